Context: an optimization exercise on an open-source flow, tuned for a short achievable clock period and few clock cycles. The choices shown serve that exercise and are no tape-out recipe.
The RTL was checked by simulation tests, not by an equivalence proof against the original design.
The runs stand in the order in which they began. Some may have run side by side, so a run need not build on the results above it, and the first need not be the original design.
The series may have gaps, and a smaller design here may also do less where the tests do not look.
Power figures rest on the tool's default switching activity, not on a simulated workload.

### flow/run.sh
#!/bin/bash
# synth_recipe.tcl (not shown) runs the flow's synth.tcl, then flattens the netlist and writes it again
# the make line also repeats each setting of config.mk as NAME=value (left out here)
make -C /OpenROAD-flow-scripts/flow DESIGN_CONFIG=/design/flow/config.mk WORK_HOME=/design/flow/orfs CLKGATE_MAP_FILE= SYNTH_SCRIPT=/design/flow/synth_recipe.tcl finish
### flow/config.mk
export PLATFORM = sky130hd
export DESIGN_NAME = mips
export DESIGN_NICKNAME = mips
export VERILOG_FILES = /design/flow/design.v
export SDC_FILE = /design/flow/constraint.sdc
export NUM_CORES = 4
export LEC_CHECK = 0
export CAP_MARGIN = 20
export CORE_MARGIN = 2
export CORE_UTILIZATION = 40
export PLACE_DENSITY = 0.6
export SLEW_MARGIN = 20
### flow/constraint.sdc
create_clock -name core_clock -period 15.0 [get_ports {clk}]
set_input_delay 3.0000 -clock core_clock [delete_from_list [all_inputs] [get_ports {clk}]]
set_output_delay 3.0000 -clock core_clock [all_outputs]
set_load 0.01 [all_outputs]
### flow/design.v
module regfile(
		input [4:0] wr_num, input [31:0] wr_data, input wr_en,
		input [4:0] rd0_num, output [31:0] rd0_data,
		input [4:0] rd1_num, output [31:0] rd1_data,
		input clk, reset);
	parameter [31:0] sp_init = 0;
	parameter [31:0] ra_init = 0;
    wire [32*32-1:0] data;
    assign data[31:0] = 32'h00000000;
    genvar i;
    generate
        for (i = 1; i < 32; i = i + 1) begin : g_reg
            reg [31:0] q;
            if (i == 29 || i == 31) begin : g_rst
                always @(posedge clk or posedge reset)
                if(reset)
                    q <= (i == 29) ? sp_init : ra_init;
                else if(wr_en && wr_num == i)
                    q <= wr_data;
            end
            else begin : g_norst
                always @(posedge clk)
                if(wr_en && wr_num == i)
                    q <= wr_data;
            end
            assign data[i*32 +: 32] = q;
        end
    endgenerate
   	assign rd0_data = data[rd0_num*32 +: 32];
   	assign rd1_data = data[rd1_num*32 +: 32];
endmodule
module mul_s1(input [31:0] a, input [31:0] b, output [159:0] rows);
    wire [31:0] p0 = b[0] ? (a << 0) : 32'd0;
    wire [31:0] p1 = b[1] ? (a << 1) : 32'd0;
    wire [31:0] p2 = b[2] ? (a << 2) : 32'd0;
    wire [31:0] p3 = b[3] ? (a << 3) : 32'd0;
    wire [31:0] p4 = b[4] ? (a << 4) : 32'd0;
    wire [31:0] p5 = b[5] ? (a << 5) : 32'd0;
    wire [31:0] p6 = b[6] ? (a << 6) : 32'd0;
    wire [31:0] p7 = b[7] ? (a << 7) : 32'd0;
    wire [31:0] p8 = b[8] ? (a << 8) : 32'd0;
    wire [31:0] p9 = b[9] ? (a << 9) : 32'd0;
    wire [31:0] p10 = b[10] ? (a << 10) : 32'd0;
    wire [31:0] p11 = b[11] ? (a << 11) : 32'd0;
    wire [31:0] p12 = b[12] ? (a << 12) : 32'd0;
    wire [31:0] p13 = b[13] ? (a << 13) : 32'd0;
    wire [31:0] p14 = b[14] ? (a << 14) : 32'd0;
    wire [31:0] p15 = b[15] ? (a << 15) : 32'd0;
    wire [31:0] p16 = b[16] ? (a << 16) : 32'd0;
    wire [31:0] p17 = b[17] ? (a << 17) : 32'd0;
    wire [31:0] p18 = b[18] ? (a << 18) : 32'd0;
    wire [31:0] p19 = b[19] ? (a << 19) : 32'd0;
    wire [31:0] p20 = b[20] ? (a << 20) : 32'd0;
    wire [31:0] p21 = b[21] ? (a << 21) : 32'd0;
    wire [31:0] p22 = b[22] ? (a << 22) : 32'd0;
    wire [31:0] p23 = b[23] ? (a << 23) : 32'd0;
    wire [31:0] p24 = b[24] ? (a << 24) : 32'd0;
    wire [31:0] p25 = b[25] ? (a << 25) : 32'd0;
    wire [31:0] p26 = b[26] ? (a << 26) : 32'd0;
    wire [31:0] p27 = b[27] ? (a << 27) : 32'd0;
    wire [31:0] p28 = b[28] ? (a << 28) : 32'd0;
    wire [31:0] p29 = b[29] ? (a << 29) : 32'd0;
    wire [31:0] p30 = b[30] ? (a << 30) : 32'd0;
    wire [31:0] p31 = b[31] ? (a << 31) : 32'd0;
    wire [31:0] s0_0 = p0 ^ p1 ^ p2;
    wire [31:0] s0_1 = ((p0 & p1) | (p0 & p2) | (p1 & p2)) << 1;
    wire [31:0] s0_2 = p3 ^ p4 ^ p5;
    wire [31:0] s0_3 = ((p3 & p4) | (p3 & p5) | (p4 & p5)) << 1;
    wire [31:0] s0_4 = p6 ^ p7 ^ p8;
    wire [31:0] s0_5 = ((p6 & p7) | (p6 & p8) | (p7 & p8)) << 1;
    wire [31:0] s0_6 = p9 ^ p10 ^ p11;
    wire [31:0] s0_7 = ((p9 & p10) | (p9 & p11) | (p10 & p11)) << 1;
    wire [31:0] s0_8 = p12 ^ p13 ^ p14;
    wire [31:0] s0_9 = ((p12 & p13) | (p12 & p14) | (p13 & p14)) << 1;
    wire [31:0] s0_10 = p15 ^ p16 ^ p17;
    wire [31:0] s0_11 = ((p15 & p16) | (p15 & p17) | (p16 & p17)) << 1;
    wire [31:0] s0_12 = p18 ^ p19 ^ p20;
    wire [31:0] s0_13 = ((p18 & p19) | (p18 & p20) | (p19 & p20)) << 1;
    wire [31:0] s0_14 = p21 ^ p22 ^ p23;
    wire [31:0] s0_15 = ((p21 & p22) | (p21 & p23) | (p22 & p23)) << 1;
    wire [31:0] s0_16 = p24 ^ p25 ^ p26;
    wire [31:0] s0_17 = ((p24 & p25) | (p24 & p26) | (p25 & p26)) << 1;
    wire [31:0] s0_18 = p27 ^ p28 ^ p29;
    wire [31:0] s0_19 = ((p27 & p28) | (p27 & p29) | (p28 & p29)) << 1;
    wire [31:0] s1_0 = s0_0 ^ s0_1 ^ s0_2;
    wire [31:0] s1_1 = ((s0_0 & s0_1) | (s0_0 & s0_2) | (s0_1 & s0_2)) << 1;
    wire [31:0] s1_2 = s0_3 ^ s0_4 ^ s0_5;
    wire [31:0] s1_3 = ((s0_3 & s0_4) | (s0_3 & s0_5) | (s0_4 & s0_5)) << 1;
    wire [31:0] s1_4 = s0_6 ^ s0_7 ^ s0_8;
    wire [31:0] s1_5 = ((s0_6 & s0_7) | (s0_6 & s0_8) | (s0_7 & s0_8)) << 1;
    wire [31:0] s1_6 = s0_9 ^ s0_10 ^ s0_11;
    wire [31:0] s1_7 = ((s0_9 & s0_10) | (s0_9 & s0_11) | (s0_10 & s0_11)) << 1;
    wire [31:0] s1_8 = s0_12 ^ s0_13 ^ s0_14;
    wire [31:0] s1_9 = ((s0_12 & s0_13) | (s0_12 & s0_14) | (s0_13 & s0_14)) << 1;
    wire [31:0] s1_10 = s0_15 ^ s0_16 ^ s0_17;
    wire [31:0] s1_11 = ((s0_15 & s0_16) | (s0_15 & s0_17) | (s0_16 & s0_17)) << 1;
    wire [31:0] s1_12 = s0_18 ^ s0_19 ^ p30;
    wire [31:0] s1_13 = ((s0_18 & s0_19) | (s0_18 & p30) | (s0_19 & p30)) << 1;
    wire [31:0] s2_0 = s1_0 ^ s1_1 ^ s1_2;
    wire [31:0] s2_1 = ((s1_0 & s1_1) | (s1_0 & s1_2) | (s1_1 & s1_2)) << 1;
    wire [31:0] s2_2 = s1_3 ^ s1_4 ^ s1_5;
    wire [31:0] s2_3 = ((s1_3 & s1_4) | (s1_3 & s1_5) | (s1_4 & s1_5)) << 1;
    wire [31:0] s2_4 = s1_6 ^ s1_7 ^ s1_8;
    wire [31:0] s2_5 = ((s1_6 & s1_7) | (s1_6 & s1_8) | (s1_7 & s1_8)) << 1;
    wire [31:0] s2_6 = s1_9 ^ s1_10 ^ s1_11;
    wire [31:0] s2_7 = ((s1_9 & s1_10) | (s1_9 & s1_11) | (s1_10 & s1_11)) << 1;
    wire [31:0] s2_8 = s1_12 ^ s1_13 ^ p31;
    wire [31:0] s2_9 = ((s1_12 & s1_13) | (s1_12 & p31) | (s1_13 & p31)) << 1;
    wire [31:0] s3_0 = s2_0 ^ s2_1 ^ s2_2;
    wire [31:0] s3_1 = ((s2_0 & s2_1) | (s2_0 & s2_2) | (s2_1 & s2_2)) << 1;
    wire [31:0] s3_2 = s2_3 ^ s2_4 ^ s2_5;
    wire [31:0] s3_3 = ((s2_3 & s2_4) | (s2_3 & s2_5) | (s2_4 & s2_5)) << 1;
    wire [31:0] s3_4 = s2_6 ^ s2_7 ^ s2_8;
    wire [31:0] s3_5 = ((s2_6 & s2_7) | (s2_6 & s2_8) | (s2_7 & s2_8)) << 1;
    wire [31:0] s4_0 = s3_0 ^ s3_1 ^ s3_2;
    wire [31:0] s4_1 = ((s3_0 & s3_1) | (s3_0 & s3_2) | (s3_1 & s3_2)) << 1;
    wire [31:0] s4_2 = s3_3 ^ s3_4 ^ s3_5;
    wire [31:0] s4_3 = ((s3_3 & s3_4) | (s3_3 & s3_5) | (s3_4 & s3_5)) << 1;
    assign rows = {s2_9, s4_3, s4_2, s4_1, s4_0};
endmodule
module mul_s2(input [159:0] rows, output [31:0] y);
    wire [31:0] r0 = rows[31:0];
    wire [31:0] r1 = rows[63:32];
    wire [31:0] r2 = rows[95:64];
    wire [31:0] r3 = rows[127:96];
    wire [31:0] r4 = rows[159:128];
    wire [31:0] t0_0 = r0 ^ r1 ^ r2;
    wire [31:0] t0_1 = ((r0 & r1) | (r0 & r2) | (r1 & r2)) << 1;
    wire [31:0] t1_0 = t0_0 ^ t0_1 ^ r3;
    wire [31:0] t1_1 = ((t0_0 & t0_1) | (t0_0 & r3) | (t0_1 & r3)) << 1;
    wire [31:0] t2_0 = t1_0 ^ t1_1 ^ r4;
    wire [31:0] t2_1 = ((t1_0 & t1_1) | (t1_0 & r4) | (t1_1 & r4)) << 1;
    assign y = t2_0 + t2_1;
endmodule
module mips(
	input clk, reset,
    output [31:0] instr_addr,
    input [31:0] instr_in,
    output [31:0] data_addr,
    input [31:0] data_in,
    output logic [31:0] data_out,
    output logic [1:0] data_access_size,
    output data_rd_wr);
	parameter [31:0] pc_init = 0;
	parameter [31:0] sp_init = 0;
	parameter [31:0] ra_init = 0;
	localparam BI = 4;                
	localparam BN = 1 << BI;
	localparam BT = 8;                
	logic [31:0] pc;
	assign instr_addr = pc;
	logic [31:0] pc_plus4;
	assign pc_plus4 = pc + 32'd4;
	logic [BN-1:0] btb_v;
	logic [BT-1:0] btb_tag [0:BN-1];
	logic [31:0] btb_tgt [0:BN-1];
	wire [BI-1:0] f_idx = pc[BI+1:2];
	wire f_hit = btb_v[f_idx] && (btb_tag[f_idx] == pc[BT+BI+1:BI+2]);
	wire [31:0] f_pred = f_hit ? btb_tgt[f_idx] : pc_plus4;
	logic i_v;
	logic [31:0] i_pc, i_pc4;
	logic d_v;
	logic [31:0] ir, d_pc, d_pc4, d_pnpc;
	logic [31:0] ras;
	wire [5:0] op = ir[31:26];
	wire [5:0] fn = ir[5:0];
	wire [4:0] rs = ir[25:21];
	wire [4:0] rt = ir[20:16];
	wire [4:0] rd = ir[15:11];
	wire [15:0] imm = ir[15:0];
	wire is_r    = (op == 6'h00);
	wire is_sll  = is_r && (fn == 6'h00);
	wire is_addu = is_r && (fn == 6'h21);
	wire is_subu = is_r && (fn == 6'h23);
	wire is_jr   = is_r && (fn == 6'h08);
	wire is_mul  = (op == 6'h1c) && (fn == 6'h02);
	wire is_addiu = (op == 6'h09);
	wire is_lui  = (op == 6'h0f);
	wire is_slti = (op == 6'h0a);
	wire is_lw   = (op == 6'h23);
	wire is_lbu  = (op == 6'h24);
	wire is_sw   = (op == 6'h2b);
	wire is_sb   = (op == 6'h28);
	wire is_j    = (op == 6'h02);
	wire is_jal  = (op == 6'h03);
	wire is_beq  = (op == 6'h04);
	wire is_bne  = (op == 6'h05);
	wire is_br   = is_beq || is_bne;
	wire is_ld   = is_lw || is_lbu;
	wire is_st   = is_sw || is_sb;
	wire [4:0] d_dst = (is_sll || is_addu || is_subu || is_mul) ? rd :
	                   (is_addiu || is_lui || is_slti || is_ld) ? rt :
	                   is_jal ? 5'd31 : 5'd0;
	wire d_wen = (d_dst != 5'd0);
	wire use_rs = is_addu || is_subu || is_mul || is_addiu || is_slti || is_ld || is_st || is_br || is_jr;
	wire use_rt = is_sll || is_addu || is_subu || is_mul || is_st || is_br;
	logic e_v;
	logic [31:0] e_a, e_b, e_imm, e_k, e_pc4, e_btgt, e_dnpc, e_pc;
	logic [4:0] e_sh, e_dst;
	logic e_faM, e_faW, e_fbM, e_fbW;
	logic e_sel_add, e_sel_sub, e_sel_shl, e_sel_slt, e_sel_k;
	logic e_use_imm, e_wen, e_ld, e_lbu, e_st, e_sb, e_mul, e_br, e_bne, e_jr, e_ptk;
	logic m_v;
	logic [31:0] m_res, m_addr, m_dout;
	logic [1:0] m_size;
	logic m_st;
	logic [4:0] m_dst;
	logic m_wen, m_ld, m_lbu, m_mul;
	logic [159:0] m_rows;
	assign data_addr = m_addr;
	assign data_out = m_dout;
	assign data_access_size = m_size;
	assign data_rd_wr = ~m_st;
	logic w_v;
	logic [31:0] w_res;
	logic [4:0] w_dst;
	logic w_wen, w_ld, w_lbu;
	wire [31:0] w_val = w_ld ? (w_lbu ? {24'b0, data_in[7:0]} : data_in) : w_res;
	wire w_we = w_v && w_wen;
	wire [31:0] rf_rs, rf_rt;
	regfile #(.sp_init(sp_init), .ra_init(ra_init)) regs(
		.wr_num(w_dst), .wr_data(w_val), .wr_en(w_we),
		.rd0_num(rs), .rd0_data(rf_rs),
		.rd1_num(rt), .rd1_data(rf_rt),
		.clk(clk), .reset(reset));
	wire [31:0] rs_val = (w_we && w_dst == rs) ? w_val : rf_rs;
	wire [31:0] rt_val = (w_we && w_dst == rt) ? w_val : rf_rt;
	wire e_wr = e_v && e_wen;
	wire m_wr = m_v && m_wen;
	wire rs_e = e_wr && (e_dst == rs);
	wire rt_e = e_wr && (e_dst == rt);
	wire rs_m = m_wr && (m_dst == rs);
	wire rt_m = m_wr && (m_dst == rt);
	wire haz_rs = use_rs && ((rs_e && (e_ld || e_mul)) || (!rs_e && rs_m && m_ld));
	wire haz_rt = use_rt && ((rt_e && (e_ld || e_mul)) || (!rt_e && rt_m && m_ld));
	wire stall = d_v && (haz_rs || haz_rt);
	wire [31:0] d_sext = {{16{imm[15]}}, imm};
	wire [31:0] d_btgt = d_pc4 + {d_sext[29:0], 2'b00};
	wire [31:0] d_jtgt = {d_pc4[31:28], ir[25:0], 2'b00};
	wire eq_pc4 = (d_pnpc == d_pc4);
	wire eq_bt = (d_pnpc == d_btgt);
	wire eq_jt = (d_pnpc == d_jtgt);
	wire eq_ras = (d_pnpc == ras);
	wire d_ptk = is_br && (imm[15] || !eq_pc4);      
	wire jr_ras = is_jr && (rs == 5'd31);
	wire d_mis = (is_j || is_jal) ? !eq_jt :
	             is_br ? (d_ptk ? !eq_bt : !eq_pc4) :
	             jr_ras ? !eq_ras :
	             is_jr ? 1'b0 : !eq_pc4;
	wire [31:0] d_npc = (is_j || is_jal) ? d_jtgt :
	                    is_br ? (d_ptk ? d_btgt : d_pc4) :
	                    jr_ras ? ras :
	                    is_jr ? d_pnpc : d_pc4;
	wire [31:0] a = e_faM ? m_res : e_faW ? w_res : e_a;
	wire [31:0] b = e_fbM ? m_res : e_fbW ? w_res : e_b;
	wire [31:0] add = a + (e_use_imm ? e_imm : b);
	wire [31:0] sub = a - b;
	wire [31:0] shl = b << e_sh;
	wire slt = (a < e_imm);
	wire [31:0] res = e_sel_add ? add : e_sel_sub ? sub : e_sel_shl ? shl :
	                  e_sel_slt ? {31'b0, slt} : e_k;
	wire taken = (a == b) ^ e_bne;
	wire redir_e = e_v && ((e_br && (taken != e_ptk)) || (e_jr && (a != e_dnpc)));
	wire [31:0] e_npc = e_jr ? a : (taken ? e_btgt : e_pc4);
	wire [159:0] mul_rows;
	mul_s1 mul1(.a(a), .b(b), .rows(mul_rows));
	wire [31:0] mul_y;
	mul_s2 mul2(.rows(m_rows), .y(mul_y));
	wire redir_d = d_v && !stall && d_mis;
	wire rewind = stall && i_v;
	always @(posedge clk or posedge reset) begin
		if (reset) begin
			pc <= pc_init;
			i_v <= 1'b0;
			d_v <= 1'b0;
			e_v <= 1'b0;
			m_v <= 1'b0;
			w_v <= 1'b0;
			m_st <= 1'b0;
			btb_v <= '0;
			ras <= ra_init;
		end else begin
			if (redir_e) pc <= e_npc;
			else if (rewind) pc <= i_pc;
			else if (redir_d) pc <= d_npc;
			else pc <= f_pred;
			i_v <= !(redir_e || rewind || redir_d);
			d_v <= redir_e ? 1'b0 : stall ? 1'b1 : (i_v && !redir_d);
			e_v <= d_v && !stall && !redir_e;
			m_v <= e_v;
			w_v <= m_v;
			m_st <= e_v && e_st;
			if (e_v && e_br) begin
				if (taken) btb_v[e_pc[BI+1:2]] <= 1'b1;
				else if (btb_tag[e_pc[BI+1:2]] == e_pc[BT+BI+1:BI+2]) btb_v[e_pc[BI+1:2]] <= 1'b0;
			end
			if (d_v && is_jal && !redir_e) ras <= d_pc4 + 32'd4;
		end
	end
	always @(posedge clk) begin
		if (e_v && e_br && taken) begin
			btb_tag[e_pc[BI+1:2]] <= e_pc[BT+BI+1:BI+2];
			btb_tgt[e_pc[BI+1:2]] <= e_btgt;
		end
		i_pc <= pc;
		i_pc4 <= pc_plus4;
		if (!stall) begin
			ir <= instr_in;
			d_pc <= i_pc;
			d_pc4 <= i_pc4;
			d_pnpc <= pc;
		end
		e_a <= rs_val;
		e_b <= rt_val;
		e_imm <= d_sext;
		e_k <= is_lui ? {imm, 16'b0} : (d_pc4 + 32'd4);
		e_pc <= d_pc;
		e_pc4 <= d_pc4;
		e_btgt <= d_btgt;
		e_dnpc <= d_npc;
		e_sh <= ir[10:6];
		e_dst <= d_dst;
		e_wen <= d_wen;
		e_faM <= rs_e;
		e_faW <= !rs_e && rs_m;
		e_fbM <= rt_e;
		e_fbW <= !rt_e && rt_m;
		e_sel_add <= is_addu || is_addiu || is_ld || is_st;
		e_sel_sub <= is_subu;
		e_sel_shl <= is_sll;
		e_sel_slt <= is_slti;
		e_sel_k <= is_lui || is_jal;
		e_use_imm <= !(is_addu || is_subu);
		e_ld <= is_ld;
		e_lbu <= is_lbu;
		e_st <= is_st;
		e_sb <= is_sb;
		e_mul <= is_mul;
		e_br <= is_br;
		e_bne <= is_bne;
		e_jr <= is_jr;
		e_ptk <= d_ptk;
		m_res <= res;
		m_addr <= add;
		m_dout <= b;
		m_size <= (e_lbu || e_sb) ? 2'd0 : 2'd1;
		m_dst <= e_dst;
		m_wen <= e_wen;
		m_ld <= e_ld;
		m_lbu <= e_lbu;
		m_mul <= e_mul;
		m_rows <= mul_rows;
		w_res <= m_mul ? mul_y : m_res;
		w_dst <= m_dst;
		w_wen <= m_wen;
		w_ld <= m_ld;
		w_lbu <= m_lbu;
	end
endmodule
==> flow_metrics.tcl, run 1 <==
set metrics [dict create \
    outcome "no timing/DRC/antenna violations" \
    yosys_warnings 2 \
    drive_gt1_share_pct 18.8 \
    synth_area_um2 122000 \
    port_buffers 163 \
    synthFlopType "edfxtp_1" \
    min_period_ns 7.37 \
    cp_data_arrival_time_ns 8.05 \
    dieArea_um2 309000 \
    multiInputGateArea_um2 53300 \
    ys_seq_area_share_pct 53.2 \
    hpwl_um 286000 \
    avgSynthCellArea_um2 14.1 \
    setup_viol 0 \
    synth_fa_ha_area_share_pct 9.54 \
    antenna_found_initial 41 \
    use_met3_pct 5.04 \
    slew_headroom_pct 18.0 \
    syn_inst 8644 \
    numClockSinks 2362 \
    start_kind "flop" \
    synth_top_family_by_area "multiplexers" \
    drtIter0Drc 10106 \
    drc_errors 0 \
    final_antenna_net_count 0 \
    p_sw_share_pct 40.4 \
    cts_resized 0 \
    start_util_pct 40.2 \
    drt_pre_antenna_iters 6 \
    met2_usage_pct 42.1 \
    insertion_delay_ns 0.92 \
    seq_area_um2 64800 \
    grt_usage_pct 27.1 \
    synthArstFlopShare_pct 6.35 \
    ir_worst_vdd_uv 369 \
    synth_cell_types 96 \
    use_met1_pct 36.8 \
    cts_made_buffers 267 \
    hold_viol 0 \
    htree_levels 5 \
    clk_pin_slew_ns 0.06 \
    power_switching_w 0.0114 \
    vias 78321 \
    postCtsSetupBuffers 0 \
    synth-xor-area-share_pct 3.10 \
    final_cell_mix "edfxtp_1 (1,676), mux4_2 (836), nor2_1 (743), dfxtp_1 (529), inv_1 (487)" \
    p_clk_share_pct 23.6 \
    rsz0062_at_grt "no" \
    ioPinCount 165 \
    die_h_um 556 \
    grt_most_used_layer "met2" \
    core_area_um2 303000 \
    wl_per_cell_um 32.8 \
    clockBufferDepth 4 \
    tns_ns 0 \
    utilization_pct 45.3 \
    synthSimpleGateAreaFrac_pct 6.21 \
    area_growth_syn_to_layout_pct 12.8 \
    synth-compound-area-share_pct 5.92 \
    critPathMaxFanout 48 \
    endpoint_kind "flop" \
    max_freq_ghz 0.136 \
    n_fill_cell 26466 \
    dieWidth_um 556 \
    synth_mux_area_share_pct 18.5 \
    internal-power_w 0.0168 \
    cts-root-buf "clkbuf_16" \
    p_leak_nw 49.5 \
    first_global_vias 78349 \
    required_ns 15.67 \
    grt_pass1_wl_um 595000 \
    row_count 202 \
    power_frac_comb_pct 42.7 \
    wirelength_um 424000 \
    globalRouteOverflowTotal 0 \
    nNetsFinal 9457 \
    cts_hold_buffers 0 \
    p_seq_share_pct 33.7 \
    hp-class "reg2reg" \
    synth_seq_cells 2362 \
    gp_congestion 0.986 \
    syn_nets 9388 \
    layout_commonest_cell "edfxtp_1" \
    synth_edf_count 1676 \
    tightest_slew_ns 1.22 \
    grt_start_max_net_pins 138 \
    p_per_area_nw_per_um2 205 \
    viasPerCell 6.06 \
    worstSetupPathType "reg2reg" \
    tritoncts "done" \
    cap_violations 0 \
    slew_viol_final 0 \
    period_share_pct 49.2 \
    fin_skew_ns 0.0913 \
]
layer usage:
metal	share of wire, %	vias up
met3	8.9	890
met4	5.4	18
met2	46	4209
met5	0.027	-
li1	-	32267
met1	40	40937
registers in the layout (all words and copies together) (netlist names), 30 cells and up, named ones only:
register,count
w_res,32
e_btgt,30
ras,32
i_pc4,32
m_dout,32
btb_tag,128
e_pc4,30
m_res,32
e_a,32
regs.g.q,992
btb_tgt,512
e_dnpc,32
m_addr,32
pc,32
ir,32
i_pc,30
e_b,32
e_k,32
m_rows,86
d_pc4,30
d_pnpc,32
final cells by class:
cell class	instances	area share, %
clock inverters	125	1.04
repair buffers	380	2.46
well taps	3978	3.63
multi-input cells	5200	38.8
diodes	20	0.0365
inverters	502	1.38
clock buffers	352	5.41
flip-flops and latches	2362	47.2
synthesized netlist by cell type (all sizes together) (30+ instances only):
cell type  number  share of area [%]
nor3           56               0.23
dfxtp         536                8.8
xor2          125               0.90
nor2b          51               0.26
and3           30               0.15
ha            261                2.7
nand2b         80               0.41
nand3          59               0.24
dfrtp         150                3.1
fa            417                6.9
xnor2         287                2.1
o21ai         285                1.2
nor2          790                2.4
a21oi         483                2.0
o21a           60               0.37
nand4          70               0.36
mux4          836                 15
nand2         464                1.4
clkbuf        400                1.2
mux2i         266                2.2
mux2           97               0.90
buf           180               0.67
inv           491                1.5
a211oi         37               0.24
edfxtp       1676                 41
o211ai         69               0.43
a21o           56               0.35
power by group through the flow:
stage	registers (W)	clock network [W]	logic, W
floorplan	0.00891	0	0.00714
global placement	0.00959	0	0.0119
detailed placement	0.00962	0	0.0120
CTS	0.00949	0.00674	0.0121
global route	0.00958	0.00697	0.0132
finish	0.00951	0.00665	0.0120
worst max-delay path, cell delays in order (launching register included):
cell and delay [ns]:
dfxtp_2 0.59, buf_4 0.49, mux2i_1 0.25, o21a_1 0.13, buf_4 0.32, clkinv_1 0.70
ha_1 0.67, nand4_1 0.12, nor4_1 0.24, and3_1 0.35, xnor2_2 0.14, buf_4 0.60
xnor2_1 0.19, a22oi_1 0.12, nor2b_4 0.67, buf_4 0.46, or2_2 0.73, o221ai_1 0.22
per-stage QoR:
stage / hold WS, ns / power, W / worst slack (ns) / area, µm² / std cells
final: 0.329 / 0.0282 / 7.63 / 137000 / 12919
after global routing: 0.345 / 0.0297 / 7.49 / 137000 / 12905
after CTS: 0.329 / 0.0283 / 7.79 / 137000 / 12899
after detailed placement: 0.325 / 0.0216 / 7.87 / 128000 / 12422
after global placement: 0.322 / 0.0215 / 7.99 / 128000 / 12421
after floorplan: 0.310 / 0.0161 / 7.96 / 122000 / 8644
logic make-up after synthesis:
group | after synthesis
adders and majority gates | 678
other | 1
buffers and inverters | 1082
and+or+nand+nor | 1714
AOI/OAI and AO/OA | 1189
muxes | 1199
DFF | 2362
xor gates and xnor gates | 419
path summary, 6_finish.rpt:
kind,startpoint,to,slack (ns),cells past startpoint
max,e_faW,pc[8],7.63,17
min reg2reg,d_pc[3],e_pc[3],0.33,0
max reg2reg,e_faW,pc[8],7.63,17
max in group asynchronous,reset,regs.g_reg[31].q[10],10.94,3
min in group asynchronous,reset,async pin,2.72,2
min,d_pc[3],e_pc[3],0.33,0
Testbench counts, summed over its fixed seeds: cycles 181,283.
==> inputs of run 2 (changes only) <==
==> flow/flow/run.sh (new file) <==
#!/bin/bash
set -euo pipefail
bash standard.sh SETUP_SLACK_MARGIN=10.5 finish > standard_flow.log 2>&1
==> flow/standard.sh (new file) <==
#!/bin/bash
# synth_recipe.tcl (not shown) runs the flow's synth.tcl, then flattens the netlist and writes it again
# the make line also repeats each setting of config.mk as NAME=value (left out here)
make -C /OpenROAD-flow-scripts/flow DESIGN_CONFIG=/design/flow/config.mk WORK_HOME=/design/flow/orfs CLKGATE_MAP_FILE= SYNTH_SCRIPT=/design/flow/synth_recipe.tcl "${@:-finish}"
removed: flow/run.sh
==> run 2 against run 1 <==
  * Final area grew 5.7%
  * Worst setup slack gained 2.7 ns
  * Count of clock-buffer cells in the layout grew 4
  * Sequential share of layout area shrank 2.5 points
  * Clock skew shrank 0.044 ns
  * Non-clock buffer count grew 429
  * Still clean
  * Maximum frequency grew 58%
  * Hold slack lost 0.0048 ns
  * Largest power group unchanged
  * Sequential cell count is the same
  * Core utilization grew 2.6 points
  * Synthesized area is the same
==> flow_metrics.tcl, run 2 <==
set metrics [dict create \
    synth.largest_area_cell "edfxtp_1" \
    fin_skew_ns 0.0476 \
    numClockSinks 2362 \
    gp_congestion 0.983 \
    drt_pre_antenna_iters 7 \
    dieWidth_um 556 \
    worstSetupPathType "reg2reg" \
    nNetsFinal 9887 \
    tritoncts "done" \
    ir_worst_vdd_uv 555 \
    cts-root-buf "clkbuf_16" \
    min_period_ns 4.68 \
    start_util_pct 40.2 \
    slew_headroom_pct 15.1 \
    setup_viol 0 \
    layout_commonest_cell "edfxtp_1" \
    synth_most_common_cell "edfxtp_1" \
    ys_seq_area_share_pct 53.2 \
    wl_per_cell_um 34.0 \
    row_count 202 \
    viasPerCell 6.14 \
    rsz0062_at_grt "yes" \
    hold_viol 0 \
    htree_levels 5 \
    wirelength_um 454000 \
    syn_nets 9388 \
    grt_pass1_wl_um 621000 \
    dieArea_um2 309000 \
    syn_inst 8644 \
    cap_violations 0 \
    synthFlopType "edfxtp_1" \
    rrSetupSlack_ns 10.32 \
    endpoint_kind "flop" \
    port_buffers 163 \
    globalRouteOverflowTotal 0 \
    regMostFlops "regs.g.q" \
    hpwl_um 290000 \
    final_cell_mix "edfxtp_1 (1,676), mux4_2 (836), nor2_1 (730), dfxtp_1 (507), a21oi_1 (445)" \
    period_share_pct 31.2 \
    outcome "no timing/DRC/antenna violations" \
    final_antenna_net_count 0 \
    synth.top_cells.by_count "edfxtp_1 (1,676), mux4_2 (836), nor2_1 (790)" \
    cp_slowest_stage_delay_ns 0.52 \
    cts_hold_buffers 0 \
    die_h_um 556 \
    r2r_cells 18 \
    synth_edf_count 1676 \
    n_fill_cell 25873 \
    antenna_found_initial 42 \
    crit_top_cell "ha_4" \
    synth_area_um2 122000 \
    grt_usage_pct 28.5 \
    insertion_delay_ns 0.90 \
    seq_area_um2 64900 \
    largest_register_ffs 992 \
    path_cells "ha_4 -> ha_4 -> ha_4 -> ha_4 -> fa_2 -> a21o_1 -> a21oi_2 -> o21bai_2 -> a2111o_1 -> a31oi_4 -> o21ai_2 -> o211ai_1 -> o21ai_2 -> or4_4 -> a31oi_4 -> xnor2_2 -> buf_6 -> mux2_4" \
    synth_cell_types 96 \
    start_kind "flop" \
    grt_start_max_net_pins 127 \
    vias 81983 \
    ioPinCount 165 \
    synthArstFlopShare_pct 6.35 \
    drc_errors 0 \
    required_ns 15.78 \
    cp_data_arrival_time_ns 5.46 \
    critPathMaxFanout 3 \
    slew_viol_final 0 \
    cts_made_buffers 264 \
    synth_area_leaders "edfxtp_1 (41%), mux4_2 (15%), dfxtp_1 (8.8%)" \
    hp-class "reg2reg" \
    hold_ws_ns 0.324 \
    synth_seq_cells 2362 \
    multiInputGateArea_um2 55200 \
    drive_gt1_share_pct 27.4 \
    p_per_area_nw_per_um2 204 \
    drtIter0Drc 10909 \
    hold-path-cell-count 0 \
    max_freq_ghz 0.214 \
    p_leak_nw 52.6 \
    clk_pin_slew_ns 0.06 \
    slowest_stage "or4_4" \
    tns_ns 0 \
    core_area_um2 303000 \
    first_global_vias 80739 \
    clockBufferDepth 4 \
    area_growth_syn_to_layout_pct 19.2 \
    yosys_warnings 2 \
    yosysTopAreaCellShare_pct 41.3 \
    avgSynthCellArea_um2 14.1 \
    tightest_slew_ns 1.26 \
]
run 2: changes by cell type in the layout (fill, tap and decap cells not counted), sizes merged, moves of 22 or more:
cell	delta
buf	+443
clkbuf	+29
clkdlybuf4s15	+22
clkdlybuf4s50	-98
clkinvlp	+34
dlygate4sd2	+25
run 2: logic make-up after synthesis:
family	synth area share [%]
mux	18.5
compound gates	5.92
other cells	0.00308
flops	53.2
simple gates	6.21
xor+xnor	3.10
buf+inv	3.45
fa+ha+maj	9.54
run 2: power by group:
| part | switching (W) | internal, W |
|---|---|---|
| Combinational | 0.00829 | 0.00534 |
| Clock | 0.00276 | 0.00380 |
| Sequential | 0.00102 | 0.00839 |
run 2: final timing paths:
kind | endpoint | startpoint
hold reg to reg | w_lbu | m_lbu
setup reg to reg | w_res[31] | m_rows[41]
setup / recovery | w_res[31] | m_rows[41]
max in group asynchronous | regs.g_reg[29].q[5] | reset
hold / removal | w_lbu | m_lbu
min in group asynchronous | async pin | reset
run 2: repair_timing:
action | CTS | global route
pin swaps | 89 | 206
setup endpoints to repair | 1046 | 868
resized for setup | 832 | 372
buffers inserted | 226 | 125
gates cloned | 31 | 31
run 2: metrics by stage:
stage | instance area, µm² | instances | total power, W | setup WS [ns] | util (%)
2_1_floorplan | 122000 | 8644 | 0.0161 | 10.11 | -
4_1_cts | 142000 | 13177 | 0.0290 | 10.31 | 46.9
3_5_place_dp | 129000 | 12442 | 0.0217 | 8.44 | 42.5
3_3_place_gp | 129000 | 12439 | 0.0215 | 8.49 | 42.5
5_1_grt | 145000 | 13336 | 0.0309 | 10.18 | 47.9
6_report | 145000 | 13347 | 0.0296 | 10.32 | 47.9
run 2: final cells by class:
type                       count  share of cell area (%)
antenna                       14                  0.0241
tap                         3978                    3.43
clock buffer                 356                    4.96
multi-input combinational   5201                    38.0
inverter                     502                    1.40
clock inverter               122                   0.998
sequential                  2362                    44.7
timing repair inverter         3                  0.0155
timing repair buffer         809                    6.39
run 2: routing by layer:
layer  up-vias  share of wire, %  track usage [%]
li1      33164                 -                -
met1     42712                38             37.9
met2      4971                45             43.9
met3      1114               9.8             5.66
met4        22               6.8             15.6
met5         -             0.034                0
run 2: worst max-delay path: cells and delay by family, from the launching register on:
kind                     cells  cell delay [ns]
adder cells (fa/ha/maj)      5             1.23
AO/OA/AOI/OAI                9             1.95
multiplexers                 1             0.26
buffers and inverters        1             0.17
flip-flops                   1             0.32
AND/OR/NAND/NOR              1             0.52
XOR/XNOR                     1             0.13
==> inputs of run 3 (changes only) <==
--- a/flow/design.v
+++ b/flow/design.v
@@ -145,22 +145,21 @@
 	parameter [31:0] sp_init = 0;
 	parameter [31:0] ra_init = 0;
-	localparam BI = 4;                
+	localparam BI = 3;                
 	localparam BN = 1 << BI;
-	localparam BT = 8;                
+	localparam BT = 6;                
+	localparam BW = 14;               
 	logic [31:0] pc;
 	assign instr_addr = pc;
-	logic [31:0] pc_plus4;
-	assign pc_plus4 = pc + 32'd4;
+	wire [31:0] pc_plus4 = pc + 32'd4;
 	logic [BN-1:0] btb_v;
 	logic [BT-1:0] btb_tag [0:BN-1];
-	logic [31:0] btb_tgt [0:BN-1];
+	logic [BW-1:0] btb_tgt [0:BN-1];
 	wire [BI-1:0] f_idx = pc[BI+1:2];
 	wire f_hit = btb_v[f_idx] && (btb_tag[f_idx] == pc[BT+BI+1:BI+2]);
-	wire [31:0] f_pred = f_hit ? btb_tgt[f_idx] : pc_plus4;
-	logic i_v;
-	logic [31:0] i_pc, i_pc4;
-	logic d_v;
-	logic [31:0] ir, d_pc, d_pc4, d_pnpc;
+	wire [31:0] f_pred = f_hit ? {pc[31:BW+2], btb_tgt[f_idx], pc[1:0]} : pc_plus4;
+	logic id_v, id_ptk, hold_v;
+	logic [31:0] id_pc, id_pc4, hold_ir;
 	logic [31:0] ras;
+	wire [31:0] ir = hold_v ? hold_ir : instr_in;
 	wire [5:0] op = ir[31:26];
 	wire [5:0] fn = ir[5:0];
@@ -187,18 +186,19 @@
 	wire is_bne  = (op == 6'h05);
 	wire is_br   = is_beq || is_bne;
+	wire is_jmp  = is_j || is_jal;
 	wire is_ld   = is_lw || is_lbu;
 	wire is_st   = is_sw || is_sb;
-	wire [4:0] d_dst = (is_sll || is_addu || is_subu || is_mul) ? rd :
-	                   (is_addiu || is_lui || is_slti || is_ld) ? rt :
-	                   is_jal ? 5'd31 : 5'd0;
-	wire d_wen = (d_dst != 5'd0);
+	wire [4:0] id_dst = (is_sll || is_addu || is_subu || is_mul) ? rd :
+	                    (is_addiu || is_lui || is_slti || is_ld) ? rt :
+	                    is_jal ? 5'd31 : 5'd0;
+	wire id_wen = (id_dst != 5'd0);
 	wire use_rs = is_addu || is_subu || is_mul || is_addiu || is_slti || is_ld || is_st || is_br || is_jr;
 	wire use_rt = is_sll || is_addu || is_subu || is_mul || is_st || is_br;
 	logic e_v;
-	logic [31:0] e_a, e_b, e_imm, e_k, e_pc4, e_btgt, e_dnpc, e_pc;
+	logic [31:0] e_a, e_b, e_imm, e_k, e_pc, e_pc4, e_jt, e_pnpc;
 	logic [4:0] e_sh, e_dst;
-	logic e_faM, e_faW, e_fbM, e_fbW;
-	logic e_sel_add, e_sel_sub, e_sel_shl, e_sel_slt, e_sel_k;
-	logic e_use_imm, e_wen, e_ld, e_lbu, e_st, e_sb, e_mul, e_br, e_bne, e_jr, e_ptk;
+	logic e_faM, e_faW, e_fbM, e_fbW, e_addop;
+	logic e_sel_add, e_sel_sub, e_sel_shl, e_sel_slt;
+	logic e_use_imm, e_wen, e_ld, e_lbu, e_st, e_sb, e_mul, e_br, e_bne, e_jmp, e_jr;
 	logic m_v;
 	logic [31:0] m_res, m_addr, m_dout;
@@ -234,22 +234,12 @@
 	wire haz_rs = use_rs && ((rs_e && (e_ld || e_mul)) || (!rs_e && rs_m && m_ld));
 	wire haz_rt = use_rt && ((rt_e && (e_ld || e_mul)) || (!rt_e && rt_m && m_ld));
-	wire stall = d_v && (haz_rs || haz_rt);
-	wire [31:0] d_sext = {{16{imm[15]}}, imm};
-	wire [31:0] d_btgt = d_pc4 + {d_sext[29:0], 2'b00};
-	wire [31:0] d_jtgt = {d_pc4[31:28], ir[25:0], 2'b00};
-	wire eq_pc4 = (d_pnpc == d_pc4);
-	wire eq_bt = (d_pnpc == d_btgt);
-	wire eq_jt = (d_pnpc == d_jtgt);
-	wire eq_ras = (d_pnpc == ras);
-	wire d_ptk = is_br && (imm[15] || !eq_pc4);      
+	wire stall = id_v && (haz_rs || haz_rt);
+	wire [31:0] id_sext = {{16{imm[15]}}, imm};
+	wire [31:0] id_jtgt = {id_pc4[31:28], ir[25:0], 2'b00};
 	wire jr_ras = is_jr && (rs == 5'd31);
-	wire d_mis = (is_j || is_jal) ? !eq_jt :
-	             is_br ? (d_ptk ? !eq_bt : !eq_pc4) :
-	             jr_ras ? !eq_ras :
-	             is_jr ? 1'b0 : !eq_pc4;
-	wire [31:0] d_npc = (is_j || is_jal) ? d_jtgt :
-	                    is_br ? (d_ptk ? d_btgt : d_pc4) :
-	                    jr_ras ? ras :
-	                    is_jr ? d_pnpc : d_pc4;
+	wire jr_e = is_jr && rs_e && e_addop;
+	wire br_nt = is_br && (rt == 5'd0) && rs_e && e_addop && (e_addz == is_bne);
+	wire redir_id = id_v && !stall && (id_ptk ? br_nt : (is_jmp || jr_e || jr_ras));
+	wire [31:0] id_tgt = id_ptk ? id_pc4 : jr_e ? add_nl : jr_ras ? ras : id_jtgt;
 	wire [31:0] a = e_faM ? m_res : e_faW ? w_res : e_a;
 	wire [31:0] b = e_fbM ? m_res : e_fbW ? w_res : e_b;
@@ -260,18 +250,23 @@
 	wire [31:0] res = e_sel_add ? add : e_sel_sub ? sub : e_sel_shl ? shl :
 	                  e_sel_slt ? {31'b0, slt} : e_k;
-	wire taken = (a == b) ^ e_bne;
-	wire redir_e = e_v && ((e_br && (taken != e_ptk)) || (e_jr && (a != e_dnpc)));
-	wire [31:0] e_npc = e_jr ? a : (taken ? e_btgt : e_pc4);
+	wire [31:0] nb = e_use_imm ? e_imm : b;
+	wire [31:0] add_nl = a + nb;
+	wire e_addz = ((a ^ nb) == {a[30:0] | nb[30:0], 1'b0});
+	wire [31:0] e_tgt = e_br ? (e_pc4 + {e_imm[29:0], 2'b00}) : e_jt;
+	wire taken = e_jmp || (e_br && ((a == b) ^ e_bne));
+	wire eq_tgt = (e_pnpc == e_tgt);
+	wire eq_pc4 = (e_pnpc == e_pc4);
+	wire redir_e = e_v && (e_jr ? (a != e_pnpc) : taken ? !eq_tgt : !eq_pc4);
+	wire [31:0] e_npc = e_jr ? a : (taken ? e_tgt : e_pc4);
 	wire [159:0] mul_rows;
 	mul_s1 mul1(.a(a), .b(b), .rows(mul_rows));
 	wire [31:0] mul_y;
 	mul_s2 mul2(.rows(m_rows), .y(mul_y));
-	wire redir_d = d_v && !stall && d_mis;
-	wire rewind = stall && i_v;
+	wire [BI-1:0] e_idx = e_pc[BI+1:2];
 	always @(posedge clk or posedge reset) begin
 		if (reset) begin
 			pc <= pc_init;
-			i_v <= 1'b0;
-			d_v <= 1'b0;
+			id_v <= 1'b0;
+			hold_v <= 1'b0;
 			e_v <= 1'b0;
 			m_v <= 1'b0;
@@ -282,53 +277,52 @@
 		end else begin
 			if (redir_e) pc <= e_npc;
-			else if (rewind) pc <= i_pc;
-			else if (redir_d) pc <= d_npc;
+			else if (stall) pc <= pc;
+			else if (redir_id) pc <= id_tgt;
 			else pc <= f_pred;
-			i_v <= !(redir_e || rewind || redir_d);
-			d_v <= redir_e ? 1'b0 : stall ? 1'b1 : (i_v && !redir_d);
-			e_v <= d_v && !stall && !redir_e;
+			id_v <= redir_e ? 1'b0 : stall ? 1'b1 : !redir_id;
+			hold_v <= stall && !redir_e;
+			e_v <= id_v && !stall && !redir_e;
 			m_v <= e_v;
 			w_v <= m_v;
 			m_st <= e_v && e_st;
-			if (e_v && e_br) begin
-				if (taken) btb_v[e_pc[BI+1:2]] <= 1'b1;
-				else if (btb_tag[e_pc[BI+1:2]] == e_pc[BT+BI+1:BI+2]) btb_v[e_pc[BI+1:2]] <= 1'b0;
+			if (e_v && (e_br || e_jmp)) begin
+				if (taken) btb_v[e_idx] <= 1'b1;
+				else if (btb_tag[e_idx] == e_pc[BT+BI+1:BI+2]) btb_v[e_idx] <= 1'b0;
 			end
-			if (d_v && is_jal && !redir_e) ras <= d_pc4 + 32'd4;
+			if (id_v && is_jal) ras <= id_pc4 + 32'd4;
 		end
 	end
 	always @(posedge clk) begin
-		if (e_v && e_br && taken) begin
-			btb_tag[e_pc[BI+1:2]] <= e_pc[BT+BI+1:BI+2];
-			btb_tgt[e_pc[BI+1:2]] <= e_btgt;
+		if (e_v && (e_br || e_jmp) && taken) begin
+			btb_tag[e_idx] <= e_pc[BT+BI+1:BI+2];
+			btb_tgt[e_idx] <= e_tgt[BW+1:2];
 		end
-		i_pc <= pc;
-		i_pc4 <= pc_plus4;
-		if (!stall) begin
-			ir <= instr_in;
-			d_pc <= i_pc;
-			d_pc4 <= i_pc4;
-			d_pnpc <= pc;
+		if (stall)
+			hold_ir <= ir;
+		else begin
+			id_pc <= pc;
+			id_pc4 <= pc_plus4;
+			id_ptk <= f_hit;
 		end
 		e_a <= rs_val;
 		e_b <= rt_val;
-		e_imm <= d_sext;
-		e_k <= is_lui ? {imm, 16'b0} : (d_pc4 + 32'd4);
-		e_pc <= d_pc;
-		e_pc4 <= d_pc4;
-		e_btgt <= d_btgt;
-		e_dnpc <= d_npc;
+		e_imm <= id_sext;
+		e_k <= is_lui ? {imm, 16'b0} : (id_pc4 + 32'd4);
+		e_pc <= id_pc;
+		e_pc4 <= id_pc4;
+		e_jt <= id_jtgt;
+		e_pnpc <= redir_id ? id_tgt : pc;
 		e_sh <= ir[10:6];
-		e_dst <= d_dst;
-		e_wen <= d_wen;
+		e_dst <= id_dst;
+		e_wen <= id_wen;
 		e_faM <= rs_e;
 		e_faW <= !rs_e && rs_m;
 		e_fbM <= rt_e;
 		e_fbW <= !rt_e && rt_m;
+		e_addop <= is_addu || is_addiu;
 		e_sel_add <= is_addu || is_addiu || is_ld || is_st;
 		e_sel_sub <= is_subu;
 		e_sel_shl <= is_sll;
 		e_sel_slt <= is_slti;
-		e_sel_k <= is_lui || is_jal;
 		e_use_imm <= !(is_addu || is_subu);
 		e_ld <= is_ld;
@@ -339,6 +333,6 @@
 		e_br <= is_br;
 		e_bne <= is_bne;
+		e_jmp <= is_jmp;
 		e_jr <= is_jr;
-		e_ptk <= d_ptk;
 		m_res <= res;
 		m_addr <= add;
==> run 3 against run 2 <==
  * Still clean
  * Final area down 12%
  * Total power down 27%
  * Cell count down 3.6%
  * Worst setup slack worse by 0.46 ns
  * Combinational power down 25%
  * Core utilization up 3.1 points
  * Clock power down 26%
  * Global-route usage up 5.6 points
  * Count of clock-buffer cells in the layout down 102
  * First-iteration DRC count up 19%
  * Die area down 17%
  * Maximum frequency down 9.0%
  * Critical endpoint is now e_fbW
==> flow_metrics.tcl, run 3 <==
set metrics [dict create \
    outcome "no timing/DRC/antenna violations" \
    final_cell_area_um2 128000 \
    finalWorstSetupSlack_ns 9.86 \
    slowest_stage "nand4_1" \
    drc_errors 0 \
    endpoint_kind "flop" \
    yosysTopAreaCellShare_pct 34.5 \
    multiInputGateArea_um2 53700 \
    drtIter0Drc 12928 \
    met2_usage_pct 51.2 \
    dieArea_um2 257000 \
    drive_gt1_share_pct 29.1 \
    hpwl_um 256000 \
    synth_area_leaders "edfxtp_1 (34%), mux4_2 (11%), dfxtp_1 (8.9%)" \
    use_met1_pct 40.9 \
    p_per_area_nw_per_um2 169 \
    post-place-ws_ns 6.92 \
    clockBufferDepth 3 \
    crit_path_end "e_fbW" \
    htree_levels 4 \
    grt_start_max_net_pins 134 \
    synth_area_um2 101000 \
    syn_nets 9381 \
    synth_mux_area_share_pct 14.4 \
    numClockSinks 1756 \
    slew_headroom_pct 7.64 \
    final_cell_mix "edfxtp_1 (1,162), nand2_1 (869), nor2_1 (801), mux4_2 (514), buf_4 (497)" \
    globalRouteOverflowTotal 0 \
    crit_top_cell "buf_4" \
    layout_commonest_cell "edfxtp_1" \
    gp_congestion 1.01 \
    regMostFlops "regs.g.q" \
    max_freq_ghz 0.195 \
    synth.largest_area_cell "edfxtp_1" \
    cp_slowest_stage_delay_ns 0.29 \
    p_seq_share_pct 30.5 \
    start_util_pct 40.2 \
    synth_cell_types 105 \
    hold_viol 0 \
    period_share_pct 34.3 \
    first_global_vias 80089 \
    power_switching_w 0.00898 \
    cts-root-buf "clkbuf_16" \
    synth-xor-area-share_pct 3.43 \
    rsz0062_at_grt "yes" \
    synth_top_family_by_area "multiplexers" \
    hp-class "reg2reg" \
    instances_no_fill 12863 \
    insertion_delay_ns 0.90 \
    p_sw_share_pct 41.5 \
    tns_ns 0 \
    required_ns 15.78 \
    core_area_um2 252000 \
    cap_violations 0 \
    viasPerCell 6.40 \
    path_cells "buf_8 -> mux2i_4 -> buf_12 -> buf_16 -> xnor2_2 -> nor4_2 -> nand4_1 -> buf_4 -> buf_4 -> buf_4 -> buf_4 -> buf_4 -> buf_4 -> buf_4 -> buf_4 -> buf_4 -> buf_4 -> buf_4 -> buf_4 -> buf_6 -> nand3_2 -> nor2_1" \
    placed_cells 11767 \
    placed_area_um2 108000 \
    p_clk_share_pct 22.4 \
    internal-power_w 0.0127 \
    rrSetupSlack_ns 10.02 \
    tightest_slew_ns 1.37 \
    vias 82356 \
    port_buffers 163 \
    final_antenna_net_count 0 \
    cts_made_buffers 183 \
    synthFlopType "edfxtp_1" \
    synth.top_cells.by_count "edfxtp_1 (1,162), nand2_1 (916), nor2_1 (904)" \
    nNetsFinal 10114 \
    dieWidth_um 507 \
    die_h_um 507 \
    setup_viol 0 \
    ys_seq_area_share_pct 46.9 \
    slew_viol_final 0 \
    synth-compound-area-share_pct 9.10 \
    tritoncts "done" \
    largest_register_ffs 992 \
    synth_fa_ha_area_share_pct 11.8 \
    antenna_found_initial 44 \
    rr_endpoint "pc[17]" \
    p_leak_nw 48.3 \
    r2r_cells 20 \
    startpoint "instr_in[16]" \
    n_fill_cell 21213 \
    synthArstFlopShare_pct 8.09 \
    yosys_warnings 2 \
    seq_area_um2 47600 \
    grt_usage_pct 34.1 \
    grt_most_used_layer "met2" \
    cp_data_arrival_time_ns 5.91 \
    power_frac_comb_pct 47.1 \
    worstSetupPathType "in2reg" \
    use_met3_pct 10.5 \
    drt_pre_antenna_iters 6 \
    fin_skew_ns 0.0377 \
    start_kind "input port" \
    min_period_ns 5.14 \
    clk_pin_slew_ns 0.07 \
    wirelength_um 456000 \
    synth_seq_cells 1756 \
    synth_edf_count 1162 \
    row_count 184 \
    syn_inst 8608 \
    grt_pass1_wl_um 617000 \
    avgSynthCellArea_um2 11.8 \
    reg2reg_from "e_faW" \
    area_growth_syn_to_layout_pct 26.8 \
    synthSimpleGateAreaFrac_pct 9.86 \
    wl_per_cell_um 35.4 \
    ir_worst_vdd_uv 374 \
    critPathMaxFanout 2 \
    synth_most_common_cell "edfxtp_1" \
    ioPinCount 165 \
]
[run 3: worst min-delay path by stage]
stage                         start       end  slack, ns  depth (start not counted)
after floorplan               m_lbu     w_lbu       0.31                          0
after global placement        m_lbu     w_lbu       0.32                          0
after detailed placement      m_lbu     w_lbu       0.32                          0
after CTS                 id_pc[10]  e_pc[10]       0.34                          0
after global routing       id_pc[2]   e_pc[2]       0.35                          0
final                      id_pc[5]   e_pc[5]       0.34                          0
[run 3: metrics by stage]
step	total power (W)	util (%)	hold slack, ns
2_1_floorplan	0.0114	-	0.310
3_5_place_dp	0.0149	42.7	0.319
4_1_cts	0.0208	49.4	0.341
3_3_place_gp	0.0148	42.7	0.317
6_report	0.0216	51.0	0.340
5_1_grt	0.0224	51.0	0.347
[run 3: logic make-up after synthesis]
group / after synthesis
xor+xnor: 393
other cells: 1
mux: 804
compound gates: 1431
buf+inv: 1164
fa+ha+maj: 707
flops: 1756
simple gates: 2352
[run 3: routing by layer]
layer / vias up / share of wire, %
li1: 32523 / -
met1: 41239 / 34
met2: 6716 / 43
met3: 1828 / 13
met4: 50 / 9.7
met5: - / 0.071
[run 3: critical path: cells and delay by family]
| family | cells | cell delay [ns] |
|---|---|---|
| and+or+nand+nor | 4 | 0.63 |
| muxes | 1 | 0.18 |
| buffers and inverters | 16 | 2.05 |
| xor gates and xnor gates | 1 | 0.06 |
[run 3: power by group through the flow]
| stage | clock network [W] | logic, W | registers, W |
|---|---|---|---|
| 5_1_grt | 0.00505 | 0.0107 | 0.00662 |
| 4_1_cts | 0.00486 | 0.00936 | 0.00656 |
| 2_1_floorplan | 0 | 0.00504 | 0.00637 |
| 3_5_place_dp | 0 | 0.00821 | 0.00669 |
| 3_3_place_gp | 0 | 0.00812 | 0.00668 |
| 6_report | 0.00485 | 0.0102 | 0.00660 |
[run 3: repair_timing]
action                                  in CTS  in global routing
buffers inserted                           463                152
gates resized for setup                   1370                526
endpoints found under the setup margin     693                569
cloned                                      92                 28
pin swaps                                  237                333
hold buffers                                 0                  0
[run 3: layout make-up]
class / count / share of cell area [%]
clock inverter: 92 / 0.916
inverter: 581 / 1.99
timing repair buffer: 1101 / 10.8
timing repair inverter: 19 / 0.163
multi-input combinational: 5699 / 41.8
tap: 3348 / 3.26
clock buffer: 254 / 4.02
sequential: 1756 / 37.1
antenna: 13 / 0.0253
Testbench counts for the RTL of run 3, summed over its fixed seeds: cycles 169,266.
==> inputs of run 4 (changes only) <==
--- a/flow/design.v
+++ b/flow/design.v
@@ -158,8 +158,17 @@
 	wire f_hit = btb_v[f_idx] && (btb_tag[f_idx] == pc[BT+BI+1:BI+2]);
 	wire [31:0] f_pred = f_hit ? {pc[31:BW+2], btb_tgt[f_idx], pc[1:0]} : pc_plus4;
-	logic id_v, id_ptk, hold_v;
-	logic [31:0] id_pc, id_pc4, hold_ir;
+	logic iv, iw_ptk;                           
+	logic [31:0] iw_pc, iw_pc4, iw_pnpc;
+	logic hold_v, hold_ptk, skid_v, skid_ptk;
+	logic [31:0] hold_ir, hold_pc, hold_pc4, hold_pnpc;
+	logic [31:0] skid_ir, skid_pc, skid_pc4, skid_pnpc;
 	logic [31:0] ras;
-	wire [31:0] ir = hold_v ? hold_ir : instr_in;
+	wire [31:0] ir = hold_v ? hold_ir : skid_v ? skid_ir : instr_in;
+	wire [31:0] id_pc = hold_v ? hold_pc : skid_v ? skid_pc : iw_pc;
+	wire [31:0] id_pc4 = hold_v ? hold_pc4 : skid_v ? skid_pc4 : iw_pc4;
+	wire [31:0] id_pnpc = hold_v ? hold_pnpc : skid_v ? skid_pnpc : iw_pnpc;
+	wire id_ptk = hold_v ? hold_ptk : skid_v ? skid_ptk : iw_ptk;
+	wire id_v = hold_v || skid_v || iv;
+	wire pc_stay = hold_v && (skid_v || iv);
 	wire [5:0] op = ir[31:26];
 	wire [5:0] fn = ir[5:0];
@@ -197,4 +206,7 @@
 	logic e_v;
 	logic [31:0] e_a, e_b, e_imm, e_k, e_pc, e_pc4, e_jt, e_pnpc;
+	logic [15:0] e_tlo;
+	logic [13:0] e_hip1, e_him1;
+	logic e_tc;
 	logic [4:0] e_sh, e_dst;
 	logic e_faM, e_faW, e_fbM, e_fbW, e_addop;
@@ -240,5 +252,5 @@
 	wire jr_e = is_jr && rs_e && e_addop;
 	wire br_nt = is_br && (rt == 5'd0) && rs_e && e_addop && (e_addz == is_bne);
-	wire redir_id = id_v && !stall && (id_ptk ? br_nt : (is_jmp || jr_e || jr_ras));
+	wire redir_id = id_v && (id_ptk ? br_nt : (is_jmp || jr_e || jr_ras));
 	wire [31:0] id_tgt = id_ptk ? id_pc4 : jr_e ? add_nl : jr_ras ? ras : id_jtgt;
 	wire [31:0] a = e_faM ? m_res : e_faW ? w_res : e_a;
@@ -253,5 +265,6 @@
 	wire [31:0] add_nl = a + nb;
 	wire e_addz = ((a ^ nb) == {a[30:0] | nb[30:0], 1'b0});
-	wire [31:0] e_tgt = e_br ? (e_pc4 + {e_imm[29:0], 2'b00}) : e_jt;
+	wire [13:0] e_thi = (e_imm[15] ^ e_tc) ? (e_tc ? e_hip1 : e_him1) : e_pc4[31:18];
+	wire [31:0] e_tgt = e_br ? {e_thi, e_tlo, e_pc4[1:0]} : e_jt;
 	wire taken = e_jmp || (e_br && ((a == b) ^ e_bne));
 	wire eq_tgt = (e_pnpc == e_tgt);
@@ -267,6 +280,7 @@
 		if (reset) begin
 			pc <= pc_init;
-			id_v <= 1'b0;
+			iv <= 1'b0;
 			hold_v <= 1'b0;
+			skid_v <= 1'b0;
 			e_v <= 1'b0;
 			m_v <= 1'b0;
@@ -277,9 +291,10 @@
 		end else begin
 			if (redir_e) pc <= e_npc;
-			else if (stall) pc <= pc;
 			else if (redir_id) pc <= id_tgt;
+			else if (pc_stay) pc <= pc;
 			else pc <= f_pred;
-			id_v <= redir_e ? 1'b0 : stall ? 1'b1 : !redir_id;
+			iv <= !(redir_e || redir_id);
 			hold_v <= stall && !redir_e;
+			skid_v <= !(redir_e || redir_id) && hold_v && (skid_v || iv);
 			e_v <= id_v && !stall && !redir_e;
 			m_v <= e_v;
@@ -298,10 +313,21 @@
 			btb_tgt[e_idx] <= e_tgt[BW+1:2];
 		end
-		if (stall)
+		iw_pc <= pc;
+		iw_pc4 <= pc_plus4;
+		iw_ptk <= f_hit;
+		iw_pnpc <= f_pred;
+		if (stall) begin
 			hold_ir <= ir;
-		else begin
-			id_pc <= pc;
-			id_pc4 <= pc_plus4;
-			id_ptk <= f_hit;
+			hold_pc <= id_pc;
+			hold_pc4 <= id_pc4;
+			hold_ptk <= id_ptk || redir_id;
+			hold_pnpc <= redir_id ? id_tgt : id_pnpc;
+		end
+		if (hold_v && !skid_v) begin
+			skid_ir <= instr_in;
+			skid_pc <= iw_pc;
+			skid_pc4 <= iw_pc4;
+			skid_ptk <= iw_ptk;
+			skid_pnpc <= iw_pnpc;
 		end
 		e_a <= rs_val;
@@ -312,5 +338,8 @@
 		e_pc4 <= id_pc4;
 		e_jt <= id_jtgt;
-		e_pnpc <= redir_id ? id_tgt : pc;
+		{e_tc, e_tlo} <= {1'b0, id_pc4[17:2]} + {1'b0, imm};
+		e_hip1 <= id_pc4[31:18] + 14'd1;
+		e_him1 <= id_pc4[31:18] - 14'd1;
+		e_pnpc <= redir_id ? id_tgt : id_pnpc;
 		e_sh <= ir[10:6];
 		e_dst <= id_dst;
==> run 4 against run 3 <==
  * Total power rose by 6.9%
  * Synthesized area is 8.5% higher
  * Register-to-register slack lost 0.02 ns
  * Critical endpoint is now hold_pc4[22]
==> flow_metrics.tcl, run 4 <==
set metrics [dict create \
    outcome "no timing/DRC/antenna violations" \
    grt_usage_pct 34.5 \
    synth_most_common_cell "edfxtp_1" \
    globalRouteOverflowTotal 0 \
    final_antenna_net_count 0 \
    antenna_found_initial 39 \
    grt_start_max_net_pins 71 \
    synthFlopType "edfxtp_1" \
    fin_skew_ns 0.0944 \
    slew_headroom_pct 11.2 \
    power_frac_comb_pct 44.3 \
    ir_worst_vdd_uv 277 \
    required_ns 15.62 \
    synth_cell_types 103 \
    path_cells "buf_6 -> mux2_4 -> a211o_1 -> a22oi_2 -> nand2_2 -> nor4b_4 -> nor4_2 -> a22o_1 -> a21oi_2 -> nor2_4 -> buf_6 -> buf_6 -> buf_12 -> buf_16" \
    p_seq_share_pct 32.3 \
    p_leak_nw 53.2 \
    final_cell_mix "edfxtp_1 (1,298), nand2_1 (1,084), nor2_1 (668), dfxtp_1 (554), inv_1 (545)" \
    start_util_pct 40.2 \
    instances_no_fill 13928 \
    gp_congestion 1.01 \
    port_buffers 163 \
    synth_edf_count 1298 \
    area_growth_syn_to_layout_pct 28.7 \
    p_clk_share_pct 23.4 \
    slowest_stage "nor4b_4" \
    row_count 192 \
    p_sw_share_pct 39.9 \
    syn_inst 9236 \
    hold_viol 0 \
    ioPinCount 165 \
    cts_hold_buffers 0 \
    drc_errors 0 \
    synth_fa_ha_area_share_pct 10.8 \
    synth_seq_cells 2009 \
    regMostFlops "regs.g.q" \
    use_met1_pct 40.6 \
    synth.largest_area_cell "edfxtp_1" \
    worstSetupPathType "in2reg" \
    synth_top_family_by_area "multiplexers" \
    synth_area_leaders "edfxtp_1 (35%), mux4_2 (11%), dfxtp_1 (10%)" \
    start_kind "input port" \
    clk_pin_slew_ns 0.07 \
    insertion_delay_ns 0.93 \
    wl_per_cell_um 35.9 \
    hpwl_um 277000 \
    cp_slowest_stage_delay_ns 0.44 \
    drtIter0Drc 13455 \
    met2_usage_pct 52.4 \
    cts_made_buffers 215 \
    cap_violations 0 \
    critPathBufInv 5 \
    tns_ns 0 \
    layout_commonest_cell "edfxtp_1" \
    drive_gt1_share_pct 29.5 \
    largest_register_ffs 992 \
    yosysTopAreaCellShare_pct 35.5 \
    placed_area_um2 117000 \
    grt_pass1_wl_um 678000 \
    synth_area_um2 110000 \
    synth.top_cells.by_count "edfxtp_1 (1,298), nand2_1 (1,156), nor2_1 (743)" \
    syn_nets 9999 \
    final_cell_area_um2 141000 \
    synthArstFlopShare_pct 7.12 \
    dieWidth_um 528 \
    rsz0062_at_grt "yes" \
    nNetsFinal 10894 \
    synth-compound-area-share_pct 8.59 \
    first_global_vias 86849 \
    use_met3_pct 9.84 \
    cp_top_family "compound AO/OA/AOI/OAI gates" \
    crit_top_cell "buf_6" \
    placed_cells 12647 \
    yosys_warnings 2 \
    p_per_area_nw_per_um2 164 \
    tightest_slew_ns 1.32 \
    numClockSinks 2009 \
    max_freq_ghz 0.200 \
    avgSynthCellArea_um2 11.9 \
    ys_seq_area_share_pct 49.1 \
    endpoint_kind "flop" \
    slew_viol_final 0 \
    period_share_pct 33.4 \
    synth-xor-area-share_pct 3.24 \
    cp_data_arrival_time_ns 5.62 \
    cts-root-buf "clkbuf_16" \
    grt_most_used_layer "met2" \
    power_switching_w 0.00923 \
    tritoncts "done" \
    htree_levels 4 \
    hp-class "reg2reg" \
    n_fill_cell 22629 \
    wirelength_um 500000 \
    synthSimpleGateAreaFrac_pct 9.75 \
    setup_viol 0 \
    viasPerCell 6.40 \
    die_h_um 528 \
    synth_mux_area_share_pct 14.1 \
    core_area_um2 273000 \
    internal-power_w 0.0139 \
    drt_pre_antenna_iters 12 \
    critPathMaxFanout 5 \
    min_period_ns 5.01 \
    dieArea_um2 279000 \
    vias 89088 \
    clockBufferDepth 4 \
]
[run 4: per-layer routing]
metal / wire length, µm / share of wire (%) / vias to the layer above
li1: - / - / 35037
met1: 165000 / 33 / 44286
met2: 217000 / 43 / 7373
met3: 63600 / 13 / 2360
met4: 54400 / 11 / 32
met5: 218 / 0.044 / -
[run 4: cells by family (layout without fill, tap and decap cells)]
family | count (synthesis) | in the layout
and+or+nand+nor | 2524 | 2528
DFF | 2009 | 2009
AOI/OAI and AO/OA | 1483 | 1485
buffers and inverters | 1237 | 2304
muxes | 880 | 880
adders and majority gates | 697 | 697
xor gates and xnor gates | 405 | 405
other | 1 | 31
[run 4: area by class of cell]
type / instances / area [µm²] / area share, %
timing repair inverter: 29 / 538 / 0.380
inverter: 645 / 2780 / 1.96
tap: 3589 / 4490 / 3.18
clock inverter: 107 / 1050 / 0.743
sequential: 2009 / 54000 / 38.2
antenna: 30 / 75.1 / 0.0531
multi-input combinational: 5996 / 56200 / 39.7
timing repair buffer: 1235 / 16300 / 11.5
clock buffer: 288 / 5990 / 4.24
[run 4: per-stage QoR]
step / utilization, % / total power [W] / worst slack, ns / hold slack, ns
5_1_grt: 51.7 / 0.0240 / 9.92 / 0.363
3_3_place_gp: 42.7 / 0.0159 / 6.88 / 0.343
2_1_floorplan: - / 0.0125 / 8.54 / 0.310
6_report: 51.7 / 0.0231 / 9.99 / 0.367
4_1_cts: 50.1 / 0.0224 / 10.10 / 0.360
3_5_place_dp: 42.7 / 0.0160 / 6.89 / 0.340
[run 4: worst paths after layout]
path / from / to / slack [ns] / cells after the start
max in group asynchronous: reset / regs.g_reg[29].q[1] / 10.67 / 4
min in group asynchronous: reset / ras[15] / 2.96 / 2
setup reg to reg: e_fbW / m_rows[20] / 10.00 / 19
setup / recovery: instr_in[23] / hold_pc4[22] / 9.99 / 14
hold / removal: m_wen / w_wen / 0.37 / 0
hold reg to reg: m_wen / w_wen / 0.37 / 0
[run 4: repair_timing]
action | CTS | global route
gates cloned | 144 | 29
buffers inserted | 515 | 168
gates resized for setup | 1596 | 572
pin swaps | 267 | 299
setup endpoints to repair | 787 | 555
[run 4: power groups by stage]
| stage | sequential, W | clock [W] | combinational [W] |
|---|---|---|---|
| 2_1_floorplan | 0.00730 | 0 | 0.00517 |
| 5_1_grt | 0.00751 | 0.00563 | 0.0109 |
| 4_1_cts | 0.00745 | 0.00542 | 0.00953 |
| 3_5_place_dp | 0.00757 | 0 | 0.00843 |
| 6_report | 0.00748 | 0.00541 | 0.0103 |
| 3_3_place_gp | 0.00756 | 0 | 0.00837 |
Testbench counts for the RTL of run 4, summed over its fixed seeds: cycles 169,266.
==> inputs of run 5 (changes only) <==
==> flow/design.v (replaced) <==
module regfile(
		input [4:0] wr_num, input [31:0] wr_data, input wr_en,
		input [4:0] rd0_num, output [31:0] rd0_data,
		input [4:0] rd1_num, output [31:0] rd1_data,
		input clk, reset);
	parameter [31:0] sp_init = 0;
	parameter [31:0] ra_init = 0;
    wire [32*32-1:0] data;
    assign data[31:0] = 32'h00000000;
    genvar i;
    generate
        for (i = 1; i < 32; i = i + 1) begin : g_reg
            reg [31:0] q;
            if (i == 29 || i == 31) begin : g_rst
                always @(posedge clk or posedge reset)
                if(reset)
                    q <= (i == 29) ? sp_init : ra_init;
                else if(wr_en && wr_num == i)
                    q <= wr_data;
            end
            else begin : g_norst
                always @(posedge clk)
                if(wr_en && wr_num == i)
                    q <= wr_data;
            end
            assign data[i*32 +: 32] = q;
        end
    endgenerate
   	assign rd0_data = data[rd0_num*32 +: 32];
   	assign rd1_data = data[rd1_num*32 +: 32];
endmodule
module mul_s1(input [31:0] a, input [31:0] b, output [191:0] rows);
    wire [32:0] bx = {b, 1'b0};
    wire [31:0] a2 = a << 1;
    wire [15:0] neg, one, two;
    genvar j;
    generate for (j = 0; j < 16; j = j + 1) begin : g_booth
        assign neg[j] = bx[2*j+2];
        assign one[j] = bx[2*j+1] ^ bx[2*j];
        assign two[j] = (bx[2*j+2] & ~bx[2*j+1] & ~bx[2*j]) | (~bx[2*j+2] & bx[2*j+1] & bx[2*j]);
    end endgenerate
    wire [31:0] x0 = ({32{one[0]}} & a) | ({32{two[0]}} & a2);
    wire [31:0] p0 = (x0 ^ {32{neg[0]}}) << 0;
    wire [31:0] x1 = ({32{one[1]}} & a) | ({32{two[1]}} & a2);
    wire [31:0] p1 = (x1 ^ {32{neg[1]}}) << 2;
    wire [31:0] x2 = ({32{one[2]}} & a) | ({32{two[2]}} & a2);
    wire [31:0] p2 = (x2 ^ {32{neg[2]}}) << 4;
    wire [31:0] x3 = ({32{one[3]}} & a) | ({32{two[3]}} & a2);
    wire [31:0] p3 = (x3 ^ {32{neg[3]}}) << 6;
    wire [31:0] x4 = ({32{one[4]}} & a) | ({32{two[4]}} & a2);
    wire [31:0] p4 = (x4 ^ {32{neg[4]}}) << 8;
    wire [31:0] x5 = ({32{one[5]}} & a) | ({32{two[5]}} & a2);
    wire [31:0] p5 = (x5 ^ {32{neg[5]}}) << 10;
    wire [31:0] x6 = ({32{one[6]}} & a) | ({32{two[6]}} & a2);
    wire [31:0] p6 = (x6 ^ {32{neg[6]}}) << 12;
    wire [31:0] x7 = ({32{one[7]}} & a) | ({32{two[7]}} & a2);
    wire [31:0] p7 = (x7 ^ {32{neg[7]}}) << 14;
    wire [31:0] x8 = ({32{one[8]}} & a) | ({32{two[8]}} & a2);
    wire [31:0] p8 = (x8 ^ {32{neg[8]}}) << 16;
    wire [31:0] x9 = ({32{one[9]}} & a) | ({32{two[9]}} & a2);
    wire [31:0] p9 = (x9 ^ {32{neg[9]}}) << 18;
    wire [31:0] x10 = ({32{one[10]}} & a) | ({32{two[10]}} & a2);
    wire [31:0] p10 = (x10 ^ {32{neg[10]}}) << 20;
    wire [31:0] x11 = ({32{one[11]}} & a) | ({32{two[11]}} & a2);
    wire [31:0] p11 = (x11 ^ {32{neg[11]}}) << 22;
    wire [31:0] x12 = ({32{one[12]}} & a) | ({32{two[12]}} & a2);
    wire [31:0] p12 = (x12 ^ {32{neg[12]}}) << 24;
    wire [31:0] x13 = ({32{one[13]}} & a) | ({32{two[13]}} & a2);
    wire [31:0] p13 = (x13 ^ {32{neg[13]}}) << 26;
    wire [31:0] x14 = ({32{one[14]}} & a) | ({32{two[14]}} & a2);
    wire [31:0] p14 = (x14 ^ {32{neg[14]}}) << 28;
    wire [31:0] x15 = ({32{one[15]}} & a) | ({32{two[15]}} & a2);
    wire [31:0] p15 = (x15 ^ {32{neg[15]}}) << 30;
    wire [31:0] pc = {1'b0, neg[15], 1'b0, neg[14], 1'b0, neg[13], 1'b0, neg[12], 1'b0, neg[11], 1'b0, neg[10], 1'b0, neg[9], 1'b0, neg[8], 1'b0, neg[7], 1'b0, neg[6], 1'b0, neg[5], 1'b0, neg[4], 1'b0, neg[3], 1'b0, neg[2], 1'b0, neg[1], 1'b0, neg[0]};
    wire [31:0] s0_0 = p0 ^ p1 ^ p2;
    wire [31:0] s0_1 = ((p0 & p1) | (p0 & p2) | (p1 & p2)) << 1;
    wire [31:0] s0_2 = p3 ^ p4 ^ p5;
    wire [31:0] s0_3 = ((p3 & p4) | (p3 & p5) | (p4 & p5)) << 1;
    wire [31:0] s0_4 = p6 ^ p7 ^ p8;
    wire [31:0] s0_5 = ((p6 & p7) | (p6 & p8) | (p7 & p8)) << 1;
    wire [31:0] s0_6 = p9 ^ p10 ^ p11;
    wire [31:0] s0_7 = ((p9 & p10) | (p9 & p11) | (p10 & p11)) << 1;
    wire [31:0] s0_8 = p12 ^ p13 ^ p14;
    wire [31:0] s0_9 = ((p12 & p13) | (p12 & p14) | (p13 & p14)) << 1;
    wire [31:0] s1_0 = s0_0 ^ s0_1 ^ s0_2;
    wire [31:0] s1_1 = ((s0_0 & s0_1) | (s0_0 & s0_2) | (s0_1 & s0_2)) << 1;
    wire [31:0] s1_2 = s0_3 ^ s0_4 ^ s0_5;
    wire [31:0] s1_3 = ((s0_3 & s0_4) | (s0_3 & s0_5) | (s0_4 & s0_5)) << 1;
    wire [31:0] s1_4 = s0_6 ^ s0_7 ^ s0_8;
    wire [31:0] s1_5 = ((s0_6 & s0_7) | (s0_6 & s0_8) | (s0_7 & s0_8)) << 1;
    wire [31:0] s1_6 = s0_9 ^ p15 ^ pc;
    wire [31:0] s1_7 = ((s0_9 & p15) | (s0_9 & pc) | (p15 & pc)) << 1;
    wire [31:0] s2_0 = s1_0 ^ s1_1 ^ s1_2;
    wire [31:0] s2_1 = ((s1_0 & s1_1) | (s1_0 & s1_2) | (s1_1 & s1_2)) << 1;
    wire [31:0] s2_2 = s1_3 ^ s1_4 ^ s1_5;
    wire [31:0] s2_3 = ((s1_3 & s1_4) | (s1_3 & s1_5) | (s1_4 & s1_5)) << 1;
    assign rows = {s1_7, s1_6, s2_3, s2_2, s2_1, s2_0};
endmodule
module mul_s2(input [191:0] rows, output [31:0] y);
    wire [31:0] r0 = rows[31:0];
    wire [31:0] r1 = rows[63:32];
    wire [31:0] r2 = rows[95:64];
    wire [31:0] r3 = rows[127:96];
    wire [31:0] r4 = rows[159:128];
    wire [31:0] r5 = rows[191:160];
    wire [31:0] t0_0 = r0 ^ r1 ^ r2;
    wire [31:0] t0_1 = ((r0 & r1) | (r0 & r2) | (r1 & r2)) << 1;
    wire [31:0] t0_2 = r3 ^ r4 ^ r5;
    wire [31:0] t0_3 = ((r3 & r4) | (r3 & r5) | (r4 & r5)) << 1;
    wire [31:0] t1_0 = t0_0 ^ t0_1 ^ t0_2;
    wire [31:0] t1_1 = ((t0_0 & t0_1) | (t0_0 & t0_2) | (t0_1 & t0_2)) << 1;
    wire [31:0] t2_0 = t1_0 ^ t1_1 ^ t0_3;
    wire [31:0] t2_1 = ((t1_0 & t1_1) | (t1_0 & t0_3) | (t1_1 & t0_3)) << 1;
    assign y = t2_0 + t2_1;
endmodule
module mips(
	input clk, reset,
    output [31:0] instr_addr,
    input [31:0] instr_in,
    output [31:0] data_addr,
    input [31:0] data_in,
    output logic [31:0] data_out,
    output logic [1:0] data_access_size,
    output data_rd_wr);
	parameter [31:0] pc_init = 0;
	parameter [31:0] sp_init = 0;
	parameter [31:0] ra_init = 0;
	localparam BI = 3;                
	localparam BN = 1 << BI;
	localparam BT = 6;                
	localparam BW = 14;               
	logic [31:0] pc, pc_out, pc_next;
	assign instr_addr = pc_out;
	wire [31:0] pc_plus4 = pc + 32'd4;
	logic [BN-1:0] btb_v;
	logic [BT-1:0] btb_tag [0:BN-1];
	logic [BW-1:0] btb_tgt [0:BN-1];
	wire [BI-1:0] f_idx = pc[BI+1:2];
	wire f_hit = btb_v[f_idx] && (btb_tag[f_idx] == pc[BT+BI+1:BI+2]);
	wire [31:0] f_pred = f_hit ? {pc[31:BW+2], btb_tgt[f_idx], pc[1:0]} : pc_plus4;
	logic iv, iw_ptk;                           
	logic [31:0] iw_pc, iw_pc4, iw_pnpc;
	logic hold_v, hold_ptk, skid_v, skid_ptk;
	logic [31:0] hold_ir, hold_pc, hold_pc4, hold_pnpc;
	logic [31:0] skid_ir, skid_pc, skid_pc4, skid_pnpc;
	logic [31:0] ras;
	wire use_in = !(hold_v || skid_v);
	wire [31:0] q_ir = hold_v ? hold_ir : skid_ir;
	wire [31:0] ir = use_in ? instr_in : q_ir;
	wire [31:0] id_pc = hold_v ? hold_pc : skid_v ? skid_pc : iw_pc;
	wire [31:0] id_pc4 = hold_v ? hold_pc4 : skid_v ? skid_pc4 : iw_pc4;
	wire [31:0] id_pnpc = hold_v ? hold_pnpc : skid_v ? skid_pnpc : iw_pnpc;
	wire id_ptk = hold_v ? hold_ptk : skid_v ? skid_ptk : iw_ptk;
	wire id_v = hold_v || skid_v || iv;
	wire pc_stay = hold_v && (skid_v || iv);
	wire [5:0] op = ir[31:26];
	wire [5:0] fn = ir[5:0];
	wire [4:0] rs = ir[25:21];
	wire [4:0] rt = ir[20:16];
	wire [4:0] rd = ir[15:11];
	wire [15:0] imm = ir[15:0];
	wire is_r    = (op == 6'h00);
	wire is_sll  = is_r && (fn == 6'h00);
	wire is_addu = is_r && (fn == 6'h21);
	wire is_subu = is_r && (fn == 6'h23);
	wire is_jr   = is_r && (fn == 6'h08);
	wire is_mul  = (op == 6'h1c) && (fn == 6'h02);
	wire is_addiu = (op == 6'h09);
	wire is_lui  = (op == 6'h0f);
	wire is_slti = (op == 6'h0a);
	wire is_lw   = (op == 6'h23);
	wire is_lbu  = (op == 6'h24);
	wire is_sw   = (op == 6'h2b);
	wire is_sb   = (op == 6'h28);
	wire is_j    = (op == 6'h02);
	wire is_jal  = (op == 6'h03);
	wire is_beq  = (op == 6'h04);
	wire is_bne  = (op == 6'h05);
	wire is_br   = is_beq || is_bne;
	wire is_jmp  = is_j || is_jal;
	wire is_ld   = is_lw || is_lbu;
	wire is_st   = is_sw || is_sb;
	wire [4:0] id_dst = (is_sll || is_addu || is_subu || is_mul) ? rd :
	                    (is_addiu || is_lui || is_slti || is_ld) ? rt :
	                    is_jal ? 5'd31 : 5'd0;
	wire id_wen = (id_dst != 5'd0);
	wire use_rs = is_addu || is_subu || is_mul || is_addiu || is_slti || is_ld || is_st || is_br || is_jr;
	wire use_rt = is_sll || is_addu || is_subu || is_mul || is_st || is_br;
	logic e_v;
	logic [31:0] e_a, e_b, e_imm, e_k, e_pc, e_pc4, e_jt, e_pnpc;
	logic [31:0] e_tokv;
	wire e_tok = &e_tokv;
	logic [4:0] e_sh, e_dst;
	logic e_faM, e_faW, e_faX, e_fbM, e_fbW, e_fbX;
	logic e_sel_add, e_sel_sub, e_sel_shl, e_sel_slt;
	logic e_use_imm, e_wen, e_ld, e_lbu, e_st, e_sb, e_mul, e_br, e_bne, e_jmp, e_jr;
	logic m_v;
	logic [31:0] m_res, m_addr, m_dout;
	logic [1:0] m_size;
	logic m_rd;
	logic [4:0] m_dst;
	logic m_wen, m_ld, m_lbu, m_mul;
	logic [191:0] m_rows;
	assign data_addr = m_addr;
	assign data_out = m_dout;
	assign data_access_size = m_size;
	assign data_rd_wr = m_rd;
	logic w_v;
	logic [31:0] w_res;
	logic [4:0] w_dst;
	logic w_wen, w_ld, w_lbu;
	wire [31:0] w_val = w_ld ? (w_lbu ? {24'b0, data_in[7:0]} : data_in) : w_res;
	wire w_we = w_v && w_wen;
	wire [31:0] rf_rs, rf_rt;
	regfile #(.sp_init(sp_init), .ra_init(ra_init)) regs(
		.wr_num(w_dst), .wr_data(w_val), .wr_en(w_we),
		.rd0_num(rs), .rd0_data(rf_rs),
		.rd1_num(rt), .rd1_data(rf_rt),
		.clk(clk), .reset(reset));
	logic [31:0] x_val;
	wire e_wr = e_v && e_wen;
	wire m_wr = m_v && m_wen;
	wire rs_e = e_wr && (e_dst == rs);
	wire rt_e = e_wr && (e_dst == rt);
	wire rs_m = m_wr && (m_dst == rs);
	wire rt_m = m_wr && (m_dst == rt);
	wire haz_rs = use_rs && ((rs_e && (e_ld || e_mul)) || (!rs_e && rs_m && m_ld));
	wire haz_rt = use_rt && ((rt_e && (e_ld || e_mul)) || (!rt_e && rt_m && m_ld));
	wire stall = id_v && (haz_rs || haz_rt);
	wire [31:0] id_sext = {{16{imm[15]}}, imm};
	wire [31:0] id_jtgt = {id_pc4[31:28], ir[25:0], 2'b00};
	wire [31:0] ta = id_pc4;
	wire [31:0] tb = {id_sext[29:0], 2'b00};
	wire [31:0] tk = id_pnpc;
	wire [31:0] tneed = ta ^ tb ^ tk;
	wire [31:0] tgen = {(ta[30:0] & tb[30:0]) | ((ta[30:0] | tb[30:0]) & ~tk[30:0]), 1'b0};
	wire [31:0] tgt_okv = ~(tneed ^ tgen);
	wire jr_ras = is_jr && (rs == 5'd31);
	wire br_back = is_br && (imm[15:6] == 10'h3ff);
	wire [6:0] bb_lo = {1'b0, id_pc4[7:2]} + {1'b0, imm[5:0]};
	wire [31:0] id_bbtgt = {id_pc4[31:8], bb_lo[5:0], id_pc4[1:0]};
	wire redir_id = id_v && !id_ptk && (is_jmp || jr_ras || br_back);
	wire [31:0] id_tgt = jr_ras ? ras : is_br ? id_bbtgt : id_jtgt;
	wire [31:0] a = e_faM ? m_res : e_faW ? w_res : e_faX ? x_val : e_a;
	wire [31:0] b = e_fbM ? m_res : e_fbW ? w_res : e_fbX ? x_val : e_b;
	wire [31:0] add = a + (e_use_imm ? e_imm : b);
	wire [31:0] sub = a - b;
	wire [31:0] shl = b << e_sh;
	wire slt = (a < e_imm);
	wire [31:0] res = e_sel_add ? add : e_sel_sub ? sub : e_sel_shl ? shl :
	                  e_sel_slt ? {31'b0, slt} : e_k;
	wire [31:0] e_tgt = e_br ? (e_pc4 + {e_imm[29:0], 2'b00}) : e_jt;
	wire taken = e_jmp || (e_br && ((a == b) ^ e_bne));
	wire eq_pc4 = (e_pnpc == e_pc4);
	wire redir_e = e_v && (e_jr ? (a != e_pnpc) : taken ? !e_tok : !eq_pc4);
	wire [31:0] e_npc = e_jr ? a : (taken ? e_tgt : e_pc4);
	wire [191:0] mul_rows;
	mul_s1 mul1(.a(a), .b(b), .rows(mul_rows));
	wire [31:0] mul_y;
	mul_s2 mul2(.rows(m_rows), .y(mul_y));
	wire [BI-1:0] e_idx = e_pc[BI+1:2];
	always @(*) begin
		if (redir_id && !redir_e) pc_next = id_tgt;
		else if (redir_e) pc_next = e_npc;
		else if (pc_stay) pc_next = pc;
		else pc_next = f_pred;
	end
	always @(posedge clk or posedge reset) begin
		if (reset) begin
			pc <= pc_init;
			iv <= 1'b0;
			hold_v <= 1'b0;
			skid_v <= 1'b0;
			e_v <= 1'b0;
			m_v <= 1'b0;
			w_v <= 1'b0;
			btb_v <= '0;
			ras <= ra_init;
		end else begin
			pc <= pc_next;
			iv <= !(redir_e || redir_id);
			hold_v <= stall && !redir_e;
			skid_v <= !(redir_e || redir_id) && hold_v && (skid_v || iv);
			e_v <= id_v && !stall && !redir_e;
			m_v <= e_v;
			w_v <= m_v;
			if (e_v && (e_br || e_jmp)) begin
				if (taken) btb_v[e_idx] <= 1'b1;
				else if (btb_tag[e_idx] == e_pc[BT+BI+1:BI+2]) btb_v[e_idx] <= 1'b0;
			end
			if (id_v && is_jal) ras <= id_pc4 + 32'd4;
		end
	end
	always @(posedge clk) begin
		if (e_v && (e_br || e_jmp) && taken) begin
			btb_tag[e_idx] <= e_pc[BT+BI+1:BI+2];
			btb_tgt[e_idx] <= e_tgt[BW+1:2];
		end
		pc_out <= reset ? pc_init : pc_next;
		m_rd <= !(e_v && e_st);
		iw_pc <= pc;
		iw_pc4 <= pc_plus4;
		iw_ptk <= f_hit;
		iw_pnpc <= f_pred;
		hold_ir <= ir;
		hold_pc <= id_pc;
		hold_pc4 <= id_pc4;
		hold_ptk <= id_ptk || redir_id;
		hold_pnpc <= redir_id ? id_tgt : id_pnpc;
		if (hold_v && !skid_v) begin
			skid_ir <= instr_in;
			skid_pc <= iw_pc;
			skid_pc4 <= iw_pc4;
			skid_ptk <= iw_ptk;
			skid_pnpc <= iw_pnpc;
		end
		e_a <= rf_rs;
		e_b <= rf_rt;
		x_val <= w_val;
		e_imm <= id_sext;
		e_k <= is_lui ? {imm, 16'b0} : (id_pc4 + 32'd4);
		e_pc <= id_pc;
		e_pc4 <= id_pc4;
		e_jt <= id_jtgt;
		e_tokv <= redir_id ? {32{!is_br || bb_lo[6]}} : is_br ? tgt_okv : ~(id_pnpc ^ id_jtgt);
		e_pnpc <= redir_id ? id_tgt : id_pnpc;
		e_sh <= ir[10:6];
		e_dst <= id_dst;
		e_wen <= id_wen;
		e_faM <= rs_e;
		e_faW <= !rs_e && rs_m;
		e_fbM <= rt_e;
		e_fbW <= !rt_e && rt_m;
		e_faX <= !rs_e && !rs_m && w_we && (w_dst == rs);
		e_fbX <= !rt_e && !rt_m && w_we && (w_dst == rt);
		e_sel_add <= is_addu || is_addiu || is_ld || is_st;
		e_sel_sub <= is_subu;
		e_sel_shl <= is_sll;
		e_sel_slt <= is_slti;
		e_use_imm <= !(is_addu || is_subu);
		e_ld <= is_ld;
		e_lbu <= is_lbu;
		e_st <= is_st;
		e_sb <= is_sb;
		e_mul <= is_mul;
		e_br <= is_br;
		e_bne <= is_bne;
		e_jmp <= is_jmp;
		e_jr <= is_jr;
		m_res <= res;
		m_addr <= add;
		m_dout <= b;
		m_size <= (e_lbu || e_sb) ? 2'd0 : 2'd1;
		m_dst <= e_dst;
		m_wen <= e_wen;
		m_ld <= e_ld;
		m_lbu <= e_lbu;
		m_mul <= e_mul;
		m_rows <= mul_rows;
		w_res <= m_mul ? mul_y : m_res;
		w_dst <= m_dst;
		w_wen <= m_wen;
		w_ld <= m_ld;
		w_lbu <= m_lbu;
	end
endmodule
==> flow/flow/run.sh (replaced) <==
#!/bin/bash
set -euo pipefail
bash standard.sh SETUP_SLACK_MARGIN=10.5 "BUFFER_PORTS_ARGS=-buffer_cell sky130_fd_sc_hd__buf_8" finish > standard_flow.log 2>&1
==> run 5 against run 4 <==
  * Maximum frequency up 5.4%
  * Hold slack worse by 0.037 ns
  * Total power up 13%
  * Count of clock-buffer cells in the layout up 13
  * Clock power up 2%
  * Final area down 3.7%
==> flow_metrics.tcl, run 5 <==
set metrics [dict create \
    dieWidth_um 527 \
    max_freq_ghz 0.211 \
    synth_area_um2 109000 \
    viasPerCell 6.53 \
    synth.top_cells.by_count "edfxtp_1 (1,201), nand2_1 (1,079), a21oi_1 (945)" \
    min_period_ns 4.75 \
    cp_data_arrival_time_ns 5.57 \
    tns_ns 0 \
    p_per_area_nw_per_um2 192 \
    outcome "no timing/DRC/antenna violations" \
    clk_pin_slew_ns 0.07 \
    power_frac_comb_pct 49.9 \
    vias 92266 \
    core_area_um2 271000 \
    htree_levels 4 \
    power_switching_w 0.0115 \
    synth.largest_area_cell "edfxtp_1" \
    hpwl_um 300000 \
    drtIter0Drc 14872 \
    utilization_pct 50.2 \
    synth_cell_types 99 \
    drt_pre_antenna_iters 9 \
    required_ns 15.82 \
    gp_congestion 1.01 \
    globalRouteOverflowTotal 0 \
    yosysTopAreaCellShare_pct 33.0 \
    ioPinCount 165 \
    p_seq_share_pct 29.1 \
    synthFlopType "edfxtp_1" \
    grt_pass1_wl_um 685000 \
    critPathMaxFanout 7 \
    cts_hold_buffers 0 \
    wl_per_cell_um 35.6 \
    antenna_found_initial 33 \
    final_cell_mix "edfxtp_1 (1,201), nand2_1 (1,046), a21oi_1 (863), dfxtp_1 (593), nor2_1 (586)" \
    hp-class "reg2reg" \
    cts-root-buf "clkbuf_16" \
    fin_skew_ns 0.0708 \
    clockBufferDepth 4 \
    finalWorstSetupSlack_ns 10.25 \
    finalPower_w 0.0262 \
    n_fill_cell 23580 \
    rsz0062_at_grt "yes" \
    hold_viol 0 \
    post-place-ws_ns 7.56 \
    row_count 191 \
    internal-power_w 0.0147 \
    synth_most_common_cell "edfxtp_1" \
    cap_violations 0 \
    final_antenna_net_count 0 \
    drive_gt1_share_pct 25.7 \
    setup_viol 0 \
    synth_area_leaders "edfxtp_1 (33%), dfxtp_1 (12%), mux4_2 (11%)" \
    period_share_pct 31.7 \
    cts_made_buffers 219 \
    tritoncts "done" \
    endpoint_kind "flop" \
    insertion_delay_ns 0.92 \
    tightest_slew_ns 1.43 \
    wirelength_um 504000 \
    largest_register_ffs 992 \
    worstSetupPathType "reg2reg" \
    nNetsFinal 10913 \
    syn_inst 9897 \
    p_leak_nw 50.5 \
    area_growth_syn_to_layout_pct 24.6 \
    ys_seq_area_share_pct 47.9 \
    p_clk_share_pct 21.0 \
    drc_errors 0 \
    die_h_um 527 \
    grt_start_max_net_pins 77 \
    layout_commonest_cell "edfxtp_1" \
    slew_headroom_pct 3.81 \
    port_buffers 163 \
    start_util_pct 40.3 \
    syn_nets 10437 \
    synth_edf_count 1201 \
    slew_viol_final 0 \
    yosys_warnings 2 \
    regMostFlops "regs.g.q" \
    dieArea_um2 277000 \
    p_sw_share_pct 43.8 \
    avgSynthCellArea_um2 11.0 \
    synthArstFlopShare_pct 7.18 \
    reg2reg_from "e_fbX" \
    startpoint "e_fbX" \
    start_kind "flop" \
    first_global_vias 87878 \
    synth_seq_cells 1978 \
    hp-start "m_lbu" \
    grt_usage_pct 34.7 \
    numClockSinks 1978 \
    ir_worst_vdd_uv 487 \
]
## run 5: changes by cell type after synthesis, sizes merged, moves of 97 or more
cell and delta:
clkbuf +130, fa -185, edfxtp -97, a21oi +439, inv -122, o221ai +131, o21ai +274
## run 5: cells by family (layout without fill, tap and decap cells)
logic type | count (synthesis) | in the layout | synth area share [%]
XOR/XNOR | 454 | 454 | 3.64
flip-flops | 1978 | 1978 | 47.9
multiplexers | 869 | 869 | 13.9
AO/OA/AOI/OAI | 2360 | 2370 | 13.1
AND/OR/NAND/NOR | 2487 | 2506 | 9.82
other | 1 | 9 | 0.00343
buffers and inverters | 1274 | 1905 | 4.62
adder cells (fa/ha/maj) | 474 | 474 | 7.02
## run 5: path summary, 6_finish.rpt
path / to / slack [ns] / cells after the start
min in group asynchronous: async pin / 2.25 / 2
max: m_rows[31] / 10.25 / 24
min: w_lbu / 0.33 / 0
min reg2reg: w_lbu / 0.33 / 0
max reg2reg: m_rows[31] / 10.25 / 24
max in group asynchronous: regs.g_reg[29].q[1] / 10.78 / 4
## run 5: metal layers
layer	vias up	track usage [%]	part of all wire [%]
li1	37300	-	-
met1	45865	44.3	36
met2	7121	50.4	42
met3	1950	9.93	13
met4	30	24.6	9.0
met5	-	0.0519	0.039
## run 5: power by group through the flow
stage               registers [W]  clock network (W)  logic [W]
floorplan                 0.00723                  0    0.00624
global placement          0.00766                  0     0.0106
detailed placement        0.00767                  0     0.0107
CTS                       0.00759            0.00554     0.0118
global route              0.00765            0.00575     0.0135
finish                    0.00763            0.00551     0.0131
## run 5: repair_timing
action | in CTS | in global routing
pin swaps | 160 | 143
gates cloned | 103 | 25
buffers inserted | 312 | 164
resized for setup | 918 | 367
endpoints found under the setup margin | 617 | 414
## run 5: layout make-up
type | instances | area [µm²] | area share (%)
Multi-Input combinational cell | 6674 | 56900 | 41.8
Sequential cell | 1978 | 52400 | 38.5
Timing Repair Buffer | 961 | 12500 | 9.22
Clock buffer | 301 | 6240 | 4.58
Tap cell | 3570 | 4470 | 3.28
Inverter | 524 | 2420 | 1.78
Clock inverter | 104 | 997 | 0.732
Timing Repair inverter | 15 | 170 | 0.125
Antenna cell | 8 | 20.0 | 0.0147
## run 5: worst max-delay path: stages, from the launching register on
cell,delay (ns)
dfxtp_4,0.40
buf_16,0.16
mux2i_4,0.20
o21ai_4,0.26
mux2i_4,0.14
buf_6,0.16
buf_8,0.13
nand2_4,0.07
buf_12,0.09
o21ai_0,0.12
o21ai_2,0.17
o221ai_2,0.12
fa_1,0.56
inv_2,0.04
fa_2,0.40
xnor2_2,0.16
xnor2_2,0.20
xnor2_2,0.14
xnor2_1,0.11
xnor2_1,0.21
xnor2_1,0.11
xnor2_1,0.22
xnor2_1,0.17
xnor2_1,0.16
xnor2_1,0.15
## run 5: stage by stage
stage,instances,hold WS (ns),instance area [µm²]
detailed placement,13117,0.320,116000
global route,14129,0.334,136000
CTS,13937,0.331,132000
floorplan,9897,0.310,111000
global placement,13117,0.317,116000
finish,14135,0.330,136000
Testbench counts for the RTL of run 5, summed over its fixed seeds: cycles 170,066.
==> inputs of run 6 (changes only) <==
--- a/flow/design.v
+++ b/flow/design.v
@@ -30,5 +30,5 @@
    	assign rd1_data = data[rd1_num*32 +: 32];
 endmodule
-module mul_s1(input [31:0] a, input [31:0] b, output [191:0] rows);
+module mul_s1(input [31:0] a, input [31:0] b, output [255:0] rows);
     wire [32:0] bx = {b, 1'b0};
     wire [31:0] a2 = a << 1;
@@ -91,11 +91,7 @@
     wire [31:0] s1_6 = s0_9 ^ p15 ^ pc;
     wire [31:0] s1_7 = ((s0_9 & p15) | (s0_9 & pc) | (p15 & pc)) << 1;
-    wire [31:0] s2_0 = s1_0 ^ s1_1 ^ s1_2;
-    wire [31:0] s2_1 = ((s1_0 & s1_1) | (s1_0 & s1_2) | (s1_1 & s1_2)) << 1;
-    wire [31:0] s2_2 = s1_3 ^ s1_4 ^ s1_5;
-    wire [31:0] s2_3 = ((s1_3 & s1_4) | (s1_3 & s1_5) | (s1_4 & s1_5)) << 1;
-    assign rows = {s1_7, s1_6, s2_3, s2_2, s2_1, s2_0};
+    assign rows = {s1_7, s1_6, s1_5, s1_4, s1_3, s1_2, s1_1, s1_0};
 endmodule
-module mul_s2(input [191:0] rows, output [31:0] y);
+module mul_s2(input [255:0] rows, output [95:0] rows2);
     wire [31:0] r0 = rows[31:0];
     wire [31:0] r1 = rows[63:32];
@@ -104,4 +100,6 @@
     wire [31:0] r4 = rows[159:128];
     wire [31:0] r5 = rows[191:160];
+    wire [31:0] r6 = rows[223:192];
+    wire [31:0] r7 = rows[255:224];
     wire [31:0] t0_0 = r0 ^ r1 ^ r2;
     wire [31:0] t0_1 = ((r0 & r1) | (r0 & r2) | (r1 & r2)) << 1;
@@ -110,7 +108,17 @@
     wire [31:0] t1_0 = t0_0 ^ t0_1 ^ t0_2;
     wire [31:0] t1_1 = ((t0_0 & t0_1) | (t0_0 & t0_2) | (t0_1 & t0_2)) << 1;
-    wire [31:0] t2_0 = t1_0 ^ t1_1 ^ t0_3;
-    wire [31:0] t2_1 = ((t1_0 & t1_1) | (t1_0 & t0_3) | (t1_1 & t0_3)) << 1;
-    assign y = t2_0 + t2_1;
+    wire [31:0] t1_2 = t0_3 ^ r6 ^ r7;
+    wire [31:0] t1_3 = ((t0_3 & r6) | (t0_3 & r7) | (r6 & r7)) << 1;
+    wire [31:0] t2_0 = t1_0 ^ t1_1 ^ t1_2;
+    wire [31:0] t2_1 = ((t1_0 & t1_1) | (t1_0 & t1_2) | (t1_1 & t1_2)) << 1;
+    assign rows2 = {t1_3, t2_1, t2_0};
+endmodule
+module mul_s3(input [95:0] rows, output [31:0] y);
+    wire [31:0] r0 = rows[31:0];
+    wire [31:0] r1 = rows[63:32];
+    wire [31:0] r2 = rows[95:64];
+    wire [31:0] u0_0 = r0 ^ r1 ^ r2;
+    wire [31:0] u0_1 = ((r0 & r1) | (r0 & r2) | (r1 & r2)) << 1;
+    assign y = u0_0 + u0_1;
 endmodule
 module mips(
@@ -130,6 +138,6 @@
 	localparam BT = 6;                
 	localparam BW = 14;               
-	logic [31:0] pc, pc_out, pc_next;
-	assign instr_addr = pc_out;
+	logic [31:0] pc, pc_next;
+	assign instr_addr = pc;
 	wire [31:0] pc_plus4 = pc + 32'd4;
 	logic [BN-1:0] btb_v;
@@ -142,5 +150,7 @@
 	logic [31:0] iw_pc, iw_pc4, iw_pnpc;
 	logic hold_v, hold_ptk, skid_v, skid_ptk;
-	logic [31:0] hold_ir, hold_pc, hold_pc4, hold_pnpc;
+	logic [31:0] hold_ir, hold_pc, hold_pc4, hold_pnp, hold_tgt;
+	logic hold_rd;
+	wire [31:0] hold_pnpc = hold_rd ? hold_tgt : hold_pnp;
 	logic [31:0] skid_ir, skid_pc, skid_pc4, skid_pnpc;
 	logic [31:0] ras;
@@ -188,7 +198,9 @@
 	wire use_rt = is_sll || is_addu || is_subu || is_mul || is_st || is_br;
 	logic e_v;
-	logic [31:0] e_a, e_b, e_imm, e_k, e_pc, e_pc4, e_jt, e_pnpc;
+	logic [31:0] e_a, e_b, e_imm, e_k, e_pc, e_pc4, e_jt, e_pn_t, e_pn_p;
 	logic [31:0] e_tokv;
-	wire e_tok = &e_tokv;
+	logic e_rd, e_tok_rv;
+	wire [31:0] e_pnpc = e_rd ? e_pn_t : e_pn_p;
+	wire e_tok = e_rd ? e_tok_rv : &e_tokv;
 	logic [4:0] e_sh, e_dst;
 	logic e_faM, e_faW, e_faX, e_fbM, e_fbW, e_fbX;
@@ -201,5 +213,9 @@
 	logic [4:0] m_dst;
 	logic m_wen, m_ld, m_lbu, m_mul;
-	logic [191:0] m_rows;
+	logic [255:0] m_rows;
+	logic m_bu, m_btk;
+	logic [BI-1:0] m_bidx;
+	logic [BT-1:0] m_btag;
+	logic [BW-1:0] m_btgt;
 	assign data_addr = m_addr;
 	assign data_out = m_dout;
@@ -209,6 +225,8 @@
 	logic [31:0] w_res;
 	logic [4:0] w_dst;
-	logic w_wen, w_ld, w_lbu;
-	wire [31:0] w_val = w_ld ? (w_lbu ? {24'b0, data_in[7:0]} : data_in) : w_res;
+	logic w_wen, w_ld, w_lbu, w_mul;
+	logic [95:0] w_rows;
+	wire [31:0] mul_y;
+	wire [31:0] w_val = w_ld ? (w_lbu ? {24'b0, data_in[7:0]} : data_in) : w_mul ? mul_y : w_res;
 	wire w_we = w_v && w_wen;
 	wire [31:0] rf_rs, rf_rt;
@@ -225,6 +243,6 @@
 	wire rs_m = m_wr && (m_dst == rs);
 	wire rt_m = m_wr && (m_dst == rt);
-	wire haz_rs = use_rs && ((rs_e && (e_ld || e_mul)) || (!rs_e && rs_m && m_ld));
-	wire haz_rt = use_rt && ((rt_e && (e_ld || e_mul)) || (!rt_e && rt_m && m_ld));
+	wire haz_rs = use_rs && ((rs_e && (e_ld || e_mul)) || (!rs_e && rs_m && (m_ld || m_mul)));
+	wire haz_rt = use_rt && ((rt_e && (e_ld || e_mul)) || (!rt_e && rt_m && (m_ld || m_mul)));
 	wire stall = id_v && (haz_rs || haz_rt);
 	wire [31:0] id_sext = {{16{imm[15]}}, imm};
@@ -255,8 +273,9 @@
 	wire redir_e = e_v && (e_jr ? (a != e_pnpc) : taken ? !e_tok : !eq_pc4);
 	wire [31:0] e_npc = e_jr ? a : (taken ? e_tgt : e_pc4);
-	wire [191:0] mul_rows;
+	wire [255:0] mul_rows;
 	mul_s1 mul1(.a(a), .b(b), .rows(mul_rows));
-	wire [31:0] mul_y;
-	mul_s2 mul2(.rows(m_rows), .y(mul_y));
+	wire [95:0] mul_rows2;
+	mul_s2 mul2(.rows(m_rows), .rows2(mul_rows2));
+	mul_s3 mul3(.rows(w_rows), .y(mul_y));
 	wire [BI-1:0] e_idx = e_pc[BI+1:2];
 	always @(*) begin
@@ -275,4 +294,5 @@
 			m_v <= 1'b0;
 			w_v <= 1'b0;
+			m_bu <= 1'b0;
 			btb_v <= '0;
 			ras <= ra_init;
@@ -285,7 +305,8 @@
 			m_v <= e_v;
 			w_v <= m_v;
-			if (e_v && (e_br || e_jmp)) begin
-				if (taken) btb_v[e_idx] <= 1'b1;
-				else if (btb_tag[e_idx] == e_pc[BT+BI+1:BI+2]) btb_v[e_idx] <= 1'b0;
+			m_bu <= e_v && (e_br || e_jmp);
+			if (m_bu) begin
+				if (m_btk) btb_v[m_bidx] <= 1'b1;
+				else if (btb_tag[m_bidx] == m_btag) btb_v[m_bidx] <= 1'b0;
 			end
 			if (id_v && is_jal) ras <= id_pc4 + 32'd4;
@@ -293,9 +314,12 @@
 	end
 	always @(posedge clk) begin
-		if (e_v && (e_br || e_jmp) && taken) begin
-			btb_tag[e_idx] <= e_pc[BT+BI+1:BI+2];
-			btb_tgt[e_idx] <= e_tgt[BW+1:2];
+		if (m_bu && m_btk) begin
+			btb_tag[m_bidx] <= m_btag;
+			btb_tgt[m_bidx] <= m_btgt;
 		end
-		pc_out <= reset ? pc_init : pc_next;
+		m_btk <= taken;
+		m_bidx <= e_idx;
+		m_btag <= e_pc[BT+BI+1:BI+2];
+		m_btgt <= e_tgt[BW+1:2];
 		m_rd <= !(e_v && e_st);
 		iw_pc <= pc;
@@ -307,5 +331,7 @@
 		hold_pc4 <= id_pc4;
 		hold_ptk <= id_ptk || redir_id;
-		hold_pnpc <= redir_id ? id_tgt : id_pnpc;
+		hold_rd <= redir_id;
+		hold_tgt <= id_tgt;
+		hold_pnp <= id_pnpc;
 		if (hold_v && !skid_v) begin
 			skid_ir <= instr_in;
@@ -323,6 +349,9 @@
 		e_pc4 <= id_pc4;
 		e_jt <= id_jtgt;
-		e_tokv <= redir_id ? {32{!is_br || bb_lo[6]}} : is_br ? tgt_okv : ~(id_pnpc ^ id_jtgt);
-		e_pnpc <= redir_id ? id_tgt : id_pnpc;
+		e_rd <= redir_id;
+		e_tok_rv <= !is_br || bb_lo[6];
+		e_tokv <= is_br ? tgt_okv : ~(id_pnpc ^ id_jtgt);
+		e_pn_t <= id_tgt;
+		e_pn_p <= id_pnpc;
 		e_sh <= ir[10:6];
 		e_dst <= id_dst;
@@ -358,5 +387,7 @@
 		m_mul <= e_mul;
 		m_rows <= mul_rows;
-		w_res <= m_mul ? mul_y : m_res;
+		w_res <= m_res;
+		w_mul <= m_mul;
+		w_rows <= mul_rows2;
 		w_dst <= m_dst;
 		w_wen <= m_wen;
==> run 6 against run 5 <==
  * Still clean
  * Hold slack got worse by 0.0020 ns
  * Final area decreased by 3.7%
  * Clock power increased by 6.5%
  * First-iteration DRC count decreased by 12%
  * Count of clock-buffer cells in the layout increased by 11
  * Critical endpoint is now pc[22]
  * Largest cell class is now registers
  * Largest power group unchanged
  * Highest routed layer unchanged
==> flow_metrics.tcl, run 6 <==
set metrics [dict create \
    outcome "no timing/DRC/antenna violations" \
    dieArea_um2 279000 \
    drt_pre_antenna_iters 7 \
    synthFlopType "edfxtp_1" \
    syn_nets 10004 \
    hp-class "reg2reg" \
    insertion_delay_ns 0.95 \
    reg2reg_from "e_faX" \
    synth_fa_ha_area_share_pct 6.98 \
    dieWidth_um 528 \
    regMostFlops "regs.g.q" \
    slew_headroom_pct 11.2 \
    area_growth_syn_to_layout_pct 19.3 \
    critPathMaxFanout 8 \
    rsz0062_at_grt "yes" \
    min_period_ns 4.78 \
    start_util_pct 40.2 \
    tightest_slew_ns 1.32 \
    synth.top_cells.by_count "edfxtp_1 (1,201), nand2_1 (1,114), a21oi_1 (766)" \
    antenna_found_initial 31 \
    drtIter0Drc 13050 \
    synth.largest_area_cell "edfxtp_1" \
    syn_inst 9464 \
    row_count 192 \
    cts_made_buffers 229 \
    cap_violations 0 \
    avgSynthCellArea_um2 11.6 \
    nNetsFinal 10283 \
    n_fill_cell 24036 \
    use_met1_pct 41.7 \
    synth_most_common_cell "edfxtp_1" \
    viasPerCell 6.34 \
    wirelength_um 453000 \
    ir_worst_vdd_uv 133 \
    setup_viol 0 \
    synth-xor-area-share_pct 3.46 \
    globalRouteOverflowTotal 0 \
    final_cell_mix "edfxtp_1 (1,201), nand2_1 (1,099), dfxtp_1 (737), a21oi_1 (724), nor2_1 (536)" \
    synthSimpleGateAreaFrac_pct 9.00 \
    p_per_area_nw_per_um2 173 \
    synthArstFlopShare_pct 6.79 \
    first_global_vias 82179 \
    tns_ns 0 \
    yosys_warnings 2 \
    drc_errors 0 \
    max_freq_ghz 0.209 \
    synth_edf_count 1201 \
    rr_endpoint "pc[23]" \
    grt_most_used_layer "met2" \
    core_area_um2 273000 \
    synth_mux_area_share_pct 14.3 \
    htree_levels 4 \
    synth-compound-area-share_pct 12.3 \
    grt_usage_pct 31.5 \
    synth_cell_types 111 \
    fin_skew_ns 0.141 \
    period_share_pct 31.8 \
    tritoncts "done" \
    use_met3_pct 7.70 \
    synth_area_um2 110000 \
    worstSetupPathType "in2reg" \
    rrSetupSlack_ns 10.40 \
    start_kind "input port" \
    synth_seq_cells 2106 \
    grt_start_max_net_pins 127 \
    r2r_cells 18 \
    cp_data_arrival_time_ns 5.58 \
    clockBufferDepth 4 \
    hold_viol 0 \
    placed_area_um2 117000 \
    met2_usage_pct 46.6 \
    ys_seq_area_share_pct 49.9 \
    endpoint_kind "flop" \
    port_buffers 163 \
    synth_area_leaders "edfxtp_1 (33%), dfxtp_1 (14%), mux4_2 (11%)" \
    wl_per_cell_um 33.5 \
    yosysTopAreaCellShare_pct 32.8 \
    cts-root-buf "clkbuf_16" \
    slew_viol_final 0 \
    instances_no_fill 13535 \
    largest_register_ffs 992 \
    synth_top_family_by_area "multiplexers" \
    die_h_um 528 \
    drive_gt1_share_pct 22.7 \
    p_leak_nw 47.9 \
    grt_pass1_wl_um 628000 \
    final_antenna_net_count 0 \
    vias 85840 \
    hold-path-cell-count 0 \
    hp-start "m_lbu" \
    hold_end "w_lbu" \
    clk_pin_slew_ns 0.07 \
    required_ns 15.80 \
    numClockSinks 2106 \
    gp_congestion 0.994 \
    ioPinCount 165 \
    finalPower_w 0.0226 \
    hpwl_um 280000 \
    placed_cells 12762 \
    final_cell_area_um2 131000 \
    layout_commonest_cell "edfxtp_1" \
]
==> run 6: cell types whose count changed after synthesis, sizes merged, moves of 39 or more <==
cell,previous run,this run
clkbuf,530,416
dfxtp,635,762
a221oi,68,121
nand2,1079,1118
o221ai,139,93
nor2,670,610
nand3,324,258
inv,505,319
a21oi,947,772
buf,220,297
o21ai,569,634
==> run 6: kinds of logic after synthesis <==
kind of cell             count (synthesis)
AND/OR/NAND/NOR                       2308
AO/OA/AOI/OAI                         2198
multiplexers                           896
adder cells (fa/ha/maj)                474
flip-flops                            2106
buffers and inverters                 1047
other                                    1
XOR/XNOR                               434
==> run 6: cell type report <==
type	count	area, µm²	share of cell area (%)
antenna	11	27.5	0.0210
sequential	2106	55000	41.9
clock inverter	111	1300	0.993
tap	3589	4490	3.42
timing repair buffer	742	9300	7.09
clock buffer	312	6410	4.89
timing repair inverter	9	98.8	0.0754
inverter	334	1530	1.16
multi-input combinational	6321	53000	40.4
==> run 6: repair_timing <==
action | CTS | global route
pin swaps | 42 | 74
hold buffers | 0 | 0
buffers inserted | 164 | 107
cloned | 53 | 13
endpoints found under the setup margin | 459 | 261
endpoints found under the hold margin | 0 | 0
resized for setup | 486 | 260
==> run 6: how the worst max path moves through the flow <==
stage | from | cells after the start | slack, ns | to
floorplan | instr_in[31] | 11 | 9.86 | pc[3]
global placement | instr_in[21] | 11 | 7.85 | e_a[6]
detailed placement | instr_in[21] | 11 | 7.76 | e_a[6]
CTS | instr_in[31] | 12 | 10.26 | pc[22]
global route | instr_in[31] | 12 | 10.24 | pc[22]
finish | instr_in[30] | 12 | 10.22 | pc[22]
==> run 6: stage by stage <==
stage          hold WS [ns]  worst slack [ns]  utilization (%)
4_1_cts               0.331             10.26             47.2
6_report              0.328             10.22             48.0
5_1_grt               0.331             10.24             48.0
3_5_place_dp          0.314              7.76             42.6
2_1_floorplan         0.310              9.86                -
3_3_place_gp          0.313              7.85             42.6
==> run 6: metal layers <==
| layer | part of all wire (%) | routed length, µm | up-vias |
|---|---|---|---|
| li1 | - | - | 35464 |
| met1 | 38 | 171000 | 43003 |
| met2 | 43 | 196000 | 6022 |
| met3 | 12 | 53300 | 1337 |
| met4 | 7.4 | 33400 | 14 |
| met5 | 0.023 | 103 | - |
==> run 6: power by group <==
| group | total, W | leakage [nW] | internal (W) | switching (W) |
|---|---|---|---|---|
| Combinational | 0.00873 | 25.4 | 0.00338 | 0.00534 |
| Clock | 0.00587 | 3.75 | 0.00342 | 0.00245 |
| Sequential | 0.00805 | 18.8 | 0.00736 | 0.000693 |
==> run 6: worst max-delay path, cell delays in order <==
cell,delay [ns]
buf_8,0.10
mux2i_4,0.24
o21a_4,0.19
inv_2,0.04
or4_4,0.57
nor4_2,0.15
and2_4,0.23
o221ai_4,0.20
buf_12,0.21
buf_16,0.16
or2_0,0.20
a32o_1,0.26
Testbench counts for the RTL of run 6, summed over its fixed seeds: cycles 172,473.
==> inputs of run 7 (changes only) <==
--- a/flow/design.v
+++ b/flow/design.v
@@ -30,5 +30,5 @@
    	assign rd1_data = data[rd1_num*32 +: 32];
 endmodule
-module mul_s1(input [31:0] a, input [31:0] b, output [255:0] rows);
+module mul_s1(input [31:0] a, input [31:0] b, output [191:0] rows);
     wire [32:0] bx = {b, 1'b0};
     wire [31:0] a2 = a << 1;
@@ -91,7 +91,11 @@
     wire [31:0] s1_6 = s0_9 ^ p15 ^ pc;
     wire [31:0] s1_7 = ((s0_9 & p15) | (s0_9 & pc) | (p15 & pc)) << 1;
-    assign rows = {s1_7, s1_6, s1_5, s1_4, s1_3, s1_2, s1_1, s1_0};
+    wire [31:0] s2_0 = s1_0 ^ s1_1 ^ s1_2;
+    wire [31:0] s2_1 = ((s1_0 & s1_1) | (s1_0 & s1_2) | (s1_1 & s1_2)) << 1;
+    wire [31:0] s2_2 = s1_3 ^ s1_4 ^ s1_5;
+    wire [31:0] s2_3 = ((s1_3 & s1_4) | (s1_3 & s1_5) | (s1_4 & s1_5)) << 1;
+    assign rows = {s1_7, s1_6, s2_3, s2_2, s2_1, s2_0};
 endmodule
-module mul_s2(input [255:0] rows, output [95:0] rows2);
+module mul_s2(input [191:0] rows, output [31:0] y);
     wire [31:0] r0 = rows[31:0];
     wire [31:0] r1 = rows[63:32];
@@ -100,6 +104,4 @@
     wire [31:0] r4 = rows[159:128];
     wire [31:0] r5 = rows[191:160];
-    wire [31:0] r6 = rows[223:192];
-    wire [31:0] r7 = rows[255:224];
     wire [31:0] t0_0 = r0 ^ r1 ^ r2;
     wire [31:0] t0_1 = ((r0 & r1) | (r0 & r2) | (r1 & r2)) << 1;
@@ -108,17 +110,7 @@
     wire [31:0] t1_0 = t0_0 ^ t0_1 ^ t0_2;
     wire [31:0] t1_1 = ((t0_0 & t0_1) | (t0_0 & t0_2) | (t0_1 & t0_2)) << 1;
-    wire [31:0] t1_2 = t0_3 ^ r6 ^ r7;
-    wire [31:0] t1_3 = ((t0_3 & r6) | (t0_3 & r7) | (r6 & r7)) << 1;
-    wire [31:0] t2_0 = t1_0 ^ t1_1 ^ t1_2;
-    wire [31:0] t2_1 = ((t1_0 & t1_1) | (t1_0 & t1_2) | (t1_1 & t1_2)) << 1;
-    assign rows2 = {t1_3, t2_1, t2_0};
-endmodule
-module mul_s3(input [95:0] rows, output [31:0] y);
-    wire [31:0] r0 = rows[31:0];
-    wire [31:0] r1 = rows[63:32];
-    wire [31:0] r2 = rows[95:64];
-    wire [31:0] u0_0 = r0 ^ r1 ^ r2;
-    wire [31:0] u0_1 = ((r0 & r1) | (r0 & r2) | (r1 & r2)) << 1;
-    assign y = u0_0 + u0_1;
+    wire [31:0] t2_0 = t1_0 ^ t1_1 ^ t0_3;
+    wire [31:0] t2_1 = ((t1_0 & t1_1) | (t1_0 & t0_3) | (t1_1 & t0_3)) << 1;
+    assign y = t2_0 + t2_1;
 endmodule
 module mips(
@@ -170,25 +162,24 @@
 	wire [4:0] rd = ir[15:11];
 	wire [15:0] imm = ir[15:0];
-	wire is_r    = (op == 6'h00);
-	wire is_sll  = is_r && (fn == 6'h00);
-	wire is_addu = is_r && (fn == 6'h21);
-	wire is_subu = is_r && (fn == 6'h23);
-	wire is_jr   = is_r && (fn == 6'h08);
-	wire is_mul  = (op == 6'h1c) && (fn == 6'h02);
-	wire is_addiu = (op == 6'h09);
-	wire is_lui  = (op == 6'h0f);
-	wire is_slti = (op == 6'h0a);
-	wire is_lw   = (op == 6'h23);
-	wire is_lbu  = (op == 6'h24);
-	wire is_sw   = (op == 6'h2b);
-	wire is_sb   = (op == 6'h28);
-	wire is_j    = (op == 6'h02);
-	wire is_jal  = (op == 6'h03);
-	wire is_beq  = (op == 6'h04);
-	wire is_bne  = (op == 6'h05);
-	wire is_br   = is_beq || is_bne;
-	wire is_jmp  = is_j || is_jal;
-	wire is_ld   = is_lw || is_lbu;
-	wire is_st   = is_sw || is_sb;
+	wire is_r    = !op[5] && !op[3] && !op[2] && !op[1];        
+	wire is_sll  = is_r && !fn[5] && !fn[3];                    
+	wire is_addu = is_r && fn[5] && !fn[1];                     
+	wire is_subu = is_r && fn[5] && fn[1];                      
+	wire is_jr   = is_r && fn[3];                               
+	wire is_mul  = op[4];                                       
+	wire is_imm  = !op[5] && !op[4] && op[3];                   
+	wire is_addiu = is_imm && !op[1];                           
+	wire is_lui  = is_imm && op[2];                             
+	wire is_slti = is_imm && op[1] && !op[2];                   
+	wire is_ld   = op[5] && !op[3];                             
+	wire is_st   = op[5] && op[3];                              
+	wire is_lw   = is_ld && op[1];                              
+	wire is_lbu  = is_ld && !op[1];                             
+	wire is_sw   = is_st && op[1];                              
+	wire is_sb   = is_st && !op[1];                             
+	wire is_jmp  = !op[5] && !op[3] && op[1];                   
+	wire is_jal  = is_jmp && op[0];                             
+	wire is_br   = !op[5] && !op[3] && op[2];                   
+	wire is_bne  = is_br && op[0];                              
 	wire [4:0] id_dst = (is_sll || is_addu || is_subu || is_mul) ? rd :
 	                    (is_addiu || is_lui || is_slti || is_ld) ? rt :
@@ -213,5 +204,5 @@
 	logic [4:0] m_dst;
 	logic m_wen, m_ld, m_lbu, m_mul;
-	logic [255:0] m_rows;
+	logic [191:0] m_rows;
 	logic m_bu, m_btk;
 	logic [BI-1:0] m_bidx;
@@ -225,8 +216,6 @@
 	logic [31:0] w_res;
 	logic [4:0] w_dst;
-	logic w_wen, w_ld, w_lbu, w_mul;
-	logic [95:0] w_rows;
-	wire [31:0] mul_y;
-	wire [31:0] w_val = w_ld ? (w_lbu ? {24'b0, data_in[7:0]} : data_in) : w_mul ? mul_y : w_res;
+	logic w_wen, w_ld, w_lbu;
+	wire [31:0] w_val = w_ld ? (w_lbu ? {24'b0, data_in[7:0]} : data_in) : w_res;
 	wire w_we = w_v && w_wen;
 	wire [31:0] rf_rs, rf_rt;
@@ -243,6 +232,6 @@
 	wire rs_m = m_wr && (m_dst == rs);
 	wire rt_m = m_wr && (m_dst == rt);
-	wire haz_rs = use_rs && ((rs_e && (e_ld || e_mul)) || (!rs_e && rs_m && (m_ld || m_mul)));
-	wire haz_rt = use_rt && ((rt_e && (e_ld || e_mul)) || (!rt_e && rt_m && (m_ld || m_mul)));
+	wire haz_rs = use_rs && ((rs_e && (e_ld || e_mul)) || (!rs_e && rs_m && m_ld));
+	wire haz_rt = use_rt && ((rt_e && (e_ld || e_mul)) || (!rt_e && rt_m && m_ld));
 	wire stall = id_v && (haz_rs || haz_rt);
 	wire [31:0] id_sext = {{16{imm[15]}}, imm};
@@ -273,9 +262,8 @@
 	wire redir_e = e_v && (e_jr ? (a != e_pnpc) : taken ? !e_tok : !eq_pc4);
 	wire [31:0] e_npc = e_jr ? a : (taken ? e_tgt : e_pc4);
-	wire [255:0] mul_rows;
+	wire [191:0] mul_rows;
 	mul_s1 mul1(.a(a), .b(b), .rows(mul_rows));
-	wire [95:0] mul_rows2;
-	mul_s2 mul2(.rows(m_rows), .rows2(mul_rows2));
-	mul_s3 mul3(.rows(w_rows), .y(mul_y));
+	wire [31:0] mul_y;
+	mul_s2 mul2(.rows(m_rows), .y(mul_y));
 	wire [BI-1:0] e_idx = e_pc[BI+1:2];
 	always @(*) begin
@@ -387,7 +375,5 @@
 		m_mul <= e_mul;
 		m_rows <= mul_rows;
-		w_res <= m_res;
-		w_mul <= m_mul;
-		w_rows <= mul_rows2;
+		w_res <= m_mul ? mul_y : m_res;
 		w_dst <= m_dst;
 		w_wen <= m_wen;
==> run 7 against run 6 <==
  * Highest routed layer unchanged
  * Clock skew is 0.018 ns higher
  * Sequential power is 1% higher
  * Critical path type unchanged
  * Via count increased by 1.4%
  * Count of clock-buffer cells in the layout fell by 23
  * First-iteration DRC count grew 1.2%
==> flow_metrics.tcl, run 7 <==
set metrics [dict create \
    yosysTopAreaCellShare_pct 33.5 \
    core_area_um2 268000 \
    ys_seq_area_share_pct 49.0 \
    ir_worst_vdd_uv 608 \
    row_count 190 \
    clockBufferDepth 4 \
    drtIter0Drc 13213 \
    grt_start_max_net_pins 140 \
    first_global_vias 83358 \
    fin_skew_ns 0.158 \
    synth_area_um2 108000 \
    avgSynthCellArea_um2 11.4 \
    outcome "no timing/DRC/antenna violations" \
    endpoint_kind "flop" \
    htree_levels 4 \
    numClockSinks 2001 \
    instances_no_fill 13584 \
    placed_cells 12694 \
    grt_usage_pct 32.2 \
    hp-class "reg2reg" \
    min_period_ns 4.75 \
    drt_pre_antenna_iters 19 \
    synth_edf_count 1201 \
    hpwl_um 280000 \
    area_growth_syn_to_layout_pct 21.6 \
    tns_ns 0 \
    globalRouteOverflowTotal 0 \
    critPathMaxFanout 7 \
    tritoncts "done" \
    wl_per_cell_um 34.1 \
    p_per_area_nw_per_um2 241 \
    viasPerCell 6.41 \
    insertion_delay_ns 0.98 \
    period_share_pct 31.7 \
    synth.largest_area_cell "edfxtp_1" \
    rsz0062_at_grt "yes" \
    dieWidth_um 523 \
    die_h_um 523 \
    required_ns 15.73 \
    yosys_warnings 2 \
    synth_cell_types 89 \
    wirelength_um 463000 \
    port_buffers 163 \
    final_antenna_net_count 0 \
    drive_gt1_share_pct 23.7 \
    finalPower_w 0.0316 \
    regMostFlops "regs.g.q" \
    cp_data_arrival_time_ns 5.48 \
    synth.top_cells.by_count "edfxtp_1 (1,201), nand2_1 (946), a21oi_1 (891)" \
    start_kind "input port" \
    cts-root-buf "clkbuf_16" \
    final_cell_mix "edfxtp_1 (1,201), nand2_1 (914), a21oi_1 (867), nor2_1 (643), dfxtp_1 (629)" \
    layout_commonest_cell "edfxtp_1" \
    gp_congestion 0.995 \
    worstSetupPathType "in2reg" \
    start_util_pct 40.2 \
    utilization_pct 48.9 \
    ioPinCount 165 \
    p_leak_nw 48.4 \
    syn_nets 10003 \
    syn_inst 9463 \
    tightest_slew_ns 1.25 \
    finalWorstSetupSlack_ns 10.25 \
    post-place-ws_ns 7.58 \
    drc_errors 0 \
    grt_pass1_wl_um 629000 \
    synth_seq_cells 2001 \
    nNetsFinal 10367 \
    antenna_found_initial 23 \
    slew_viol_final 0 \
    largest_register_ffs 992 \
    dieArea_um2 273000 \
    clk_pin_slew_ns 0.06 \
    synthArstFlopShare_pct 7.15 \
    hold_viol 0 \
    synth_most_common_cell "edfxtp_1" \
    vias 87008 \
    synth_area_leaders "edfxtp_1 (33%), dfxtp_1 (12%), mux4_2 (11%)" \
    cap_violations 0 \
    setup_viol 0 \
    max_freq_ghz 0.210 \
    cts_made_buffers 217 \
    synthFlopType "edfxtp_1" \
    slew_headroom_pct 16.4 \
]
## run 7: cell count changes after synthesis, moves of 43 or more
cell	before	now
nand3_1	256	165
o21ai_0	584	494
xor2_1	84	150
nand2_1	1114	946
a21oi_1	766	891
buf_1	70	114
o221ai_1	90	134
buf_2	165	67
nor2_1	604	711
a221oi_1	119	74
clkbuf_1	415	507
dfxtp_1	762	657
inv_1	302	456
o211ai_1	62	105
## run 7: stage by stage
| step | cell area [µm²] | hold WS, ns |
|---|---|---|
| after global routing | 131000 | 0.347 |
| after detailed placement | 114000 | 0.328 |
| after floorplan | 109000 | 0.310 |
| after global placement | 114000 | 0.321 |
| after CTS | 128000 | 0.342 |
| final | 131000 | 0.334 |
## run 7: critical path: stages
cell and delay, ns:
buf_8 0.10, mux2i_4 0.26, o21a_4 0.26, inv_16 0.04, nand4_1 0.19, nor4_4 0.09
buf_12 0.15, or3_4 0.38, o211ai_4 0.16, buf_12 0.25, nand2_8 0.12, o22ai_2 0.22
nor2_1 0.07, a22o_1 0.17
## run 7: path summary, 6_finish.rpt
| kind | start | to | slack [ns] | depth (start not counted) |
|---|---|---|---|---|
| setup / recovery | instr_in[22] | pc[31] | 10.25 | 14 |
| max in group asynchronous | reset | skid_v | 11.27 | 3 |
| min in group asynchronous | reset | pc[29] | 2.22 | 2 |
| hold reg to reg | m_lbu | w_lbu | 0.33 | 0 |
| hold / removal | m_lbu | w_lbu | 0.33 | 0 |
| setup reg to reg | e_faM | pc[30] | 10.29 | 14 |
## run 7: area by class of cell
cell class | instances | area, µm²
clock buffer | 289 | 6110
multi-input combinational | 6269 | 53400
fill | 23313 | 137000
antenna | 26 | 65.1
tap | 3552 | 4440
timing repair buffer | 841 | 10400
sequential | 2001 | 52900
timing repair inverter | 11 | 124
inverter | 486 | 2160
clock inverter | 109 | 1360
## run 7: logic make-up (layout without fill, tap and decap cells)
group                      count (synthesis)  after routing  synth area share (%)
xor gates and xnor gates                 466            466                  3.80
muxes                                    840            840                  13.9
AOI/OAI and AO/OA                       2266           2272                  12.9
buffers and inverters                   1209           1736                  4.42
DFF                                     2001           2001                  49.0
and+or+nand+nor                         2206           2216                  8.77
adders and majority gates                474            474                  7.12
other                                      1             27               0.00348
## run 7: routing by layer
metal / routed length (µm) / track usage, %
met3: 56300 / 8.58
met1: 167000 / 40.9
met4: 39000 / 20.8
met2: 201000 / 48.6
met5: 8 / 0
## run 7: repair_timing
| item | in CTS | in global routing |
|---|---|---|
| pin swaps | 82 | 123 |
| endpoints found under the setup margin | 369 | 162 |
| hold buffers | 0 | 0 |
| gates resized for setup | 657 | 267 |
| gates cloned | 61 | 29 |
| endpoints found under the hold margin | 0 | 0 |
| buffers inserted | 233 | 143 |
## run 7: where the power goes
| group | total, W | leakage (nW) | internal, W | switching, W |
|---|---|---|---|---|
| Sequential | 0.00816 | 17.9 | 0.00734 | 0.000826 |
| Combinational | 0.0177 | 26.8 | 0.00665 | 0.0111 |
| Clock | 0.00570 | 3.66 | 0.00334 | 0.00235 |
Testbench counts for the RTL of run 7, summed over its fixed seeds: cycles 170,054.
==> inputs of run 8 (changes only) <==
==> flow/flow/run.sh (replaced) <==
#!/bin/bash
set -euo pipefail
bash standard.sh SETUP_SLACK_MARGIN=10.5 "BUFFER_PORTS_ARGS=-buffer_cell sky130_fd_sc_hd__buf_8" CTS_CLUSTER_SIZE=20 CTS_CLUSTER_DIAMETER=100 finish > standard_flow.log 2>&1
==> run 8 against run 7 <==
  * First-iteration DRC count rose by 2.5%
  * Hold slack improved by 0.0073 ns
  * Critical path depth fell by 1
  * Sequential share of layout area rose by 1.2 points
  * Maximum frequency fell by 0.43%
  * Combinational power barely moved
  * Final area fell by 2.8%
  * Sequential cell count did not move
  * Critical path type unchanged
  * Highest routed layer unchanged
==> flow_metrics.tcl, run 8 <==
set metrics [dict create \
    p_per_area_nw_per_um2 231 \
    final_cell_area_um2 127000 \
    globalRouteOverflowTotal 0 \
    cp_data_arrival_time_ns 5.44 \
    grt_pass1_wl_um 626000 \
    required_ns 15.67 \
    wl_per_cell_um 34.1 \
    yosysTopAreaCellShare_pct 33.5 \
    slowest_stage "or4_4" \
    syn_inst 9463 \
    tightest_slew_ns 1.26 \
    gp_congestion 0.995 \
    syn_nets 10003 \
    hold_viol 0 \
    min_period_ns 4.77 \
    ys_seq_area_share_pct 49.0 \
    critPathMaxFanout 7 \
    tritoncts "done" \
    hpwl_um 280000 \
    synth.largest_area_cell "edfxtp_1" \
    drtIter0Drc 13546 \
    synth_seq_cells 2001 \
    hp-class "reg2reg" \
    drt_pre_antenna_iters 10 \
    ir_worst_vdd_uv 428 \
    synth_most_common_cell "edfxtp_1" \
    core_area_um2 268000 \
    synth_cell_types 89 \
    cp_slowest_stage_delay_ns 0.59 \
    antenna_found_initial 28 \
    slew_headroom_pct 15.3 \
    dieWidth_um 523 \
    wirelength_um 457000 \
    htree_levels 3 \
    synthArstFlopShare_pct 7.15 \
    yosys_warnings 2 \
    final_antenna_net_count 0 \
    row_count 190 \
    clockBufferDepth 3 \
    crit_top_cell "buf_12" \
    slew_viol_final 0 \
    clk_pin_slew_ns 0.09 \
    outcome "no timing/DRC/antenna violations" \
    dieArea_um2 273000 \
    synthFlopType "edfxtp_1" \
    p_leak_nw 46.6 \
    synth_area_leaders "edfxtp_1 (33%), dfxtp_1 (12%), mux4_2 (11%)" \
    grt_start_max_net_pins 140 \
    numClockSinks 2001 \
    drc_errors 0 \
    area_growth_syn_to_layout_pct 18.2 \
    final_cell_mix "edfxtp_1 (1,201), nand2_1 (912), a21oi_1 (864), nor2_1 (641), dfxtp_1 (635)" \
    regMostFlops "regs.g.q" \
    insertion_delay_ns 0.88 \
    endpoint_kind "flop" \
    ioPinCount 165 \
    critPathBufInv 5 \
    synth_edf_count 1201 \
    die_h_um 523 \
    cp_top_family "simple AND/OR/NAND/NOR gates" \
    synth.top_cells.by_count "edfxtp_1 (1,201), nand2_1 (946), a21oi_1 (891)" \
    tns_ns 0 \
    cts-root-buf "clkbuf_16" \
    viasPerCell 6.42 \
    worstSetupPathType "in2reg" \
    largest_register_ffs 992 \
    grt_usage_pct 32.1 \
    period_share_pct 31.8 \
    synth_area_um2 108000 \
    nNetsFinal 10268 \
    cts_made_buffers 116 \
    rsz0062_at_grt "yes" \
    path_cells "buf_8 -> mux2i_4 -> o21a_2 -> inv_2 -> or4_4 -> nor4_4 -> buf_12 -> or3_4 -> o211ai_4 -> buf_12 -> buf_6 -> mux2i_2 -> a22oi_2" \
    start_util_pct 40.2 \
    layout_commonest_cell "edfxtp_1" \
    avgSynthCellArea_um2 11.4 \
    drive_gt1_share_pct 22.2 \
    first_global_vias 82560 \
    cap_violations 0 \
    start_kind "input port" \
    max_freq_ghz 0.210 \
    setup_viol 0 \
    vias 85935 \
    port_buffers 163 \
    placed_area_um2 114000 \
    fin_skew_ns 0.117 \
]
run 8: cell count changes in the layout (fill, tap and decap cells not counted), moves of 18 or more:
cell,delta
clkbuf_1,+40
bufinv_16,-28
clkbuf_8,-21
buf_4,-18
clkbuf_16,-120
clkinv_2,-36
run 8: report_power, final:
part           internal, W  switching [W]  total [W]  leakage [nW]
sequential         0.00732       0.000838    0.00816          17.9
combinational      0.00672         0.0110     0.0178          26.9
clock              0.00151        0.00198    0.00349          1.69
run 8: cell families (layout without fill, tap and decap cells):
family                     after synthesis  in the layout  synth area share, %
AOI/OAI and AO/OA                     2266           2272                 12.9
and+or+nand+nor                       2206           2217                 8.77
DFF                                   2001           2001                 49.0
buffers and inverters                 1209           1559                 4.42
muxes                                  840            840                 13.9
adders and majority gates              474            474                 7.12
xor gates and xnor gates               466            466                 3.80
other                                    1             12              0.00348
run 8: path summary, 6_finish.rpt:
path | start | slack [ns] | depth (start not counted) | to
hold / removal | m_lbu | 0.34 | 0 | w_lbu
min in group asynchronous | reset | 2.26 | 2 | ras[24]
setup reg to reg | e_faW | 10.27 | 13 | pc[0]
max in group asynchronous | reset | 11.23 | 3 | pc[2]
hold reg to reg | m_lbu | 0.34 | 0 | w_lbu
setup / recovery | instr_in[31] | 10.23 | 13 | pc[23]
run 8: cell type report:
class / count / area [µm²]
Antenna cell: 11 / 27.5
Clock buffer: 200 / 3250
Clock inverter: 20 / 319
Fill cell: 23714 / 141000
Inverter: 486 / 2130
Multi-Input combinational cell: 6270 / 53500
Sequential cell: 2001 / 52900
Tap cell: 3552 / 4440
Timing Repair Buffer: 840 / 10500
Timing Repair inverter: 13 / 146
run 8: through the flow:
stage                     total power [W]  std cells  util, %  worst slack (ns)  hold WS (ns)
after global placement             0.0230      12694     42.7              7.61         0.321
after CTS                          0.0280      13223     46.4             10.24         0.340
final                              0.0294      13393     47.5             10.23         0.341
after detailed placement           0.0232      12694     42.7              7.58         0.328
after floorplan                    0.0170       9463        -              9.77         0.310
after global routing               0.0306      13383     47.5             10.22         0.353
run 8: layer usage:
metal	part of all wire (%)	track usage [%]	routed length [µm]	vias up
li1	-	-	-	35212
met1	37	41.2	168000	42781
met2	44	48.8	199000	6268
met3	12	7.70	53000	1654
met4	8.1	20.1	37000	20
met5	0.027	0	125	-
run 8: what timing repair did:
item,in CTS,in global routing
resized for setup,661,307
setup buffers,241,136
hold buffers,0,0
endpoints found under the hold margin,0,0
cloned,68,22
pin swaps,97,104
endpoints found under the setup margin,370,171
run 8: worst register-to-register path: cells and delay by family (launching register included):
family                    cells  cell delay, ns
and+or+nand+nor               5            1.52
muxes                         1            0.25
buffers and inverters         4            0.87
DFF                           1            0.44
xor gates and xnor gates      1            0.58
AOI/OAI and AO/OA             2            0.99
==> inputs of run 9 (changes only) <==
--- a/flow/design.v
+++ b/flow/design.v
@@ -146,5 +146,4 @@
 	wire [31:0] hold_pnpc = hold_rd ? hold_tgt : hold_pnp;
 	logic [31:0] skid_ir, skid_pc, skid_pc4, skid_pnpc;
-	logic [31:0] ras;
 	wire use_in = !(hold_v || skid_v);
 	wire [31:0] q_ir = hold_v ? hold_ir : skid_ir;
@@ -243,10 +242,9 @@
 	wire [31:0] tgen = {(ta[30:0] & tb[30:0]) | ((ta[30:0] | tb[30:0]) & ~tk[30:0]), 1'b0};
 	wire [31:0] tgt_okv = ~(tneed ^ tgen);
-	wire jr_ras = is_jr && (rs == 5'd31);
 	wire br_back = is_br && (imm[15:6] == 10'h3ff);
 	wire [6:0] bb_lo = {1'b0, id_pc4[7:2]} + {1'b0, imm[5:0]};
 	wire [31:0] id_bbtgt = {id_pc4[31:8], bb_lo[5:0], id_pc4[1:0]};
-	wire redir_id = id_v && !id_ptk && (is_jmp || jr_ras || br_back);
-	wire [31:0] id_tgt = jr_ras ? ras : is_br ? id_bbtgt : id_jtgt;
+	wire redir_id = id_v && !id_ptk && (is_jmp || br_back);
+	wire [31:0] id_tgt = is_br ? id_bbtgt : id_jtgt;
 	wire [31:0] a = e_faM ? m_res : e_faW ? w_res : e_faX ? x_val : e_a;
 	wire [31:0] b = e_fbM ? m_res : e_fbW ? w_res : e_fbX ? x_val : e_b;
@@ -284,5 +282,4 @@
 			m_bu <= 1'b0;
 			btb_v <= '0;
-			ras <= ra_init;
 		end else begin
 			pc <= pc_next;
@@ -298,5 +295,4 @@
 				else if (btb_tag[m_bidx] == m_btag) btb_v[m_bidx] <= 1'b0;
 			end
-			if (id_v && is_jal) ras <= id_pc4 + 32'd4;
 		end
 	end
==> run 9 against run 8 <==
  * Still clean
  * Non-clock buffer count rose by 35
  * Count of clock-buffer cells in the layout fell by 2
  * Hold slack got worse by 0.0044 ns
  * Clock power barely moved
  * Global-route usage fell by 0.30 points
  * Die area fell by 1.0%
  * Maximum frequency rose by 0.57%
  * Critical path type unchanged
  * Largest cell class unchanged
  * Largest power group unchanged
  * Highest routed layer unchanged
==> flow_metrics.tcl, run 9 <==
set metrics [dict create \
    outcome "no timing/DRC/antenna violations" \
    p_per_area_nw_per_um2 224 \
    hp-class "reg2reg" \
    ioPinCount 165 \
    drc_errors 0 \
    tns_ns 0 \
    tightest_slew_ns 1.22 \
    hp-start "m_lbu" \
    drive_gt1_share_pct 22.8 \
    synth_area_um2 107000 \
    clk_pin_slew_ns 0.09 \
    gp_congestion 1.00 \
    reg2reg_from "e_fbX" \
    grt_pass1_wl_um 615000 \
    wl_per_cell_um 34.3 \
    layout_commonest_cell "edfxtp_1" \
    cp_top_family "buffers and inverters" \
    cap_violations 0 \
    slew_viol_final 0 \
    rr_endpoint "m_res[12]" \
    synth-compound-area-share_pct 12.9 \
    path_cells "buf_8 -> mux2i_4 -> buf_12 -> o21a_4 -> buf_12 -> clkinv_16 -> buf_16 -> buf_6 -> mux4_2 -> nor2_1 -> a21oi_1 -> o211ai_1 -> o21ai_4" \
    dieWidth_um 520 \
    synth_fa_ha_area_share_pct 7.20 \
    slew_headroom_pct 16.2 \
    synth_top_family_by_area "multiplexers" \
    period_share_pct 31.6 \
    min_period_ns 4.75 \
    row_count 189 \
    cts_made_buffers 115 \
    worstSetupPathType "in2reg" \
    ir_worst_vdd_uv 401 \
    regMostFlops "regs.g.q" \
    nNetsFinal 10174 \
    power_frac_comb_pct 59.3 \
    ys_seq_area_share_pct 48.7 \
    synth.top_cells.by_count "edfxtp_1 (1,201), a21oi_1 (1,053), nand2_1 (965)" \
    dieArea_um2 271000 \
    grt_start_max_net_pins 131 \
    rsz0062_at_grt "yes" \
    synth_edf_count 1201 \
    internal-power_w 0.0153 \
    synth_area_leaders "edfxtp_1 (34%), dfxtp_1 (12%), mux4_2 (11%)" \
    rrSetupSlack_ns 10.36 \
    synth_mux_area_share_pct 14.8 \
    yosys_warnings 2 \
    hold_end "w_lbu" \
    p_sw_share_pct 46.1 \
    r2r_cells 18 \
    viasPerCell 6.47 \
    placed_cells 12568 \
    hold_viol 0 \
    drtIter0Drc 13714 \
    core_area_um2 265000 \
    instances_no_fill 13287 \
    first_global_vias 80898 \
    hpwl_um 272000 \
    yosysTopAreaCellShare_pct 33.8 \
    utilization_pct 47.9 \
    synth.largest_area_cell "edfxtp_1" \
    slowest_stage "o211ai_1" \
    vias 85917 \
    fin_skew_ns 0.105 \
    p_seq_share_pct 28.3 \
    power_switching_w 0.0131 \
    start_util_pct 40.2 \
    startpoint "instr_in[21]" \
    required_ns 15.66 \
    cp_slowest_stage_delay_ns 0.44 \
    synth_seq_cells 1965 \
    endpoint_kind "flop" \
    drt_pre_antenna_iters 17 \
    cts-root-buf "clkbuf_16" \
    area_growth_syn_to_layout_pct 19.1 \
    finalPower_w 0.0284 \
    cp_data_arrival_time_ns 5.41 \
    synth-xor-area-share_pct 3.82 \
    die_h_um 520 \
    clockBufferDepth 3 \
    syn_inst 9347 \
    avgSynthCellArea_um2 11.4 \
    start_kind "input port" \
    p_leak_nw 46.3 \
    synthFlopType "edfxtp_1" \
    synthArstFlopShare_pct 5.65 \
    wirelength_um 456000 \
    port_buffers 163 \
    final_antenna_net_count 0 \
    final_cell_mix "edfxtp_1 (1,201), a21oi_1 (972), nand2_1 (938), dfxtp_1 (636), mux4_2 (525)" \
    critPathBufInv 6 \
    hold-path-cell-count 0 \
    numClockSinks 1965 \
    hold_ws_ns 0.337 \
    tritoncts "done" \
    globalRouteOverflowTotal 0 \
    grt_usage_pct 31.8 \
    synth_most_common_cell "edfxtp_1" \
    htree_levels 3 \
    setup_viol 0 \
    synthSimpleGateAreaFrac_pct 8.10 \
    antenna_found_initial 34 \
    crit_top_cell "buf_12" \
    p_clk_share_pct 12.4 \
    critPathMaxFanout 5 \
    synth_cell_types 90 \
    insertion_delay_ns 0.85 \
    largest_register_ffs 992 \
    max_freq_ghz 0.211 \
    syn_nets 9887 \
]
-- run 9: cell count changes after synthesis, sizes merged, moves of 18 or more --
cell | before | now
a21oi | 891 | 1057
a221oi | 74 | 36
and3 | 11 | 31
dfrtp | 143 | 111
mux2 | 73 | 95
mux2i | 247 | 291
nand2 | 946 | 965
nor2 | 711 | 483
o21a | 73 | 55
o221ai | 134 | 45
o22ai | 78 | 177
xnor2 | 315 | 337
xor2 | 150 | 128
-- run 9: layout make-up --
cell class	count	area, µm²
diodes	19	47.5
clock buffers	198	3280
clock inverters	20	365
fillers	23277	138000
inverters	467	2040
multi-input cells	6197	53000
flip-flops and latches	1965	52000
well taps	3533	4420
repair buffers	875	11600
repair inverters	13	193
-- run 9: how the worst max path moves through the flow --
stage	slack, ns	to	cells after the start
2_1_floorplan	10.18	pc[6]	16
3_3_place_gp	7.51	e_b[20]	11
3_5_place_dp	7.53	e_b[17]	11
4_1_cts	10.37	m_res[12]	18
5_1_grt	10.20	m_rows[31]	23
6_report	10.25	e_a[24]	13
-- run 9: through the flow --
step           setup WS (ns)  instance area [µm²]
6_report               10.25               127000
5_1_grt                10.20               127000
4_1_cts                10.37               124000
3_5_place_dp            7.53               113000
3_3_place_gp            7.51               113000
2_1_floorplan          10.18               108000
-- run 9: power by group through the flow --
stage | combinational [W] | sequential (W) | clock [W]
3_3_place_gp | 0.0144 | 0.00813 | 0
3_5_place_dp | 0.0145 | 0.00814 | 0
4_1_cts | 0.0158 | 0.00801 | 0.00354
2_1_floorplan | 0.00914 | 0.00768 | 0
5_1_grt | 0.0178 | 0.00811 | 0.00372
6_report | 0.0168 | 0.00805 | 0.00352
-- run 9: timing repair --
action | in CTS | in global routing
gates cloned | 74 | 45
endpoints found under the setup margin | 359 | 190
hold buffers | 0 | 0
pin swaps | 80 | 119
resized for setup | 654 | 321
buffers inserted | 242 | 119
-- run 9: cell families after synthesis --
logic type      count (synthesis)
mux                           911
buf+inv                      1192
compound gates               2346
simple gates                 1993
xor+xnor                      465
flops                        1965
other cells                     1
fa+ha+maj                     474
-- run 9: worst register-to-register path: stages, from the launching register on --
cell,delay (ns)
dfxtp_4,0.46
buf_12,0.17
mux2_2,0.35
mux2i_2,0.18
o21a_4,0.22
buf_4,0.13
buf_6,0.12
buf_12,0.16
ha_4,0.25
nor2b_1,0.15
o31a_1,0.27
o21a_1,0.23
o21a_1,0.21
o21a_1,0.18
o21a_1,0.19
o21a_1,0.22
o41ai_4,0.26
xor2_2,0.21
a311oi_4,0.55
-- run 9: metal layers --
metal | vias to the layer above | wire length [µm] | track usage (%) | share of wire (%)
li1 | 34878 | - | - | -
met1 | 42945 | 165000 | 40.6 | 36
met2 | 6476 | 198000 | 48.5 | 44
met3 | 1596 | 55000 | 7.94 | 12
met4 | 22 | 36900 | 19.5 | 8.1
met5 | - | 308 | 0 | 0.068
Testbench counts for the RTL of run 9, summed over its fixed seeds: cycles 171,234.

what the ideal ports hide:
No port has a modelled driver above. Below, the same layouts with a new extraction and two added sets of constraints.
Step 1 assumes that a clkbuf_16 drives the clock port and a buf_2 every other input.
Step 2 moves the port delays by t, midway between the first and last clock arrival at a register: inputs arrive t later, outputs are due t later. That takes back most of the time a late clock gives input paths.
a / b / c = no drivers / after step 1 / after step 2; a / b = the first two.
run | shift t [ns] | slack for setup (ns) | pins driven straight from the clock port
run 1 | 0.980 | 7.625 / 7.625 / 7.625 | 1
run 2 | 0.980 | 10.323 / 10.313 / 9.751 | 1
run 3 | 0.972 | 9.862 / 9.899 / 8.928 | 1
run 4 | 0.978 | 9.994 / 9.997 / 9.075 | 1
run 5 | 0.991 | 10.251 / 10.251 / 9.365 | 1
run 6 | 0.980 | 10.225 / 10.278 / 9.297 | 1
run 7 | 0.992 | 10.247 / 10.289 / 9.308 | 1
run 8 | 0.921 | 10.227 / 10.269 / 9.371 | 1
run 9 | 0.891 | 10.254 / 10.308 / 9.417 | 1
After both steps every run listed still meets setup and hold. For run 7, which loses most, drivers alone change the setup slack by +0.042 ns; drivers and shift together by -0.939 ns.
